Background: an optimization exercise with open tools, aiming at small area, a short achievable clock period and few clock cycles. Do not read the settings as production practice.
Where RTL was checked, it was by simulation tests only, not by an equivalence proof against the original.
Runs are listed by start time; runs that overlapped did not see each other's results, and the first one shown may already differ from the original design.
Not every run is shown, and edits may drop behaviour that the tests do not exercise.
No functional check of the RTL was part of runs 2, 3, 6 to 8 and 13.
Power and IR drop assume default switching activity.

==> design/flow/design.v <==
module RegisterUnit
#(
    parameter W = 8,
    parameter RstValue = 0
)(
    input                   clk, rst, en, 
    input       [W-1:0]     D,
    output reg  [W-1:0]     Q
);
always @(posedge clk or negedge rst)begin
    if (!rst) Q <= RstValue;
    else if (en) Q <= D;
    else Q <= Q;
end
endmodule
module MultiplexerUnit
#(
    parameter SEL = 2,
    parameter WORD = 8
)
(
    input   [(2**SEL)*WORD-1:0] DATAin,
    input   [SEL-1:0] Select,
    output  [WORD-1:0] DATAout
);
wire [WORD-1:0] Ddatas [2**SEL-1:0];
genvar i;
generate
    for(i = 0; i < 2**SEL; i = i + 1)begin : Dat
        assign Ddatas[i] = DATAin[(WORD-1+WORD*i):(0+WORD*i)];
    end
endgenerate
assign DATAout = Ddatas[Select];
endmodule
module DecoderUnit
#(
    parameter LEN = 2
)
(
    input   [LEN-1:0]   Dir,
    output  [2**LEN-1:0] Sal
);
localparam [2**LEN-1:0]ONE = 'b1;
assign Sal = ONE << Dir;
endmodule
module Register_File
#(
    parameter N = 32,
    parameter ADDR = 5
)
(
    input               clk,
    input               reset,
    input               Reg_Write_i,
    input   [ADDR-1:0]  Write_Register_i,
    input   [ADDR-1:0]  Read_Register_1_i,
    input   [ADDR-1:0]  Read_Register_2_i,
    input   [N-1:0]     Write_Data_i,
    output  [N-1:0]     Read_Data_1_o,
    output  [N-1:0]     Read_Data_2_o
);
wire [2**ADDR-1:0] DecEnables;
wire [(2**ADDR)*N-1:0] Words;
genvar i;
generate
    for(i = 0; i < 2**ADDR; i = i + 1) begin: REG
        if (i == 0)
            RegisterUnit #(.W(N)) R(.clk(clk), .rst(reset), .en(Reg_Write_i & DecEnables[i]), .D({N{1'b0}}), .Q(Words[(N-1+N*i):(0+N*i)]));
        else if (i == 29)
            RegisterUnit #(.W(N), .RstValue(32'h1001_0000 + ('d63 << 2))) R(.clk(clk), .rst(reset), .en(Reg_Write_i & DecEnables[i]), .D(Write_Data_i), .Q(Words[(N-1+N*i):(0+N*i)]));
        else
            RegisterUnit #(.W(N)) R(.clk(clk), .rst(reset), .en(Reg_Write_i & DecEnables[i]), .D(Write_Data_i), .Q(Words[(N-1+N*i):(0+N*i)]));
    end
endgenerate
DecoderUnit #(.LEN(ADDR)) Decoder(.Dir(Write_Register_i), .Sal(DecEnables));
MultiplexerUnit #(.SEL(ADDR), .WORD(N)) Mux0(.DATAin(Words),.Select(Read_Register_1_i),.DATAout(Read_Data_1_o));
MultiplexerUnit #(.SEL(ADDR), .WORD(N)) Mux1(.DATAin(Words),.Select(Read_Register_2_i),.DATAout(Read_Data_2_o));
endmodule
module ALU 
#(
	parameter WIDTH = 8
)(
	input	[WIDTH-1:0]		A_in, B_in,
	input	[3:0]			select,
	output					Z,
	output reg [WIDTH-1:0]		ALUres	
);		  
wire [4:0] shampt;
assign Z = (ALUres == 'h0)? 1'b1: 1'b0;
assign shampt = B_in[10:6];
always @(*) begin
	case (select)
		4'b0000:	ALUres = A_in + B_in;
		4'b0001:	ALUres = A_in & B_in;
		4'b0010:	ALUres = A_in | B_in;
		4'b0011:	ALUres = ~(A_in | B_in);
		4'b0100:	ALUres = (A_in < B_in) ? 'b1: 'b0; 
		4'b0101:	ALUres = A_in << shampt;
		4'b0110:	ALUres = A_in >> shampt;
		4'b0111:	ALUres = A_in - B_in;
		4'b1000:	ALUres = A_in * B_in;
		4'b1001:	ALUres = {B_in[15:0], 16'b0};
		default: 	ALUres = A_in + B_in;
	endcase
end
endmodule
module RAM_mem
#(
    parameter WORD = 32, DEPTH = 64
)(
    input [$clog2(DEPTH)-1:0] ADDR,
    input [WORD-1:0] DATA_in,
    input clk, we,
    output [WORD-1:0] DATA_out
);
reg [WORD-1:0] ram [DEPTH-1:0];
always @(posedge clk) begin
    if (we) ram[ADDR] <= DATA_in;
end
assign DATA_out = ram[ADDR];
endmodule
module Memory_System
#(
    parameter MEMORY_DEPTH = 64,
    DATA_WIDTH = 32,
    ROM_ADDR_W = 10
)(
    input Write_Enable_i, CLK, RST,
    input [DATA_WIDTH-1:0] Write_Data,
    input [31:0] Address_i,
    output [DATA_WIDTH-1:0] Read_Data,
    output [DATA_WIDTH-1:0] OutPort1,
    input [DATA_WIDTH-1:0] InPort1,
    output [ROM_ADDR_W-1:0] ROM_Addr_o,
    input [DATA_WIDTH-1:0] ROM_Data_i
);
wire [DATA_WIDTH-1:0] ram_out, rom_out;
reg [1:0] MUXsel;
wire Outen;
wire [$clog2(MEMORY_DEPTH)-1:0] Addr_mems;
assign ROM_Addr_o = Address_i[ROM_ADDR_W+1:2];
assign rom_out = ROM_Data_i;
RAM_mem
#(
    .WORD(DATA_WIDTH), .DEPTH(MEMORY_DEPTH)
) RAM_U0(
    .ADDR(Addr_mems),
    .DATA_in(Write_Data),
    .clk(CLK),
    .we(Write_Enable_i & (MUXsel == 2'b01)),
    .DATA_out(ram_out)
);
MultiplexerUnit
#(    
    .SEL(2), .WORD(DATA_WIDTH)
) MUX_U0(
    .DATAin({OutPort1, InPort1, ram_out, rom_out}),
    .Select(MUXsel),
    .DATAout(Read_Data)
);
RegisterUnit 
#(
    .W(DATA_WIDTH)
)   OutPort(
    .clk(CLK),
    .rst(RST),
    .en(Outen),
    .D(Write_Data),
    .Q(OutPort1)
);
assign Addr_mems = Address_i[$clog2(MEMORY_DEPTH)+1:2];
assign Outen = (Write_Enable_i && MUXsel == 2'b11)? 1'b1: 1'b0;
always @(*)begin
    if (Address_i == 32'h3F_FFC0) MUXsel <= 2'b11;
    else if (Address_i == 32'h3F_FFBC) MUXsel <= 2'b10;
    else if (Address_i >= 32'h1001_0000) MUXsel <= 2'b01;
    else  MUXsel <= 2'b00;
end
endmodule
module SignExtend(
    input       [15:0]  Imm,
    input               SignZero,
    output      [31:0]  ExtImm
);
assign ExtImm = SignZero? {16'b0,Imm} : {{16{Imm[15]}}, Imm};
endmodule
module UC_FSM
(
    input CLK,
    input CLR,
    input [5:0] Op,
    input [5:0] Funct,
    output  PCWrite, BranchEq, BranchNeq, IorD, MemWrite, IRWrite,
    output  RegDst, MemtoReg, RegWrite, ALUSrcA, PCSrc, Jen, Jal,
    output  SignZero, IntorPeri,
    output [1:0] ALUSrcB,
    output [3:0] ALUControl
);
reg [20:0] Ctrl_signals;
localparam [2:0] 
    IF = 3'b000,
    ID = 3'b001, 
    EX = 3'b010, 
    MA = 3'b011, 
    WB = 3'b100;
localparam [5:0]
    _add    = 'h20,
    _addu   = 'h21,
    _and    = 'h24,
    _jr     = 'h8,
    _nor    = 'h27,
    _or     = 'h25,
    _slt    = 'h2a,
    _sltu   = 'h2b,
    _sll    = 'h0,
    _srl    = 'h2,
    _sub    = 'h22,
    _subu   = 'h23,
    _addi   = 'h8,
    _addiu  = 'h9,
    _andi   = 'hc,
    _beq    = 'h4,
    _bne    = 'h5,
    _lbu    = 'h24,
    _lhu    = 'h25,
    _ll     = 'h30,
    _lui    = 'hf,
    _lw     = 'h23,
    _ori    = 'hd,
    _slti   = 'ha,
    _sltiu  = 'hb,
    _sb     = 'h28,
    _sc     = 'h38,
    _sh     = 'h29,
    _sw     = 'h2b,
    _j      = 'h2,
    _jal    = 'h3,
    _mul    = 'h1C;  
assign {Jal,
        IntorPeri, SignZero, Jen, PCWrite,           
        BranchEq, BranchNeq, IorD, MemWrite,     
        IRWrite, RegDst, MemtoReg, RegWrite,     
        ALUSrcA, ALUSrcB, PCSrc,              
        ALUControl                        
        } = Ctrl_signals;
reg [2:0] STATE, NEXT;
always @(posedge CLK or negedge CLR) begin
    if (!CLR) STATE <= IF;
    else STATE <= NEXT;
end
always @(*) begin
    case (STATE)
        IF:begin     
            NEXT = ID;
            Ctrl_signals = 'h01_08_20;
        end  
        ID:begin     
            case (Op)
                'h0:begin
                    NEXT = EX;
                    case (Funct)
                        _jr:Ctrl_signals = 'h00_00_80;
                        default: Ctrl_signals = 'h0;
                    endcase
                end
                _addi:begin
                    NEXT = EX;
                    Ctrl_signals = 'h00_00_C0;
                end
                _addiu:begin
                    NEXT = EX;
                    Ctrl_signals = 'h00_00_C0;
                end
                _ori:begin
                    NEXT = EX;
                    Ctrl_signals = 'h04_00_C2;
                end
                _slti:begin
                    NEXT = EX;
                    Ctrl_signals = 'h00_00_C4;
                end
                _beq:begin
                    NEXT = EX;
                    Ctrl_signals = 'h00_00_60;
                end
                _j:begin
                    NEXT = IF;
                    Ctrl_signals = 'h03_00_00;
                end
                _jal:begin
                    NEXT = IF;
                    Ctrl_signals = 'h13_01_00;
                end
                _lui:begin
                    NEXT = EX;
                    Ctrl_signals = 'h00_00_C9;
                end
                _lw:begin
                    NEXT = EX;
                    Ctrl_signals = 'h00_22_C0;
                end
                _sw:begin
                    NEXT = EX;
                    Ctrl_signals = 'h00_20_C0;
                end
                _mul:begin
                    NEXT = EX;
                    Ctrl_signals = 'h0;
                end
                default:begin
                    NEXT = EX;
                    Ctrl_signals = 'h0;
                end  
            endcase
        end  
        EX:begin     
            case (Op)
                'h0:begin  
                    case (Funct)
                        _add :begin
                            NEXT = WB;
                            Ctrl_signals = 'h00_04_80;
                        end
                        _jr:begin
                            NEXT = IF;
                            Ctrl_signals = 'h01_00_80;
                        end
                        default: begin
                            NEXT = EX;
                            Ctrl_signals = 'h0;
                        end
                    endcase
                end
                _addi:begin
                    NEXT = WB;
                    Ctrl_signals = 'h00_00_C0;
                end
                _addiu:begin
                    NEXT = WB;
                    Ctrl_signals = 'h00_00_C0;
                end
                _ori:begin
                    NEXT = WB;
                    Ctrl_signals = 'h04_00_C2;
                end
                _slti:begin
                    NEXT = WB;
                    Ctrl_signals = 'h00_00_C4;
                end
                _beq:begin
                    NEXT = IF;
                    Ctrl_signals = 'h00_80_97;
                end
                _lui:begin
                    NEXT = WB;
                    Ctrl_signals = 'h00_00_C9;
                end
                _lw:begin
                    NEXT = MA;
                    Ctrl_signals = 'h00_22_C0;
                end
                _sw:begin
                    NEXT = WB;
                    Ctrl_signals = 'h00_20_C0;
                end
                _mul:begin
                    NEXT = WB;
                    Ctrl_signals = 'h00_04_88;
                end
                default: begin
                    NEXT = WB;
                    Ctrl_signals = 'h0;
                end
            endcase
        end  
        MA:begin  
            case (Op)
                _lw:begin
                    NEXT = WB;
                    Ctrl_signals = 'h00_22_00;
                end
                default:begin
                    NEXT = IF;
                    Ctrl_signals = 'h0;
                end
            endcase
        end       
        WB:begin     
            case (Op)
                'h0:begin  
                    NEXT = IF;
                    case (Funct)
                        _add : Ctrl_signals = 'h00_05_00;
                        default: Ctrl_signals = 'h0;
                    endcase
                end
                _addi:begin
                    NEXT = IF;
                    Ctrl_signals = 'h0_01_00;
                end
                _addiu:begin
                    NEXT = IF;
                    Ctrl_signals = 'h0_01_00;
                end
                _ori :begin
                    NEXT = IF;
                    Ctrl_signals = 'h08_01_00;
                end
                _slti:begin
                    NEXT = IF;
                    Ctrl_signals = 'h00_01_00;
                end
                _lui:begin
                    NEXT = IF;
                    Ctrl_signals = 'h00_01_00;
                end
                _lw:begin
                    NEXT = IF;
                    Ctrl_signals = 'h00_03_00;
                end
                _sw:begin
                    NEXT = IF;
                    Ctrl_signals = 'h00_30_00;
                end
                _mul:begin
                    NEXT = IF;
                    Ctrl_signals = 'h00_05_00;
                end
                default: begin
                    NEXT = IF;
                    Ctrl_signals = 'h0;
                end
            endcase
        end  
        default:begin    
            NEXT = IF;
            Ctrl_signals = 'h0;
        end
    endcase  
end  
endmodule
module MIPS_Multi_Cycle
(
    input clk,
    input reset,
    input   [7:0] GPIO_i,
    output  [31:0] GPIO_o_hex,
    output  [9:0] rom_addr,
    input   [31:0] rom_data
);
localparam BUS = 32;
wire    [BUS-1:0]  MS_Rdat;     
wire    [BUS-1:0]  RF_RD1, RF_RD2;  
wire               ALU_z, PCen;
wire    [BUS-1:0]  ALUresult;  
wire    [BUS-1:0]  SignImm;  
wire IorD, MemWrite, IRWrite, PCWrite;
wire BranchEq, PCSrc, ALUSrcA, RegWrite, Jal;
wire MemtoReg, RegDst, BranchNeq, Jen, SignZero, IntorPeri;
wire [1:0] ALUSrcB;
wire [3:0] ALUControl;
wire [BUS-1:0]  PC_reg, Instr_reg, Data_reg, A_reg, B_reg, ACC_reg;  
wire [BUS-1:0]  AdrSM_mux, WDRF_mux, SrcA_mux, SrcB_mux, PCin_mux, ALUR_mux, Peri_mux;    
wire [4:0] A3RF_mux, IorR_mux;
assign PCen = PCWrite || (BranchEq && ALU_z) || (BranchNeq && ~ALU_z) ;
Memory_System #(.MEMORY_DEPTH(64), .DATA_WIDTH(BUS), .ROM_ADDR_W(10)) 
IDM_U0(
    .Write_Enable_i(MemWrite),
    .CLK(clk),
    .RST(reset),
    .Write_Data(B_reg),
    .Address_i(AdrSM_mux),
    .Read_Data(MS_Rdat),
    .OutPort1(GPIO_o_hex),
    .InPort1({24'b0, GPIO_i}),
    .ROM_Addr_o(rom_addr),
    .ROM_Data_i(rom_data)
);
Register_File #(.N(BUS), .ADDR(5))
RF_U1(
    .clk(clk),
    .reset(reset),
    .Reg_Write_i(RegWrite),
    .Write_Register_i(A3RF_mux),
    .Read_Register_1_i(Instr_reg[25:21]),
    .Read_Register_2_i(Instr_reg[20:16]),
    .Write_Data_i(Peri_mux),
    .Read_Data_1_o(RF_RD1),
    .Read_Data_2_o(RF_RD2)
);
ALU #(.WIDTH(BUS))
ALU_U2(
    .A_in(SrcA_mux),
    .B_in(SrcB_mux),
	.select(ALUControl),
    .Z(ALU_z),
    .ALUres(ALUresult)	
);
SignExtend SigExt_U14(
    .Imm(Instr_reg[15:0]),
    .SignZero(SignZero),
    .ExtImm(SignImm)
);
UC_FSM UC_U15(
    .CLK(clk),
    .CLR(reset),
    .Op(Instr_reg[31:26]),
    .Funct(Instr_reg[5:0]),
    .PCWrite(PCWrite),
    .BranchEq(BranchEq),
    .BranchNeq(BranchNeq),
    .IorD(IorD),
    .MemWrite(MemWrite),
    .IRWrite(IRWrite),
    .RegDst(RegDst),
    .MemtoReg(MemtoReg),
    .RegWrite(RegWrite),
    .ALUSrcA(ALUSrcA),
    .PCSrc(PCSrc),
    .ALUSrcB(ALUSrcB),
    .ALUControl(ALUControl),
    .Jen(Jen),
    .SignZero(SignZero),
    .IntorPeri(IntorPeri),
    .Jal(Jal)
);
RegisterUnit#(.W(BUS), .RstValue(32'h0040_0000))
PC_U3(
    .clk(clk),
    .rst(reset),
    .en(PCen),
    .D(PCin_mux),
    .Q(PC_reg)
);
RegisterUnit#(.W(BUS))
IR_U4(
    .clk(clk),
    .rst(reset),
    .en(IRWrite),
    .D(MS_Rdat),
    .Q(Instr_reg)
);
RegisterUnit#(.W(BUS))
DT_U5(
    .clk(clk),
    .rst(reset),
    .en(1'b1),
    .D(MS_Rdat),
    .Q(Data_reg)
);
RegisterUnit#(.W(2*BUS))
RFreg_U6(
    .clk(clk),
    .rst(reset),
    .en(1'b1),
    .D({RF_RD2, RF_RD1}),
    .Q({B_reg, A_reg})
);
RegisterUnit#(.W(BUS))
ACC_U7(
    .clk(clk),
    .rst(reset),
    .en(1'b1),
    .D(ALUresult),
    .Q(ACC_reg)
);
MultiplexerUnit#(.SEL(1), .WORD(BUS))
DIRmux_U8(
    .DATAin({ACC_reg, PC_reg}),
    .Select(IorD),
    .DATAout(AdrSM_mux)
);
MultiplexerUnit#(.SEL(1), .WORD(5))
WRRFmux_U9(
    .DATAin({Instr_reg[15:11], Instr_reg[20:16]}),
    .Select(RegDst),
    .DATAout(IorR_mux)
);
MultiplexerUnit#(.SEL(1), .WORD(5))
WRRFmux_U18(
    .DATAin({5'd31, IorR_mux}),
    .Select(Jal),
    .DATAout(A3RF_mux)
);
MultiplexerUnit#(.SEL(1), .WORD(BUS))
WDRFmux_U10(
    .DATAin({Data_reg, ACC_reg}),
    .Select(MemtoReg),
    .DATAout(WDRF_mux)
);
MultiplexerUnit#(.SEL(1), .WORD(BUS))
Aselmux_U11(
    .DATAin({A_reg, PC_reg}),
    .Select(ALUSrcA),
    .DATAout(SrcA_mux)
);
MultiplexerUnit#(.SEL(2), .WORD(BUS))
Bselmux_U12(
    .DATAin({SignImm << 2, SignImm, 32'h4, B_reg}),
    .Select(ALUSrcB),
    .DATAout(SrcB_mux)
);
MultiplexerUnit#(.SEL(1), .WORD(BUS))
ALUoutmux_U13(
    .DATAin({ACC_reg, ALUresult}),
    .Select(PCSrc),
    .DATAout(ALUR_mux)
);
MultiplexerUnit#(.SEL(1), .WORD(BUS))
PCselmux_U16(
    .DATAin({{PC_reg[31:28], Instr_reg[25:0], 2'b00}, ALUR_mux}),
    .Select(Jen),
    .DATAout(PCin_mux)
);
MultiplexerUnit#(.SEL(1), .WORD(BUS))
Periphmux_U17(
    .DATAin({{24'h0 , GPIO_i} , WDRF_mux}),
    .Select(IntorPeri),
    .DATAout(Peri_mux)
);
endmodule
==> design/flow/run.sh <==
#!/bin/bash
# synth_recipe.tcl (not shown) runs the flow's synth.tcl, then flattens the netlist and writes it again
# the make line also repeats each setting of config.mk as NAME=value (left out here)
make -C /OpenROAD-flow-scripts/flow DESIGN_CONFIG=/design/flow/config.mk WORK_HOME=/design/flow/orfs CLKGATE_MAP_FILE= SYNTH_SCRIPT=/design/flow/synth_recipe.tcl finish
==> design/flow/config.mk <==
export PLATFORM = sky130hd
export DESIGN_NAME = MIPS_Multi_Cycle
export DESIGN_NICKNAME = MIPS_Multi_Cycle
export VERILOG_FILES = /design/flow/design.v
export SDC_FILE = /design/flow/constraint.sdc
export NUM_CORES = 8
export LEC_CHECK = 0
export CAP_MARGIN = 30
export CORE_MARGIN = 2
export CORE_UTILIZATION = 40
export SLEW_MARGIN = 30
==> design/flow/constraint.sdc <==
create_clock -name core_clock -period 15.0 [get_ports {clk}]
set_input_delay 3.0000 -clock core_clock [delete_from_list [all_inputs] [get_ports {clk}]]
set_output_delay 3.0000 -clock core_clock [all_outputs]
set_load 0.01 [all_outputs]
==> results.txt, run 1 <==
status finished clean; Fmax 0.07204 GHz; hold_buf cts 0; number of placed I/O pins 84; TritonRoute pass-1 iters 13; crit share post-route 92.54%; final slew viol count 0; Final HPWL DP 371700 um; Clock Skew 0.1145 ns; relative slew slack 19.83%; Setup crit end PC_U3.Q[12]$_DFFE_PN0P_; routed wire length 633100 um; slowest CP cell clkinv_1; CP Buf/Inv Count 4; Area Overhead vs Synth 13.49%; Worst setup startpoint IR_U4.Q[29]$_DFFE_PN0P_; min Tclk post-route 13.88 ns; Setup crit start kind register; placed cell areas around 0.16 sq mm; Die X-Extent 617.1 um; RSZ-0062 raised after global routing no; Pwr per Cell Area 253.7 mW/mm^2; EDFF count, synth 2048; grt ovf 0; Sum Neg Setup Slack 0 ns; most used cell, CP fa_1; largest net degree at the start of global routing 163; Root Driver clkbuf_16; latest clock arrival within the worst-skew pair 1.01 ns; Mapped Nets 11760; instance count of the mapped netlist 11090; Worst Path Required 15.88 ns; area of the multi-input gates 0.05510 sq mm; share of layout cells above drive strength 1 20.41%; Final setup viols 0; ys async rst share 37.31%; CTS Buffer Depth 4; final instance area 0.1706 sq mm; ys flop type edfxtp_1; CP Class register to register; Post-DRT Antenna Nets 0; Final GP Congestion approximately 0.98; first-pass GRT wire length 868200 um; cell count along the critical path 34; WP data arrival 14.76 ns; Via density 6.818; clock-pin transition on the worst setup and hold timing paths 0.06 ns; post-synthesis sequential area ratio just over 60%; mean post-synth cell area between 10 and 15 sq um; Max rail drop VDD 0.9478 mV; nets 11760; reg2reg start IR_U4.Q[29]$_DFFE_PN0P_; CTS tree yes; flops & latches, synth 3267; delay-heaviest family, CP compound AO/OA/AOI/OAI gates; die height about 620 um; R2R Setup Slk 1.12 ns; Hold/Removal Path Class register to register; slew of the pin with the lowest slew margin 1.203 ns; floorplan row count 225; register area between 0.09 and 0.1 sq mm; most frequent cells in the layout edfxtp_1 (2048), dfrtp_1 (1178), mux2_2 (1081); initial antenna violation count 44; CP Capture Type register; total track usage roughly a third; number of library cell types mapped by synthesis 103; TritonCTS Buffers about 340; vias in the first global route 108200; cts repair resizes 0; clk sinks roughly 3300; final hold vios 0; number of port buffers 83; final core occ about 46%; reg2reg path depth 34; commonest non-fill, non-tap cell in the layout edfxtp_1; Worst R2R End PC_U3.Q[12]$_DFFE_PN0P_; total core area 0.3750 sq mm; crit-path max FO 36; setup repair bufs after CTS 0; die area 0.3808 sq mm; max incr delay on CP ~0.72 ns; drt initial violations ~18000; WL/cell 38.60 um; Initial Util about 40%; number of remaining DRC errors 0; Max H-tree Level 5; Via Count 111800; Ys Warns 12; Fillers 33190; Leak 60.70 nW; mapped cell area 0.1504 sq mm; Max Cap Viol 0
## metrics by stage
step | cells | hold slack [ns] | setup slack [ns] | total power, W
finish | 16400 | 0.5244 | 1.119 | 0.04329
global route | 16370 | 0.5372 | 0.6638 | 0.04538
CTS | 16360 | 0.5245 | 1.437 | 0.04283
detailed placement | 15740 | 0.5098 | 1.572 | 0.03434
global placement | 15730 | 0.4933 | 1.554 | 0.03426
floorplan | 11090 | 0.4774 | 3.784 | 0.02576
## worst reg2reg max path, delay by kind of cell (launching register included)
| family | cells | cell delay [ns] |
|---|---|---|
| compound gates | 11 | 4.14 |
| xor+xnor | 1 | 0.24 |
| fa+ha+maj | 9 | 3.66 |
| buf+inv | 4 | 0.99 |
| flops | 1 | 0.65 |
| mux | 1 | 0.49 |
| simple gates | 8 | 3.59 |
## state kept, by name, summed over array words and instances, names as in the netlist
signal / cells
IDM_U0.RAM_U0.ram: 2048
RF_U1.REG.genblk1.genblk1.R.Q: 992
RFreg_U6.Q: 64
ACC_U7.Q: 32
DT_U5.Q: 32
IDM_U0.OutPort.Q: 32
IR_U4.Q: 32
PC_U3.Q: 32
UC_U15.STATE: 3
## cells by family after synthesis
kind of cell    after synthesis  synth area share [%]
compound gates             2794                 13.17
xor+xnor                    103                0.6466
fa+ha+maj                   629                 7.281
buf+inv                    1341                 3.392
flops                      3267                 61.20
mux                        1151                 8.568
simple gates               1806                 5.746
## area by class of cell
type / instances / share of cell area (%)
sequential: 3267 / 53.95
multi-input combinational: 6483 / 32.29
clock buffer: 476 / 5.592
tap: 4994 / 3.662
timing repair buffer: 483 / 2.461
inverter: 511 / 1.126
clock inverter: 143 / 0.8586
antenna: 45 / 0.06599
## power breakdown
part / switching (W) / internal [W] / total (W)
clock: 0.00364 / 0.00485 / 0.00848
sequential: 0.000367 / 0.00997 / 0.0103
combinational: 0.0161 / 0.00840 / 0.0245
## how the worst min path moves through the flow
stage | startpoint | end | slack (ns) | cells after the start
floorplan | PC_U3.Q[29]$_DFFE_PN0P_ | PC_U3.Q[29]$_DFFE_PN0P_ | 0.48 | 1
global placement | PC_U3.Q[29]$_DFFE_PN0P_ | PC_U3.Q[29]$_DFFE_PN0P_ | 0.49 | 1
detailed placement | PC_U3.Q[29]$_DFFE_PN0P_ | PC_U3.Q[29]$_DFFE_PN0P_ | 0.51 | 1
CTS | PC_U3.Q[29]$_DFFE_PN0P_ | PC_U3.Q[29]$_DFFE_PN0P_ | 0.52 | 1
global route | RF_U1.REG[26].genblk1.genblk1.R.Q[4]$_DFFE_PN0P_ | RF_U1.REG[26].genblk1.genblk1.R.Q[4]$_DFFE_PN0P_ | 0.54 | 1
finish | PC_U3.Q[29]$_DFFE_PN0P_ | PC_U3.Q[29]$_DFFE_PN0P_ | 0.52 | 1
## per-layer routing
| metal | vias to the layer above | share of wire (%) | track usage [%] |
|---|---|---|---|
| met1 | 57710 | 37 | 42.16 |
| met3 | 2312 | 13 | 10.66 |
| li1 | 42960 | - | - |
| met2 | 8826 | 42 | 47.09 |
| met4 | 22 | 7.2 | 18.76 |
| met5 | - | 0.057 | 0.05051 |
## Yosys cell counts, types with 162 or more instances
cell type	number	area share, %
edfxtp_1	2048	41
dfrtp_1	1210	20
mux2_2	1081	8.1
o22ai_1	1068	4.4
clkbuf_1	679	1.7
nor2_1	631	1.6
a22oi_1	622	3.1
inv_1	495	1.2
fa_1	410	5.5
nand2_1	392	0.98
ha_1	219	1.8
nand3_1	203	0.68
a221oi_1	162	0.94
Testbench counts, summed over its fixed seeds: cycles 1,843,110.
==> run 2, diff against run 1 <==
==> design/flow/design.v (replaced) <==
module Register_File (
    input             clk,
    input             reset,
    input             we,
    input      [4:0]  wa,
    input      [31:0] wd,
    input      [4:0]  ra1,
    input      [4:0]  ra2,
    output     [31:0] rd1,
    output     [31:0] rd2
);
reg [31:0] rf [1:31];
reg [31:1] rv;
always @(posedge clk) begin
    if (we) rf[wa] <= wd;
end
always @(posedge clk or negedge reset) begin
    if (!reset) rv <= 31'b0;
    else if (we) rv[wa] <= 1'b1;
end
function [31:0] rd_port;
    input [4:0] a;
    begin
        if (we && wa == a)
            rd_port = wd;
        else if (a == 5'd0)
            rd_port = 32'h0;
        else if (rv[a])
            rd_port = rf[a];
        else if (a == 5'd29)
            rd_port = 32'h1001_00FC;
        else
            rd_port = 32'h0;
    end
endfunction
assign rd1 = rd_port(ra1);
assign rd2 = rd_port(ra2);
endmodule
module MUL_S1 (
    input  [31:0] a,
    input  [31:0] b,
    output [118:0] cs
);
wire neg0 = b[1];
wire one0 = b[0] ^ 1'b0;
wire two0 = (b[1] & ~b[0] & ~1'b0) | (~b[1] & b[0] & 1'b0);
wire neg1 = b[3];
wire one1 = b[2] ^ b[1];
wire two1 = (b[3] & ~b[2] & ~b[1]) | (~b[3] & b[2] & b[1]);
wire neg2 = b[5];
wire one2 = b[4] ^ b[3];
wire two2 = (b[5] & ~b[4] & ~b[3]) | (~b[5] & b[4] & b[3]);
wire neg3 = b[7];
wire one3 = b[6] ^ b[5];
wire two3 = (b[7] & ~b[6] & ~b[5]) | (~b[7] & b[6] & b[5]);
wire neg4 = b[9];
wire one4 = b[8] ^ b[7];
wire two4 = (b[9] & ~b[8] & ~b[7]) | (~b[9] & b[8] & b[7]);
wire neg5 = b[11];
wire one5 = b[10] ^ b[9];
wire two5 = (b[11] & ~b[10] & ~b[9]) | (~b[11] & b[10] & b[9]);
wire neg6 = b[13];
wire one6 = b[12] ^ b[11];
wire two6 = (b[13] & ~b[12] & ~b[11]) | (~b[13] & b[12] & b[11]);
wire neg7 = b[15];
wire one7 = b[14] ^ b[13];
wire two7 = (b[15] & ~b[14] & ~b[13]) | (~b[15] & b[14] & b[13]);
wire neg8 = b[17];
wire one8 = b[16] ^ b[15];
wire two8 = (b[17] & ~b[16] & ~b[15]) | (~b[17] & b[16] & b[15]);
wire neg9 = b[19];
wire one9 = b[18] ^ b[17];
wire two9 = (b[19] & ~b[18] & ~b[17]) | (~b[19] & b[18] & b[17]);
wire neg10 = b[21];
wire one10 = b[20] ^ b[19];
wire two10 = (b[21] & ~b[20] & ~b[19]) | (~b[21] & b[20] & b[19]);
wire neg11 = b[23];
wire one11 = b[22] ^ b[21];
wire two11 = (b[23] & ~b[22] & ~b[21]) | (~b[23] & b[22] & b[21]);
wire neg12 = b[25];
wire one12 = b[24] ^ b[23];
wire two12 = (b[25] & ~b[24] & ~b[23]) | (~b[25] & b[24] & b[23]);
wire neg13 = b[27];
wire one13 = b[26] ^ b[25];
wire two13 = (b[27] & ~b[26] & ~b[25]) | (~b[27] & b[26] & b[25]);
wire neg14 = b[29];
wire one14 = b[28] ^ b[27];
wire two14 = (b[29] & ~b[28] & ~b[27]) | (~b[29] & b[28] & b[27]);
wire neg15 = b[31];
wire one15 = b[30] ^ b[29];
wire two15 = (b[31] & ~b[30] & ~b[29]) | (~b[31] & b[30] & b[29]);
wire pp0_0 = ((one0 & a[0]) | (two0 & 1'b0)) ^ neg0;
wire pp0_1 = ((one0 & a[1]) | (two0 & a[0])) ^ neg0;
wire pp0_2 = ((one0 & a[2]) | (two0 & a[1])) ^ neg0;
wire pp0_3 = ((one0 & a[3]) | (two0 & a[2])) ^ neg0;
wire pp0_4 = ((one0 & a[4]) | (two0 & a[3])) ^ neg0;
wire pp0_5 = ((one0 & a[5]) | (two0 & a[4])) ^ neg0;
wire pp0_6 = ((one0 & a[6]) | (two0 & a[5])) ^ neg0;
wire pp0_7 = ((one0 & a[7]) | (two0 & a[6])) ^ neg0;
wire pp0_8 = ((one0 & a[8]) | (two0 & a[7])) ^ neg0;
wire pp0_9 = ((one0 & a[9]) | (two0 & a[8])) ^ neg0;
wire pp0_10 = ((one0 & a[10]) | (two0 & a[9])) ^ neg0;
wire pp0_11 = ((one0 & a[11]) | (two0 & a[10])) ^ neg0;
wire pp0_12 = ((one0 & a[12]) | (two0 & a[11])) ^ neg0;
wire pp0_13 = ((one0 & a[13]) | (two0 & a[12])) ^ neg0;
wire pp0_14 = ((one0 & a[14]) | (two0 & a[13])) ^ neg0;
wire pp0_15 = ((one0 & a[15]) | (two0 & a[14])) ^ neg0;
wire pp0_16 = ((one0 & a[16]) | (two0 & a[15])) ^ neg0;
wire pp0_17 = ((one0 & a[17]) | (two0 & a[16])) ^ neg0;
wire pp0_18 = ((one0 & a[18]) | (two0 & a[17])) ^ neg0;
wire pp0_19 = ((one0 & a[19]) | (two0 & a[18])) ^ neg0;
wire pp0_20 = ((one0 & a[20]) | (two0 & a[19])) ^ neg0;
wire pp0_21 = ((one0 & a[21]) | (two0 & a[20])) ^ neg0;
wire pp0_22 = ((one0 & a[22]) | (two0 & a[21])) ^ neg0;
wire pp0_23 = ((one0 & a[23]) | (two0 & a[22])) ^ neg0;
wire pp0_24 = ((one0 & a[24]) | (two0 & a[23])) ^ neg0;
wire pp0_25 = ((one0 & a[25]) | (two0 & a[24])) ^ neg0;
wire pp0_26 = ((one0 & a[26]) | (two0 & a[25])) ^ neg0;
wire pp0_27 = ((one0 & a[27]) | (two0 & a[26])) ^ neg0;
wire pp0_28 = ((one0 & a[28]) | (two0 & a[27])) ^ neg0;
wire pp0_29 = ((one0 & a[29]) | (two0 & a[28])) ^ neg0;
wire pp0_30 = ((one0 & a[30]) | (two0 & a[29])) ^ neg0;
wire pp0_31 = ((one0 & a[31]) | (two0 & a[30])) ^ neg0;
wire pp1_0 = ((one1 & a[0]) | (two1 & 1'b0)) ^ neg1;
wire pp1_1 = ((one1 & a[1]) | (two1 & a[0])) ^ neg1;
wire pp1_2 = ((one1 & a[2]) | (two1 & a[1])) ^ neg1;
wire pp1_3 = ((one1 & a[3]) | (two1 & a[2])) ^ neg1;
wire pp1_4 = ((one1 & a[4]) | (two1 & a[3])) ^ neg1;
wire pp1_5 = ((one1 & a[5]) | (two1 & a[4])) ^ neg1;
wire pp1_6 = ((one1 & a[6]) | (two1 & a[5])) ^ neg1;
wire pp1_7 = ((one1 & a[7]) | (two1 & a[6])) ^ neg1;
wire pp1_8 = ((one1 & a[8]) | (two1 & a[7])) ^ neg1;
wire pp1_9 = ((one1 & a[9]) | (two1 & a[8])) ^ neg1;
wire pp1_10 = ((one1 & a[10]) | (two1 & a[9])) ^ neg1;
wire pp1_11 = ((one1 & a[11]) | (two1 & a[10])) ^ neg1;
wire pp1_12 = ((one1 & a[12]) | (two1 & a[11])) ^ neg1;
wire pp1_13 = ((one1 & a[13]) | (two1 & a[12])) ^ neg1;
wire pp1_14 = ((one1 & a[14]) | (two1 & a[13])) ^ neg1;
wire pp1_15 = ((one1 & a[15]) | (two1 & a[14])) ^ neg1;
wire pp1_16 = ((one1 & a[16]) | (two1 & a[15])) ^ neg1;
wire pp1_17 = ((one1 & a[17]) | (two1 & a[16])) ^ neg1;
wire pp1_18 = ((one1 & a[18]) | (two1 & a[17])) ^ neg1;
wire pp1_19 = ((one1 & a[19]) | (two1 & a[18])) ^ neg1;
wire pp1_20 = ((one1 & a[20]) | (two1 & a[19])) ^ neg1;
wire pp1_21 = ((one1 & a[21]) | (two1 & a[20])) ^ neg1;
wire pp1_22 = ((one1 & a[22]) | (two1 & a[21])) ^ neg1;
wire pp1_23 = ((one1 & a[23]) | (two1 & a[22])) ^ neg1;
wire pp1_24 = ((one1 & a[24]) | (two1 & a[23])) ^ neg1;
wire pp1_25 = ((one1 & a[25]) | (two1 & a[24])) ^ neg1;
wire pp1_26 = ((one1 & a[26]) | (two1 & a[25])) ^ neg1;
wire pp1_27 = ((one1 & a[27]) | (two1 & a[26])) ^ neg1;
wire pp1_28 = ((one1 & a[28]) | (two1 & a[27])) ^ neg1;
wire pp1_29 = ((one1 & a[29]) | (two1 & a[28])) ^ neg1;
wire pp2_0 = ((one2 & a[0]) | (two2 & 1'b0)) ^ neg2;
wire pp2_1 = ((one2 & a[1]) | (two2 & a[0])) ^ neg2;
wire pp2_2 = ((one2 & a[2]) | (two2 & a[1])) ^ neg2;
wire pp2_3 = ((one2 & a[3]) | (two2 & a[2])) ^ neg2;
wire pp2_4 = ((one2 & a[4]) | (two2 & a[3])) ^ neg2;
wire pp2_5 = ((one2 & a[5]) | (two2 & a[4])) ^ neg2;
wire pp2_6 = ((one2 & a[6]) | (two2 & a[5])) ^ neg2;
wire pp2_7 = ((one2 & a[7]) | (two2 & a[6])) ^ neg2;
wire pp2_8 = ((one2 & a[8]) | (two2 & a[7])) ^ neg2;
wire pp2_9 = ((one2 & a[9]) | (two2 & a[8])) ^ neg2;
wire pp2_10 = ((one2 & a[10]) | (two2 & a[9])) ^ neg2;
wire pp2_11 = ((one2 & a[11]) | (two2 & a[10])) ^ neg2;
wire pp2_12 = ((one2 & a[12]) | (two2 & a[11])) ^ neg2;
wire pp2_13 = ((one2 & a[13]) | (two2 & a[12])) ^ neg2;
wire pp2_14 = ((one2 & a[14]) | (two2 & a[13])) ^ neg2;
wire pp2_15 = ((one2 & a[15]) | (two2 & a[14])) ^ neg2;
wire pp2_16 = ((one2 & a[16]) | (two2 & a[15])) ^ neg2;
wire pp2_17 = ((one2 & a[17]) | (two2 & a[16])) ^ neg2;
wire pp2_18 = ((one2 & a[18]) | (two2 & a[17])) ^ neg2;
wire pp2_19 = ((one2 & a[19]) | (two2 & a[18])) ^ neg2;
wire pp2_20 = ((one2 & a[20]) | (two2 & a[19])) ^ neg2;
wire pp2_21 = ((one2 & a[21]) | (two2 & a[20])) ^ neg2;
wire pp2_22 = ((one2 & a[22]) | (two2 & a[21])) ^ neg2;
wire pp2_23 = ((one2 & a[23]) | (two2 & a[22])) ^ neg2;
wire pp2_24 = ((one2 & a[24]) | (two2 & a[23])) ^ neg2;
wire pp2_25 = ((one2 & a[25]) | (two2 & a[24])) ^ neg2;
wire pp2_26 = ((one2 & a[26]) | (two2 & a[25])) ^ neg2;
wire pp2_27 = ((one2 & a[27]) | (two2 & a[26])) ^ neg2;
wire pp3_0 = ((one3 & a[0]) | (two3 & 1'b0)) ^ neg3;
wire pp3_1 = ((one3 & a[1]) | (two3 & a[0])) ^ neg3;
wire pp3_2 = ((one3 & a[2]) | (two3 & a[1])) ^ neg3;
wire pp3_3 = ((one3 & a[3]) | (two3 & a[2])) ^ neg3;
wire pp3_4 = ((one3 & a[4]) | (two3 & a[3])) ^ neg3;
wire pp3_5 = ((one3 & a[5]) | (two3 & a[4])) ^ neg3;
wire pp3_6 = ((one3 & a[6]) | (two3 & a[5])) ^ neg3;
wire pp3_7 = ((one3 & a[7]) | (two3 & a[6])) ^ neg3;
wire pp3_8 = ((one3 & a[8]) | (two3 & a[7])) ^ neg3;
wire pp3_9 = ((one3 & a[9]) | (two3 & a[8])) ^ neg3;
wire pp3_10 = ((one3 & a[10]) | (two3 & a[9])) ^ neg3;
wire pp3_11 = ((one3 & a[11]) | (two3 & a[10])) ^ neg3;
wire pp3_12 = ((one3 & a[12]) | (two3 & a[11])) ^ neg3;
wire pp3_13 = ((one3 & a[13]) | (two3 & a[12])) ^ neg3;
wire pp3_14 = ((one3 & a[14]) | (two3 & a[13])) ^ neg3;
wire pp3_15 = ((one3 & a[15]) | (two3 & a[14])) ^ neg3;
wire pp3_16 = ((one3 & a[16]) | (two3 & a[15])) ^ neg3;
wire pp3_17 = ((one3 & a[17]) | (two3 & a[16])) ^ neg3;
wire pp3_18 = ((one3 & a[18]) | (two3 & a[17])) ^ neg3;
wire pp3_19 = ((one3 & a[19]) | (two3 & a[18])) ^ neg3;
wire pp3_20 = ((one3 & a[20]) | (two3 & a[19])) ^ neg3;
wire pp3_21 = ((one3 & a[21]) | (two3 & a[20])) ^ neg3;
wire pp3_22 = ((one3 & a[22]) | (two3 & a[21])) ^ neg3;
wire pp3_23 = ((one3 & a[23]) | (two3 & a[22])) ^ neg3;
wire pp3_24 = ((one3 & a[24]) | (two3 & a[23])) ^ neg3;
wire pp3_25 = ((one3 & a[25]) | (two3 & a[24])) ^ neg3;
wire pp4_0 = ((one4 & a[0]) | (two4 & 1'b0)) ^ neg4;
wire pp4_1 = ((one4 & a[1]) | (two4 & a[0])) ^ neg4;
wire pp4_2 = ((one4 & a[2]) | (two4 & a[1])) ^ neg4;
wire pp4_3 = ((one4 & a[3]) | (two4 & a[2])) ^ neg4;
wire pp4_4 = ((one4 & a[4]) | (two4 & a[3])) ^ neg4;
wire pp4_5 = ((one4 & a[5]) | (two4 & a[4])) ^ neg4;
wire pp4_6 = ((one4 & a[6]) | (two4 & a[5])) ^ neg4;
wire pp4_7 = ((one4 & a[7]) | (two4 & a[6])) ^ neg4;
wire pp4_8 = ((one4 & a[8]) | (two4 & a[7])) ^ neg4;
wire pp4_9 = ((one4 & a[9]) | (two4 & a[8])) ^ neg4;
wire pp4_10 = ((one4 & a[10]) | (two4 & a[9])) ^ neg4;
wire pp4_11 = ((one4 & a[11]) | (two4 & a[10])) ^ neg4;
wire pp4_12 = ((one4 & a[12]) | (two4 & a[11])) ^ neg4;
wire pp4_13 = ((one4 & a[13]) | (two4 & a[12])) ^ neg4;
wire pp4_14 = ((one4 & a[14]) | (two4 & a[13])) ^ neg4;
wire pp4_15 = ((one4 & a[15]) | (two4 & a[14])) ^ neg4;
wire pp4_16 = ((one4 & a[16]) | (two4 & a[15])) ^ neg4;
wire pp4_17 = ((one4 & a[17]) | (two4 & a[16])) ^ neg4;
wire pp4_18 = ((one4 & a[18]) | (two4 & a[17])) ^ neg4;
wire pp4_19 = ((one4 & a[19]) | (two4 & a[18])) ^ neg4;
wire pp4_20 = ((one4 & a[20]) | (two4 & a[19])) ^ neg4;
wire pp4_21 = ((one4 & a[21]) | (two4 & a[20])) ^ neg4;
wire pp4_22 = ((one4 & a[22]) | (two4 & a[21])) ^ neg4;
wire pp4_23 = ((one4 & a[23]) | (two4 & a[22])) ^ neg4;
wire pp5_0 = ((one5 & a[0]) | (two5 & 1'b0)) ^ neg5;
wire pp5_1 = ((one5 & a[1]) | (two5 & a[0])) ^ neg5;
wire pp5_2 = ((one5 & a[2]) | (two5 & a[1])) ^ neg5;
wire pp5_3 = ((one5 & a[3]) | (two5 & a[2])) ^ neg5;
wire pp5_4 = ((one5 & a[4]) | (two5 & a[3])) ^ neg5;
wire pp5_5 = ((one5 & a[5]) | (two5 & a[4])) ^ neg5;
wire pp5_6 = ((one5 & a[6]) | (two5 & a[5])) ^ neg5;
wire pp5_7 = ((one5 & a[7]) | (two5 & a[6])) ^ neg5;
wire pp5_8 = ((one5 & a[8]) | (two5 & a[7])) ^ neg5;
wire pp5_9 = ((one5 & a[9]) | (two5 & a[8])) ^ neg5;
wire pp5_10 = ((one5 & a[10]) | (two5 & a[9])) ^ neg5;
wire pp5_11 = ((one5 & a[11]) | (two5 & a[10])) ^ neg5;
wire pp5_12 = ((one5 & a[12]) | (two5 & a[11])) ^ neg5;
wire pp5_13 = ((one5 & a[13]) | (two5 & a[12])) ^ neg5;
wire pp5_14 = ((one5 & a[14]) | (two5 & a[13])) ^ neg5;
wire pp5_15 = ((one5 & a[15]) | (two5 & a[14])) ^ neg5;
wire pp5_16 = ((one5 & a[16]) | (two5 & a[15])) ^ neg5;
wire pp5_17 = ((one5 & a[17]) | (two5 & a[16])) ^ neg5;
wire pp5_18 = ((one5 & a[18]) | (two5 & a[17])) ^ neg5;
wire pp5_19 = ((one5 & a[19]) | (two5 & a[18])) ^ neg5;
wire pp5_20 = ((one5 & a[20]) | (two5 & a[19])) ^ neg5;
wire pp5_21 = ((one5 & a[21]) | (two5 & a[20])) ^ neg5;
wire pp6_0 = ((one6 & a[0]) | (two6 & 1'b0)) ^ neg6;
wire pp6_1 = ((one6 & a[1]) | (two6 & a[0])) ^ neg6;
wire pp6_2 = ((one6 & a[2]) | (two6 & a[1])) ^ neg6;
wire pp6_3 = ((one6 & a[3]) | (two6 & a[2])) ^ neg6;
wire pp6_4 = ((one6 & a[4]) | (two6 & a[3])) ^ neg6;
wire pp6_5 = ((one6 & a[5]) | (two6 & a[4])) ^ neg6;
wire pp6_6 = ((one6 & a[6]) | (two6 & a[5])) ^ neg6;
wire pp6_7 = ((one6 & a[7]) | (two6 & a[6])) ^ neg6;
wire pp6_8 = ((one6 & a[8]) | (two6 & a[7])) ^ neg6;
wire pp6_9 = ((one6 & a[9]) | (two6 & a[8])) ^ neg6;
wire pp6_10 = ((one6 & a[10]) | (two6 & a[9])) ^ neg6;
wire pp6_11 = ((one6 & a[11]) | (two6 & a[10])) ^ neg6;
wire pp6_12 = ((one6 & a[12]) | (two6 & a[11])) ^ neg6;
wire pp6_13 = ((one6 & a[13]) | (two6 & a[12])) ^ neg6;
wire pp6_14 = ((one6 & a[14]) | (two6 & a[13])) ^ neg6;
wire pp6_15 = ((one6 & a[15]) | (two6 & a[14])) ^ neg6;
wire pp6_16 = ((one6 & a[16]) | (two6 & a[15])) ^ neg6;
wire pp6_17 = ((one6 & a[17]) | (two6 & a[16])) ^ neg6;
wire pp6_18 = ((one6 & a[18]) | (two6 & a[17])) ^ neg6;
wire pp6_19 = ((one6 & a[19]) | (two6 & a[18])) ^ neg6;
wire pp7_0 = ((one7 & a[0]) | (two7 & 1'b0)) ^ neg7;
wire pp7_1 = ((one7 & a[1]) | (two7 & a[0])) ^ neg7;
wire pp7_2 = ((one7 & a[2]) | (two7 & a[1])) ^ neg7;
wire pp7_3 = ((one7 & a[3]) | (two7 & a[2])) ^ neg7;
wire pp7_4 = ((one7 & a[4]) | (two7 & a[3])) ^ neg7;
wire pp7_5 = ((one7 & a[5]) | (two7 & a[4])) ^ neg7;
wire pp7_6 = ((one7 & a[6]) | (two7 & a[5])) ^ neg7;
wire pp7_7 = ((one7 & a[7]) | (two7 & a[6])) ^ neg7;
wire pp7_8 = ((one7 & a[8]) | (two7 & a[7])) ^ neg7;
wire pp7_9 = ((one7 & a[9]) | (two7 & a[8])) ^ neg7;
wire pp7_10 = ((one7 & a[10]) | (two7 & a[9])) ^ neg7;
wire pp7_11 = ((one7 & a[11]) | (two7 & a[10])) ^ neg7;
wire pp7_12 = ((one7 & a[12]) | (two7 & a[11])) ^ neg7;
wire pp7_13 = ((one7 & a[13]) | (two7 & a[12])) ^ neg7;
wire pp7_14 = ((one7 & a[14]) | (two7 & a[13])) ^ neg7;
wire pp7_15 = ((one7 & a[15]) | (two7 & a[14])) ^ neg7;
wire pp7_16 = ((one7 & a[16]) | (two7 & a[15])) ^ neg7;
wire pp7_17 = ((one7 & a[17]) | (two7 & a[16])) ^ neg7;
wire pp8_0 = ((one8 & a[0]) | (two8 & 1'b0)) ^ neg8;
wire pp8_1 = ((one8 & a[1]) | (two8 & a[0])) ^ neg8;
wire pp8_2 = ((one8 & a[2]) | (two8 & a[1])) ^ neg8;
wire pp8_3 = ((one8 & a[3]) | (two8 & a[2])) ^ neg8;
wire pp8_4 = ((one8 & a[4]) | (two8 & a[3])) ^ neg8;
wire pp8_5 = ((one8 & a[5]) | (two8 & a[4])) ^ neg8;
wire pp8_6 = ((one8 & a[6]) | (two8 & a[5])) ^ neg8;
wire pp8_7 = ((one8 & a[7]) | (two8 & a[6])) ^ neg8;
wire pp8_8 = ((one8 & a[8]) | (two8 & a[7])) ^ neg8;
wire pp8_9 = ((one8 & a[9]) | (two8 & a[8])) ^ neg8;
wire pp8_10 = ((one8 & a[10]) | (two8 & a[9])) ^ neg8;
wire pp8_11 = ((one8 & a[11]) | (two8 & a[10])) ^ neg8;
wire pp8_12 = ((one8 & a[12]) | (two8 & a[11])) ^ neg8;
wire pp8_13 = ((one8 & a[13]) | (two8 & a[12])) ^ neg8;
wire pp8_14 = ((one8 & a[14]) | (two8 & a[13])) ^ neg8;
wire pp8_15 = ((one8 & a[15]) | (two8 & a[14])) ^ neg8;
wire pp9_0 = ((one9 & a[0]) | (two9 & 1'b0)) ^ neg9;
wire pp9_1 = ((one9 & a[1]) | (two9 & a[0])) ^ neg9;
wire pp9_2 = ((one9 & a[2]) | (two9 & a[1])) ^ neg9;
wire pp9_3 = ((one9 & a[3]) | (two9 & a[2])) ^ neg9;
wire pp9_4 = ((one9 & a[4]) | (two9 & a[3])) ^ neg9;
wire pp9_5 = ((one9 & a[5]) | (two9 & a[4])) ^ neg9;
wire pp9_6 = ((one9 & a[6]) | (two9 & a[5])) ^ neg9;
wire pp9_7 = ((one9 & a[7]) | (two9 & a[6])) ^ neg9;
wire pp9_8 = ((one9 & a[8]) | (two9 & a[7])) ^ neg9;
wire pp9_9 = ((one9 & a[9]) | (two9 & a[8])) ^ neg9;
wire pp9_10 = ((one9 & a[10]) | (two9 & a[9])) ^ neg9;
wire pp9_11 = ((one9 & a[11]) | (two9 & a[10])) ^ neg9;
wire pp9_12 = ((one9 & a[12]) | (two9 & a[11])) ^ neg9;
wire pp9_13 = ((one9 & a[13]) | (two9 & a[12])) ^ neg9;
wire pp10_0 = ((one10 & a[0]) | (two10 & 1'b0)) ^ neg10;
wire pp10_1 = ((one10 & a[1]) | (two10 & a[0])) ^ neg10;
wire pp10_2 = ((one10 & a[2]) | (two10 & a[1])) ^ neg10;
wire pp10_3 = ((one10 & a[3]) | (two10 & a[2])) ^ neg10;
wire pp10_4 = ((one10 & a[4]) | (two10 & a[3])) ^ neg10;
wire pp10_5 = ((one10 & a[5]) | (two10 & a[4])) ^ neg10;
wire pp10_6 = ((one10 & a[6]) | (two10 & a[5])) ^ neg10;
wire pp10_7 = ((one10 & a[7]) | (two10 & a[6])) ^ neg10;
wire pp10_8 = ((one10 & a[8]) | (two10 & a[7])) ^ neg10;
wire pp10_9 = ((one10 & a[9]) | (two10 & a[8])) ^ neg10;
wire pp10_10 = ((one10 & a[10]) | (two10 & a[9])) ^ neg10;
wire pp10_11 = ((one10 & a[11]) | (two10 & a[10])) ^ neg10;
wire pp11_0 = ((one11 & a[0]) | (two11 & 1'b0)) ^ neg11;
wire pp11_1 = ((one11 & a[1]) | (two11 & a[0])) ^ neg11;
wire pp11_2 = ((one11 & a[2]) | (two11 & a[1])) ^ neg11;
wire pp11_3 = ((one11 & a[3]) | (two11 & a[2])) ^ neg11;
wire pp11_4 = ((one11 & a[4]) | (two11 & a[3])) ^ neg11;
wire pp11_5 = ((one11 & a[5]) | (two11 & a[4])) ^ neg11;
wire pp11_6 = ((one11 & a[6]) | (two11 & a[5])) ^ neg11;
wire pp11_7 = ((one11 & a[7]) | (two11 & a[6])) ^ neg11;
wire pp11_8 = ((one11 & a[8]) | (two11 & a[7])) ^ neg11;
wire pp11_9 = ((one11 & a[9]) | (two11 & a[8])) ^ neg11;
wire pp12_0 = ((one12 & a[0]) | (two12 & 1'b0)) ^ neg12;
wire pp12_1 = ((one12 & a[1]) | (two12 & a[0])) ^ neg12;
wire pp12_2 = ((one12 & a[2]) | (two12 & a[1])) ^ neg12;
wire pp12_3 = ((one12 & a[3]) | (two12 & a[2])) ^ neg12;
wire pp12_4 = ((one12 & a[4]) | (two12 & a[3])) ^ neg12;
wire pp12_5 = ((one12 & a[5]) | (two12 & a[4])) ^ neg12;
wire pp12_6 = ((one12 & a[6]) | (two12 & a[5])) ^ neg12;
wire pp12_7 = ((one12 & a[7]) | (two12 & a[6])) ^ neg12;
wire pp13_0 = ((one13 & a[0]) | (two13 & 1'b0)) ^ neg13;
wire pp13_1 = ((one13 & a[1]) | (two13 & a[0])) ^ neg13;
wire pp13_2 = ((one13 & a[2]) | (two13 & a[1])) ^ neg13;
wire pp13_3 = ((one13 & a[3]) | (two13 & a[2])) ^ neg13;
wire pp13_4 = ((one13 & a[4]) | (two13 & a[3])) ^ neg13;
wire pp13_5 = ((one13 & a[5]) | (two13 & a[4])) ^ neg13;
wire pp14_0 = ((one14 & a[0]) | (two14 & 1'b0)) ^ neg14;
wire pp14_1 = ((one14 & a[1]) | (two14 & a[0])) ^ neg14;
wire pp14_2 = ((one14 & a[2]) | (two14 & a[1])) ^ neg14;
wire pp14_3 = ((one14 & a[3]) | (two14 & a[2])) ^ neg14;
wire pp15_0 = ((one15 & a[0]) | (two15 & 1'b0)) ^ neg15;
wire pp15_1 = ((one15 & a[1]) | (two15 & a[0])) ^ neg15;
wire s1 = pp0_24 ^ pp1_22;
wire c2 = pp0_24 & pp1_22;
wire s3 = pp0_25 ^ pp1_23;
wire c4 = pp0_25 & pp1_23;
wire s5 = pp0_26 ^ pp1_24 ^ pp2_22;
wire c6 = (pp0_26 & pp1_24) | (pp0_26 & pp2_22) | (pp1_24 & pp2_22);
wire s7 = pp3_20 ^ pp4_18;
wire c8 = pp3_20 & pp4_18;
wire s9 = pp0_27 ^ pp1_25 ^ pp2_23;
wire c10 = (pp0_27 & pp1_25) | (pp0_27 & pp2_23) | (pp1_25 & pp2_23);
wire s11 = pp3_21 ^ pp4_19;
wire c12 = pp3_21 & pp4_19;
wire s13 = pp0_28 ^ pp1_26 ^ pp2_24;
wire c14 = (pp0_28 & pp1_26) | (pp0_28 & pp2_24) | (pp1_26 & pp2_24);
wire s15 = pp3_22 ^ pp4_20 ^ pp5_18;
wire c16 = (pp3_22 & pp4_20) | (pp3_22 & pp5_18) | (pp4_20 & pp5_18);
wire s17 = pp6_16 ^ pp7_14;
wire c18 = pp6_16 & pp7_14;
wire s19 = pp0_29 ^ pp1_27 ^ pp2_25;
wire c20 = (pp0_29 & pp1_27) | (pp0_29 & pp2_25) | (pp1_27 & pp2_25);
wire s21 = pp3_23 ^ pp4_21 ^ pp5_19;
wire c22 = (pp3_23 & pp4_21) | (pp3_23 & pp5_19) | (pp4_21 & pp5_19);
wire s23 = pp6_17 ^ pp7_15;
wire c24 = pp6_17 & pp7_15;
wire s25 = pp0_30 ^ pp1_28 ^ pp2_26;
wire c26 = (pp0_30 & pp1_28) | (pp0_30 & pp2_26) | (pp1_28 & pp2_26);
wire s27 = pp3_24 ^ pp4_22 ^ pp5_20;
wire c28 = (pp3_24 & pp4_22) | (pp3_24 & pp5_20) | (pp4_22 & pp5_20);
wire s29 = pp6_18 ^ pp7_16 ^ pp8_14;
wire c30 = (pp6_18 & pp7_16) | (pp6_18 & pp8_14) | (pp7_16 & pp8_14);
wire s31 = pp9_12 ^ pp10_10;
wire c32 = pp9_12 & pp10_10;
wire s33 = pp0_31 ^ pp1_29 ^ pp2_27;
wire s35 = pp3_25 ^ pp4_23 ^ pp5_21;
wire s37 = pp6_19 ^ pp7_17 ^ pp8_15;
wire s39 = pp9_13 ^ pp10_11;
wire s41 = pp0_16 ^ pp1_14;
wire c42 = pp0_16 & pp1_14;
wire s43 = pp0_17 ^ pp1_15;
wire c44 = pp0_17 & pp1_15;
wire s45 = pp0_18 ^ pp1_16 ^ pp2_14;
wire c46 = (pp0_18 & pp1_16) | (pp0_18 & pp2_14) | (pp1_16 & pp2_14);
wire s47 = pp3_12 ^ pp4_10;
wire c48 = pp3_12 & pp4_10;
wire s49 = pp0_19 ^ pp1_17 ^ pp2_15;
wire c50 = (pp0_19 & pp1_17) | (pp0_19 & pp2_15) | (pp1_17 & pp2_15);
wire s51 = pp3_13 ^ pp4_11;
wire c52 = pp3_13 & pp4_11;
wire s53 = pp0_20 ^ pp1_18 ^ pp2_16;
wire c54 = (pp0_20 & pp1_18) | (pp0_20 & pp2_16) | (pp1_18 & pp2_16);
wire s55 = pp3_14 ^ pp4_12 ^ pp5_10;
wire c56 = (pp3_14 & pp4_12) | (pp3_14 & pp5_10) | (pp4_12 & pp5_10);
wire s57 = pp6_8 ^ pp7_6;
wire c58 = pp6_8 & pp7_6;
wire s59 = pp0_21 ^ pp1_19 ^ pp2_17;
wire c60 = (pp0_21 & pp1_19) | (pp0_21 & pp2_17) | (pp1_19 & pp2_17);
wire s61 = pp3_15 ^ pp4_13 ^ pp5_11;
wire c62 = (pp3_15 & pp4_13) | (pp3_15 & pp5_11) | (pp4_13 & pp5_11);
wire s63 = pp6_9 ^ pp7_7;
wire c64 = pp6_9 & pp7_7;
wire s65 = pp0_22 ^ pp1_20 ^ pp2_18;
wire c66 = (pp0_22 & pp1_20) | (pp0_22 & pp2_18) | (pp1_20 & pp2_18);
wire s67 = pp3_16 ^ pp4_14 ^ pp5_12;
wire c68 = (pp3_16 & pp4_14) | (pp3_16 & pp5_12) | (pp4_14 & pp5_12);
wire s69 = pp6_10 ^ pp7_8 ^ pp8_6;
wire c70 = (pp6_10 & pp7_8) | (pp6_10 & pp8_6) | (pp7_8 & pp8_6);
wire s71 = pp9_4 ^ pp10_2;
wire c72 = pp9_4 & pp10_2;
wire s73 = pp0_23 ^ pp1_21 ^ pp2_19;
wire c74 = (pp0_23 & pp1_21) | (pp0_23 & pp2_19) | (pp1_21 & pp2_19);
wire s75 = pp3_17 ^ pp4_15 ^ pp5_13;
wire c76 = (pp3_17 & pp4_15) | (pp3_17 & pp5_13) | (pp4_15 & pp5_13);
wire s77 = pp6_11 ^ pp7_9 ^ pp8_7;
wire c78 = (pp6_11 & pp7_9) | (pp6_11 & pp8_7) | (pp7_9 & pp8_7);
wire s79 = pp9_5 ^ pp10_3;
wire c80 = pp9_5 & pp10_3;
wire s81 = s1 ^ pp2_20 ^ pp3_18;
wire c82 = (s1 & pp2_20) | (s1 & pp3_18) | (pp2_20 & pp3_18);
wire s83 = pp4_16 ^ pp5_14 ^ pp6_12;
wire c84 = (pp4_16 & pp5_14) | (pp4_16 & pp6_12) | (pp5_14 & pp6_12);
wire s85 = pp7_10 ^ pp8_8 ^ pp9_6;
wire c86 = (pp7_10 & pp8_8) | (pp7_10 & pp9_6) | (pp8_8 & pp9_6);
wire s87 = pp10_4 ^ pp11_2 ^ pp12_0;
wire c88 = (pp10_4 & pp11_2) | (pp10_4 & pp12_0) | (pp11_2 & pp12_0);
wire s89 = s3 ^ pp2_21 ^ pp3_19;
wire c90 = (s3 & pp2_21) | (s3 & pp3_19) | (pp2_21 & pp3_19);
wire s91 = pp4_17 ^ pp5_15 ^ pp6_13;
wire c92 = (pp4_17 & pp5_15) | (pp4_17 & pp6_13) | (pp5_15 & pp6_13);
wire s93 = pp7_11 ^ pp8_9 ^ pp9_7;
wire c94 = (pp7_11 & pp8_9) | (pp7_11 & pp9_7) | (pp8_9 & pp9_7);
wire s95 = pp10_5 ^ pp11_3 ^ pp12_1;
wire c96 = (pp10_5 & pp11_3) | (pp10_5 & pp12_1) | (pp11_3 & pp12_1);
wire s97 = s5 ^ s7 ^ pp5_16;
wire c98 = (s5 & s7) | (s5 & pp5_16) | (s7 & pp5_16);
wire s99 = pp6_14 ^ pp7_12 ^ pp8_10;
wire c100 = (pp6_14 & pp7_12) | (pp6_14 & pp8_10) | (pp7_12 & pp8_10);
wire s101 = pp9_8 ^ pp10_6 ^ pp11_4;
wire c102 = (pp9_8 & pp10_6) | (pp9_8 & pp11_4) | (pp10_6 & pp11_4);
wire s103 = pp12_2 ^ pp13_0 ^ neg13;
wire c104 = (pp12_2 & pp13_0) | (pp12_2 & neg13) | (pp13_0 & neg13);
wire s105 = s9 ^ s11 ^ pp5_17;
wire c106 = (s9 & s11) | (s9 & pp5_17) | (s11 & pp5_17);
wire s107 = pp6_15 ^ pp7_13 ^ pp8_11;
wire c108 = (pp6_15 & pp7_13) | (pp6_15 & pp8_11) | (pp7_13 & pp8_11);
wire s109 = pp9_9 ^ pp10_7 ^ pp11_5;
wire c110 = (pp9_9 & pp10_7) | (pp9_9 & pp11_5) | (pp10_7 & pp11_5);
wire s111 = pp12_3 ^ pp13_1 ^ c6;
wire c112 = (pp12_3 & pp13_1) | (pp12_3 & c6) | (pp13_1 & c6);
wire s113 = s13 ^ s15 ^ s17;
wire c114 = (s13 & s15) | (s13 & s17) | (s15 & s17);
wire s115 = pp8_12 ^ pp9_10 ^ pp10_8;
wire c116 = (pp8_12 & pp9_10) | (pp8_12 & pp10_8) | (pp9_10 & pp10_8);
wire s117 = pp11_6 ^ pp12_4 ^ pp13_2;
wire c118 = (pp11_6 & pp12_4) | (pp11_6 & pp13_2) | (pp12_4 & pp13_2);
wire s119 = pp14_0 ^ neg14 ^ c10;
wire c120 = (pp14_0 & neg14) | (pp14_0 & c10) | (neg14 & c10);
wire s121 = s19 ^ s21 ^ s23;
wire c122 = (s19 & s21) | (s19 & s23) | (s21 & s23);
wire s123 = pp8_13 ^ pp9_11 ^ pp10_9;
wire c124 = (pp8_13 & pp9_11) | (pp8_13 & pp10_9) | (pp9_11 & pp10_9);
wire s125 = pp11_7 ^ pp12_5 ^ pp13_3;
wire c126 = (pp11_7 & pp12_5) | (pp11_7 & pp13_3) | (pp12_5 & pp13_3);
wire s127 = pp14_1 ^ c14 ^ c16;
wire c128 = (pp14_1 & c14) | (pp14_1 & c16) | (c14 & c16);
wire s129 = s25 ^ s27 ^ s29;
wire c130 = (s25 & s27) | (s25 & s29) | (s27 & s29);
wire s131 = s31 ^ pp11_8 ^ pp12_6;
wire c132 = (s31 & pp11_8) | (s31 & pp12_6) | (pp11_8 & pp12_6);
wire s133 = pp13_4 ^ pp14_2 ^ pp15_0;
wire c134 = (pp13_4 & pp14_2) | (pp13_4 & pp15_0) | (pp14_2 & pp15_0);
wire s135 = neg15 ^ c20 ^ c22;
wire c136 = (neg15 & c20) | (neg15 & c22) | (c20 & c22);
wire s137 = s33 ^ s35 ^ s37;
wire s139 = s39 ^ pp11_9 ^ pp12_7;
wire s141 = pp13_5 ^ pp14_3 ^ pp15_1;
wire s143 = c26 ^ c28 ^ c30;
wire s145 = pp0_10 ^ pp1_8;
wire c146 = pp0_10 & pp1_8;
wire s147 = pp0_11 ^ pp1_9;
wire c148 = pp0_11 & pp1_9;
wire s149 = pp0_12 ^ pp1_10 ^ pp2_8;
wire c150 = (pp0_12 & pp1_10) | (pp0_12 & pp2_8) | (pp1_10 & pp2_8);
wire s151 = pp3_6 ^ pp4_4;
wire c152 = pp3_6 & pp4_4;
wire s153 = pp0_13 ^ pp1_11 ^ pp2_9;
wire c154 = (pp0_13 & pp1_11) | (pp0_13 & pp2_9) | (pp1_11 & pp2_9);
wire s155 = pp3_7 ^ pp4_5;
wire c156 = pp3_7 & pp4_5;
wire s157 = pp0_14 ^ pp1_12 ^ pp2_10;
wire c158 = (pp0_14 & pp1_12) | (pp0_14 & pp2_10) | (pp1_12 & pp2_10);
wire s159 = pp3_8 ^ pp4_6 ^ pp5_4;
wire c160 = (pp3_8 & pp4_6) | (pp3_8 & pp5_4) | (pp4_6 & pp5_4);
wire s161 = pp6_2 ^ pp7_0;
wire c162 = pp6_2 & pp7_0;
wire s163 = pp0_15 ^ pp1_13 ^ pp2_11;
wire c164 = (pp0_15 & pp1_13) | (pp0_15 & pp2_11) | (pp1_13 & pp2_11);
wire s165 = pp3_9 ^ pp4_7 ^ pp5_5;
wire c166 = (pp3_9 & pp4_7) | (pp3_9 & pp5_5) | (pp4_7 & pp5_5);
wire s167 = pp6_3 ^ pp7_1;
wire c168 = pp6_3 & pp7_1;
wire s169 = s41 ^ pp2_12 ^ pp3_10;
wire c170 = (s41 & pp2_12) | (s41 & pp3_10) | (pp2_12 & pp3_10);
wire s171 = pp4_8 ^ pp5_6 ^ pp6_4;
wire c172 = (pp4_8 & pp5_6) | (pp4_8 & pp6_4) | (pp5_6 & pp6_4);
wire s173 = pp7_2 ^ pp8_0 ^ neg8;
wire c174 = (pp7_2 & pp8_0) | (pp7_2 & neg8) | (pp8_0 & neg8);
wire s175 = s43 ^ pp2_13 ^ pp3_11;
wire c176 = (s43 & pp2_13) | (s43 & pp3_11) | (pp2_13 & pp3_11);
wire s177 = pp4_9 ^ pp5_7 ^ pp6_5;
wire c178 = (pp4_9 & pp5_7) | (pp4_9 & pp6_5) | (pp5_7 & pp6_5);
wire s179 = pp7_3 ^ pp8_1 ^ c42;
wire c180 = (pp7_3 & pp8_1) | (pp7_3 & c42) | (pp8_1 & c42);
wire s181 = s45 ^ s47 ^ pp5_8;
wire c182 = (s45 & s47) | (s45 & pp5_8) | (s47 & pp5_8);
wire s183 = pp6_6 ^ pp7_4 ^ pp8_2;
wire c184 = (pp6_6 & pp7_4) | (pp6_6 & pp8_2) | (pp7_4 & pp8_2);
wire s185 = pp9_0 ^ neg9 ^ c44;
wire c186 = (pp9_0 & neg9) | (pp9_0 & c44) | (neg9 & c44);
wire s187 = s49 ^ s51 ^ pp5_9;
wire c188 = (s49 & s51) | (s49 & pp5_9) | (s51 & pp5_9);
wire s189 = pp6_7 ^ pp7_5 ^ pp8_3;
wire c190 = (pp6_7 & pp7_5) | (pp6_7 & pp8_3) | (pp7_5 & pp8_3);
wire s191 = pp9_1 ^ c46 ^ c48;
wire c192 = (pp9_1 & c46) | (pp9_1 & c48) | (c46 & c48);
wire s193 = s53 ^ s55 ^ s57;
wire c194 = (s53 & s55) | (s53 & s57) | (s55 & s57);
wire s195 = pp8_4 ^ pp9_2 ^ pp10_0;
wire c196 = (pp8_4 & pp9_2) | (pp8_4 & pp10_0) | (pp9_2 & pp10_0);
wire s197 = neg10 ^ c50 ^ c52;
wire c198 = (neg10 & c50) | (neg10 & c52) | (c50 & c52);
wire s199 = s59 ^ s61 ^ s63;
wire c200 = (s59 & s61) | (s59 & s63) | (s61 & s63);
wire s201 = pp8_5 ^ pp9_3 ^ pp10_1;
wire c202 = (pp8_5 & pp9_3) | (pp8_5 & pp10_1) | (pp9_3 & pp10_1);
wire s203 = c54 ^ c56 ^ c58;
wire c204 = (c54 & c56) | (c54 & c58) | (c56 & c58);
wire s205 = s65 ^ s67 ^ s69;
wire c206 = (s65 & s67) | (s65 & s69) | (s67 & s69);
wire s207 = s71 ^ pp11_0 ^ neg11;
wire c208 = (s71 & pp11_0) | (s71 & neg11) | (pp11_0 & neg11);
wire s209 = c60 ^ c62 ^ c64;
wire c210 = (c60 & c62) | (c60 & c64) | (c62 & c64);
wire s211 = s73 ^ s75 ^ s77;
wire c212 = (s73 & s75) | (s73 & s77) | (s75 & s77);
wire s213 = s79 ^ pp11_1 ^ c66;
wire c214 = (s79 & pp11_1) | (s79 & c66) | (pp11_1 & c66);
wire s215 = c68 ^ c70 ^ c72;
wire c216 = (c68 & c70) | (c68 & c72) | (c70 & c72);
wire s217 = s81 ^ s83 ^ s85;
wire c218 = (s81 & s83) | (s81 & s85) | (s83 & s85);
wire s219 = s87 ^ neg12 ^ c74;
wire c220 = (s87 & neg12) | (s87 & c74) | (neg12 & c74);
wire s221 = c76 ^ c78 ^ c80;
wire c222 = (c76 & c78) | (c76 & c80) | (c78 & c80);
wire s223 = s89 ^ s91 ^ s93;
wire c224 = (s89 & s91) | (s89 & s93) | (s91 & s93);
wire s225 = s95 ^ c2 ^ c82;
wire c226 = (s95 & c2) | (s95 & c82) | (c2 & c82);
wire s227 = c84 ^ c86 ^ c88;
wire c228 = (c84 & c86) | (c84 & c88) | (c86 & c88);
wire s229 = s97 ^ s99 ^ s101;
wire c230 = (s97 & s99) | (s97 & s101) | (s99 & s101);
wire s231 = s103 ^ c4 ^ c90;
wire c232 = (s103 & c4) | (s103 & c90) | (c4 & c90);
wire s233 = c92 ^ c94 ^ c96;
wire c234 = (c92 & c94) | (c92 & c96) | (c94 & c96);
wire s235 = s105 ^ s107 ^ s109;
wire c236 = (s105 & s107) | (s105 & s109) | (s107 & s109);
wire s237 = s111 ^ c8 ^ c98;
wire c238 = (s111 & c8) | (s111 & c98) | (c8 & c98);
wire s239 = c100 ^ c102 ^ c104;
wire c240 = (c100 & c102) | (c100 & c104) | (c102 & c104);
wire s241 = s113 ^ s115 ^ s117;
wire c242 = (s113 & s115) | (s113 & s117) | (s115 & s117);
wire s243 = s119 ^ c12 ^ c106;
wire c244 = (s119 & c12) | (s119 & c106) | (c12 & c106);
wire s245 = c108 ^ c110 ^ c112;
wire c246 = (c108 & c110) | (c108 & c112) | (c110 & c112);
wire s247 = s121 ^ s123 ^ s125;
wire c248 = (s121 & s123) | (s121 & s125) | (s123 & s125);
wire s249 = s127 ^ c18 ^ c114;
wire c250 = (s127 & c18) | (s127 & c114) | (c18 & c114);
wire s251 = c116 ^ c118 ^ c120;
wire c252 = (c116 & c118) | (c116 & c120) | (c118 & c120);
wire s253 = s129 ^ s131 ^ s133;
wire c254 = (s129 & s131) | (s129 & s133) | (s131 & s133);
wire s255 = s135 ^ c24 ^ c122;
wire c256 = (s135 & c24) | (s135 & c122) | (c24 & c122);
wire s257 = c124 ^ c126 ^ c128;
wire c258 = (c124 & c126) | (c124 & c128) | (c126 & c128);
wire s259 = s137 ^ s139 ^ s141;
wire s261 = s143 ^ c32 ^ c130;
wire s263 = c132 ^ c134 ^ c136;
wire s265 = pp0_6 ^ pp1_4;
wire c266 = pp0_6 & pp1_4;
wire s267 = pp0_7 ^ pp1_5;
wire c268 = pp0_7 & pp1_5;
wire s269 = pp0_8 ^ pp1_6 ^ pp2_4;
wire c270 = (pp0_8 & pp1_6) | (pp0_8 & pp2_4) | (pp1_6 & pp2_4);
wire s271 = pp3_2 ^ pp4_0;
wire c272 = pp3_2 & pp4_0;
wire s273 = pp0_9 ^ pp1_7 ^ pp2_5;
wire c274 = (pp0_9 & pp1_7) | (pp0_9 & pp2_5) | (pp1_7 & pp2_5);
wire s275 = pp3_3 ^ pp4_1;
wire c276 = pp3_3 & pp4_1;
wire s277 = s145 ^ pp2_6 ^ pp3_4;
wire c278 = (s145 & pp2_6) | (s145 & pp3_4) | (pp2_6 & pp3_4);
wire s279 = pp4_2 ^ pp5_0 ^ neg5;
wire c280 = (pp4_2 & pp5_0) | (pp4_2 & neg5) | (pp5_0 & neg5);
wire s281 = s147 ^ pp2_7 ^ pp3_5;
wire c282 = (s147 & pp2_7) | (s147 & pp3_5) | (pp2_7 & pp3_5);
wire s283 = pp4_3 ^ pp5_1 ^ c146;
wire c284 = (pp4_3 & pp5_1) | (pp4_3 & c146) | (pp5_1 & c146);
wire s285 = s149 ^ s151 ^ pp5_2;
wire c286 = (s149 & s151) | (s149 & pp5_2) | (s151 & pp5_2);
wire s287 = pp6_0 ^ neg6 ^ c148;
wire c288 = (pp6_0 & neg6) | (pp6_0 & c148) | (neg6 & c148);
wire s289 = s153 ^ s155 ^ pp5_3;
wire c290 = (s153 & s155) | (s153 & pp5_3) | (s155 & pp5_3);
wire s291 = pp6_1 ^ c150 ^ c152;
wire c292 = (pp6_1 & c150) | (pp6_1 & c152) | (c150 & c152);
wire s293 = s157 ^ s159 ^ s161;
wire c294 = (s157 & s159) | (s157 & s161) | (s159 & s161);
wire s295 = neg7 ^ c154 ^ c156;
wire c296 = (neg7 & c154) | (neg7 & c156) | (c154 & c156);
wire s297 = s163 ^ s165 ^ s167;
wire c298 = (s163 & s165) | (s163 & s167) | (s165 & s167);
wire s299 = c158 ^ c160 ^ c162;
wire c300 = (c158 & c160) | (c158 & c162) | (c160 & c162);
wire s301 = s169 ^ s171 ^ s173;
wire c302 = (s169 & s171) | (s169 & s173) | (s171 & s173);
wire s303 = c164 ^ c166 ^ c168;
wire c304 = (c164 & c166) | (c164 & c168) | (c166 & c168);
wire s305 = s175 ^ s177 ^ s179;
wire c306 = (s175 & s177) | (s175 & s179) | (s177 & s179);
wire s307 = c170 ^ c172 ^ c174;
wire c308 = (c170 & c172) | (c170 & c174) | (c172 & c174);
wire s309 = s181 ^ s183 ^ s185;
wire c310 = (s181 & s183) | (s181 & s185) | (s183 & s185);
wire s311 = c176 ^ c178 ^ c180;
wire c312 = (c176 & c178) | (c176 & c180) | (c178 & c180);
wire s313 = s187 ^ s189 ^ s191;
wire c314 = (s187 & s189) | (s187 & s191) | (s189 & s191);
wire s315 = c182 ^ c184 ^ c186;
wire c316 = (c182 & c184) | (c182 & c186) | (c184 & c186);
wire s317 = s193 ^ s195 ^ s197;
wire c318 = (s193 & s195) | (s193 & s197) | (s195 & s197);
wire s319 = c188 ^ c190 ^ c192;
wire c320 = (c188 & c190) | (c188 & c192) | (c190 & c192);
wire s321 = s199 ^ s201 ^ s203;
wire c322 = (s199 & s201) | (s199 & s203) | (s201 & s203);
wire s323 = c194 ^ c196 ^ c198;
wire c324 = (c194 & c196) | (c194 & c198) | (c196 & c198);
wire s325 = s205 ^ s207 ^ s209;
wire c326 = (s205 & s207) | (s205 & s209) | (s207 & s209);
wire s327 = c200 ^ c202 ^ c204;
wire c328 = (c200 & c202) | (c200 & c204) | (c202 & c204);
wire s329 = s211 ^ s213 ^ s215;
wire c330 = (s211 & s213) | (s211 & s215) | (s213 & s215);
wire s331 = c206 ^ c208 ^ c210;
wire c332 = (c206 & c208) | (c206 & c210) | (c208 & c210);
wire s333 = s217 ^ s219 ^ s221;
wire c334 = (s217 & s219) | (s217 & s221) | (s219 & s221);
wire s335 = c212 ^ c214 ^ c216;
wire c336 = (c212 & c214) | (c212 & c216) | (c214 & c216);
wire s337 = s223 ^ s225 ^ s227;
wire c338 = (s223 & s225) | (s223 & s227) | (s225 & s227);
wire s339 = c218 ^ c220 ^ c222;
wire c340 = (c218 & c220) | (c218 & c222) | (c220 & c222);
wire s341 = s229 ^ s231 ^ s233;
wire c342 = (s229 & s231) | (s229 & s233) | (s231 & s233);
wire s343 = c224 ^ c226 ^ c228;
wire c344 = (c224 & c226) | (c224 & c228) | (c226 & c228);
wire s345 = s235 ^ s237 ^ s239;
wire c346 = (s235 & s237) | (s235 & s239) | (s237 & s239);
wire s347 = c230 ^ c232 ^ c234;
wire c348 = (c230 & c232) | (c230 & c234) | (c232 & c234);
wire s349 = s241 ^ s243 ^ s245;
wire c350 = (s241 & s243) | (s241 & s245) | (s243 & s245);
wire s351 = c236 ^ c238 ^ c240;
wire c352 = (c236 & c238) | (c236 & c240) | (c238 & c240);
wire s353 = s247 ^ s249 ^ s251;
wire c354 = (s247 & s249) | (s247 & s251) | (s249 & s251);
wire s355 = c242 ^ c244 ^ c246;
wire c356 = (c242 & c244) | (c242 & c246) | (c244 & c246);
wire s357 = s253 ^ s255 ^ s257;
wire c358 = (s253 & s255) | (s253 & s257) | (s255 & s257);
wire s359 = c248 ^ c250 ^ c252;
wire c360 = (c248 & c250) | (c248 & c252) | (c250 & c252);
wire s361 = s259 ^ s261 ^ s263;
wire s363 = c254 ^ c256 ^ c258;
assign cs[0] = pp0_0;
assign cs[1] = neg0;
assign cs[2] = pp0_1;
assign cs[3] = pp0_2;
assign cs[4] = pp1_0;
assign cs[5] = neg1;
assign cs[6] = pp0_3;
assign cs[7] = pp1_1;
assign cs[8] = pp0_4;
assign cs[9] = pp1_2;
assign cs[10] = pp2_0;
assign cs[11] = neg2;
assign cs[12] = pp0_5;
assign cs[13] = pp1_3;
assign cs[14] = pp2_1;
assign cs[15] = s265;
assign cs[16] = pp2_2;
assign cs[17] = pp3_0;
assign cs[18] = neg3;
assign cs[19] = s267;
assign cs[20] = pp2_3;
assign cs[21] = pp3_1;
assign cs[22] = c266;
assign cs[23] = s269;
assign cs[24] = s271;
assign cs[25] = neg4;
assign cs[26] = c268;
assign cs[27] = s273;
assign cs[28] = s275;
assign cs[29] = c270;
assign cs[30] = c272;
assign cs[31] = s277;
assign cs[32] = s279;
assign cs[33] = c274;
assign cs[34] = c276;
assign cs[35] = s281;
assign cs[36] = s283;
assign cs[37] = c278;
assign cs[38] = c280;
assign cs[39] = s285;
assign cs[40] = s287;
assign cs[41] = c282;
assign cs[42] = c284;
assign cs[43] = s289;
assign cs[44] = s291;
assign cs[45] = c286;
assign cs[46] = c288;
assign cs[47] = s293;
assign cs[48] = s295;
assign cs[49] = c290;
assign cs[50] = c292;
assign cs[51] = s297;
assign cs[52] = s299;
assign cs[53] = c294;
assign cs[54] = c296;
assign cs[55] = s301;
assign cs[56] = s303;
assign cs[57] = c298;
assign cs[58] = c300;
assign cs[59] = s305;
assign cs[60] = s307;
assign cs[61] = c302;
assign cs[62] = c304;
assign cs[63] = s309;
assign cs[64] = s311;
assign cs[65] = c306;
assign cs[66] = c308;
assign cs[67] = s313;
assign cs[68] = s315;
assign cs[69] = c310;
assign cs[70] = c312;
assign cs[71] = s317;
assign cs[72] = s319;
assign cs[73] = c314;
assign cs[74] = c316;
assign cs[75] = s321;
assign cs[76] = s323;
assign cs[77] = c318;
assign cs[78] = c320;
assign cs[79] = s325;
assign cs[80] = s327;
assign cs[81] = c322;
assign cs[82] = c324;
assign cs[83] = s329;
assign cs[84] = s331;
assign cs[85] = c326;
assign cs[86] = c328;
assign cs[87] = s333;
assign cs[88] = s335;
assign cs[89] = c330;
assign cs[90] = c332;
assign cs[91] = s337;
assign cs[92] = s339;
assign cs[93] = c334;
assign cs[94] = c336;
assign cs[95] = s341;
assign cs[96] = s343;
assign cs[97] = c338;
assign cs[98] = c340;
assign cs[99] = s345;
assign cs[100] = s347;
assign cs[101] = c342;
assign cs[102] = c344;
assign cs[103] = s349;
assign cs[104] = s351;
assign cs[105] = c346;
assign cs[106] = c348;
assign cs[107] = s353;
assign cs[108] = s355;
assign cs[109] = c350;
assign cs[110] = c352;
assign cs[111] = s357;
assign cs[112] = s359;
assign cs[113] = c354;
assign cs[114] = c356;
assign cs[115] = s361;
assign cs[116] = s363;
assign cs[117] = c358;
assign cs[118] = c360;
endmodule
module MUL_S2 (
    input  [118:0] cs,
    output [31:0] p
);
wire s1 = cs[8] ^ cs[9];
wire c2 = cs[8] & cs[9];
wire s3 = cs[12] ^ cs[13];
wire c4 = cs[12] & cs[13];
wire s5 = cs[15] ^ cs[16] ^ cs[17];
wire c6 = (cs[15] & cs[16]) | (cs[15] & cs[17]) | (cs[16] & cs[17]);
wire s7 = cs[19] ^ cs[20] ^ cs[21];
wire c8 = (cs[19] & cs[20]) | (cs[19] & cs[21]) | (cs[20] & cs[21]);
wire s9 = cs[23] ^ cs[24] ^ cs[25];
wire c10 = (cs[23] & cs[24]) | (cs[23] & cs[25]) | (cs[24] & cs[25]);
wire s11 = cs[27] ^ cs[28] ^ cs[29];
wire c12 = (cs[27] & cs[28]) | (cs[27] & cs[29]) | (cs[28] & cs[29]);
wire s13 = cs[31] ^ cs[32] ^ cs[33];
wire c14 = (cs[31] & cs[32]) | (cs[31] & cs[33]) | (cs[32] & cs[33]);
wire s15 = cs[35] ^ cs[36] ^ cs[37];
wire c16 = (cs[35] & cs[36]) | (cs[35] & cs[37]) | (cs[36] & cs[37]);
wire s17 = cs[39] ^ cs[40] ^ cs[41];
wire c18 = (cs[39] & cs[40]) | (cs[39] & cs[41]) | (cs[40] & cs[41]);
wire s19 = cs[43] ^ cs[44] ^ cs[45];
wire c20 = (cs[43] & cs[44]) | (cs[43] & cs[45]) | (cs[44] & cs[45]);
wire s21 = cs[47] ^ cs[48] ^ cs[49];
wire c22 = (cs[47] & cs[48]) | (cs[47] & cs[49]) | (cs[48] & cs[49]);
wire s23 = cs[51] ^ cs[52] ^ cs[53];
wire c24 = (cs[51] & cs[52]) | (cs[51] & cs[53]) | (cs[52] & cs[53]);
wire s25 = cs[55] ^ cs[56] ^ cs[57];
wire c26 = (cs[55] & cs[56]) | (cs[55] & cs[57]) | (cs[56] & cs[57]);
wire s27 = cs[59] ^ cs[60] ^ cs[61];
wire c28 = (cs[59] & cs[60]) | (cs[59] & cs[61]) | (cs[60] & cs[61]);
wire s29 = cs[63] ^ cs[64] ^ cs[65];
wire c30 = (cs[63] & cs[64]) | (cs[63] & cs[65]) | (cs[64] & cs[65]);
wire s31 = cs[67] ^ cs[68] ^ cs[69];
wire c32 = (cs[67] & cs[68]) | (cs[67] & cs[69]) | (cs[68] & cs[69]);
wire s33 = cs[71] ^ cs[72] ^ cs[73];
wire c34 = (cs[71] & cs[72]) | (cs[71] & cs[73]) | (cs[72] & cs[73]);
wire s35 = cs[75] ^ cs[76] ^ cs[77];
wire c36 = (cs[75] & cs[76]) | (cs[75] & cs[77]) | (cs[76] & cs[77]);
wire s37 = cs[79] ^ cs[80] ^ cs[81];
wire c38 = (cs[79] & cs[80]) | (cs[79] & cs[81]) | (cs[80] & cs[81]);
wire s39 = cs[83] ^ cs[84] ^ cs[85];
wire c40 = (cs[83] & cs[84]) | (cs[83] & cs[85]) | (cs[84] & cs[85]);
wire s41 = cs[87] ^ cs[88] ^ cs[89];
wire c42 = (cs[87] & cs[88]) | (cs[87] & cs[89]) | (cs[88] & cs[89]);
wire s43 = cs[91] ^ cs[92] ^ cs[93];
wire c44 = (cs[91] & cs[92]) | (cs[91] & cs[93]) | (cs[92] & cs[93]);
wire s45 = cs[95] ^ cs[96] ^ cs[97];
wire c46 = (cs[95] & cs[96]) | (cs[95] & cs[97]) | (cs[96] & cs[97]);
wire s47 = cs[99] ^ cs[100] ^ cs[101];
wire c48 = (cs[99] & cs[100]) | (cs[99] & cs[101]) | (cs[100] & cs[101]);
wire s49 = cs[103] ^ cs[104] ^ cs[105];
wire c50 = (cs[103] & cs[104]) | (cs[103] & cs[105]) | (cs[104] & cs[105]);
wire s51 = cs[107] ^ cs[108] ^ cs[109];
wire c52 = (cs[107] & cs[108]) | (cs[107] & cs[109]) | (cs[108] & cs[109]);
wire s53 = cs[111] ^ cs[112] ^ cs[113];
wire c54 = (cs[111] & cs[112]) | (cs[111] & cs[113]) | (cs[112] & cs[113]);
wire s55 = cs[115] ^ cs[116] ^ cs[117];
wire s57 = cs[3] ^ cs[4];
wire c58 = cs[3] & cs[4];
wire s59 = cs[6] ^ cs[7];
wire c60 = cs[6] & cs[7];
wire s61 = s1 ^ cs[10] ^ cs[11];
wire c62 = (s1 & cs[10]) | (s1 & cs[11]) | (cs[10] & cs[11]);
wire s63 = s3 ^ cs[14] ^ c2;
wire c64 = (s3 & cs[14]) | (s3 & c2) | (cs[14] & c2);
wire s65 = s5 ^ cs[18] ^ c4;
wire c66 = (s5 & cs[18]) | (s5 & c4) | (cs[18] & c4);
wire s67 = s7 ^ cs[22] ^ c6;
wire c68 = (s7 & cs[22]) | (s7 & c6) | (cs[22] & c6);
wire s69 = s9 ^ cs[26] ^ c8;
wire c70 = (s9 & cs[26]) | (s9 & c8) | (cs[26] & c8);
wire s71 = s11 ^ cs[30] ^ c10;
wire c72 = (s11 & cs[30]) | (s11 & c10) | (cs[30] & c10);
wire s73 = s13 ^ cs[34] ^ c12;
wire c74 = (s13 & cs[34]) | (s13 & c12) | (cs[34] & c12);
wire s75 = s15 ^ cs[38] ^ c14;
wire c76 = (s15 & cs[38]) | (s15 & c14) | (cs[38] & c14);
wire s77 = s17 ^ cs[42] ^ c16;
wire c78 = (s17 & cs[42]) | (s17 & c16) | (cs[42] & c16);
wire s79 = s19 ^ cs[46] ^ c18;
wire c80 = (s19 & cs[46]) | (s19 & c18) | (cs[46] & c18);
wire s81 = s21 ^ cs[50] ^ c20;
wire c82 = (s21 & cs[50]) | (s21 & c20) | (cs[50] & c20);
wire s83 = s23 ^ cs[54] ^ c22;
wire c84 = (s23 & cs[54]) | (s23 & c22) | (cs[54] & c22);
wire s85 = s25 ^ cs[58] ^ c24;
wire c86 = (s25 & cs[58]) | (s25 & c24) | (cs[58] & c24);
wire s87 = s27 ^ cs[62] ^ c26;
wire c88 = (s27 & cs[62]) | (s27 & c26) | (cs[62] & c26);
wire s89 = s29 ^ cs[66] ^ c28;
wire c90 = (s29 & cs[66]) | (s29 & c28) | (cs[66] & c28);
wire s91 = s31 ^ cs[70] ^ c30;
wire c92 = (s31 & cs[70]) | (s31 & c30) | (cs[70] & c30);
wire s93 = s33 ^ cs[74] ^ c32;
wire c94 = (s33 & cs[74]) | (s33 & c32) | (cs[74] & c32);
wire s95 = s35 ^ cs[78] ^ c34;
wire c96 = (s35 & cs[78]) | (s35 & c34) | (cs[78] & c34);
wire s97 = s37 ^ cs[82] ^ c36;
wire c98 = (s37 & cs[82]) | (s37 & c36) | (cs[82] & c36);
wire s99 = s39 ^ cs[86] ^ c38;
wire c100 = (s39 & cs[86]) | (s39 & c38) | (cs[86] & c38);
wire s101 = s41 ^ cs[90] ^ c40;
wire c102 = (s41 & cs[90]) | (s41 & c40) | (cs[90] & c40);
wire s103 = s43 ^ cs[94] ^ c42;
wire c104 = (s43 & cs[94]) | (s43 & c42) | (cs[94] & c42);
wire s105 = s45 ^ cs[98] ^ c44;
wire c106 = (s45 & cs[98]) | (s45 & c44) | (cs[98] & c44);
wire s107 = s47 ^ cs[102] ^ c46;
wire c108 = (s47 & cs[102]) | (s47 & c46) | (cs[102] & c46);
wire s109 = s49 ^ cs[106] ^ c48;
wire c110 = (s49 & cs[106]) | (s49 & c48) | (cs[106] & c48);
wire s111 = s51 ^ cs[110] ^ c50;
wire c112 = (s51 & cs[110]) | (s51 & c50) | (cs[110] & c50);
wire s113 = s53 ^ cs[114] ^ c52;
wire c114 = (s53 & cs[114]) | (s53 & c52) | (cs[114] & c52);
wire s115 = s55 ^ cs[118] ^ c54;
wire [31:0] r0 = {s115, s113, s111, s109, s107, s105, s103, s101, s99, s97, s95, s93, s91, s89, s87, s85, s83, s81, s79, s77, s75, s73, s71, s69, s67, s65, s63, s61, s59, s57, cs[2], cs[0]};
wire [31:0] r1 = {c114, c112, c110, c108, c106, c104, c102, c100, c98, c96, c94, c92, c90, c88, c86, c84, c82, c80, c78, c76, c74, c72, c70, c68, c66, c64, c62, c60, c58, cs[5], 1'b0, cs[1]};
assign p = r0 + r1;
endmodule
module MUL (
    input         clk,
    input  [31:0] a,
    input  [31:0] b,
    output [31:0] p
);
wire [118:0] cs;
reg  [118:0] cs_q;
MUL_S1 S1 (.a(a), .b(b), .cs(cs));
always @(posedge clk) cs_q <= cs;
MUL_S2 S2 (.cs(cs_q), .p(p));
endmodule
module RAM_mem (
    input         clk,
    input         we,
    input  [5:0]  addr,
    input  [31:0] din,
    output [31:0] dout
);
reg [31:0] ram [0:63];
always @(posedge clk) begin
    if (we) ram[addr] <= din;
end
assign dout = ram[addr];
endmodule
module Memory_System (
    input  [31:0] addr,
    input  [31:0] ram_q,
    input  [31:0] port_q,
    input  [7:0]  gpio_i,
    input  [31:0] rom_q,
    output        is_port,
    output        is_ram,
    output        is_rom,
    output [31:0] load_q
);
wire is_gpio;
assign is_port = (addr == 32'h003F_FFC0);
assign is_gpio = (addr == 32'h003F_FFBC);
assign is_ram  = (addr[31:16] >= 16'h1001);
assign is_rom  = ~is_port & ~is_gpio & ~is_ram;
assign load_q = is_port ? port_q :
                is_gpio ? {24'b0, gpio_i} :
                is_ram  ? ram_q : rom_q;
endmodule
module UC_FSM (
    input  [31:0] ir,
    output        is_jr,
    output        is_halt,
    output        is_jmp,      
    output        is_jal,
    output        is_beq,
    output        is_slti,
    output        is_mul,
    output        is_lw,
    output        is_sw,
    output        imm_b,       
    output        const_b,     
    output        use_rs,      
    output        use_rt,      
    output        wen,         
    output [4:0]  wdest
);
wire [5:0] op = ir[31:26];
wire [5:0] fn = ir[5:0];
wire [4:0] rt = ir[20:16];
wire [4:0] rd = ir[15:11];
wire is_r    = (op == 6'h00);
wire is_add  = is_r & (fn == 6'h20);
assign is_jr   = is_r & (fn == 6'h08);
assign is_halt = is_r & ~is_add & ~is_jr;
assign is_jal  = (op == 6'h03);
assign is_jmp  = (op == 6'h02) | is_jal;
assign is_beq  = (op == 6'h04);
wire is_addi = (op == 6'h08) | (op == 6'h09);
assign is_slti = (op == 6'h0A);
wire is_ori  = (op == 6'h0D);
wire is_lui  = (op == 6'h0F);
assign is_mul  = (op == 6'h1C);
assign is_lw   = (op == 6'h23);
assign is_sw   = (op == 6'h2B);
assign imm_b   = is_addi | is_slti | is_lw | is_sw;
assign const_b = is_lui | is_ori | is_jal;
assign use_rs  = is_add | is_mul | is_beq | imm_b;
assign use_rt  = is_add | is_mul | is_beq;
wire writes_rd = is_add | is_mul;
wire writes_rt = is_addi | is_slti | is_ori | is_lui | is_lw;
assign wdest = writes_rd ? rd : is_jal ? 5'd31 : rt;
assign wen   = (writes_rd | writes_rt | is_jal) & (wdest != 5'd0);
endmodule
module MIPS_Multi_Cycle
(
    input clk,
    input reset,
    input   [7:0] GPIO_i,
    output  [31:0] GPIO_o_hex,
    output  [9:0] rom_addr,
    input   [31:0] rom_data
);
reg  [9:0]  pc_f;         
reg  [9:0]  ra_q;         
reg         halted;
reg  [31:0] d_ir;
reg  [9:0]  d_pc;
reg         d_v;
reg  [31:0] e_a, e_b, e_sd;
reg  [9:0]  e_bt;
reg  [4:0]  e_rd;
reg         e_we, e_beq, e_lw, e_sw, e_mul, e_slt;
reg         e_sdl;
reg  [31:0] m_res, m_sd;
reg  [4:0]  m_rd;
reg         m_we, m_lw, m_sw, m_mul, m_rom;
reg  [31:0] w_res;
reg  [4:0]  w_rd;
reg         w_we;
reg  [31:0] port_q;
assign rom_addr   = ra_q;
assign GPIO_o_hex = port_q;
wire [4:0] d_rs = d_ir[25:21];
wire [4:0] d_rt = d_ir[20:16];
wire is_jr, is_halt, is_jmp, is_jal, is_beq, is_slti, is_mul, is_lw, is_sw;
wire imm_b, const_b, use_rs, use_rt, wen;
wire [4:0] wdest;
UC_FSM DEC (
    .ir(d_ir), .is_jr(is_jr), .is_halt(is_halt), .is_jmp(is_jmp), .is_jal(is_jal),
    .is_beq(is_beq), .is_slti(is_slti), .is_mul(is_mul), .is_lw(is_lw), .is_sw(is_sw),
    .imm_b(imm_b), .const_b(const_b), .use_rs(use_rs), .use_rt(use_rt),
    .wen(wen), .wdest(wdest)
);
wire [31:0] rs_v, rt_v;
Register_File RF (
    .clk(clk), .reset(reset),
    .we(w_we), .wa(w_rd), .wd(w_res),
    .ra1(d_rs), .ra2(d_rt),
    .rd1(rs_v), .rd2(rt_v)
);
wire ex_wr_rs  = e_we & (e_rd == d_rs);
wire ex_wr_rt  = e_we & (e_rd == d_rt);
wire mem_wr_rs = m_we & (m_rd == d_rs);
wire mem_wr_rt = m_we & (m_rd == d_rt);
wire e_late    = e_lw | e_mul;
wire stall_lu = e_late & (((use_rs | is_jr) & ex_wr_rs) | (use_rt & ex_wr_rt));
wire        ex_taken;
wire        ex_rom;
wire [9:0]  ex_ra;
wire [31:0] x_res;
wire [31:0] mem_res;
wire d_stall = d_v & stall_lu;
wire d_go    = d_v & ~d_stall & ~ex_taken;
wire d_jump  = d_go & (is_jmp | is_jr);
wire d_halt  = d_go & is_halt;
wire [31:0] fwd_rs = ex_wr_rs ? x_res : mem_wr_rs ? mem_res : rs_v;
wire [31:0] fwd_rt = ex_wr_rt ? x_res : mem_wr_rt ? mem_res : rt_v;
wire [9:0]  d_jt = is_jr ? fwd_rs[11:2] : d_ir[9:0];
wire [31:0] sext = {{16{d_ir[15]}}, d_ir[15:0]};
wire [10:0] pc_inc = {1'b0, d_pc} + 11'd1;
wire [31:0] link = {9'b0, 1'b1, 9'b0, pc_inc[10], pc_inc[9:0], 2'b00};
wire [31:0] cval = is_jal ? link :
                   d_ir[27] ? {d_ir[15:0], 16'b0} :    
                   {24'b0, GPIO_i};
wire [31:0] d_b = const_b ? cval :
                  imm_b ? (is_slti ? ~sext : sext) : fwd_rt;
wire [31:0] d_a = const_b ? 32'b0 : fwd_rs;
wire [9:0] pc_next = ex_taken ? e_bt :
                     d_jump   ? d_jt :
                     (d_stall | m_rom | halted | d_halt) ? pc_f :
                     pc_f + 10'd1;
always @(posedge clk or negedge reset) begin
    if (!reset) begin
        pc_f   <= 10'd0;
        ra_q   <= 10'd0;
        halted <= 1'b0;
        d_v    <= 1'b0;
    end else begin
        pc_f   <= pc_next;
        ra_q   <= ex_rom ? ex_ra : pc_next;
        if (d_halt) halted <= 1'b1;
        if (ex_taken | ~d_stall)
            d_v <= ~(ex_taken | d_jump | d_halt | halted | m_rom);
    end
end
always @(posedge clk) begin
    if (~d_stall) begin
        d_ir <= rom_data;
        d_pc <= pc_f;
    end
end
always @(posedge clk or negedge reset) begin
    if (!reset) begin
        e_we <= 1'b0; e_beq <= 1'b0; e_lw <= 1'b0; e_sw <= 1'b0; e_mul <= 1'b0;
        e_slt <= 1'b0; e_sdl <= 1'b0;
    end else begin
        e_we   <= d_go & wen;
        e_beq  <= d_go & is_beq;
        e_lw   <= d_go & is_lw;
        e_sw   <= d_go & is_sw;
        e_mul  <= d_go & is_mul;
        e_slt  <= is_slti;
        e_sdl  <= ex_wr_rt & e_late;
    end
end
always @(posedge clk) begin
    e_a  <= d_a;
    e_b  <= d_b;
    e_sd <= fwd_rt;
    e_bt <= d_pc + 10'd1 + d_ir[9:0];
    e_rd <= wdest;
end
wire [32:0] sum = {1'b0, e_a} + {1'b0, e_b} + {32'b0, e_slt};
assign x_res = e_slt ? {31'b0, ~sum[32]} : sum[31:0];
assign ex_taken = e_beq & (e_a == e_b);
wire x_port = (sum[31:0] == 32'h003F_FFC0);
wire x_gpio = (sum[31:0] == 32'h003F_FFBC);
wire x_ram  = (sum[31:16] >= 16'h1001);
assign ex_rom = e_lw & ~x_port & ~x_gpio & ~x_ram;
assign ex_ra  = sum[11:2];
wire [31:0] mul_p;
MUL MULT (.clk(clk), .a(e_a), .b(e_b), .p(mul_p));
always @(posedge clk or negedge reset) begin
    if (!reset) begin
        m_we <= 1'b0; m_lw <= 1'b0; m_sw <= 1'b0; m_mul <= 1'b0; m_rom <= 1'b0;
    end else begin
        m_we  <= e_we;
        m_lw  <= e_lw;
        m_sw  <= e_sw;
        m_mul <= e_mul;
        m_rom <= ex_rom;
    end
end
always @(posedge clk) begin
    m_res <= x_res;
    m_sd  <= e_sdl ? mem_res : e_sd;    
    m_rd  <= e_rd;
end
wire [31:0] ram_q, load_q;
wire is_port, is_ram, is_rom_unused;
Memory_System MS (
    .addr(m_res), .ram_q(ram_q), .port_q(port_q), .gpio_i(GPIO_i), .rom_q(rom_data),
    .is_port(is_port), .is_ram(is_ram), .is_rom(is_rom_unused), .load_q(load_q)
);
RAM_mem RAM (
    .clk(clk), .we(m_sw & is_ram), .addr(m_res[7:2]), .din(m_sd), .dout(ram_q)
);
assign mem_res = m_lw ? load_q : m_mul ? mul_p : m_res;
always @(posedge clk or negedge reset) begin
    if (!reset) begin
        port_q <= 32'h0;
        w_we   <= 1'b0;
    end else begin
        if (m_sw & is_port) port_q <= m_sd;
        w_we <= m_we;
    end
end
always @(posedge clk) begin
    w_res <= mem_res;
    w_rd  <= m_rd;
end
endmodule
--- a/design/flow/config.mk
+++ b/design/flow/config.mk
@@ -5,6 +5,7 @@
 export SDC_FILE = /design/flow/constraint.sdc
 export NUM_CORES = 8
 export LEC_CHECK = 0
+export ABC_CLOCK_PERIOD_IN_PS = 3000
 export CAP_MARGIN = 30
 export CORE_MARGIN = 2
 export CORE_UTILIZATION = 40
==> run 2 against run 1 <==
Against the previous run:
- setup slack improved by 6.9 ns
- non-clock buffer count fell by 17
- sequential share of layout area rose by 2.9 points
- still clean on timing, DRC and antenna
- sequential power is 17% higher
- die area grew 6.1%
- worst hold slack lost 0.20 ns
- critical path depth shrank 21
- clock skew shrank 0.034 ns
==> results.txt, run 2 <==
Max Cap Viol 0; Via Count 108300; Leak 58.82 nW; total track usage 28.95%; largest family of logic cells by synthesized area multiplexers; TritonRoute pass-1 iters 6; CP Capture Type register; EDFF count, synth 3082; latest clock arrival within the worst-skew pair 1.00 ns; Mapped Nets 11140; ys async rst share 2.779%; Hold/Removal Path Class register to register; area of the multi-input gates 0.05429 sq mm; hold_buf cts 0; grt ovf 0; Hold WS 0.3292 ns; final slew viol count 0; final core occ 45.31%; flops & latches, synth 3526; Post-DRT Antenna Nets 0; Worst Path Required 15.86 ns; Synth Area in Simple Gates ~5%; area leader, netlist edfxtp_1; Sum Neg Setup Slack 0 ns; post-synthesis sequential area ratio between 60 and 70%; die height 635.7 um; vias in the first global route roughly 100k; first-pass GRT wire length ~830000 um; drt initial violations 17760; RSZ-0062 raised after global routing no; max FFs per register 2048; Via density 6.637; WP data arrival ~7.8 ns; routed wire length about 600000 um; final hold vios 0; share of layout cells above drive strength 1 18.91%; Fillers between 30000 and 40000; register area 0.1021 sq mm; die area roughly 0.40 sq mm; mean post-synth cell area 14.80 sq um; Max rail drop VDD 0.2262 mV; Max H-tree Level 5; Final setup viols 0; Die X-Extent 635.7 um; floorplan row count ~230; WL/cell roughly 37 um; clk sinks around 3500; Pwr per Cell Area 168.1 mW/mm^2; post-synthesis compound-gate area fraction 11.35%; number of library cell types mapped by synthesis 100; Setup crit start kind register; nets 11100; number of port buffers 83; post-synthesis xor/xnor area fraction between 1 and 1.5%; Root Driver clkbuf_16; crit share post-route 46.46%; instance count of the mapped netlist 10790; commonest non-fill, non-tap cell in the layout edfxtp_1; slew of the pin with the lowest slew margin 1.177 ns; number of remaining DRC errors 0; Most flops, register RAM.ram; Fmax roughly 0.14 GHz; status finished clean; Area Overhead vs Synth 12.56%; Initial Util between 40 and 50%; Ys Warns 4; relative slew slack 19.27%; multiplexer area fraction after synthesis 12.06%; crit-path max FO 104; Final HPWL DP 373900 um; hold path cells 0; most common cell in the netlist edfxtp_1; top flop regs RAM.ram (2048), RF.rf (992), MULT.cs_q (119); total core area 0.3965 sq mm; post-synth top area share 57.98%; CTS tree yes; CP Class register to register; setup repair bufs after CTS 0; reg2reg path depth 13; Clock Skew 0.08009 ns; most frequent cells in the layout edfxtp_1 (3082), mux4_2 (628), a21oi_1 (588); ys flop type edfxtp_1; Final GP Congestion 0.9807; Synth area leaders edfxtp_1 (58%), mux4_2 (8.9%), dfxtp_1 (4.3%); CTS Buffer Depth 4; largest net degree at the start of global routing 105; initial antenna violation count 44; min Tclk post-route 6.969 ns; clock-pin transition on the worst setup and hold timing paths 0.06 ns; cts repair resizes 0; top cells by count, synth edfxtp_1 (3082), nor2_1 (659), mux4_2 (628), a21oi_1 (590), nand2_1 (547); TritonCTS Buffers 372; mapped cell area 0.1596 sq mm; number of placed I/O pins 84; Synth Area in Adders 3.714%
-- run 2: metrics by stage --
stage,instances,setup slack (ns),power [W],cell area [sq um]
after floorplan,10790,10.64,0.01706,159600
after global placement,15600,8.448,0.02076,167200
after detailed placement,15600,8.469,0.02086,167500
after CTS,16290,8.460,0.02999,179500
after global routing,16300,8.161,0.03101,179600
final,16320,8.031,0.03020,179700
-- run 2: area by class of cell --
class	instances	share of cell area, %
Clock inverter	208	1.178
Multi-Input combinational cell	6185	30.22
Clock buffer	481	5.512
Sequential cell	3526	56.82
Antenna cell	19	0.02646
Tap cell	5242	3.650
Inverter	190	0.3997
Timing Repair Buffer	466	2.192
-- run 2: worst paths after layout --
path / start / to / slack, ns
worst min-delay path: e_sw$_DFF_PN0_ / m_sw$_DFF_PN0_ / 0.33
worst max-delay path: m_res[4]$_DFF_P_ / e_b[24]$_DFF_P_ / 8.03
worst min register to register: e_sw$_DFF_PN0_ / m_sw$_DFF_PN0_ / 0.33
min in group asynchronous: reset / port_q[19]$_DFFE_PN0P_ / 2.05
max in group asynchronous: reset / port_q[28]$_DFFE_PN0P_ / 11.48
worst max register to register: m_res[4]$_DFF_P_ / e_b[24]$_DFF_P_ / 8.03
-- run 2: kinds of logic (layout without fill, tap and decap cells) --
logic type / Yosys count / in the layout
other cells: 0 / 19
xor+xnor: 231 / 231
flops: 3526 / 3526
mux: 1105 / 1105
buf+inv: 1078 / 1345
compound gates: 2724 / 2724
simple gates: 1755 / 1755
fa+ha+maj: 370 / 370
-- run 2: metal layers --
layer	share of wire, %	GRT usage (%)
met1	37	38.87
met2	44	43.41
met5	0.030	0
met3	12	6.779
met4	6.9	16.10
-- run 2: critical path: stages, from the launching register on --
cell       delay, ns
dfxtp_4         0.56
buf_4           0.67
buf_12          0.56
buf_4           0.77
clkinv_1        0.88
a221oi_1        0.54
nor2_1          0.10
a2111oi_2       0.56
buf_4           0.24
a21oi_1         0.25
a2111oi_2       0.87
o221a_2         0.36
a21oi_1         0.06
nor2_1          0.14
-- run 2: where the power goes --
group          internal (W)  leakage [nW]  switching, W
clock               0.00526          5.87       0.00399
sequential           0.0114          32.4      0.000647
combinational       0.00291          20.5       0.00598
==> run 3, diff against run 2 <==
--- a/design/flow/design.v
+++ b/design/flow/design.v
@@ -969,35 +969,36 @@
 module RAM_mem (
     input         clk,
     input         we,
-    input  [5:0]  addr,
+    input  [63:0] wsel,
     input  [31:0] din,
     output [31:0] dout
 );
 reg [31:0] ram [0:63];
+integer i;
 always @(posedge clk) begin
-    if (we) ram[addr] <= din;
+    for (i = 0; i < 64; i = i + 1)
+        if (we & wsel[i]) ram[i] <= din;
 end
-assign dout = ram[addr];
+reg [31:0] q;
+always @(*) begin
+    q = 32'b0;
+    for (i = 0; i < 64; i = i + 1)
+        q = q | (ram[i] & {32{wsel[i]}});
+end
+assign dout = q;
 endmodule
 module Memory_System (
-    input  [31:0] addr,
+    input         is_port,
+    input         is_gpio,
+    input         is_ram,
     input  [31:0] ram_q,
     input  [31:0] port_q,
-    input  [7:0]  gpio_i,
-    input  [31:0] rom_q,
-    output        is_port,
-    output        is_ram,
-    output        is_rom,
+    input  [7:0]  gpio_q,
     output [31:0] load_q
 );
-wire is_gpio;
-assign is_port = (addr == 32'h003F_FFC0);
-assign is_gpio = (addr == 32'h003F_FFBC);
-assign is_ram  = (addr[31:16] >= 16'h1001);
-assign is_rom  = ~is_port & ~is_gpio & ~is_ram;
 assign load_q = is_port ? port_q :
-                is_gpio ? {24'b0, gpio_i} :
-                is_ram  ? ram_q : rom_q;
+                is_gpio ? {24'b0, gpio_q} :
+                is_ram  ? ram_q : 32'b0;
 endmodule
 module UC_FSM (
     input  [31:0] ir,
@@ -1066,11 +1067,14 @@
 reg         e_sdl;
 reg  [31:0] m_res, m_sd;
 reg  [4:0]  m_rd;
-reg         m_we, m_lw, m_sw, m_mul, m_rom;
+reg         m_we, m_lw, m_sw, m_mul, m_rom, m_sdr;
+reg         m_isport, m_isgpio, m_isram;
+reg  [63:0] m_wsel;       
 reg  [31:0] w_res;
 reg  [4:0]  w_rd;
 reg         w_we;
 reg  [31:0] port_q;
+reg  [7:0]  gpio_q;
 assign rom_addr   = ra_q;
 assign GPIO_o_hex = port_q;
 wire [4:0] d_rs = d_ir[25:21];
@@ -1096,7 +1100,9 @@
 wire mem_wr_rs = m_we & (m_rd == d_rs);
 wire mem_wr_rt = m_we & (m_rd == d_rt);
 wire e_late    = e_lw | e_mul;
-wire stall_lu = e_late & (((use_rs | is_jr) & ex_wr_rs) | (use_rt & ex_wr_rt));
+wire m_late    = m_rom | m_mul;    
+wire stall_lu = (e_late & (((use_rs | is_jr) & ex_wr_rs) | (use_rt & ex_wr_rt))) |
+                (m_late & (((use_rs | is_jr) & mem_wr_rs) | ((use_rt | is_sw) & mem_wr_rt)));
 wire        ex_taken;
 wire        ex_rom;
 wire [9:0]  ex_ra;
@@ -1114,7 +1120,7 @@
 wire [31:0] link = {9'b0, 1'b1, 9'b0, pc_inc[10], pc_inc[9:0], 2'b00};
 wire [31:0] cval = is_jal ? link :
                    d_ir[27] ? {d_ir[15:0], 16'b0} :    
-                   {24'b0, GPIO_i};
+                   {24'b0, gpio_q};
 wire [31:0] d_b = const_b ? cval :
                   imm_b ? (is_slti ? ~sext : sext) : fwd_rt;
 wire [31:0] d_a = const_b ? 32'b0 : fwd_rs;
@@ -1171,45 +1177,53 @@
 wire x_ram  = (sum[31:16] >= 16'h1001);
 assign ex_rom = e_lw & ~x_port & ~x_gpio & ~x_ram;
 assign ex_ra  = sum[11:2];
+wire [63:0] x_wsel = 64'b1 << sum[7:2];
 wire [31:0] mul_p;
 MUL MULT (.clk(clk), .a(e_a), .b(e_b), .p(mul_p));
 always @(posedge clk or negedge reset) begin
     if (!reset) begin
         m_we <= 1'b0; m_lw <= 1'b0; m_sw <= 1'b0; m_mul <= 1'b0; m_rom <= 1'b0;
+        m_sdr <= 1'b0;
     end else begin
         m_we  <= e_we;
         m_lw  <= e_lw;
         m_sw  <= e_sw;
         m_mul <= e_mul;
         m_rom <= ex_rom;
+        m_sdr <= e_sdl & m_late;
     end
 end
 always @(posedge clk) begin
     m_res <= x_res;
     m_sd  <= e_sdl ? mem_res : e_sd;    
     m_rd  <= e_rd;
+    m_isport <= x_port;
+    m_isgpio <= x_gpio;
+    m_isram  <= x_ram;
+    m_wsel   <= x_wsel;
+    gpio_q   <= GPIO_i;
 end
+wire [31:0] st_d = m_sdr ? w_res : m_sd;
 wire [31:0] ram_q, load_q;
-wire is_port, is_ram, is_rom_unused;
-Memory_System MS (
-    .addr(m_res), .ram_q(ram_q), .port_q(port_q), .gpio_i(GPIO_i), .rom_q(rom_data),
-    .is_port(is_port), .is_ram(is_ram), .is_rom(is_rom_unused), .load_q(load_q)
-);
 RAM_mem RAM (
-    .clk(clk), .we(m_sw & is_ram), .addr(m_res[7:2]), .din(m_sd), .dout(ram_q)
+    .clk(clk), .we(m_sw & m_isram), .wsel(m_wsel), .din(st_d), .dout(ram_q)
+);
+Memory_System MS (
+    .is_port(m_isport), .is_gpio(m_isgpio), .is_ram(m_isram),
+    .ram_q(ram_q), .port_q(port_q), .gpio_q(gpio_q), .load_q(load_q)
 );
-assign mem_res = m_lw ? load_q : m_mul ? mul_p : m_res;
+assign mem_res = m_lw ? load_q : m_res;
 always @(posedge clk or negedge reset) begin
     if (!reset) begin
         port_q <= 32'h0;
         w_we   <= 1'b0;
     end else begin
-        if (m_sw & is_port) port_q <= m_sd;
+        if (m_sw & m_isport) port_q <= st_d;
         w_we <= m_we;
     end
 end
 always @(posedge clk) begin
-    w_res <= mem_res;
+    w_res <= m_rom ? rom_data : m_mul ? mul_p : mem_res;
     w_rd  <= m_rd;
 end
 endmodule
--- a/design/flow/config.mk
+++ b/design/flow/config.mk
@@ -8,5 +8,5 @@
 export ABC_CLOCK_PERIOD_IN_PS = 3000
 export CAP_MARGIN = 30
 export CORE_MARGIN = 2
-export CORE_UTILIZATION = 40
+export CORE_UTILIZATION = 60
 export SLEW_MARGIN = 30
==> run 3 against run 2 <==
Against the previous run:
- fmax rose by 29%
- global-route usage rose by 17 points
- combinational power fell by about 30%
- critical path depth fell by 1
- routed wire length rose by 2.1%
- sequential power barely moved
- register-to-register slack improved by 1.6 ns
- total power fell by 8.6%
- sequential cell count rose by 76
- via count rose by 0.95%
- cell area fell by 2.0%
- final cell count fell by 13%
==> results.txt, run 3 <==
mean post-synth cell area about 15 sq um; relative slew slack between 20% and 30%; final hold vios 0; Via density roughly 7.7; max FFs per register a little over 2000; flops & latches, synth 3602; final slew viol count 0; first-pass GRT wire length 833000 um; Via Count 109300; Sum Neg Setup Slack 0 ns; Synth area leaders edfxtp_1 (59%), mux4_2 (8.3%), dfxtp_1 (5.3%); nets 10760; Max H-tree Level 5; final core occ 67.20%; Mapped Nets between 10000 and 15000; post-synthesis xor/xnor area fraction 1.397%; total track usage 45.95%; Post-DRT Antenna Nets 0; status finished clean; Worst Path Required 15.81 ns; largest net degree at the start of global routing 118; CP Class register to register; crit-path max FO 18; post-synth top area share 58.57%; most common cell in the netlist edfxtp_1; final instance area 0.1761 sq mm; TritonRoute pass-1 iters 10; WL/cell 43.26 um; hold_buf cts 0; setup repair bufs after CTS 0; mapped cell area 0.1580 sq mm; top flop regs RAM.ram (2048), RF.rf (992), MULT.cs_q (119); CTS Buffer Depth 4; most frequent cells in the layout edfxtp_1 (3082), nor2_1 (598), mux4_2 (582); instance count of the mapped netlist ~10000; vias in the first global route 101100; initial antenna violation count 38; clk sinks between 3000 and 4000; Pwr per Cell Area 156.7 mW/mm^2; delay-heaviest family, CP compound AO/OA/AOI/OAI gates; area leader, netlist edfxtp_1; cts repair resizes 0; largest family of logic cells by synthesized area compound AO/OA/AOI/OAI gates; CP cell instances buf_4 > a22o_1 > a221oi_1 > nand4_1 > or4_1 > a22oi_1 > a21o_1 > o22ai_1 > a211oi_1 > a211o_1 > nand2_1 > mux2_2; Initial Util 60.30%; Max Cap Viol 0; Final setup viols 0; ys flop type edfxtp_1; Synth Area in Simple Gates 4.872%; RSZ-0062 raised after global routing no; TritonCTS Buffers 365; Most flops, register RAM.ram; number of remaining DRC errors 0; post-synthesis sequential area ratio 65.48%; Fmax 0.1846 GHz; crit share post-route 36.12%; drt initial violations 21690; post-synthesis compound-gate area fraction 11.85%; placed cell areas 0.1636 sq mm; number of placed I/O pins between 80 and 90; ys async rst share 2.748%; die height 517.2 um; number of port buffers 83; latest clock arrival within the worst-skew pair 0.99 ns; top cells by count, synth edfxtp_1 (3082), nor2_1 (622), clkbuf_1 (588), mux4_2 (582), a221oi_1 (548); EDFF count, synth between 3000 and 4000; Clock Skew around 0.082 ns; multiplexer area fraction after synthesis 10.18%; Final GP Congestion 1.008; CP Buf/Inv Count 1; Max rail drop VDD 0.1451 mV; slowest CP cell a22oi_1; Area Overhead vs Synth 11.46%; min Tclk post-route roughly 5.4 ns; number of library cell types mapped by synthesis 94; Hold/Removal Path Class register to register; Root Driver clkbuf_16; commonest non-fill, non-tap cell in the layout edfxtp_1; clock-pin transition on the worst setup and hold timing paths 0.06 ns; Ys Warns 5; total core area ~0.26 sq mm; die area 0.2675 sq mm; Synth Area in Adders 3.780%; CP Capture Type register; routed wire length 616300 um; slew of the pin with the lowest slew margin 1.167 ns; Die X-Extent 517.2 um; CTS tree yes; floorplan row count 188; WP data arrival ~6.2 ns; grt ovf 0; max incr delay on CP approximately 0.98 ns; Leak 59.67 nW; Final HPWL DP 357800 um; Setup crit start kind register; share of layout cells above drive strength 1 17.75%
## run 3: area by class of cell
class	instances	area, sq um
well taps	3515	4398
inverters	177	666.9
diodes	18	45.04
fillers	18070	85940
clock buffers	464	9847
multi-input cells	5782	51150
flip-flops and latches	3602	103600
repair buffers	472	3961
clock inverters	215	2414
## run 3: worst reg2reg max path, stage by stage (launching register included)
cell and delay (ns):
dfxtp_2 0.59, buf_4 0.44, a22o_1 0.34, a221oi_1 0.27, nand4_1 0.18, or4_1 0.80, a22oi_1 0.98, a21o_1 0.30
o22ai_1 0.10, a211oi_1 0.65, a211o_1 0.24, nand2_1 0.08, mux2_2 0.27
## run 3: final timing paths
check | start | cells past startpoint | endpoint | slack [ns]
min in group asynchronous | reset | 1 | w_we$_DFF_PN0_ | 2.03
hold / removal | e_sw$_DFF_PN0_ | 0 | m_sw$_DFF_PN0_ | 0.35
setup reg to reg | m_wsel[50]$_SDFF_PP0_ | 12 | ra_q[9]$_DFF_PN0_ | 9.58
hold reg to reg | e_sw$_DFF_PN0_ | 0 | m_sw$_DFF_PN0_ | 0.35
max in group asynchronous | reset | 2 | m_sw$_DFF_PN0_ | 11.66
setup / recovery | m_wsel[50]$_SDFF_PP0_ | 12 | ra_q[9]$_DFF_PN0_ | 9.58
## run 3: kinds of logic (layout without fill, tap and decap cells)
kind of cell	count (synthesis)	in the layout
adder cells (fa/ha/maj)	374	374
XOR/XNOR	249	249
flip-flops	3602	3602
AO/OA/AOI/OAI	2606	2606
other	0	18
AND/OR/NAND/NOR	1693	1693
buffers and inverters	990	1328
multiplexers	860	860
## run 3: stage by stage
stage | instances | setup slack, ns | total power (W) | hold slack [ns]
after floorplan | 10370 | 11.10 | 0.01528 | 0.3312
after global placement | 13530 | 9.656 | 0.01788 | 0.3381
after detailed placement | 13540 | 9.676 | 0.01799 | 0.3449
after CTS | 14220 | 9.668 | 0.02725 | 0.3533
after global routing | 14230 | 9.574 | 0.02819 | 0.3594
final | 14250 | 9.582 | 0.02760 | 0.3548
## run 3: power breakdown
part           switching, W  total (W)  internal, W
clock network       0.00400    0.00946      0.00547
logic               0.00423    0.00621      0.00198
registers          0.000422     0.0119       0.0115
## run 3: routing by layer
layer  track usage (%)  share of wire, %
met1             62.48                34
met2             63.76                41
met3             17.49                17
met4             25.79               7.2
met5            0.2163             0.045
==> run 4, diff against run 3 <==
--- a/design/flow/design.v
+++ b/design/flow/design.v
@@ -1059,7 +1059,9 @@
 reg         halted;
 reg  [31:0] d_ir;
 reg  [9:0]  d_pc;
+reg  [9:0]  d_pt;         
 reg         d_v;
+reg  [9:0]  ras0, ras1;
 reg  [31:0] e_a, e_b, e_sd;
 reg  [9:0]  e_bt;
 reg  [4:0]  e_rd;
@@ -1101,8 +1103,9 @@
 wire mem_wr_rt = m_we & (m_rd == d_rt);
 wire e_late    = e_lw | e_mul;
 wire m_late    = m_rom | m_mul;    
-wire stall_lu = (e_late & (((use_rs | is_jr) & ex_wr_rs) | (use_rt & ex_wr_rt))) |
-                (m_late & (((use_rs | is_jr) & mem_wr_rs) | ((use_rt | is_sw) & mem_wr_rt)));
+wire stall_lu = (e_late & ((use_rs & ex_wr_rs) | (use_rt & ex_wr_rt))) |
+                (m_late & (((use_rs | is_jr) & mem_wr_rs) | ((use_rt | is_sw) & mem_wr_rt))) |
+                (is_jr & ex_wr_rs);
 wire        ex_taken;
 wire        ex_rom;
 wire [9:0]  ex_ra;
@@ -1110,11 +1113,12 @@
 wire [31:0] mem_res;
 wire d_stall = d_v & stall_lu;
 wire d_go    = d_v & ~d_stall & ~ex_taken;
-wire d_jump  = d_go & (is_jmp | is_jr);
+wire [31:0] jr_v = mem_wr_rs ? mem_res : rs_v;
+wire d_jump  = d_go & is_jr & (jr_v[11:2] != d_pt);
 wire d_halt  = d_go & is_halt;
 wire [31:0] fwd_rs = ex_wr_rs ? x_res : mem_wr_rs ? mem_res : rs_v;
 wire [31:0] fwd_rt = ex_wr_rt ? x_res : mem_wr_rt ? mem_res : rt_v;
-wire [9:0]  d_jt = is_jr ? fwd_rs[11:2] : d_ir[9:0];
+wire [9:0]  d_jt = jr_v[11:2];
 wire [31:0] sext = {{16{d_ir[15]}}, d_ir[15:0]};
 wire [10:0] pc_inc = {1'b0, d_pc} + 11'd1;
 wire [31:0] link = {9'b0, 1'b1, 9'b0, pc_inc[10], pc_inc[9:0], 2'b00};
@@ -1124,10 +1128,27 @@
 wire [31:0] d_b = const_b ? cval :
                   imm_b ? (is_slti ? ~sext : sext) : fwd_rt;
 wire [31:0] d_a = const_b ? 32'b0 : fwd_rs;
+wire       if_jmp  = (rom_data[31:27] == 5'b00001);
+wire       if_jal  = if_jmp & rom_data[26];
+wire       if_jr   = (rom_data[31:26] == 6'h00) & (rom_data[5:0] == 6'h08);
+wire [9:0] pc_inc1 = pc_f + 10'd1;
+wire [9:0] pc_seq  = if_jmp ? rom_data[9:0] : if_jr ? ras0 : pc_inc1;
+wire       pc_hold = d_stall | m_rom | halted | d_halt;
+wire       if_go   = ~(ex_taken | d_jump | pc_hold);
 wire [9:0] pc_next = ex_taken ? e_bt :
                      d_jump   ? d_jt :
-                     (d_stall | m_rom | halted | d_halt) ? pc_f :
-                     pc_f + 10'd1;
+                     pc_hold  ? pc_f : pc_seq;
+always @(posedge clk or negedge reset) begin
+    if (!reset) begin
+        ras0 <= 10'd0;
+        ras1 <= 10'd0;
+    end else if (if_go & if_jal) begin
+        ras0 <= pc_inc1;
+        ras1 <= ras0;
+    end else if (if_go & if_jr) begin
+        ras0 <= ras1;
+    end
+end
 always @(posedge clk or negedge reset) begin
     if (!reset) begin
         pc_f   <= 10'd0;
@@ -1146,6 +1167,7 @@
     if (~d_stall) begin
         d_ir <= rom_data;
         d_pc <= pc_f;
+        d_pt <= ras0;
     end
 end
 always @(posedge clk or negedge reset) begin
--- a/design/flow/config.mk
+++ b/design/flow/config.mk
@@ -9,4 +9,7 @@
 export CAP_MARGIN = 30
 export CORE_MARGIN = 2
 export CORE_UTILIZATION = 60
+export CTS_BUF_LIST = sky130_fd_sc_hd__clkbuf_8
+export CTS_CLUSTER_DIAMETER = 50
+export CTS_CLUSTER_SIZE = 12
 export SLEW_MARGIN = 30
==> run 4 against run 3 <==
Against the previous run:
- still clean on timing, DRC and antenna
- register-to-register slack worse by 1.6 ns
- final cell count up 1.4%
- die area up 1.5%
- clock skew up 0.022 ns
- worst hold slack better by 0.0075 ns
- total power down 8.8%
- sequential cell count up 30
- first-iteration DRC count up 1.3%
- fmax down 23%
- largest power group unchanged
==> results.txt, run 4 <==
largest net degree at the start of global routing 137; flops & latches, synth 3632; grt ovf 0; number of remaining DRC errors 0; ys async rst share 3.276%; Pwr per Cell Area roughly 150 mW/mm^2; Hold WS 0.3623 ns; Leak 58.51 nW; Max H-tree Level 5; CTS tree yes; final hold vios 0; Fmax about 0.14 GHz; Clock Skew 0.1040 ns; die area 0.2715 sq mm; TritonRoute pass-1 iters 7; max FFs per register 2048; ys flop type edfxtp_1; Sum Neg Setup Slack 0 ns; first-pass GRT wire length 832800 um; clock-pin transition on the worst setup and hold timing paths 0.09 ns; Post-DRT Antenna Nets 0; hold_buf cts 0; Mapped Nets 11020; Max rail drop VDD between 0.15 and 0.2 mV; CP Capture Type register; mapped cell area 0.1604 sq mm; crit share post-route 46.88%; relative slew slack 25.56%; number of placed I/O pins 84; Hold/Removal Path Class register to register; Die X-Extent about 520 um; WL/cell 42.63 um; instance count of the mapped netlist 10670; vias in the first global route 103200; TritonCTS Buffers 387; Most flops, register RAM.ram; area leader, netlist edfxtp_1; Hold Crit Start e_sw$_DFF_PN0_; floorplan row count approximately 190; WP data arrival 7.98 ns; Worst Path Required 15.94 ns; total core area 0.2656 sq mm; top cells by count, synth edfxtp_1 (3092), nor2_1 (660), a221oi_1 (564), mux4_2 (564), clkbuf_1 (556); top flop regs RAM.ram (2048), RF.rf (992), MULT.cs_q (119); Final HPWL DP 362300 um; post-synthesis sequential area ratio 64.98%; status finished clean; Initial Util 60.41%; final slew viol count 0; share of layout cells above drive strength 1 16.80%; setup repair bufs after CTS 0; cts repair resizes 0; die height 521.1 um; Via density 7.672; Setup crit start kind register; clk sinks 3632; RSZ-0062 raised after global routing no; Root Driver clkbuf_8; min Tclk post-route roughly 7.0 ns; mean post-synth cell area 15.04 sq um; initial antenna violation count 38; EDFF count, synth 3092; routed wire length 615700 um; total track usage 44.77%; Final GP Congestion 0.9695; Max Cap Viol 0; number of library cell types mapped by synthesis 104; number of port buffers 83; slew of the pin with the lowest slew margin 1.117 ns; most common cell in the netlist edfxtp_1; commonest non-fill, non-tap cell in the layout edfxtp_1; most frequent cells in the layout edfxtp_1 (3092), nor2_1 (632), a221oi_1 (564), mux4_2 (564), nand2_1 (542); drt initial violations 21970; crit-path max FO 71; Via Count 110800; CP Class register to register; nets 11010; Final setup viols 0; post-synth top area share 57.87%; Ys Warns 5; Synth area leaders edfxtp_1 (58%), mux4_2 (7.9%), dfxtp_1 (5.3%); CTS Buffer Depth 4; latest clock arrival within the worst-skew pair between 1 and 1.5 ns; Area Overhead vs Synth 7.830%
[run 4: layout make-up]
cell class	count	area (sq um)
flip-flops and latches	3632	104400
clock buffers	401	5519
repair buffers	426	3591
well taps	3533	4420
clock inverters	220	1603
inverters	177	666.9
diodes	30	75.07
multi-input cells	6025	52690
fillers	18700	92570
[run 4: per-layer routing]
layer	global-route usage, %	up-vias	part of all wire (%)
met5	0	-	0.043
met4	24.66	30	7.0
met3	16.50	2340	17
met2	62.95	10490	42
met1	60.78	55430	34
li1	-	42530	-
[run 4: path summary, 6_finish.rpt]
check	end	depth (start not counted)	slack (ns)
worst min register to register	m_sw$_DFF_PN0_	0	0.36
worst max-delay path	ras1[2]$_DFFE_PN0P_	16	7.97
max in group asynchronous	port_q[19]$_DFFE_PN0P_	3	11.78
min in group asynchronous	ras1[9]$_DFFE_PN0P_	1	1.94
worst max register to register	ras1[2]$_DFFE_PN0P_	16	7.97
worst min-delay path	m_sw$_DFF_PN0_	0	0.36
[run 4: stage by stage]
step | total power [W] | utilization [%] | cells | cell area (sq um) | worst slack, ns
after global routing | 0.02580 | 65.12 | 14420 | 172900 | 7.616
after floorplan | 0.01564 | - | 10670 | 160400 | 10.31
final | 0.02518 | 65.14 | 14440 | 173000 | 7.969
after global placement | 0.01851 | 62.30 | 13780 | 165400 | 8.136
after CTS | 0.02483 | 65.03 | 14410 | 172700 | 8.066
after detailed placement | 0.01864 | 62.35 | 13780 | 165600 | 8.126
[run 4: worst max-delay path, cell delays in order, from the launching register on]
cell,delay (ns)
dfxtp_4,0.95
buf_4,0.80
buf_12,0.50
buf_16,0.37
mux4_2,0.55
mux4_2,0.47
nand2_1,0.10
nand3_1,0.29
a222oi_1,0.47
nand2_1,0.11
a32oi_1,0.20
a21oi_1,0.14
a21oi_1,0.29
a31oi_4,0.12
buf_4,0.29
nor2b_4,0.59
mux2_4,0.35
[run 4: kinds of logic (layout without fill, tap and decap cells)]
logic type               count (synthesis)  after routing  share of synthesized area (%)
AND/OR/NAND/NOR                       1835           1835                          5.314
XOR/XNOR                               239            239                          1.309
AO/OA/AOI/OAI                         2710           2710                          12.27
other                                    0             30                              0
buffers and inverters                 1009           1224                          2.470
adder cells (fa/ha/maj)                381            381                          3.767
flip-flops                            3632           3632                          64.98
multiplexers                           860            860                          9.886
[run 4: where the power goes]
| group | total [W] | internal [W] | switching, W |
|---|---|---|---|
| clock | 0.00640 | 0.00277 | 0.00363 |
| combinational | 0.00669 | 0.00212 | 0.00457 |
| sequential | 0.0121 | 0.0116 | 0.000493 |
| total | 0.0252 | 0.0165 | 0.00870 |
Testbench counts for the RTL of run 4, summed over its fixed seeds: cycles 501,966.
==> run 5, diff against run 4 <==
==> design/flow/flow/run.sh (new file) <==
#!/bin/bash
set -euo pipefail
bash standard.sh SETUP_SLACK_MARGIN=10.5 finish > standard.log 2>&1
==> design/flow/standard.sh (new file) <==
#!/bin/bash
# synth_recipe.tcl (not shown) runs the flow's synth.tcl, then flattens the netlist and writes it again
# the make line also repeats each setting of config.mk as NAME=value (left out here)
make -C /OpenROAD-flow-scripts/flow DESIGN_CONFIG=/design/flow/config.mk WORK_HOME=/design/flow/orfs CLKGATE_MAP_FILE= SYNTH_SCRIPT=/design/flow/synth_recipe.tcl "${@:-finish}"
removed: design/flow/run.sh
==> run 5 against run 4 <==
Against the previous run:
- still clean on timing, DRC and antenna
- die area did not move
- total power rose by 2.2%
- clock power rose by 4.1%
- synthesized cell count did not move
- non-clock buffer count rose by 162
- cell area rose by 2.4%
- largest power group unchanged
- highest routed layer unchanged
==> results.txt, run 5 <==
top cells by count, synth edfxtp_1 (3092), nor2_1 (660), a221oi_1 (564), mux4_2 (564), clkbuf_1 (556); Power Internal ~0.017 W; die area 0.2715 sq mm; Setup crit start kind register; routed wire length 631700 um; largest net degree at the start of global routing 113; mapped cell area 0.1604 sq mm; sw power 0.008891 W; Seq pwr share 46.8%; drt initial violations between 20000 and 25000; CP cell instances buf_6; Worst Slack Setup Final 10.22 ns; mean post-synth cell area ~15 sq um; total track usage a little under half; crit share post-route 31.90%; Fmax approximately 0.21 GHz; TritonCTS Buffers 394; final slew viol count 0; latest clock arrival within the worst-skew pair around 1.2 ns; CTS Buffer Depth 4; ys flop type edfxtp_1; switching fraction of total power 34.54%; EDFF count, synth between 3000 and 4000; share of layout cells above drive strength 1 20.26%; Pwr per Cell Area 145.3 mW/mm^2; CP Class register to output pin; number of placed I/O pins 84; CTS tree yes; Via density 7.702; number of library cell types mapped by synthesis ~100; Worst Path Required between 10 and 15 ns; CP Capture Type output pin; Via Count 112600; Max rail drop VDD 0.1765 mV; number of remaining DRC errors 0; grt ovf 0; Hold/Removal Path Class register to register; Final GP Congestion between 0.9 and 1; clock-pin transition on the worst setup and hold timing paths around 0.090 ns; slowest CP cell dfrtp_2; most frequent cells in the layout edfxtp_1 (3092), nor2_1 (627), mux4_2 (564); relative slew slack between 20% and 30%; post-synth top area share between 50 and 60%; most common cell in the netlist edfxtp_1; first-pass GRT wire length between 800000 and 900000 um; total core area 0.2656 sq mm; delay-heaviest family, CP flip-flops; Root Driver clkbuf_8; Ys Warns 5; final hold vios 0; Mapped Nets 11020; Clock Skew 0.1359 ns; Final HPWL DP 361000 um; clk sinks 3632; commonest non-fill, non-tap cell in the layout edfxtp_1; Area Overhead vs Synth 10.42%; floorplan row count 189; Synth area leaders edfxtp_1 (58%), mux4_2 (7.9%), dfxtp_1 (5.3%); Max Cap Viol 0; initial antenna violation count 34; die height 521.1 um; Fillers 18460; nets 11180; Initial Util 60.41%; Post-DRT Antenna Nets 0; max FFs per register roughly 2000; DP Worst Slack 8.489 ns; top flop regs RAM.ram (2048), RF.rf (992), MULT.cs_q (119); crit-path max FO 2; number of port buffers 83; TritonRoute pass-1 iters 9; WP data arrival 1.78 ns; RSZ-0062 raised after global routing yes; slew of the pin with the lowest slew margin 1.173 ns; status finished clean; Die X-Extent 521.1 um; Comb pwr share 27.3%; Sum Neg Setup Slack 0 ns; Max H-tree Level 5; vias in the first global route around 100k; Leak around 60 nW; instance count of the mapped netlist 10670; ys async rst share 3.276%; clock share of power between 20% and 30%; Most flops, register RAM.ram; min Tclk post-route 4.785 ns; max incr delay on CP 0.47 ns; CP Buf/Inv Count 1; post-synthesis sequential area ratio 64.98%; WL/cell 43.22 um; area leader, netlist edfxtp_1; flops & latches, synth 3632; Final setup viols 0
[run 5: cell families (layout without fill, tap and decap cells)]
logic type,after synthesis,count (layout),synth area share (%)
AO/OA/AOI/OAI,2710,2711,12.27
other,0,31,0
flip-flops,3632,3632,64.98
buffers and inverters,1009,1393,2.470
adder cells (fa/ha/maj),381,381,3.767
multiplexers,860,860,9.886
AND/OR/NAND/NOR,1835,1836,5.314
XOR/XNOR,239,239,1.309
[run 5: worst paths after layout]
path	from	end	slack, ns	cells after the start
setup / recovery	port_q[19]$_DFFE_PN0P_	GPIO_o_hex[19]	10.22	1
hold / removal	e_sw$_DFF_PN0_	m_sw$_DFF_PN0_	0.36	0
setup reg to reg	m_wsel[6]$_SDFF_PN0_	w_res[22]$_DFF_P_	10.30	11
hold reg to reg	e_sw$_DFF_PN0_	m_sw$_DFF_PN0_	0.36	0
max in group asynchronous	reset	e_slt$_DFF_PN0_	11.47	2
min in group asynchronous	reset	ras0[0]$_DFFE_PN0P_	1.84	1
[run 5: layout make-up]
class	count	area [sq um]	area share, %
sequential	3632	104600	59.03
multi-input combinational	6027	53670	30.30
timing repair buffer	588	6262	3.535
clock buffer	405	5574	3.147
tap	3533	4420	2.495
clock inverter	223	1886	1.064
inverter	177	686.9	0.3878
antenna	31	77.57	0.04379
[run 5: stage by stage]
step                      hold WS [ns]  instance area (sq um)  utilization [%]  power (W)  cells
after floorplan                 0.3312                 160500                -    0.01564  10670
after global placement          0.3364                 165500            62.32    0.01837  13790
after detailed placement        0.3555                 165600            62.36    0.01848  13790
after CTS                       0.3693                 175600            66.13    0.02512  14520
after global routing            0.3668                 177100            66.68    0.02635  14590
final                           0.3603                 177100            66.71    0.02574  14620
[run 5: what timing repair did]
| item | CTS | global route |
|---|---|---|
| hold buffers | 0 | 0 |
| pin swaps | 31 | 48 |
| gates cloned | 10 | 8 |
| setup endpoints to repair | 215 | 142 |
| setup buffers | 90 | 55 |
| resized for setup | 585 | 152 |
[run 5: routing by layer]
| metal | vias up | wire [um] | track usage (%) |
|---|---|---|---|
| met5 | - | 173 | 0.08775 |
| met4 | 24 | 45740 | 24.89 |
| met3 | 2346 | 106000 | 17.17 |
| met2 | 10570 | 264900 | 64.57 |
| met1 | 56720 | 214800 | 61.53 |
| li1 | 42920 | - | - |
[run 5: power groups by stage]
stage	Clock [W]	Sequential (W)	Combinational, W
floorplan	0	0.0121	0.00355
global placement	0	0.0123	0.00611
detailed placement	0	0.0123	0.00620
CTS	0.00659	0.0120	0.00648
global route	0.00697	0.0121	0.00731
finish	0.00666	0.0120	0.00704
==> run 6, diff against run 5 <==
--- a/design/flow/design.v
+++ b/design/flow/design.v
@@ -1,40 +1,40 @@
 module Register_File (
     input             clk,
     input             reset,
-    input             we,
+    input             we,           
     input      [4:0]  wa,
     input      [31:0] wd,
     input      [4:0]  ra1,
     input      [4:0]  ra2,
+    input      [31:0] ra1_oh,
+    input      [31:0] ra2_oh,
     output     [31:0] rd1,
     output     [31:0] rd2
 );
 reg [31:0] rf [1:31];
 reg [31:1] rv;
+integer i;
 always @(posedge clk) begin
-    if (we) rf[wa] <= wd;
+    for (i = 1; i < 32; i = i + 1)
+        if (we && wa == i) rf[i] <= wd;
 end
 always @(posedge clk or negedge reset) begin
     if (!reset) rv <= 31'b0;
     else if (we) rv[wa] <= 1'b1;
 end
-function [31:0] rd_port;
-    input [4:0] a;
-    begin
-        if (we && wa == a)
-            rd_port = wd;
-        else if (a == 5'd0)
-            rd_port = 32'h0;
-        else if (rv[a])
-            rd_port = rf[a];
-        else if (a == 5'd29)
-            rd_port = 32'h1001_00FC;
-        else
-            rd_port = 32'h0;
+wire [31:1] vs1 = ra1_oh[31:1] & rv;
+wire [31:1] vs2 = ra2_oh[31:1] & rv;
+reg [31:0] q1, q2;
+always @(*) begin
+    q1 = (ra1_oh[29] & ~rv[29]) ? 32'h1001_00FC : 32'h0;
+    q2 = (ra2_oh[29] & ~rv[29]) ? 32'h1001_00FC : 32'h0;
+    for (i = 1; i < 32; i = i + 1) begin
+        q1 = q1 | (rf[i] & {32{vs1[i]}});
+        q2 = q2 | (rf[i] & {32{vs2[i]}});
     end
-endfunction
-assign rd1 = rd_port(ra1);
-assign rd2 = rd_port(ra2);
+end
+assign rd1 = (we && wa == ra1) ? wd : q1;
+assign rd2 = (we && wa == ra2) ? wd : q2;
 endmodule
 module MUL_S1 (
     input  [31:0] a,
@@ -1060,6 +1060,7 @@
 reg  [31:0] d_ir;
 reg  [9:0]  d_pc;
 reg  [9:0]  d_pt;         
+reg  [31:0] d_rs_oh, d_rt_oh;    
 reg         d_v;
 reg  [9:0]  ras0, ras1;
 reg  [31:0] e_a, e_b, e_sd;
@@ -1094,7 +1095,7 @@
 Register_File RF (
     .clk(clk), .reset(reset),
     .we(w_we), .wa(w_rd), .wd(w_res),
-    .ra1(d_rs), .ra2(d_rt),
+    .ra1(d_rs), .ra2(d_rt), .ra1_oh(d_rs_oh), .ra2_oh(d_rt_oh),
     .rd1(rs_v), .rd2(rt_v)
 );
 wire ex_wr_rs  = e_we & (e_rd == d_rs);
@@ -1168,6 +1169,8 @@
         d_ir <= rom_data;
         d_pc <= pc_f;
         d_pt <= ras0;
+        d_rs_oh <= 32'b1 << rom_data[25:21];
+        d_rt_oh <= 32'b1 << rom_data[20:16];
     end
 end
 always @(posedge clk or negedge reset) begin
==> run 6 against run 5 <==
Against the previous run:
- combinational power fell by 31%
- routed wire length rose by 14%
- die area decreased by 2.4%
- total power shrank 8.5%
- setup slack worse by 0.15 ns
- sequential share of layout area grew 2.3 points
- fmax shrank 3.0%
- count of clock-buffer cells in the layout shrank 4
==> results.txt, run 6 <==
floorplan row count 187; routed wire length 720100 um; top flop regs RAM.ram (2048), RF.rf (992), MULT.cs_q (119); min Tclk post-route 4.935 ns; Final GP Congestion 1.004; Synth area leaders edfxtp_1 (61%), dfxtp_1 (5.3%), a221oi_1 (4.5%); top cells by count, synth edfxtp_1 (3154), a221oi_1 (802), a22o_1 (766), clkbuf_1 (717), nor2_1 (641); final core occ about 67%; die height 514.7 um; final slew viol count 0; CTS Buffer Depth 4; Initial Util 60.32%; flops & latches, synth 3684; nets around 12000; TritonCTS Buffers 389; hold_buf cts 0; CP cell instances buf_6; slew of the pin with the lowest slew margin around 1.3 ns; CP Class register to output pin; largest net degree at the start of global routing roughly 80; total core area roughly 0.26 sq mm; crit-path max FO 3; crit share post-route approximately a third; vias in the first global route around 110k; number of placed I/O pins 84; mean post-synth cell area 14.01 sq um; mapped cell area ~0.16 sq mm; Root Driver clkbuf_8; Hold/Removal Path Class register to register; area leader, netlist edfxtp_1; R2R Setup Slk 10.08 ns; Via density 8.188; post-synth top area share approximately three fifths; Worst Path Required about 12 ns; total track usage 53.24%; Max Cap Viol 0; final hold vios 0; drt initial violations 27080; Final setup viols 0; Setup crit start kind register; CTS tree yes; Die X-Extent 514.7 um; Fmax 0.2026 GHz; ys flop type edfxtp_1; Max rail drop VDD 0.1152 mV; commonest non-fill, non-tap cell in the layout edfxtp_1; TritonRoute pass-1 iters 13; CP Buf/Inv Count 1; status finished clean; number of port buffers 83; Sum Neg Setup Slack 0 ns; Final HPWL DP 410300 um; Max H-tree Level 5; number of remaining DRC errors 0; ys async rst share under 10%; first-pass GRT wire length about 950000 um; RSZ-0062 raised after global routing yes; most common cell in the netlist edfxtp_1; slowest CP cell dfrtp_2; Via Count 123000; EDFF count, synth 3154; latest clock arrival within the worst-skew pair 1.24 ns; initial antenna violation count between 50 and 60; CP Capture Type output pin; share of layout cells above drive strength 1 15.10%; grt ovf 0; WL/cell approximately 48 um; relative slew slack 10.18%; clk sinks 3684; WP data arrival roughly 1.9 ns; max FFs per register 2048; number of library cell types mapped by synthesis 95; Leak approximately 60 nW; instance count of the mapped netlist around 11000; Post-DRT Antenna Nets 0; clock-pin transition on the worst setup and hold timing paths 0.09 ns; die area 0.2649 sq mm; Clock Skew 0.1420 ns; post-synthesis sequential area ratio 67.68%; max incr delay on CP 0.52 ns; Ys Warns 6; Most flops, register RAM.ram; Pwr per Cell Area roughly 140 mW/mm^2; most frequent cells in the layout edfxtp_1 (3154), a221oi_1 (779), a22o_1 (766); Area Overhead vs Synth 10.57%; delay-heaviest family, CP flip-flops; Mapped Nets around 12000
==> run 6: area by class of cell <==
class	instances	area [sq um]
clock inverters	220	1755
diodes	41	102.6
flip-flops and latches	3684	106200
clock buffers	401	5519
multi-input cells	6417	48200
repair buffers	664	6306
fillers	18370	86430
inverters	188	718.2
well taps	3402	4257
==> run 6: timing repair <==
| item | in CTS | in global routing |
|---|---|---|
| gates resized for setup | 526 | 141 |
| pin swaps | 35 | 52 |
| gates cloned | 12 | 2 |
| setup buffers | 100 | 52 |
| setup endpoints to repair | 144 | 97 |
==> run 6: per-layer routing <==
layer	part of all wire, %	GRT usage [%]	up-vias
met5	0.053	0.2374	-
met4	11	44.75	52
met3	17	20.79	4227
met2	41	74.71	13960
met1	30	64.67	59620
li1	-	-	45110
==> run 6: metrics by stage <==
| stage | setup slack (ns) | power [W] | cell area [sq um] | hold WS [ns] | instances |
|---|---|---|---|---|---|
| 3_3_place_gp | 7.864 | 0.01657 | 162000 | 0.3411 | 14180 |
| 5_1_grt | 10.11 | 0.02393 | 173000 | 0.3873 | 14980 |
| 4_1_cts | 10.09 | 0.02305 | 171800 | 0.3731 | 14920 |
| 6_report | 10.07 | 0.02355 | 173000 | 0.3804 | 15020 |
| 2_1_floorplan | 9.160 | 0.01454 | 156500 | 0.3312 | 11170 |
| 3_5_place_dp | 8.495 | 0.01665 | 162200 | 0.3457 | 14190 |
==> run 6: path summary, 6_finish.rpt <==
| path | cells past startpoint | from | endpoint |
|---|---|---|---|
| min | 0 | e_mul$_DFF_PN0_ | m_mul$_DFF_PN0_ |
| max in group asynchronous | 2 | reset | m_sdr$_DFF_PN0_ |
| min in group asynchronous | 1 | reset | RF.rv[31]$_DFFE_PN0P_ |
| max | 1 | port_q[31]$_DFFE_PN0P_ | GPIO_o_hex[31] |
| max reg2reg | 10 | RF.rv[24]$_DFFE_PN0P_ | e_b[4]$_DFF_P_ |
| min reg2reg | 0 | e_mul$_DFF_PN0_ | m_mul$_DFF_PN0_ |
==> run 6: kinds of logic after synthesis <==
family,Yosys count,share of synthesized area [%]
flip-flops,3684,67.68
AO/OA/AOI/OAI,3434,16.68
AND/OR/NAND/NOR,2229,6.918
buffers and inverters,1076,2.601
adder cells (fa/ha/maj),371,3.785
XOR/XNOR,237,1.326
multiplexers,141,1.019
==> run 6: report_power, final <==
group          total [W]  internal [W]  switching, W
registers         0.0121        0.0117      0.000417
logic            0.00485       0.00147       0.00337
clock network    0.00660       0.00286       0.00375
==> run 7, diff against run 6 <==
--- a/design/flow/design.v
+++ b/design/flow/design.v
@@ -4,10 +4,11 @@
     input             we,           
     input      [4:0]  wa,
     input      [31:0] wd,
-    input      [4:0]  ra1,
+    input             hold,         
+    input      [4:0]  rs_n,
+    input      [4:0]  rt_n,
+    input      [4:0]  ra1,          
     input      [4:0]  ra2,
-    input      [31:0] ra1_oh,
-    input      [31:0] ra2_oh,
     output     [31:0] rd1,
     output     [31:0] rd2
 );
@@ -18,19 +19,30 @@
     for (i = 1; i < 32; i = i + 1)
         if (we && wa == i) rf[i] <= wd;
 end
+wire [31:1] rv_n = rv | ({31{we}} & (31'b1 << (wa - 5'd1)));
 always @(posedge clk or negedge reset) begin
     if (!reset) rv <= 31'b0;
-    else if (we) rv[wa] <= 1'b1;
+    else rv <= rv_n;
+end
+reg  [31:1] s1, s2;
+reg         sp1, sp2;
+wire [4:0]  a1_n  = hold ? ra1 : rs_n;
+wire [4:0]  a2_n  = hold ? ra2 : rt_n;
+wire [31:1] h1_n  = 31'b1 << (a1_n - 5'd1);
+wire [31:1] h2_n  = 31'b1 << (a2_n - 5'd1);
+always @(posedge clk) begin
+    s1  <= (a1_n == 5'd0) ? 31'b0 : h1_n & rv_n;
+    s2  <= (a2_n == 5'd0) ? 31'b0 : h2_n & rv_n;
+    sp1 <= (a1_n == 5'd29) & ~rv_n[29];
+    sp2 <= (a2_n == 5'd29) & ~rv_n[29];
 end
-wire [31:1] vs1 = ra1_oh[31:1] & rv;
-wire [31:1] vs2 = ra2_oh[31:1] & rv;
 reg [31:0] q1, q2;
 always @(*) begin
-    q1 = (ra1_oh[29] & ~rv[29]) ? 32'h1001_00FC : 32'h0;
-    q2 = (ra2_oh[29] & ~rv[29]) ? 32'h1001_00FC : 32'h0;
+    q1 = sp1 ? 32'h1001_00FC : 32'h0;
+    q2 = sp2 ? 32'h1001_00FC : 32'h0;
     for (i = 1; i < 32; i = i + 1) begin
-        q1 = q1 | (rf[i] & {32{vs1[i]}});
-        q2 = q2 | (rf[i] & {32{vs2[i]}});
+        q1 = q1 | (rf[i] & {32{s1[i]}});
+        q2 = q2 | (rf[i] & {32{s2[i]}});
     end
 end
 assign rd1 = (we && wa == ra1) ? wd : q1;
@@ -1060,7 +1072,6 @@
 reg  [31:0] d_ir;
 reg  [9:0]  d_pc;
 reg  [9:0]  d_pt;         
-reg  [31:0] d_rs_oh, d_rt_oh;    
 reg         d_v;
 reg  [9:0]  ras0, ras1;
 reg  [31:0] e_a, e_b, e_sd;
@@ -1080,6 +1091,7 @@
 reg  [7:0]  gpio_q;
 assign rom_addr   = ra_q;
 assign GPIO_o_hex = port_q;
+wire       d_stall;       
 wire [4:0] d_rs = d_ir[25:21];
 wire [4:0] d_rt = d_ir[20:16];
 wire is_jr, is_halt, is_jmp, is_jal, is_beq, is_slti, is_mul, is_lw, is_sw;
@@ -1095,7 +1107,8 @@
 Register_File RF (
     .clk(clk), .reset(reset),
     .we(w_we), .wa(w_rd), .wd(w_res),
-    .ra1(d_rs), .ra2(d_rt), .ra1_oh(d_rs_oh), .ra2_oh(d_rt_oh),
+    .hold(d_stall), .rs_n(rom_data[25:21]), .rt_n(rom_data[20:16]),
+    .ra1(d_rs), .ra2(d_rt),
     .rd1(rs_v), .rd2(rt_v)
 );
 wire ex_wr_rs  = e_we & (e_rd == d_rs);
@@ -1103,7 +1116,7 @@
 wire mem_wr_rs = m_we & (m_rd == d_rs);
 wire mem_wr_rt = m_we & (m_rd == d_rt);
 wire e_late    = e_lw | e_mul;
-wire m_late    = m_rom | m_mul;    
+wire m_late    = m_lw | m_mul;     
 wire stall_lu = (e_late & ((use_rs & ex_wr_rs) | (use_rt & ex_wr_rt))) |
                 (m_late & (((use_rs | is_jr) & mem_wr_rs) | ((use_rt | is_sw) & mem_wr_rt))) |
                 (is_jr & ex_wr_rs);
@@ -1112,7 +1125,7 @@
 wire [9:0]  ex_ra;
 wire [31:0] x_res;
 wire [31:0] mem_res;
-wire d_stall = d_v & stall_lu;
+assign d_stall = d_v & stall_lu;
 wire d_go    = d_v & ~d_stall & ~ex_taken;
 wire [31:0] jr_v = mem_wr_rs ? mem_res : rs_v;
 wire d_jump  = d_go & is_jr & (jr_v[11:2] != d_pt);
@@ -1169,8 +1182,6 @@
         d_ir <= rom_data;
         d_pc <= pc_f;
         d_pt <= ras0;
-        d_rs_oh <= 32'b1 << rom_data[25:21];
-        d_rt_oh <= 32'b1 << rom_data[20:16];
     end
 end
 always @(posedge clk or negedge reset) begin
@@ -1215,12 +1226,12 @@
         m_sw  <= e_sw;
         m_mul <= e_mul;
         m_rom <= ex_rom;
-        m_sdr <= e_sdl & m_late;
+        m_sdr <= e_sdl;
     end
 end
 always @(posedge clk) begin
     m_res <= x_res;
-    m_sd  <= e_sdl ? mem_res : e_sd;    
+    m_sd  <= e_sd;
     m_rd  <= e_rd;
     m_isport <= x_port;
     m_isgpio <= x_gpio;
@@ -1237,7 +1248,7 @@
     .is_port(m_isport), .is_gpio(m_isgpio), .is_ram(m_isram),
     .ram_q(ram_q), .port_q(port_q), .gpio_q(gpio_q), .load_q(load_q)
 );
-assign mem_res = m_lw ? load_q : m_res;
+assign mem_res = m_res;
 always @(posedge clk or negedge reset) begin
     if (!reset) begin
         port_q <= 32'h0;
@@ -1248,7 +1259,7 @@
     end
 end
 always @(posedge clk) begin
-    w_res <= m_rom ? rom_data : m_mul ? mul_p : mem_res;
+    w_res <= m_rom ? rom_data : m_mul ? mul_p : m_lw ? load_q : m_res;
     w_rd  <= m_rd;
 end
 endmodule
==> run 7 against run 6 <==
Against the previous run:
- still clean on timing, DRC and antenna
- critical path depth is the same
- routed wire length shrank 2.5%
- count of clock-buffer cells in the layout grew 5
- global-route usage shrank 0.69 points
- via count shrank 2.0%
- fmax shrank 0.60%
- combinational power grew 11%
- sequential power is essentially flat
- non-clock buffer count shrank 86
- clock power is essentially flat
- synthesized cell count shrank 1.9%
- area after synthesis shrank 1.4%
- critical endpoint is now GPIO_o_hex[24]
- largest power group unchanged
- highest routed layer unchanged
==> results.txt, run 7 <==
largest net degree at the start of global routing 110; CTS tree yes; CP cell instances buf_6; Hold/Removal Path Class register to register; vias in the first global route 109900; relative slew slack 13.13%; die area roughly 0.26 sq mm; Ys Warns 6; Max Cap Viol 0; Leak 57.34 nW; flops & latches, synth 3686; top flop regs RAM.ram (2048), RF.rf (992), MULT.cs_q (119); total core area 0.2565 sq mm; TritonRoute pass-1 iters 22; post-synth top area share around 60%; max incr delay on CP 0.60 ns; TritonCTS Buffers 386; max FFs per register 2048; routed wire length 702300 um; delay-heaviest family, CP flip-flops; Most flops, register RAM.ram; slowest CP cell dfrtp_2; WL/cell 47.61 um; min Tclk post-route 4.965 ns; number of remaining DRC errors 0; number of port buffers 83; mean post-synth cell area 14.09 sq um; Sum Neg Setup Slack 0 ns; latest clock arrival within the worst-skew pair 1.23 ns; top cells by count, synth edfxtp_1 (3092), a221oi_1 (800), a22o_1 (761), nor2_1 (668), clkbuf_1 (666); Via Count 120500; floorplan row count 186; reg2reg start m_wsel[6]$_SDFF_PN0_; final instance area 0.1690 sq mm; Max H-tree Level 5; Worst setup startpoint port_q[24]$_DFFE_PN0P_; Final HPWL DP 403800 um; total track usage approximately 53%; most frequent cells in the layout edfxtp_1 (3092), a221oi_1 (800), a22o_1 (761); final hold vios 0; Area Overhead vs Synth 9.450%; nets 11410; Worst Path Required between 10 and 15 ns; fin cells 14750; initial antenna violation count 44; CP Class register to output pin; Mapped Nets 11300; CP Capture Type output pin; area leader, netlist edfxtp_1; first-pass GRT wire length 933900 um; crit share post-route 33.10%; commonest non-fill, non-tap cell in the layout edfxtp_1; instance count of the mapped netlist between 10000 and 15000; Clock Skew 0.1610 ns; Die X-Extent 511.3 um; clk sinks roughly 3700; Synth area leaders edfxtp_1 (60%), dfxtp_1 (6.2%), a221oi_1 (4.5%); RSZ-0062 raised after global routing yes; Hold Crit Start e_sd[13]$_DFF_P_; Initial Util 60.20%; crit-path max FO 2; CP Buf/Inv Count 1; DP Cell Count 14000; die height 511.3 um; WP data arrival 1.96 ns; post-synthesis sequential area ratio 68.23%; most common cell in the netlist edfxtp_1; Pwr per Cell Area about 140 mW/mm^2; number of library cell types mapped by synthesis 94; Setup crit start kind register; mapped cell area 0.1544 sq mm; grt ovf 0; Max rail drop VDD 0.1223 mV; Via density 8.166; CTS Buffer Depth 4; Final GP Congestion 0.9870; ys flop type edfxtp_1; Fmax 0.2014 GHz; slew of the pin with the lowest slew margin 1.292 ns; Final setup viols 0; status finished clean; ys async rst share under 10%; EDFF count, synth 3092; Root Driver clkbuf_8; placed cell areas around 0.16 sq mm; Post-DRT Antenna Nets 0; drt initial violations ~26000; number of placed I/O pins 84; final slew viol count 0; share of layout cells above drive strength 1 13.56%; clock-pin transition on the worst setup and hold timing paths 0.09 ns
run 7: changes by cell type after synthesis, moves of 51 or more:
cell      change
clkbuf_1     -51
and2_1       -59
a211oi_1     +53
nand2_1      -53
nor3_1       +62
a21oi_1      +86
dfxtp_1      +64
edfxtp_1     -62
nand3_1     -115
run 7: layout make-up:
cell class              instances  area (sq um)
inverters                     212         802.0
fillers                     18360         87490
multi-input cells            6213         46000
flip-flops and latches       3686        105700
clock buffers                 406          5588
diodes                         46         115.1
clock inverters               228          1669
repair buffers                578          4916
well taps                    3384          4234
run 7: per-stage QoR:
step	setup slack, ns	power (W)	hold slack, ns	util [%]
6_report	10.04	0.02416	0.2788	65.89
5_1_grt	10.12	0.02462	0.2903	65.84
4_1_cts	10.07	0.02372	0.2717	65.56
3_5_place_dp	9.063	0.01739	0.3121	62.51
3_3_place_gp	8.987	0.01732	0.3124	62.42
2_1_floorplan	10.39	0.01495	0.3096	-
run 7: per-layer routing:
layer  track usage, %  part of all wire (%)  vias up
li1                 -                     -    44180
met4            42.87                    11       39
met1            63.39                    30    58200
met5           0.9498                 0.088        -
met3            21.46                    17     4283
met2            74.14                    41    13780
run 7: power by group:
part           internal, W  switching [W]
sequential          0.0117       0.000453
clock              0.00284        0.00374
combinational      0.00163        0.00376
run 7: what timing repair did:
item / 4_1_cts / 5_1_grt
hold buffers: 0 / 0
resized for setup: 261 / 50
pin swaps: 6 / 5
hold endpoints to repair: 0 / 0
buffers inserted: 38 / 25
gates cloned: 3 / 0
setup endpoints to repair: 147 / 138
run 7: worst register-to-register path, cell delays in order, from the launching register on:
cell and delay [ns]:
dfxtp_2 0.47, buf_4 0.34, buf_4 0.32, a22o_1 0.34, a221oi_1 0.29, nand4_1 0.32, nor4_4 0.65, nor2_1 0.16
a21oi_2 0.49, a211oi_1 0.17, a211oi_1 0.56, buf_4 0.29, a21oi_1 0.09
run 7: final timing paths:
path / endpoint / slack (ns) / cells past startpoint
max: GPIO_o_hex[24] / 10.04 / 1
min: m_sd[13]$_DFF_P_ / 0.28 / 0
max reg2reg: w_res[24]$_DFF_P_ / 10.33 / 12
min reg2reg: m_sd[13]$_DFF_P_ / 0.28 / 0
max in group asynchronous: RF.rv[29]$_DFF_PN0_ / 11.77 / 2
min in group asynchronous: port_q[13]$_DFFE_PN0P_ / 1.84 / 1
run 7: logic make-up after synthesis:
| group | count (synthesis) | share of synthesized area (%) |
|---|---|---|
| compound gates | 3485 | 16.96 |
| xor+xnor | 244 | 1.384 |
| fa+ha+maj | 353 | 3.701 |
| buf+inv | 1062 | 2.618 |
| flops | 3686 | 68.23 |
| mux | 136 | 0.9685 |
| simple gates | 1993 | 6.138 |
==> run 8, diff against run 7 <==
==> design/flow/flow/run.sh (replaced) <==
#!/bin/bash
set -euo pipefail
bash standard.sh SETUP_SLACK_MARGIN=11.0 finish > standard.log 2>&1
==> run 8 against run 7 <==
Against the previous run:
- still clean on timing, DRC and antenna
- register-to-register slack lost 0.05 ns
- core utilization increased by 0.82 points
- combinational power is 6.1% higher
==> results.txt, run 8 <==
routed wire length 710400 um; CP Class register to output pin; Worst setup startpoint port_q[21]$_DFFE_PN0P_; post-synthesis sequential area ratio about two thirds; die area 0.2614 sq mm; final core occ 66.71%; clock share of power 26.8%; reg2reg start m_wsel[44]$_SDFF_PP0_; Fillers 18200; Leak 58.23 nW; top cells by count, synth edfxtp_1 (3092), a221oi_1 (800), a22o_1 (761), nor2_1 (668), clkbuf_1 (666); met3 WL 125100 um; slew of the pin with the lowest slew margin 1.337 ns; Area Overhead vs Synth 10.82%; Ys Warns 6; max FFs per register 2048; initial antenna violation count 57; total core area 0.2565 sq mm; WP data arrival 1.96 ns; clock-pin transition on the worst setup and hold timing paths roughly 0.080 ns; final instance area 0.1711 sq mm; max incr delay on CP 0.61 ns; slowest CP cell dfrtp_2; post-synth top area share roughly 60%; RSZ-0062 raised after global routing yes; Via Count ~120k; vias in the first global route between 100k and 150k; Worst Slack Setup Final 10.04 ns; Via density 8.157; Seq pwr share 49.7%; CTS tree yes; met2 wire len ~290000 um; most common cell in the netlist edfxtp_1; Initial Util 60.20%; crit-path max FO 2; Hold Crit Start e_sd[1]$_DFF_P_; DP Worst Slack slightly above 9 ns; Die X-Extent 511.3 um; flops & latches, synth about 3700; latest clock arrival within the worst-skew pair roughly 1.2 ns; Final HPWL DP 410100 um; number of placed I/O pins 84; floorplan row count roughly 190; Mapped Nets approximately 11000; Fmax 0.2015 GHz; Top Metal Used met5; grt ovf 0; TritonCTS Buffers 387; final slew viol count 0; CP Buf/Inv Count 1; Max Cap Viol 0; Synth area leaders edfxtp_1 (60%), dfxtp_1 (6.2%), a221oi_1 (4.5%); Comb pwr share between 20% and 30%; final hold vios 0; largest net degree at the start of global routing 93; Final GP Congestion between 1 and 1.5; placed cell areas 0.1606 sq mm; number of library cell types mapped by synthesis between 90 and 100; TritonRoute pass-1 iters 22; die height between 500 and 600 um; Max H-tree Level 5; sw power 0.008072 W; Final setup viols 0; Setup crit start kind register; Most flops, register RAM.ram; instance count of the mapped netlist 10960; status finished clean; Root Driver clkbuf_8; number of port buffers 83; drt initial violations between 20000 and 30000; relative slew slack 10.89%; met1 wire length 213000 um; ys flop type edfxtp_1; crit share post-route between 30 and 40%; Clock Skew about 0.15 ns; first-pass GRT wire length roughly 940000 um; EDFF count, synth 3092; share of layout cells above drive strength 1 15.26%; total track usage 53.05%; mean post-synth cell area 14.09 sq um; area leader, netlist edfxtp_1; post-layout total power 0.02441 W; CP Capture Type output pin; delay-heaviest family, CP flip-flops; Power Internal 0.01634 W; commonest non-fill, non-tap cell in the layout edfxtp_1; Hold/Removal Path Class register to register; Post-DRT Antenna Nets 0; Sum Neg Setup Slack 0 ns; Pwr per Cell Area 142.7 mW/mm^2; mapped cell area between 0.15 and 0.2 sq mm; WL/cell 47.90 um; CTS Buffer Depth 4; Worst Path Required 12.00 ns; nets 11500; min Tclk post-route 4.962 ns; CP cell instances buf_6; number of remaining DRC errors 0; top flop regs RAM.ram (2048), RF.rf (992), MULT.cs_q (119); clk sinks 3686; ys async rst share 3.228%; most frequent cells in the layout edfxtp_1 (3092), a221oi_1 (794), a22o_1 (761); switching fraction of total power 33.06%; Max rail drop VDD 0.09200 mV
## run 8: cell types whose count changed in the layout (fill, tap and decap cells not counted), moves of 14 or more
cell	before	now
a21oi_1	481	463
a21oi_2	12	26
buf_12	11	41
buf_6	43	87
clkinv_1	29	14
dfxtp_4	35	52
mux2_4	19	36
## run 8: cells by family (layout without fill, tap and decap cells)
family,count (synthesis),count (layout),synth area share (%)
adder cells (fa/ha/maj),353,353,3.701
multiplexers,136,136,0.9685
buffers and inverters,1062,1504,2.618
flip-flops,3686,3686,68.23
AND/OR/NAND/NOR,1993,1993,6.138
XOR/XNOR,244,244,1.384
other,0,43,0
AO/OA/AOI/OAI,3485,3486,16.96
## run 8: stage by stage
stage / cells / hold slack [ns]
detailed placement: 14010 / 0.3121
finish: 14830 / 0.3031
global placement: 14010 / 0.3114
global route: 14790 / 0.3235
CTS: 14750 / 0.3220
floorplan: 10960 / 0.3096
## run 8: final cells by class
| class | instances | area (sq um) | area share, % |
|---|---|---|---|
| well taps | 3384 | 4234 | 2.475 |
| clock inverters | 228 | 1673 | 0.9778 |
| clock buffers | 402 | 5533 | 3.234 |
| inverters | 212 | 812.0 | 0.4746 |
| repair buffers | 662 | 6289 | 3.676 |
| flip-flops and latches | 3686 | 105700 | 61.79 |
| diodes | 43 | 107.6 | 0.06289 |
| multi-input cells | 6212 | 46730 | 27.31 |
## run 8: final timing paths
path                       slack (ns)                      to  depth (start not counted)
hold reg to reg                  0.30         m_sd[1]$_DFF_P_                          0
setup / recovery                10.04          GPIO_o_hex[21]                          1
max in group asynchronous       11.72  port_q[22]$_DFFE_PN0P_                          2
hold / removal                   0.30         m_sd[1]$_DFF_P_                          0
setup reg to reg                10.28       w_res[22]$_DFF_P_                         11
min in group asynchronous        1.81   port_q[9]$_DFFE_PN0P_                          1
## run 8: metal layers
layer	global-route usage, %	vias up
met2	74.40	13920
met1	63.29	58220
met5	0.5114	-
li1	-	44330
met4	45.36	64
met3	22.07	4428
## run 8: power groups by stage
stage          registers (W)  clock network, W  logic [W]
2_1_floorplan         0.0122                 0    0.00271
3_3_place_gp          0.0124                 0    0.00498
3_5_place_dp          0.0124                 0    0.00507
4_1_cts               0.0121           0.00645    0.00533
5_1_grt               0.0122           0.00681    0.00587
6_report              0.0121           0.00655    0.00572
## run 8: what timing repair did
item                                    in CTS  in global routing
cloned                                       6                  3
pin swaps                                   48                 44
setup buffers                              104                 29
hold buffers                                 0                  0
resized for setup                          472                159
endpoints found under the setup margin     268                185
==> run 9, diff against run 8 <==
--- a/design/flow/design.v
+++ b/design/flow/design.v
@@ -9,6 +9,8 @@
     input      [4:0]  rt_n,
     input      [4:0]  ra1,          
     input      [4:0]  ra2,
+    input             byp1,         
+    input             byp2,
     output     [31:0] rd1,
     output     [31:0] rd2
 );
@@ -45,8 +47,8 @@
         q2 = q2 | (rf[i] & {32{s2[i]}});
     end
 end
-assign rd1 = (we && wa == ra1) ? wd : q1;
-assign rd2 = (we && wa == ra2) ? wd : q2;
+assign rd1 = byp1 ? wd : q1;
+assign rd2 = byp2 ? wd : q2;
 endmodule
 module MUL_S1 (
     input  [31:0] a,
@@ -1002,15 +1004,11 @@
 module Memory_System (
     input         is_port,
     input         is_gpio,
-    input         is_ram,
-    input  [31:0] ram_q,
     input  [31:0] port_q,
     input  [7:0]  gpio_q,
-    output [31:0] load_q
+    output [31:0] io_q
 );
-assign load_q = is_port ? port_q :
-                is_gpio ? {24'b0, gpio_q} :
-                is_ram  ? ram_q : 32'b0;
+assign io_q = (port_q & {32{is_port}}) | ({24'b0, gpio_q} & {32{is_gpio}});
 endmodule
 module UC_FSM (
     input  [31:0] ir,
@@ -1075,23 +1073,29 @@
 reg         d_v;
 reg  [9:0]  ras0, ras1;
 reg  [31:0] e_a, e_b, e_sd;
-reg  [9:0]  e_bt;
+reg  [9:0]  e_bt;         
+reg         e_jr, e_jlate;
 reg  [4:0]  e_rd;
 reg         e_we, e_beq, e_lw, e_sw, e_mul, e_slt;
 reg         e_sdl;
 reg  [31:0] m_res, m_sd;
 reg  [4:0]  m_rd;
 reg         m_we, m_lw, m_sw, m_mul, m_rom, m_sdr;
-reg         m_isport, m_isgpio, m_isram;
+reg         m_isport, m_isgpio, m_isram, m_ldram;
 reg  [63:0] m_wsel;       
 reg  [31:0] w_res;
 reg  [4:0]  w_rd;
 reg         w_we;
 reg  [31:0] port_q;
+reg  [31:0] port_rb;
+reg         port_wr;      
 reg  [7:0]  gpio_q;
 assign rom_addr   = ra_q;
 assign GPIO_o_hex = port_q;
 wire       d_stall;       
+reg        f_xs, f_xt;    
+reg        f_ms, f_mt;    
+reg        f_ws, f_wt;    
 wire [4:0] d_rs = d_ir[25:21];
 wire [4:0] d_rt = d_ir[20:16];
 wire is_jr, is_halt, is_jmp, is_jal, is_beq, is_slti, is_mul, is_lw, is_sw;
@@ -1108,31 +1112,42 @@
     .clk(clk), .reset(reset),
     .we(w_we), .wa(w_rd), .wd(w_res),
     .hold(d_stall), .rs_n(rom_data[25:21]), .rt_n(rom_data[20:16]),
-    .ra1(d_rs), .ra2(d_rt),
+    .ra1(d_rs), .ra2(d_rt), .byp1(f_ws), .byp2(f_wt),
     .rd1(rs_v), .rd2(rt_v)
 );
-wire ex_wr_rs  = e_we & (e_rd == d_rs);
-wire ex_wr_rt  = e_we & (e_rd == d_rt);
-wire mem_wr_rs = m_we & (m_rd == d_rs);
-wire mem_wr_rt = m_we & (m_rd == d_rt);
+wire ex_wr_rs  = f_xs;
+wire ex_wr_rt  = f_xt;
+wire mem_wr_rs = f_ms;
+wire mem_wr_rt = f_mt;
 wire e_late    = e_lw | e_mul;
 wire m_late    = m_lw | m_mul;     
-wire stall_lu = (e_late & ((use_rs & ex_wr_rs) | (use_rt & ex_wr_rt))) |
-                (m_late & (((use_rs | is_jr) & mem_wr_rs) | ((use_rt | is_sw) & mem_wr_rt))) |
-                (is_jr & ex_wr_rs);
-wire        ex_taken;
+wire stall_lu = (e_late & (((use_rs | is_jr) & ex_wr_rs) | (use_rt & ex_wr_rt))) |
+                (m_late & ((use_rs & mem_wr_rs) | ((use_rt | is_sw) & mem_wr_rt)));
+wire        ex_redir;      
+wire [9:0]  ex_tgt;
 wire        ex_rom;
 wire [9:0]  ex_ra;
 wire [31:0] x_res;
 wire [31:0] mem_res;
 assign d_stall = d_v & stall_lu;
-wire d_go    = d_v & ~d_stall & ~ex_taken;
-wire [31:0] jr_v = mem_wr_rs ? mem_res : rs_v;
-wire d_jump  = d_go & is_jr & (jr_v[11:2] != d_pt);
+wire d_go    = d_v & ~d_stall & ~ex_redir;
 wire d_halt  = d_go & is_halt;
+wire [4:0] rs_nx = d_stall ? d_rs : rom_data[25:21];
+wire [4:0] rt_nx = d_stall ? d_rt : rom_data[20:16];
+always @(posedge clk or negedge reset) begin
+    if (!reset) begin
+        f_xs <= 1'b0; f_xt <= 1'b0; f_ms <= 1'b0; f_mt <= 1'b0; f_ws <= 1'b0; f_wt <= 1'b0;
+    end else begin
+        f_xs <= d_go & wen & (wdest == rom_data[25:21]);
+        f_xt <= d_go & wen & (wdest == rom_data[20:16]);
+        f_ms <= e_we & (e_rd == rs_nx);
+        f_mt <= e_we & (e_rd == rt_nx);
+        f_ws <= m_we & (m_rd == rs_nx);
+        f_wt <= m_we & (m_rd == rt_nx);
+    end
+end
 wire [31:0] fwd_rs = ex_wr_rs ? x_res : mem_wr_rs ? mem_res : rs_v;
 wire [31:0] fwd_rt = ex_wr_rt ? x_res : mem_wr_rt ? mem_res : rt_v;
-wire [9:0]  d_jt = jr_v[11:2];
 wire [31:0] sext = {{16{d_ir[15]}}, d_ir[15:0]};
 wire [10:0] pc_inc = {1'b0, d_pc} + 11'd1;
 wire [31:0] link = {9'b0, 1'b1, 9'b0, pc_inc[10], pc_inc[9:0], 2'b00};
@@ -1148,9 +1163,8 @@
 wire [9:0] pc_inc1 = pc_f + 10'd1;
 wire [9:0] pc_seq  = if_jmp ? rom_data[9:0] : if_jr ? ras0 : pc_inc1;
 wire       pc_hold = d_stall | m_rom | halted | d_halt;
-wire       if_go   = ~(ex_taken | d_jump | pc_hold);
-wire [9:0] pc_next = ex_taken ? e_bt :
-                     d_jump   ? d_jt :
+wire       if_go   = ~(ex_redir | pc_hold);
+wire [9:0] pc_next = ex_redir ? ex_tgt :
                      pc_hold  ? pc_f : pc_seq;
 always @(posedge clk or negedge reset) begin
     if (!reset) begin
@@ -1173,8 +1187,8 @@
         pc_f   <= pc_next;
         ra_q   <= ex_rom ? ex_ra : pc_next;
         if (d_halt) halted <= 1'b1;
-        if (ex_taken | ~d_stall)
-            d_v <= ~(ex_taken | d_jump | d_halt | halted | m_rom);
+        if (ex_redir | ~d_stall)
+            d_v <= ~(ex_redir | d_halt | halted | m_rom);
     end
 end
 always @(posedge clk) begin
@@ -1187,10 +1201,12 @@
 always @(posedge clk or negedge reset) begin
     if (!reset) begin
         e_we <= 1'b0; e_beq <= 1'b0; e_lw <= 1'b0; e_sw <= 1'b0; e_mul <= 1'b0;
-        e_slt <= 1'b0; e_sdl <= 1'b0;
+        e_slt <= 1'b0; e_sdl <= 1'b0; e_jr <= 1'b0; e_jlate <= 1'b0;
     end else begin
         e_we   <= d_go & wen;
         e_beq  <= d_go & is_beq;
+        e_jr   <= d_go & is_jr;
+        e_jlate <= m_late & mem_wr_rs;
         e_lw   <= d_go & is_lw;
         e_sw   <= d_go & is_sw;
         e_mul  <= d_go & is_mul;
@@ -1202,15 +1218,18 @@
     e_a  <= d_a;
     e_b  <= d_b;
     e_sd <= fwd_rt;
-    e_bt <= d_pc + 10'd1 + d_ir[9:0];
+    e_bt <= is_jr ? d_pt : d_pc + 10'd1 + d_ir[9:0];
     e_rd <= wdest;
 end
 wire [32:0] sum = {1'b0, e_a} + {1'b0, e_b} + {32'b0, e_slt};
 assign x_res = e_slt ? {31'b0, ~sum[32]} : sum[31:0];
-assign ex_taken = e_beq & (e_a == e_b);
+wire [9:0] jr_t = e_jlate ? w_res[11:2] : e_a[11:2];
+assign ex_redir = (e_beq & (e_a == e_b)) | (e_jr & (jr_t != e_bt));
+assign ex_tgt   = e_jr ? jr_t : e_bt;
 wire x_port = (sum[31:0] == 32'h003F_FFC0);
 wire x_gpio = (sum[31:0] == 32'h003F_FFBC);
 wire x_ram  = (sum[31:16] >= 16'h1001);
+wire x_ldram = e_lw & x_ram;
 assign ex_rom = e_lw & ~x_port & ~x_gpio & ~x_ram;
 assign ex_ra  = sum[11:2];
 wire [63:0] x_wsel = 64'b1 << sum[7:2];
@@ -1236,30 +1255,37 @@
     m_isport <= x_port;
     m_isgpio <= x_gpio;
     m_isram  <= x_ram;
+    m_ldram  <= x_ldram;
     m_wsel   <= x_wsel;
     gpio_q   <= GPIO_i;
 end
 wire [31:0] st_d = m_sdr ? w_res : m_sd;
-wire [31:0] ram_q, load_q;
+wire [31:0] ram_q, io_q;
 RAM_mem RAM (
     .clk(clk), .we(m_sw & m_isram), .wsel(m_wsel), .din(st_d), .dout(ram_q)
 );
 Memory_System MS (
-    .is_port(m_isport), .is_gpio(m_isgpio), .is_ram(m_isram),
-    .ram_q(ram_q), .port_q(port_q), .gpio_q(gpio_q), .load_q(load_q)
+    .is_port(m_isport), .is_gpio(m_isgpio),
+    .port_q(port_rb & {32{port_wr}}), .gpio_q(gpio_q), .io_q(io_q)
 );
 assign mem_res = m_res;
 always @(posedge clk or negedge reset) begin
     if (!reset) begin
-        port_q <= 32'h0;
-        w_we   <= 1'b0;
+        port_q  <= 32'h0;
+        port_wr <= 1'b0;
+        w_we    <= 1'b0;
     end else begin
-        if (m_sw & m_isport) port_q <= st_d;
+        if (m_sw & m_isport) begin
+            port_q  <= st_d;
+            port_wr <= 1'b1;
+        end
         w_we <= m_we;
     end
 end
 always @(posedge clk) begin
-    w_res <= m_rom ? rom_data : m_mul ? mul_p : m_lw ? load_q : m_res;
+    if (m_sw & m_isport) port_rb <= st_d;
+    w_res <= (ram_q & {32{m_ldram}}) | (rom_data & {32{m_rom}}) |
+             (m_mul ? mul_p : m_lw ? io_q : m_res);
     w_rd  <= m_rd;
 end
 endmodule
==> design/flow/flow/run.sh (replaced) <==
#!/bin/bash
set -euo pipefail
bash standard.sh SETUP_SLACK_MARGIN=10.5 finish > standard.log 2>&1
--- a/design/flow/config.mk
+++ b/design/flow/config.mk
@@ -9,7 +9,4 @@
 export CAP_MARGIN = 30
 export CORE_MARGIN = 2
 export CORE_UTILIZATION = 60
-export CTS_BUF_LIST = sky130_fd_sc_hd__clkbuf_8
-export CTS_CLUSTER_DIAMETER = 50
-export CTS_CLUSTER_SIZE = 12
 export SLEW_MARGIN = 30
==> run 9 against run 8 <==
Against the previous run:
- setup slack better by 0.30 ns
- final cell count fell by 0.92%
- sequential cell count is 42 higher
- fmax grew 6.5%
- cell area up 1.7%
- combinational power decreased by 3%
- clock skew is 0.034 ns lower
- area after synthesis rose by 0.22%
- global-route usage decreased by 1.1 points
- register-to-register slack better by 0.19 ns
- routed wire length is 2.4% lower
- largest cell class unchanged
==> results.txt, run 9 <==
CP cell instances buf_6; hold path cells 0; top flop regs RAM.ram (2048), RF.rf (992), MULT.cs_q (119); routed wire length 693500 um; slowest CP cell dfrtp_2; Root Driver clkbuf_16; number of remaining DRC errors 0; Hold Crit Start e_sd[29]$_DFF_P_; min Tclk post-route 4.657 ns; Initial Util 60.28%; CTS Buffer Depth 4; Via density 8.108; Final GP Congestion a little over 1; number of port buffers 83; CTS tree yes; post-synth top area share 60.63%; Sum Neg Setup Slack 0 ns; RSZ-0062 raised after global routing yes; Final setup viols 0; number of placed I/O pins 84; largest net degree at the start of global routing 87; Ys Warns 6; Setup crit start kind register; Hold/Removal Path Class register to register; CP Class register to output pin; Mapped Nets 11180; ys flop type edfxtp_1; crit share post-route a little over 30%; Worst R2R End ra_q[3]$_DFF_PN0_; Area Overhead vs Synth 12.44%; max incr delay on CP 0.49 ns; final hold vios 0; reg2reg path depth 15; Worst Path Required 12.00 ns; total core area between 0.2 and 0.3 sq mm; Max Cap Viol 0; hold_buf cts 0; initial antenna violation count 68; Pwr per Cell Area 156.4 mW/mm^2; status finished clean; Fillers 17830; first-pass GRT wire length 923800 um; top cells by count, synth edfxtp_1 (3124), a221oi_1 (860), a22o_1 (797), clkbuf_1 (678), nand2_1 (590); mapped cell area 0.1547 sq mm; clk sinks between 3000 and 4000; EDFF count, synth 3124; floorplan row count 186; slew of the pin with the lowest slew margin 1.192 ns; Max rail drop VDD 0.1291 mV; Clock Skew 0.1112 ns; area leader, netlist edfxtp_1; flops & latches, synth 3728; Die X-Extent 511.8 um; Via Count 119100; final slew viol count 0; TritonRoute pass-1 iters 13; delay-heaviest family, CP flip-flops; max FFs per register 2048; met2 usage roughly 73%; Final HPWL DP 390400 um; Hold Path End m_sd[29]$_DFF_P_; post-synthesis sequential area ratio 68.86%; fin cells 14690; reg2reg start e_slt$_DFF_PN0_; Fmax about 0.21 GHz; grt peak-use layer met2; DP Cell Count roughly 14000; R2R Setup Slk about 10 ns; met1 usage 63.72%; drt initial violations about 26000; instance count of the mapped netlist 10840; Synth area leaders edfxtp_1 (61%), dfxtp_1 (6.2%), a221oi_1 (4.9%); TritonCTS Buffers 374; GR Util met3 between 20 and 25%; die area 0.2620 sq mm; number of library cell types mapped by synthesis 90; most frequent cells in the layout edfxtp_1 (3124), a221oi_1 (860), a22o_1 (797); Post-DRT Antenna Nets 0; clock-pin transition on the worst setup and hold timing paths 0.07 ns; vias in the first global route 109200; Most flops, register RAM.ram; commonest non-fill, non-tap cell in the layout edfxtp_1; mean post-synth cell area 14.27 sq um; CP Buf/Inv Count 1; share of layout cells above drive strength 1 13.56%; most common cell in the netlist edfxtp_1; latest clock arrival within the worst-skew pair a little over 1 ns; WP data arrival approximately 1.7 ns; grt ovf 0; total track usage 51.95%; Max H-tree Level 5; WL/cell 47.20 um; ys async rst share 3.433%; nets around 11000; Leak around 60 nW; die height 511.8 um; relative slew slack 20.50%; CP Capture Type output pin; crit-path max FO 2
==> run 9: layout make-up <==
class | instances | area [sq um] | area share [%]
repair buffers | 549 | 4644 | 2.670
inverters | 182 | 691.9 | 0.3977
flip-flops and latches | 3728 | 106800 | 61.41
diodes | 52 | 130.1 | 0.07480
clock inverters | 215 | 1999 | 1.149
well taps | 3384 | 4234 | 2.434
clock buffers | 471 | 10010 | 5.756
multi-input cells | 6112 | 45420 | 26.11
==> run 9: cell families after synthesis <==
logic type / after synthesis / share of synthesized area (%)
AOI/OAI and AO/OA: 3425 / 16.75
xor gates and xnor gates: 241 / 1.364
adders and majority gates: 339 / 3.602
buffers and inverters: 1004 / 2.451
DFF: 3728 / 68.86
muxes: 144 / 1.021
and+or+nand+nor: 1961 / 5.957
==> run 9: stage by stage <==
| stage | total power, W | instance area (sq um) | worst slack, ns | utilization, % | hold WS [ns] |
|---|---|---|---|---|---|
| final | 0.02721 | 174000 | 10.34 | 67.77 | 0.2835 |
| after CTS | 0.02674 | 173400 | 10.34 | 67.55 | 0.2866 |
| after detailed placement | 0.01762 | 161000 | 8.990 | 62.71 | 0.3121 |
| after global placement | 0.01750 | 160700 | 9.068 | 62.59 | 0.3145 |
| after global routing | 0.02765 | 173900 | 10.37 | 67.74 | 0.2886 |
| after floorplan | 0.01498 | 154800 | 10.48 | - | 0.3096 |
==> run 9: how the worst max path moves through the flow <==
stage	startpoint	end	slack, ns	cells after the start
final	port_q[25]$_DFFE_PN0P_	GPIO_o_hex[25]	10.34	1
after global routing	port_q[25]$_DFFE_PN0P_	GPIO_o_hex[25]	10.37	1
after CTS	port_q[25]$_DFFE_PN0P_	GPIO_o_hex[25]	10.34	1
after detailed placement	e_b[0]$_DFF_P_	ra_q[0]$_DFF_PN0_	8.99	14
after global placement	e_b[0]$_DFF_P_	ra_q[7]$_DFF_PN0_	9.07	14
after floorplan	rom_data[28]	ra_q[7]$_DFF_PN0_	10.48	8
==> run 9: what timing repair did <==
item                       4_1_cts  5_1_grt
gates resized for setup        242       38
pin swaps                       11        4
setup endpoints to repair       84       93
setup buffers                   23       14
gates cloned                     5        0
==> run 9: per-layer routing <==
layer	share of wire, %	vias to the layer above
met3	18	3944
met2	41	13310
met1	31	57890
li1	-	43930
met4	11	48
met5	0.080	-
==> run 9: power by group <==
group / internal [W] / switching, W / total [W]
sequential: 0.0119 / 0.000435 / 0.0123
clock: 0.00520 / 0.00417 / 0.00937
combinational: 0.00167 / 0.00387 / 0.00555
Testbench counts for the RTL of run 9, summed over its fixed seeds: cycles 508,117.
==> run 10, diff against run 9 <==
--- a/design/flow/config.mk
+++ b/design/flow/config.mk
@@ -9,4 +9,7 @@
 export CAP_MARGIN = 30
 export CORE_MARGIN = 2
 export CORE_UTILIZATION = 60
+export CTS_BUF_LIST = sky130_fd_sc_hd__clkbuf_8
+export CTS_CLUSTER_DIAMETER = 50
+export CTS_CLUSTER_SIZE = 12
 export SLEW_MARGIN = 30
==> run 10 against run 9 <==
Against the previous run:
- still clean
- register-to-register slack hardly changed
- worst hold slack better by 0.019 ns
- cell area is 2.7% lower
- clock skew is 0.086 ns higher
- count of clock-buffer cells in the layout is 64 lower
- sequential power hardly changed
- fmax is 3.9% lower
- non-clock buffer count is 4 lower
- critical path depth stayed put
==> results.txt, run 10 <==
status finished clean; Area Overhead vs Synth 9.412%; TritonCTS Buffers around 400; grt ovf 0; Ys Warns 6; max FFs per register 2048; flops & latches, synth around 3700; instance count of the mapped netlist approximately 11000; Max Cap Viol 0; Sum Neg Setup Slack 0 ns; slowest CP cell dfrtp_2; post-synth top area share 60.63%; Setup crit start kind register; max incr delay on CP approximately 0.50 ns; post-synthesis sequential area ratio a little under 70%; commonest non-fill, non-tap cell in the layout edfxtp_1; number of placed I/O pins 84; Worst Path Required 12.00 ns; top flop regs RAM.ram (2048), RF.rf (992), MULT.cs_q (119); number of remaining DRC errors 0; routed wire length about 700000 um; met2 usage between 70% and 80%; CP cell instances buf_6; GR Util met3 20.78%; most common cell in the netlist edfxtp_1; min Tclk post-route slightly below 5 ns; vias in the first global route 109000; TritonRoute pass-1 iters 13; clock share of power a little over a quarter; Mapped Nets 11180; slew of the pin with the lowest slew margin between 1 and 1.5 ns; CP Capture Type output pin; WP data arrival 1.85 ns; die height 511.8 um; Leak 57.20 nW; CTS Buffer Depth 4; Clock Skew 0.1967 ns; Seq pwr share 50.1%; Max H-tree Level 5; clock-pin transition on the worst setup and hold timing paths approximately 0.09 ns; most frequent cells in the layout edfxtp_1 (3124), a221oi_1 (860), a22o_1 (797); DP Worst Slack 8.990 ns; latest clock arrival within the worst-skew pair 1.25 ns; Worst Slack Setup Final 10.15 ns; Initial Util 60.28%; delay-heaviest family, CP flip-flops; sw power 0.008075 W; Via density 8.115; CP Buf/Inv Count 1; ys async rst share 3.433%; number of port buffers 83; Fmax 0.2063 GHz; initial antenna violation count 65; EDFF count, synth about 3100; crit-path max FO 2; total core area 0.2567 sq mm; ys flop type edfxtp_1; met1 usage a little under two thirds; die area 0.2620 sq mm; number of library cell types mapped by synthesis 90; grt peak-use layer met2; first-pass GRT wire length between 900000 and 1000000 um; switching fraction of total power ~33%; Max rail drop VDD 0.1270 mV; Fillers 18350; CP Class register to output pin; RSZ-0062 raised after global routing yes; drt initial violations between 20000 and 30000; Hold/Removal Path Class register to register; Hold WS slightly above 0.3 ns; mean post-synth cell area 14.27 sq um; final hold vios 0; Via Count 118600; crit share post-route 32.32%; Root Driver clkbuf_8; CTS tree yes; final slew viol count 0; Final HPWL DP 390400 um; Most flops, register RAM.ram; Final GP Congestion 1.021; total track usage 51.84%; Die X-Extent 511.8 um; Pwr per Cell Area 144.8 mW/mm^2; WL/cell about 47 um; Post-DRT Antenna Nets 0; clk sinks roughly 3700; Power Internal about 0.016 W; relative slew slack between 20% and 30%; Final setup viols 0; area leader, netlist edfxtp_1; mapped cell area around 0.15 sq mm; floorplan row count roughly 190; top cells by count, synth edfxtp_1 (3124), a221oi_1 (860), a22o_1 (797), clkbuf_1 (678), nand2_1 (590); nets 11300; share of layout cells above drive strength 1 a little over an eighth; Synth area leaders edfxtp_1 (61%), dfxtp_1 (6.2%), a221oi_1 (4.9%); largest net degree at the start of global routing 87; Comb pwr share 22.5%
run 10: cell count changes in the layout (fill, tap and decap cells not counted), sizes merged:
cell,before,now
clkbuf,471,407
buf,506,502
bufinv,26,21
clkinv,155,74
clkinvlp,21,22
clkdlybuf4s50,39,40
diode,52,41
dlygate4sd2,1,0
inv,195,284
run 10: timing repair:
item	in CTS	in global routing
setup endpoints to repair	81	95
cloned	5	0
hold buffers	0	0
pin swaps	10	2
gates resized for setup	240	43
setup buffers	23	11
run 10: kinds of logic after synthesis:
kind of cell	after synthesis	share of synthesized area (%)
xor+xnor	241	1.364
fa+ha+maj	339	3.602
buf+inv	1004	2.451
mux	144	1.021
simple gates	1961	5.957
flops	3728	68.86
compound gates	3425	16.75
run 10: power groups by stage:
| stage | registers, W | clock network [W] | logic [W] |
|---|---|---|---|
| after detailed placement | 0.0125 | 0 | 0.00512 |
| after global placement | 0.0125 | 0 | 0.00501 |
| after floorplan | 0.0123 | 0 | 0.00263 |
| after global routing | 0.0123 | 0.00698 | 0.00567 |
| after CTS | 0.0123 | 0.00661 | 0.00521 |
| final | 0.0123 | 0.00670 | 0.00552 |
run 10: worst paths after layout:
| kind | start | endpoint | slack (ns) | cells after the start |
|---|---|---|---|---|
| max reg2reg | e_slt$_DFF_PN0_ | ra_q[3]$_DFF_PN0_ | 10.46 | 15 |
| min in group asynchronous | reset | e_lw$_DFF_PN0_ | 1.93 | 1 |
| min | e_sd[29]$_DFF_P_ | m_sd[29]$_DFF_P_ | 0.30 | 0 |
| min reg2reg | e_sd[29]$_DFF_P_ | m_sd[29]$_DFF_P_ | 0.30 | 0 |
| max in group asynchronous | reset | f_ms$_DFF_PN0_ | 11.58 | 2 |
| max | port_q[12]$_DFFE_PN0P_ | GPIO_o_hex[12] | 10.15 | 1 |
run 10: area by class of cell:
class                   count  area (sq um)  share of cell area [%]
flip-flops and latches   3728        106800                   63.11
multi-input cells        6112         45410                   26.83
clock buffers             407          5602                   3.309
repair buffers            545          4593                   2.713
well taps                3384          4234                   2.501
clock inverters           219          1809                   1.069
inverters                 182         691.9                  0.4087
diodes                     41         102.6                 0.06061
run 10: metrics by stage:
stage          cell area (sq um)  total power, W  cells  utilization, %
5_1_grt                   169200         0.02494  14590           65.92
6_report                  169300         0.02451  14620           65.95
3_5_place_dp              161000         0.01762  13910           62.71
3_3_place_gp              160700         0.01750  13900           62.59
2_1_floorplan             154800         0.01498  10840               -
4_1_cts                   168800         0.02407  14560           65.75
run 10: per-layer routing:
metal,vias to the layer above,wire length [um],part of all wire (%)
li1,43780,-,-
met3,3717,121800,18
met4,44,72440,10
met1,57800,214800,31
met5,-,349,0.050
met2,13280,283300,41
==> run 11, diff against run 10 <==
--- a/design/flow/config.mk
+++ b/design/flow/config.mk
@@ -9,7 +9,6 @@
 export CAP_MARGIN = 30
 export CORE_MARGIN = 2
 export CORE_UTILIZATION = 60
-export CTS_BUF_LIST = sky130_fd_sc_hd__clkbuf_8
-export CTS_CLUSTER_DIAMETER = 50
-export CTS_CLUSTER_SIZE = 12
+export CTS_CLUSTER_DIAMETER = 90
+export CTS_CLUSTER_SIZE = 27
 export SLEW_MARGIN = 30
==> run 11 against run 10 <==
Against the previous run:
- non-clock buffer count down 1
- critical endpoint unchanged
- area after synthesis unchanged
- sequential share of layout area up 0.89 points
- combinational power about the same
- final cell count down 2.5%
- critical path depth unchanged
- global-route usage down 0.34 points
- routed wire length down 0.58%
- largest cell class unchanged
- clock skew down 0.097 ns
- largest power group unchanged
- setup slack better by 0.28 ns
- critical path type unchanged
==> results.txt, run 11 <==
grt ovf 0; relative slew slack between 20% and 30%; R2R Setup Slk between 10 and 15 ns; Final setup viols 0; initial antenna violation count 61; CP Capture Type output pin; CP cell instances buf_6; Worst Path Required approximately 12 ns; Max Cap Viol 0; floorplan row count 186; hold path cells 0; CTS tree yes; Most flops, register RAM.ram; routed wire length 688600 um; delay-heaviest family, CP flip-flops; max FFs per register 2048; drt initial violations 24980; CP Buf/Inv Count 1; Hold Crit Start e_sd[29]$_DFF_P_; mapped cell area roughly 0.15 sq mm; nets approximately 11000; status finished clean; Max H-tree Level 4; crit-path max FO 2; Final GP Congestion 1.021; ys async rst share between 3 and 4%; Area Overhead vs Synth 7.894%; slew of the pin with the lowest slew margin 1.178 ns; CP Class register to output pin; share of layout cells above drive strength 1 11.05%; vias in the first global route approximately 110k; Synth area leaders edfxtp_1 (61%), dfxtp_1 (6.2%), a221oi_1 (4.9%); most frequent cells in the layout edfxtp_1 (3124), a221oi_1 (860), a22o_1 (797); latest clock arrival within the worst-skew pair 0.93 ns; total track usage 51.50%; top flop regs RAM.ram (2048), RF.rf (992), MULT.cs_q (119); clk sinks about 3700; post-synth top area share 60.63%; number of placed I/O pins 84; EDFF count, synth about 3100; Synth Area in Simple Gates 5.957%; Initial Util 60.28%; TritonRoute pass-1 iters 12; TritonCTS Buffers 169; first-pass GRT wire length 913100 um; Via Count roughly 120k; WP data arrival 1.57 ns; total core area 0.2567 sq mm; final hold vios 0; post-layout total power 0.02344 W; largest family of logic cells by synthesized area compound AO/OA/AOI/OAI gates; die area 0.2620 sq mm; number of remaining DRC errors 0; most common cell in the netlist edfxtp_1; min Tclk post-route 4.572 ns; mean post-synth cell area ~14 sq um; Ys Warns 6; number of library cell types mapped by synthesis 90; post-synthesis sequential area ratio 68.86%; Mapped Nets 11180; WL/cell between 40 and 50 um; slowest CP cell dfrtp_2; Max rail drop VDD 0.1462 mV; reg2reg path depth 14; top cells by count, synth edfxtp_1 (3124), a221oi_1 (860), a22o_1 (797), clkbuf_1 (678), nand2_1 (590); Final HPWL DP approximately 390000 um; Hold Path End m_sd[29]$_DFF_P_; Post-DRT Antenna Nets 0; ys flop type edfxtp_1; Die X-Extent 511.8 um; Fillers 18520; Via density between 8 and 9; RSZ-0062 raised after global routing yes; die height 511.8 um; flops & latches, synth 3728; area leader, netlist edfxtp_1; Leak 55.64 nW; final slew viol count 0; multiplexer area fraction after synthesis 1.021%; instance count of the mapped netlist ~11000; CTS Buffer Depth 3; clock-pin transition on the worst setup and hold timing paths 0.11 ns; Hold/Removal Path Class register to register; DP Worst Slack 8.990 ns; Setup crit start kind register; Clock Skew 0.09970 ns; post-synthesis xor/xnor area fraction under 10%; Pwr per Cell Area 140.4 mW/mm^2; Root Driver clkbuf_16; Synth Area in Adders 3.602%; reg2reg start e_a[3]$_SDFF_PN0_; number of port buffers slightly above 80; Worst R2R End ra_q[3]$_DFF_PN0_; post-synthesis compound-gate area fraction approximately 17%; Fmax between 0.2 and 0.25 GHz; largest net degree at the start of global routing between 80 and 90; crit share post-route a little under a third; Sum Neg Setup Slack 0 ns; max incr delay on CP roughly 0.5 ns; Worst Slack Setup Final 10.43 ns; commonest non-fill, non-tap cell in the layout edfxtp_1
==> run 11: where the power goes <==
| group | internal, W | switching (W) | leakage (nW) |
|---|---|---|---|
| Clock | 0.00222 | 0.00340 | 2.46 |
| Sequential | 0.0118 | 0.000432 | 34.6 |
| Combinational | 0.00167 | 0.00387 | 18.6 |
| Total | 0.0157 | 0.00770 | 55.6 |
==> run 11: kinds of logic after synthesis <==
family                     Yosys count
muxes                              144
xor gates and xnor gates           241
adders and majority gates          339
AOI/OAI and AO/OA                 3425
and+or+nand+nor                   1961
buffers and inverters             1004
DFF                               3728
==> run 11: final cells by class <==
cell class	instances	area [sq um]	area share (%)
Multi-Input combinational cell	6112	45400	27.20
Tap cell	3384	4234	2.536
Inverter	182	691.9	0.4145
Clock buffer	209	4410	2.642
Clock inverter	44	721.9	0.4325
Antenna cell	49	122.6	0.07345
Timing Repair Buffer	544	4514	2.704
Sequential cell	3728	106800	64.00
==> run 11: layer usage <==
layer | global-route usage, % | vias up | share of wire, %
met3 | 20.25 | 3774 | 17
met5 | 0.4201 | - | 0.050
met4 | 40.65 | 42 | 11
met2 | 72.52 | 12810 | 41
met1 | 63.42 | 57600 | 31
li1 | - | 43220 | -
==> run 11: per-stage QoR <==
| stage | instances | util, % | hold WS [ns] | cell area [sq um] |
|---|---|---|---|---|
| finish | 14250 | 65.03 | 0.3330 | 166900 |
| global placement | 13900 | 62.59 | 0.3145 | 160700 |
| global route | 14220 | 65.00 | 0.3365 | 166900 |
| CTS | 14190 | 64.82 | 0.3364 | 166400 |
| detailed placement | 13910 | 62.71 | 0.3121 | 161000 |
| floorplan | 10840 | - | 0.3096 | 154800 |
==> run 11: how the worst max path moves through the flow <==
stage                                      start                 to  slack [ns]  cells after the start
after global routing      port_q[25]$_DFFE_PN0P_     GPIO_o_hex[25]       10.43                      1
after floorplan                     rom_data[28]  ra_q[7]$_DFF_PN0_       10.48                      8
after detailed placement          e_b[0]$_DFF_P_  ra_q[0]$_DFF_PN0_        8.99                     14
after CTS                 port_q[12]$_DFFE_PN0P_     GPIO_o_hex[12]       10.42                      1
after global placement            e_b[0]$_DFF_P_  ra_q[7]$_DFF_PN0_        9.07                     14
final                     port_q[12]$_DFFE_PN0P_     GPIO_o_hex[12]       10.43                      1
==> run 11: timing repair <==
action | in CTS | in global routing
buffers inserted | 19 | 14
gates resized for setup | 222 | 38
endpoints found under the setup margin | 97 | 77
pin swaps | 11 | 4
endpoints found under the hold margin | 0 | 0
hold buffers | 0 | 0
cloned | 5 | 0
==> run 12, diff against run 11 <==
--- a/design/flow/config.mk
+++ b/design/flow/config.mk
@@ -8,7 +8,7 @@
 export ABC_CLOCK_PERIOD_IN_PS = 3000
 export CAP_MARGIN = 30
 export CORE_MARGIN = 2
-export CORE_UTILIZATION = 60
+export CORE_UTILIZATION = 66
 export CTS_CLUSTER_DIAMETER = 90
 export CTS_CLUSTER_SIZE = 27
 export SLEW_MARGIN = 30
==> run 12 against run 11 <==
Against the previous run:
- sequential share of layout area is 0.32 points higher
- critical path depth stayed put
- first-iteration DRC count is 11% higher
- total power is 0.72% lower
- count of clock-buffer cells in the layout is 21 higher
- final cell count is 1.8% lower
- fmax is 0.40% lower
- combinational power is 1% lower
- sequential power hardly changed
- cell area is 0.44% lower
- synthesized cell count stayed put
- global-route usage is 4.2 points higher
- highest routed layer unchanged
==> results.txt, run 12 <==
post-synth top area share 60.63%; Final GP Congestion ~1.1; Most flops, register RAM.ram; post-synthesis compound-gate area fraction approximately 17%; final instance area roughly 0.17 sq mm; Area Overhead vs Synth 7.417%; Fmax roughly 0.22 GHz; post-synthesis sequential area ratio 68.86%; instance count of the mapped netlist 10840; nets 11030; Synth area leaders edfxtp_1 (61%), dfxtp_1 (6.2%), a221oi_1 (4.9%); EDFF count, synth 3124; flops & latches, synth approximately 3700; WL/cell 48.01 um; WP data arrival roughly 1.6 ns; vias in the first global route between 100k and 150k; clock-pin transition on the worst setup and hold timing paths roughly 0.11 ns; delay-heaviest family, CP flip-flops; number of placed I/O pins 84; largest net degree at the start of global routing 100; most frequent cells in the layout edfxtp_1 (3124), a221oi_1 (860), a22o_1 (797); hold path cells 0; number of library cell types mapped by synthesis 90; Fillers about 15000; CP cell instances buf_6; Mapped Nets 11180; final slew viol count 0; cell count along the critical path 1; final hold vios 0; Post-DRT Antenna Nets 0; ys async rst share 3.433%; top flop regs RAM.ram (2048), RF.rf (992), MULT.cs_q (119); Worst Path Required 12.00 ns; largest family of logic cells by synthesized area compound AO/OA/AOI/OAI gates; CP Buf/Inv Count 1; floorplan row count approximately 180; Hold/Removal Path Class register to register; total track usage 55.68%; Final HPWL DP 374800 um; commonest non-fill, non-tap cell in the layout edfxtp_1; drt initial violations 27610; slew of the pin with the lowest slew margin 1.229 ns; CTS Buffer Depth 3; crit share post-route between 30% and 40%; Synth Area in Adders roughly 3.6%; total core area 0.2328 sq mm; Final setup viols 0; Pwr per Cell Area roughly 140 mW/mm^2; CP Class register to output pin; Ys Warns 6; initial antenna violation count 64; mean post-synth cell area roughly 14 sq um; CP Capture Type output pin; reg2reg path depth 15; Initial Util 66.47%; first-pass GRT wire length around 890000 um; Synth Area in Simple Gates under 10%; Via Count 119200; max incr delay on CP 0.52 ns; number of port buffers 83; share of layout cells above drive strength 1 a little over a tenth; Max rail drop VDD 0.1736 mV; die height 488.2 um; CTS tree yes; slowest CP cell dfrtp_2; min Tclk post-route between 4 and 5 ns; grt ovf 0; placed cell areas 0.1602 sq mm; crit-path max FO 2; number of remaining DRC errors 0; max FFs per register about 2000; most common cell in the netlist edfxtp_1; Clock Skew 0.08375 ns; Setup crit start kind register; Sum Neg Setup Slack 0 ns; TritonRoute pass-1 iters 15; Max H-tree Level 4; Max Cap Viol 0; clk sinks 3728; Leak 55.38 nW; Worst R2R End ra_q[3]$_DFF_PN0_; latest clock arrival within the worst-skew pair 0.94 ns; TritonCTS Buffers 163; routed wire length a little under 700000 um; status finished clean; relative slew slack 18.06%; Die X-Extent 488.2 um; R2R Setup Slk 10.48 ns; Via density about 8.5; reg2reg start e_a[1]$_SDFF_PN0_; post-synthesis xor/xnor area fraction 1.364%; area leader, netlist edfxtp_1; die area 0.2383 sq mm; RSZ-0062 raised after global routing yes; ys flop type edfxtp_1; top cells by count, synth edfxtp_1 (3124), a221oi_1 (860), a22o_1 (797), clkbuf_1 (678), nand2_1 (590); Setup crit end GPIO_o_hex[16]; Root Driver clkbuf_16; mapped cell area ~0.15 sq mm; Worst setup startpoint port_q[16]$_DFFE_PN0P_; multiplexer area fraction after synthesis 1.021%
-- run 12: cell types whose count changed in the layout (fill, tap and decap cells not counted), sizes merged --
cell | previous run | this run
clkdlybuf4s50 | 38 | 34
dlymetal6s2s | 1 | 0
diode | 49 | 73
buf | 500 | 458
clkinv | 25 | 18
clkbuf | 210 | 233
dlygate4sd2 | 1 | 6
a311o | 3 | 2
-- run 12: cell type report --
class	instances	area, sq um	share of cell area (%)
antenna	73	182.7	0.1099
clock buffer	230	4424	2.662
sequential	3728	106900	64.32
multi-input combinational	6111	45310	27.26
timing repair buffer	504	4168	2.508
clock inverter	37	605.6	0.3644
inverter	182	696.9	0.4193
tap	3132	3919	2.358
-- run 12: how the worst min path moves through the flow --
stage | start | end | slack, ns
5_1_grt | e_sd[5]$_DFF_P_ | m_sd[5]$_DFF_P_ | 0.34
4_1_cts | e_sd[7]$_DFF_P_ | m_sd[7]$_DFF_P_ | 0.33
3_3_place_gp | e_sd[10]$_DFF_P_ | m_sd[10]$_DFF_P_ | 0.31
2_1_floorplan | e_sd[0]$_DFF_P_ | m_sd[0]$_DFF_P_ | 0.31
3_5_place_dp | e_sd[3]$_DFF_P_ | m_sd[3]$_DFF_P_ | 0.31
6_report | e_sd[7]$_DFF_P_ | m_sd[7]$_DFF_P_ | 0.34
-- run 12: logic make-up (layout without fill, tap and decap cells) --
family | Yosys count | after routing
simple gates | 1961 | 1962
buf+inv | 1004 | 953
flops | 3728 | 3728
xor+xnor | 241 | 241
fa+ha+maj | 339 | 339
compound gates | 3425 | 3425
mux | 144 | 144
other cells | 0 | 73
-- run 12: worst register-to-register path, stage by stage (launching register included) --
cell and delay, ns:
dfxtp_1 0.34, buf_12 0.17, inv_4 0.45, fa_2 0.33, nand2b_4 0.14, a21oi_4 0.08
o41a_1 0.43, a211o_1 0.44, a311oi_2 0.28, o32ai_1 0.18, nor4_4 0.30, a41oi_2 0.16
or2_1 0.28, a311o_2 0.37, buf_12 0.16, mux2_4 0.30
-- run 12: stage by stage --
| stage | std cells | total power (W) | setup WS, ns | hold WS [ns] | utilization (%) |
|---|---|---|---|---|---|
| 3_3_place_gp | 13620 | 0.01739 | 9.233 | 0.3107 | 68.74 |
| 5_1_grt | 13930 | 0.02360 | 10.41 | 0.3434 | 71.34 |
| 2_1_floorplan | 10840 | 0.01498 | 10.48 | 0.3096 | - |
| 3_5_place_dp | 13620 | 0.01750 | 9.190 | 0.3147 | 68.81 |
| 4_1_cts | 13910 | 0.02272 | 10.41 | 0.3328 | 71.15 |
| 6_report | 14000 | 0.02327 | 10.41 | 0.3363 | 71.41 |
-- run 12: timing repair --
action | in CTS | in global routing
setup buffers | 25 | 8
endpoints found under the setup margin | 94 | 75
cloned | 4 | 0
pin swaps | 11 | 4
resized for setup | 242 | 35
hold buffers | 0 | 0
-- run 12: layer usage --
layer  share of wire, %  track usage, %  vias up
met5              0.085           1.511        -
met4                 12           47.41       55
met3                 19           27.65     4738
met2                 40           75.43    14610
met1                 29           65.83    56710
li1                   -               -    43130
-- run 12: where the power goes --
part	total, W	switching, W	internal (W)
clock	0.00551	0.00333	0.00218
combinational	0.00548	0.00380	0.00168
sequential	0.0123	0.000446	0.0118
==> run 13, diff against run 12 <==
--- a/design/flow/design.v
+++ b/design/flow/design.v
@@ -1132,6 +1132,20 @@
 assign d_stall = d_v & stall_lu;
 wire d_go    = d_v & ~d_stall & ~ex_redir;
 wire d_halt  = d_go & is_halt;
+wire [32:0] sum;
+wire        rs0  = (d_rs == 5'd0);
+wire        rt0  = (d_rt == 5'd0);
+wire        bz   = is_beq & (rs0 | rt0);
+wire        z_x  = rt0 ? ex_wr_rs  : ex_wr_rt;      
+wire        z_m  = rt0 ? mem_wr_rs : mem_wr_rt;     
+wire [31:0] z_rf = rt0 ? rs_v : rt_v;
+wire        z_ex = e_slt ? sum[32] :               
+              &(~(e_a ^ e_b ^ {(e_a[30:0] | e_b[30:0]), 1'b0}));    
+wire        z_is = (rs0 & rt0) ? 1'b1 :
+                   z_x ? z_ex :
+                   z_m ? (m_res == 32'b0) : (z_rf == 32'b0);
+wire        d_btaken = d_go & bz & z_is;
+wire [9:0]  d_bt = d_pc + 10'd1 + d_ir[9:0];
 wire [4:0] rs_nx = d_stall ? d_rs : rom_data[25:21];
 wire [4:0] rt_nx = d_stall ? d_rt : rom_data[20:16];
 always @(posedge clk or negedge reset) begin
@@ -1163,8 +1177,9 @@
 wire [9:0] pc_inc1 = pc_f + 10'd1;
 wire [9:0] pc_seq  = if_jmp ? rom_data[9:0] : if_jr ? ras0 : pc_inc1;
 wire       pc_hold = d_stall | m_rom | halted | d_halt;
-wire       if_go   = ~(ex_redir | pc_hold);
+wire       if_go   = ~(ex_redir | d_btaken | pc_hold);
 wire [9:0] pc_next = ex_redir ? ex_tgt :
+                     d_btaken ? d_bt :
                      pc_hold  ? pc_f : pc_seq;
 always @(posedge clk or negedge reset) begin
     if (!reset) begin
@@ -1188,7 +1203,7 @@
         ra_q   <= ex_rom ? ex_ra : pc_next;
         if (d_halt) halted <= 1'b1;
         if (ex_redir | ~d_stall)
-            d_v <= ~(ex_redir | d_halt | halted | m_rom);
+            d_v <= ~(ex_redir | d_btaken | d_halt | halted | m_rom);
     end
 end
 always @(posedge clk) begin
@@ -1204,7 +1219,7 @@
         e_slt <= 1'b0; e_sdl <= 1'b0; e_jr <= 1'b0; e_jlate <= 1'b0;
     end else begin
         e_we   <= d_go & wen;
-        e_beq  <= d_go & is_beq;
+        e_beq  <= d_go & is_beq & ~bz;
         e_jr   <= d_go & is_jr;
         e_jlate <= m_late & mem_wr_rs;
         e_lw   <= d_go & is_lw;
@@ -1218,10 +1233,10 @@
     e_a  <= d_a;
     e_b  <= d_b;
     e_sd <= fwd_rt;
-    e_bt <= is_jr ? d_pt : d_pc + 10'd1 + d_ir[9:0];
+    e_bt <= is_jr ? d_pt : d_bt;
     e_rd <= wdest;
 end
-wire [32:0] sum = {1'b0, e_a} + {1'b0, e_b} + {32'b0, e_slt};
+assign sum = {1'b0, e_a} + {1'b0, e_b} + {32'b0, e_slt};
 assign x_res = e_slt ? {31'b0, ~sum[32]} : sum[31:0];
 wire [9:0] jr_t = e_jlate ? w_res[11:2] : e_a[11:2];
 assign ex_redir = (e_beq & (e_a == e_b)) | (e_jr & (jr_t != e_bt));
--- a/design/flow/config.mk
+++ b/design/flow/config.mk
@@ -8,7 +8,7 @@
 export ABC_CLOCK_PERIOD_IN_PS = 3000
 export CAP_MARGIN = 30
 export CORE_MARGIN = 2
-export CORE_UTILIZATION = 66
+export CORE_UTILIZATION = 60
 export CTS_CLUSTER_DIAMETER = 90
 export CTS_CLUSTER_SIZE = 27
 export SLEW_MARGIN = 30
==> run 13 against run 12 <==
Against the previous run:
- still clean on timing, DRC and antenna
- critical path type is now register to register
- sequential power hardly changed
- cell area is 2.4% higher
- largest cell class unchanged
- worst hold slack worse by 0.0086 ns
- sequential share of layout area is 1.5 points lower
- first-iteration DRC count is 5.9% higher
- die area is 11% higher
- synthesized cell count is 1.1% higher
==> results.txt, run 13 <==
R2R Setup Slk ~10 ns; routed wire length 727200 um; Ys Warns 6; WL/cell 50.24 um; TritonCTS Buffers between 150 and 200; Final GP Congestion ~1.0; min Tclk post-route 4.955 ns; grt ovf 0; Synth area leaders edfxtp_1 (60%), dfxtp_1 (6.1%), a221oi_1 (4.9%); share of layout cells above drive strength 1 12.30%; latest clock arrival within the worst-skew pair 0.98 ns; placed cell areas around 0.16 sq mm; CP Class register to register; Seq pwr share 51.1%; switching fraction of total power 33.61%; top cells by count, synth edfxtp_1 (3124), a221oi_1 (877), a22o_1 (811), clkbuf_1 (697), nor2_1 (565); Via Count 122600; number of port buffers between 80 and 90; flops & latches, synth around 3700; total track usage 53.78%; post-layout total power 0.02401 W; top flop regs RAM.ram (2048), RF.rf (992), MULT.cs_q (119); Power Internal around 0.016 W; Post-DRT Antenna Nets 0; Fmax 0.2018 GHz; TritonRoute pass-1 iters 22; Initial Util 60.30%; Most flops, register RAM.ram; nets 11260; instance count of the mapped netlist approximately 11000; initial antenna violation count 66; Mapped Nets 11330; Leak approximately 57 nW; CTS tree yes; final hold vios 0; Final HPWL DP 417800 um; Hold/Removal Path Class register to register; area leader, netlist edfxtp_1; commonest non-fill, non-tap cell in the layout edfxtp_1; largest net degree at the start of global routing 84; vias in the first global route 111100; Sum Neg Setup Slack 0 ns; final core occ 65.56%; Die X-Extent just over 500 um; max FFs per register between 2000 and 2500; number of remaining DRC errors 0; crit share post-route between 30 and 40%; Max rail drop VDD 0.2164 mV; status finished clean; number of library cell types mapped by synthesis 93; Final setup viols 0; sw power 0.008069 W; Max H-tree Level 4; clk sinks around 3700; post-synthesis sequential area ratio 68.09%; Pwr per Cell Area about 140 mW/mm^2; Clock Skew 0.1065 ns; Worst Path Required 15.68 ns; final slew viol count 0; final instance area between 0.15 and 0.2 sq mm; number of placed I/O pins 84; die area about 0.26 sq mm; first-pass GRT wire length between 900000 and 1000000 um; hold path cells 0; Area Overhead vs Synth 8.714%; most frequent cells in the layout edfxtp_1 (3124), a221oi_1 (876), a22o_1 (811); drt initial violations 29230; Root Driver clkbuf_16; ys flop type edfxtp_1; Setup crit start kind register; Max Cap Viol 0; post-synth top area share 59.95%; clock-pin transition on the worst setup and hold timing paths 0.12 ns; reg2reg path depth 8; slew of the pin with the lowest slew margin between 1 and 1.5 ns; ys async rst share 3.433%; CTS Buffer Depth 4; relative slew slack between 10% and 20%; most common cell in the netlist edfxtp_1; RSZ-0062 raised after global routing yes; crit-path max FO 26; mapped cell area 0.1565 sq mm; Comb pwr share 25.4%; CP Capture Type register; clock share of power a little under a quarter; mean post-synth cell area 14.27 sq um; floorplan row count 187; Via density 8.469; EDFF count, synth 3124; WP data arrival between 5 and 6 ns; die height 514.7 um; total core area between 0.2 and 0.3 sq mm
==> run 13: timing repair <==
| item | 4_1_cts | 5_1_grt |
|---|---|---|
| hold buffers | 0 | 0 |
| pin swaps | 23 | 10 |
| endpoints found under the setup margin | 187 | 74 |
| gates resized for setup | 430 | 70 |
| gates cloned | 13 | 4 |
| buffers inserted | 56 | 42 |
==> run 13: cells by family after synthesis <==
group,share of synthesized area [%]
xor+xnor,1.455
simple gates,5.723
compound gates,17.26
buf+inv,2.664
flops,68.09
mux,1.274
fa+ha+maj,3.534
==> run 13: area by class of cell <==
type | instances | area, sq um
well taps | 3402 | 4257
clock inverters | 36 | 480.5
flip-flops and latches | 3728 | 106900
multi-input cells | 6141 | 47160
repair buffers | 588 | 5405
diodes | 88 | 220.2
clock buffers | 237 | 4612
inverters | 255 | 1069
fillers | 18390 | 89370
==> run 13: worst paths after layout <==
| check | startpoint | endpoint |
|---|---|---|
| setup / recovery | f_wt$_DFF_PN0_ | e_b[12]$_DFF_P_ |
| hold / removal | e_sd[17]$_DFF_P_ | m_sd[17]$_DFF_P_ |
| setup reg to reg | f_wt$_DFF_PN0_ | e_b[12]$_DFF_P_ |
| hold reg to reg | e_sd[17]$_DFF_P_ | m_sd[17]$_DFF_P_ |
| max in group asynchronous | reset | ra_q[8]$_DFF_PN0_ |
| min in group asynchronous | reset | port_q[5]$_DFFE_PN0P_ |
==> run 13: layer usage <==
layer	vias up	track usage, %	share of wire, %
met2	14690	74.57	40
met5	-	0.8219	0.072
met1	59080	65.35	31
met4	44	44.37	12
li1	44110	-	-
met3	4674	22.57	18
==> run 13: power by group through the flow <==
stage | Sequential, W | Clock, W | Combinational, W
floorplan | 0.0123 | 0 | 0.00274
global placement | 0.0125 | 0 | 0.00532
detailed placement | 0.0125 | 0 | 0.00539
CTS | 0.0122 | 0.00552 | 0.00562
global route | 0.0123 | 0.00583 | 0.00621
finish | 0.0123 | 0.00563 | 0.00611
==> run 13: worst max-delay path: stages, from the launching register on <==
cell and delay [ns]:
dfrtp_4 0.66, buf_4 0.33, inv_1 0.36, buf_4 0.61, o32a_1 0.37, mux2i_1 0.28, o21ai_0 0.71, a21oi_1 0.40
o21ai_0 0.88
==> run 13: per-stage QoR <==
step	hold WS [ns]	worst slack, ns	std cells
final	0.3277	10.05	14480
after global routing	0.3401	10.34	14400
after CTS	0.3312	10.34	14340
after detailed placement	0.3121	8.485	14000
after global placement	0.3107	8.512	14000
after floorplan	0.3096	10.38	10970
==> run 14, diff against run 13 <==
--- a/design/flow/design.v
+++ b/design/flow/design.v
@@ -1135,15 +1135,12 @@
 wire [32:0] sum;
 wire        rs0  = (d_rs == 5'd0);
 wire        rt0  = (d_rt == 5'd0);
-wire        bz   = is_beq & (rs0 | rt0);
 wire        z_x  = rt0 ? ex_wr_rs  : ex_wr_rt;      
 wire        z_m  = rt0 ? mem_wr_rs : mem_wr_rt;     
-wire [31:0] z_rf = rt0 ? rs_v : rt_v;
+wire        bz   = is_beq & (rs0 | rt0) & (z_x | z_m);
 wire        z_ex = e_slt ? sum[32] :               
               &(~(e_a ^ e_b ^ {(e_a[30:0] | e_b[30:0]), 1'b0}));    
-wire        z_is = (rs0 & rt0) ? 1'b1 :
-                   z_x ? z_ex :
-                   z_m ? (m_res == 32'b0) : (z_rf == 32'b0);
+wire        z_is = z_x ? z_ex : (m_res == 32'b0);
 wire        d_btaken = d_go & bz & z_is;
 wire [9:0]  d_bt = d_pc + 10'd1 + d_ir[9:0];
 wire [4:0] rs_nx = d_stall ? d_rs : rom_data[25:21];
==> run 14 against run 13 <==
Against the previous run:
- largest cell class unchanged
- total power is 0.40% higher
- still clean
- via count is 1.9% lower
- non-clock buffer count is 7 lower
- worst hold slack worse by 0.048 ns
- register-to-register slack better by 0.44 ns
==> results.txt, run 14 <==
status finished clean; delay-heaviest family, CP flip-flops; Mapped Nets 11260; R2R Setup Slk 10.49 ns; Worst setup startpoint port_q[13]$_DFFE_PN0P_; mean post-synth cell area 14.28 sq um; Final GP Congestion ~1.0; slowest CP cell dfrtp_2; number of library cell types mapped by synthesis 86; CP Buf/Inv Count 1; Most flops, register RAM.ram; EDFF count, synth 3124; Max Cap Viol 0; top cells by count, synth edfxtp_1 (3124), a221oi_1 (885), a22o_1 (815), clkbuf_1 (664), nor2_1 (656); Via Count 120200; most common cell in the netlist edfxtp_1; grt ovf 0; final hold vios 0; most frequent cells in the layout edfxtp_1 (3124), a221oi_1 (884), a22o_1 (815); Max rail drop VDD 0.1670 mV; Root Driver clkbuf_16; ys async rst share about 3.4%; number of port buffers 83; Post-DRT Antenna Nets 0; TritonCTS Buffers 178; Pwr per Cell Area 143.2 mW/mm^2; max incr delay on CP 0.56 ns; Final HPWL DP 419600 um; clk sinks 3728; Clock Skew around 0.11 ns; die height between 500 and 600 um; clock-pin transition on the worst setup and hold timing paths 0.11 ns; Hold Crit Start e_sd[18]$_DFF_P_; Worst Path Required 12.00 ns; die area 0.2632 sq mm; relative slew slack 18.87%; Synth area leaders edfxtp_1 (60%), dfxtp_1 (6.1%), a221oi_1 (5.0%); reg2reg start e_a[11]$_SDFF_PN0_; Sum Neg Setup Slack 0 ns; min Tclk post-route 4.660 ns; DP Worst Slack 9.081 ns; instance count of the mapped netlist 10890; final slew viol count 0; number of remaining DRC errors 0; hold_buf cts 0; total track usage 53.50%; post-synth top area share 60.33%; crit-path max FO 2; RSZ-0062 raised after global routing yes; Leak 56.58 nW; drt initial violations 27940; Die X-Extent 513.1 um; Worst Slack Setup Final 10.34 ns; slew of the pin with the lowest slew margin roughly 1.2 ns; top flop regs RAM.ram (2048), RF.rf (992), MULT.cs_q (119); TritonRoute pass-1 iters 14; initial antenna violation count between 60 and 70; floorplan row count 186; commonest non-fill, non-tap cell in the layout edfxtp_1; CP Class register to output pin; latest clock arrival within the worst-skew pair 0.96 ns; Via density approximately 8.4; CP Capture Type output pin; CP cell instances buf_6; share of layout cells above drive strength 1 11.76%; first-pass GRT wire length about 950000 um; Initial Util 60.41%; area leader, netlist edfxtp_1; routed wire length 718300 um; nets about 11000; largest net degree at the start of global routing 88; Ys Warns 6; Area Overhead vs Synth 8.218%; CTS Buffer Depth 4; WP data arrival 1.66 ns; crit share post-route 31.07%; post-synthesis sequential area ratio 68.52%; Hold/Removal Path Class register to register; Setup crit start kind register; mapped cell area 0.1555 sq mm; Max H-tree Level 4; Final setup viols 0; WL/cell 50.05 um; CTS tree yes; number of placed I/O pins 84; vias in the first global route 110200; Fmax about 0.21 GHz; flops & latches, synth 3728; max FFs per register between 2000 and 2500; ys flop type edfxtp_1; total core area 0.2574 sq mm
==> run 14: cell count changes in the layout (fill, tap and decap cells not counted), moves of 23 or more <==
cell,delta
nor2_1,+96
a21oi_1,+79
o32a_1,-64
a211oi_1,-39
o32ai_1,+38
diode_2,-35
dfxtp_2,+28
dfxtp_4,-26
o32ai_2,+25
nand3_1,-23
==> run 14: final cells by class <==
class | instances | area, sq um
Inverter | 233 | 945.9
Antenna cell | 53 | 132.6
Multi-Input combinational cell | 6107 | 46020
Clock inverter | 38 | 503.0
Sequential cell | 3728 | 106800
Tap cell | 3384 | 4234
Fill cell | 18280 | 89120
Timing Repair Buffer | 581 | 4920
Clock buffer | 228 | 4683
==> run 14: what timing repair did <==
action                     in CTS  in global routing
pin swaps                       8                 11
gates cloned                    1                  2
buffers inserted               26                 30
gates resized for setup       294                 84
setup endpoints to repair     120                 69
==> run 14: worst paths after layout <==
path,endpoint,depth (start not counted)
min reg2reg,m_sd[18]$_DFF_P_,0
min in group asynchronous,pc_f[2]$_DFF_PN0_,1
max,GPIO_o_hex[13],1
min,m_sd[18]$_DFF_P_,0
max in group asynchronous,f_mt$_DFF_PN0_,2
max reg2reg,e_b[22]$_DFF_P_,14
==> run 14: power breakdown <==
part / total (W) / internal (W) / switching [W]
clock network: 0.00570 / 0.00230 / 0.00339
registers: 0.0123 / 0.0119 / 0.000453
logic: 0.00610 / 0.00182 / 0.00428
==> run 14: logic make-up after synthesis <==
group,share of synthesized area [%]
buf+inv,2.568
xor+xnor,1.526
simple gates,5.639
mux,1.154
fa+ha+maj,3.557
compound gates,17.04
flops,68.52
==> run 14: metrics by stage <==
stage / instance area, sq um / hold WS (ns) / std cells / total power [W] / util, %
4_1_cts: 167400 / 0.3005 / 14270 / 0.02357 / 65.04
2_1_floorplan: 155600 / 0.3096 / 10890 / 0.01515 / -
5_1_grt: 168200 / 0.3039 / 14310 / 0.02443 / 65.34
3_5_place_dp: 161700 / 0.3121 / 13970 / 0.01813 / 62.82
6_report: 168300 / 0.2802 / 14350 / 0.02410 / 65.38
3_3_place_gp: 161500 / 0.3109 / 13970 / 0.01806 / 62.76
==> run 14: layer usage <==
layer,wire length (um),vias to the layer above,GRT usage [%],part of all wire (%)
met1,221100,58360,65.92,31
met3,127800,4314,21.81,18
met5,680,-,0.9498,0.095
met4,81370,52,44.22,11
li1,-,43580,-,-
met2,287300,13900,73.69,40
Testbench counts for the RTL of run 14, summed over its fixed seeds: cycles 499,189.
==> run 15, diff against run 14 <==
--- a/design/flow/design.v
+++ b/design/flow/design.v
@@ -1132,17 +1132,6 @@
 assign d_stall = d_v & stall_lu;
 wire d_go    = d_v & ~d_stall & ~ex_redir;
 wire d_halt  = d_go & is_halt;
-wire [32:0] sum;
-wire        rs0  = (d_rs == 5'd0);
-wire        rt0  = (d_rt == 5'd0);
-wire        z_x  = rt0 ? ex_wr_rs  : ex_wr_rt;      
-wire        z_m  = rt0 ? mem_wr_rs : mem_wr_rt;     
-wire        bz   = is_beq & (rs0 | rt0) & (z_x | z_m);
-wire        z_ex = e_slt ? sum[32] :               
-              &(~(e_a ^ e_b ^ {(e_a[30:0] | e_b[30:0]), 1'b0}));    
-wire        z_is = z_x ? z_ex : (m_res == 32'b0);
-wire        d_btaken = d_go & bz & z_is;
-wire [9:0]  d_bt = d_pc + 10'd1 + d_ir[9:0];
 wire [4:0] rs_nx = d_stall ? d_rs : rom_data[25:21];
 wire [4:0] rt_nx = d_stall ? d_rt : rom_data[20:16];
 always @(posedge clk or negedge reset) begin
@@ -1174,9 +1163,8 @@
 wire [9:0] pc_inc1 = pc_f + 10'd1;
 wire [9:0] pc_seq  = if_jmp ? rom_data[9:0] : if_jr ? ras0 : pc_inc1;
 wire       pc_hold = d_stall | m_rom | halted | d_halt;
-wire       if_go   = ~(ex_redir | d_btaken | pc_hold);
+wire       if_go   = ~(ex_redir | pc_hold);
 wire [9:0] pc_next = ex_redir ? ex_tgt :
-                     d_btaken ? d_bt :
                      pc_hold  ? pc_f : pc_seq;
 always @(posedge clk or negedge reset) begin
     if (!reset) begin
@@ -1200,7 +1188,7 @@
         ra_q   <= ex_rom ? ex_ra : pc_next;
         if (d_halt) halted <= 1'b1;
         if (ex_redir | ~d_stall)
-            d_v <= ~(ex_redir | d_btaken | d_halt | halted | m_rom);
+            d_v <= ~(ex_redir | d_halt | halted | m_rom);
     end
 end
 always @(posedge clk) begin
@@ -1216,7 +1204,7 @@
         e_slt <= 1'b0; e_sdl <= 1'b0; e_jr <= 1'b0; e_jlate <= 1'b0;
     end else begin
         e_we   <= d_go & wen;
-        e_beq  <= d_go & is_beq & ~bz;
+        e_beq  <= d_go & is_beq;
         e_jr   <= d_go & is_jr;
         e_jlate <= m_late & mem_wr_rs;
         e_lw   <= d_go & is_lw;
@@ -1230,10 +1218,10 @@
     e_a  <= d_a;
     e_b  <= d_b;
     e_sd <= fwd_rt;
-    e_bt <= is_jr ? d_pt : d_bt;
+    e_bt <= is_jr ? d_pt : d_pc + 10'd1 + d_ir[9:0];
     e_rd <= wdest;
 end
-assign sum = {1'b0, e_a} + {1'b0, e_b} + {32'b0, e_slt};
+wire [32:0] sum = {1'b0, e_a} + {1'b0, e_b} + {32'b0, e_slt};
 assign x_res = e_slt ? {31'b0, ~sum[32]} : sum[31:0];
 wire [9:0] jr_t = e_jlate ? w_res[11:2] : e_a[11:2];
 assign ex_redir = (e_beq & (e_a == e_b)) | (e_jr & (jr_t != e_bt));
==> design/flow/flow/run.sh (replaced) <==
#!/bin/bash
set -euo pipefail
bash standard.sh SETUP_SLACK_MARGIN=10.7 finish > standard.log 2>&1
==> run 15 against run 14 <==
Against the previous run:
- non-clock buffer count is 9 lower
- worst hold slack worse by 0.010 ns
- synthesized cell count is 0.42% lower
- via count is 1.8% lower
- global-route usage is 1.2 points lower
- setup slack worse by 0.070 ns
- critical path type is now register to register
==> results.txt, run 15 <==
status finished clean; Fmax 0.2114 GHz; top cells by count, synth edfxtp_1 (3124), a221oi_1 (860), a22o_1 (797), clkbuf_1 (678), nand2_1 (590); grt ovf 0; hold_buf cts 0; most common cell in the netlist edfxtp_1; commonest non-fill, non-tap cell in the layout edfxtp_1; clock-pin transition on the worst setup and hold timing paths approximately 0.11 ns; CP cell instances inv_1 > buf_4 > o32ai_1 > buf_4 > nor2_1 > a21oi_1 > o21ai_1 > a21oi_1 > o21ai_0; total core area 0.2567 sq mm; share of layout cells above drive strength 1 11.55%; Initial Util between 60% and 70%; Setup crit start kind register; crit-path max FO 24; Area Overhead vs Synth 8.259%; RSZ-0062 raised after global routing yes; CP Class register to register; slew of the pin with the lowest slew margin 1.281 ns; max incr delay on CP 0.81 ns; Die X-Extent 511.8 um; Ys Warns 6; Via density roughly 8.3; post-synthesis sequential area ratio between 60 and 70%; min Tclk post-route 4.730 ns; flops & latches, synth about 3700; routed wire length 698500 um; clk sinks 3728; top flop regs RAM.ram (2048), RF.rf (992), MULT.cs_q (119); nets between 10000 and 15000; CTS tree yes; Clock Skew 0.09929 ns; first-pass GRT wire length 924100 um; largest net degree at the start of global routing 92; total track usage 52.25%; CTS Buffer Depth 3; instance count of the mapped netlist 10840; ys flop type edfxtp_1; fin cells between 10000 and 15000; Mapped Nets 11180; number of library cell types mapped by synthesis 90; latest clock arrival within the worst-skew pair 0.93 ns; Max H-tree Level 4; R2R Setup Slk 10.27 ns; Most flops, register RAM.ram; post-synth top area share 60.63%; Max Cap Viol 0; relative slew slack 14.35%; die height slightly above 500 um; number of placed I/O pins 84; max FFs per register about 2000; delay-heaviest family, CP compound AO/OA/AOI/OAI gates; EDFF count, synth between 3000 and 4000; ys async rst share under 10%; DP Cell Count 13900; WP data arrival 5.40 ns; TritonRoute pass-1 iters 10; Leak approximately 56 nW; number of remaining DRC errors 0; Post-DRT Antenna Nets 0; most frequent cells in the layout edfxtp_1 (3124), a221oi_1 (859), a22o_1 (797); Final setup viols 0; Via Count 118100; CP Capture Type register; drt initial violations 27600; Hold/Removal Path Class register to register; area leader, netlist edfxtp_1; final hold vios 0; mean post-synth cell area 14.27 sq um; WL/cell 48.94 um; Synth area leaders edfxtp_1 (61%), dfxtp_1 (6.2%), a221oi_1 (4.9%); slowest CP cell buf_4; CP Buf/Inv Count 3; Max rail drop VDD 0.1516 mV; vias in the first global route 107500; floorplan row count around 190; Pwr per Cell Area around 140 mW/mm^2; die area ~0.26 sq mm; Worst Path Required around 16 ns; TritonCTS Buffers 167; final slew viol count 0; Final GP Congestion 1.001; crit share post-route 31.53%; Sum Neg Setup Slack 0 ns; number of port buffers between 80 and 90; mapped cell area 0.1547 sq mm; Root Driver clkbuf_16; initial antenna violation count 61; Final HPWL DP about 400000 um
## run 15: layer usage
metal  wire [um]  up-vias  track usage [%]
met4       74230       45            41.33
met3      121200     3797            20.03
li1            -    43250                -
met2      285500    13340            73.34
met1      216900    57640            64.88
met5         654        -           0.5114
## run 15: area by class of cell
class	count	area, sq um
Antenna cell	48	120.1
Clock buffer	205	4322
Clock inverter	42	730.7
Fill cell	18360	89190
Inverter	182	699.4
Multi-Input combinational cell	6111	45660
Sequential cell	3728	106800
Tap cell	3384	4234
Timing Repair Buffer	572	4882
Timing Repair inverter	1	5.005
## run 15: worst register-to-register path: cells and delay by family (launching register included)
kind | cells | cell delay [ns]
flops | 1 | 0.56
simple gates | 1 | 0.11
buf+inv | 3 | 1.71
compound gates | 5 | 2.09
## run 15: where the power goes
| group | internal (W) | switching [W] | total [W] |
|---|---|---|---|
| Sequential | 0.0118 | 0.000402 | 0.0122 |
| Clock | 0.00218 | 0.00339 | 0.00558 |
| Combinational | 0.00172 | 0.00405 | 0.00576 |
| Total | 0.0157 | 0.00784 | 0.0236 |
## run 15: stage by stage
stage                     setup slack [ns]  power (W)  hold slack, ns  util (%)  cell area [sq um]
after CTS                            10.43    0.02309          0.2815     64.90             166600
after global placement               9.215    0.01759          0.3101     62.59             160700
after detailed placement             9.106    0.01773          0.3128     62.70             160900
after global routing                 10.41    0.02396          0.2769     65.22             167400
final                                10.27    0.02359          0.2698     65.25             167500
after floorplan                      10.48    0.01498          0.3096         -             154800
## run 15: cell families after synthesis
group / after synthesis / share of synthesized area [%]
AOI/OAI and AO/OA: 3425 / 16.75
buffers and inverters: 1004 / 2.451
DFF: 3728 / 68.86
adders and majority gates: 339 / 3.602
xor gates and xnor gates: 241 / 1.364
and+or+nand+nor: 1961 / 5.957
muxes: 144 / 1.021
## run 15: worst paths after layout
| kind | from | end | cells after the start |
|---|---|---|---|
| min in group asynchronous | reset | port_q[27]$_DFFE_PN0P_ | 1 |
| setup / recovery | f_wt$_DFF_PN0_ | e_b[1]$_DFF_P_ | 9 |
| hold reg to reg | e_sd[13]$_DFF_P_ | m_sd[13]$_DFF_P_ | 0 |
| max in group asynchronous | reset | f_mt$_DFF_PN0_ | 2 |
| setup reg to reg | f_wt$_DFF_PN0_ | e_b[1]$_DFF_P_ | 9 |
| hold / removal | e_sd[13]$_DFF_P_ | m_sd[13]$_DFF_P_ | 0 |
## run 15: what timing repair did
| action | CTS | global route |
|---|---|---|
| pin swaps | 11 | 11 |
| endpoints found under the setup margin | 162 | 150 |
| buffers inserted | 29 | 37 |
| resized for setup | 265 | 58 |
| cloned | 5 | 0 |
Testbench counts for the RTL of run 15, summed over its fixed seeds: cycles 508,117.
==> run 16, diff against run 15 <==
--- a/design/flow/design.v
+++ b/design/flow/design.v
@@ -1132,6 +1132,17 @@
 assign d_stall = d_v & stall_lu;
 wire d_go    = d_v & ~d_stall & ~ex_redir;
 wire d_halt  = d_go & is_halt;
+wire [32:0] sum;
+wire        rs0  = (d_rs == 5'd0);
+wire        rt0  = (d_rt == 5'd0);
+wire        z_x  = rt0 ? ex_wr_rs  : ex_wr_rt;      
+wire        z_m  = rt0 ? mem_wr_rs : mem_wr_rt;     
+wire        bz   = is_beq & (rs0 | rt0) & (z_x | z_m);
+wire        z_ex = e_slt ? sum[32] :               
+              &(~(e_a ^ e_b ^ {(e_a[30:0] | e_b[30:0]), 1'b0}));    
+wire        z_is = z_x ? z_ex : (m_res == 32'b0);
+wire        d_btaken = d_go & bz & z_is;
+wire [9:0]  d_bt = d_pc + 10'd1 + d_ir[9:0];
 wire [4:0] rs_nx = d_stall ? d_rs : rom_data[25:21];
 wire [4:0] rt_nx = d_stall ? d_rt : rom_data[20:16];
 always @(posedge clk or negedge reset) begin
@@ -1163,8 +1174,9 @@
 wire [9:0] pc_inc1 = pc_f + 10'd1;
 wire [9:0] pc_seq  = if_jmp ? rom_data[9:0] : if_jr ? ras0 : pc_inc1;
 wire       pc_hold = d_stall | m_rom | halted | d_halt;
-wire       if_go   = ~(ex_redir | pc_hold);
+wire       if_go   = ~(ex_redir | d_btaken | pc_hold);
 wire [9:0] pc_next = ex_redir ? ex_tgt :
+                     d_btaken ? d_bt :
                      pc_hold  ? pc_f : pc_seq;
 always @(posedge clk or negedge reset) begin
     if (!reset) begin
@@ -1188,7 +1200,7 @@
         ra_q   <= ex_rom ? ex_ra : pc_next;
         if (d_halt) halted <= 1'b1;
         if (ex_redir | ~d_stall)
-            d_v <= ~(ex_redir | d_halt | halted | m_rom);
+            d_v <= ~(ex_redir | d_btaken | d_halt | halted | m_rom);
     end
 end
 always @(posedge clk) begin
@@ -1204,7 +1216,7 @@
         e_slt <= 1'b0; e_sdl <= 1'b0; e_jr <= 1'b0; e_jlate <= 1'b0;
     end else begin
         e_we   <= d_go & wen;
-        e_beq  <= d_go & is_beq;
+        e_beq  <= d_go & is_beq & ~bz;
         e_jr   <= d_go & is_jr;
         e_jlate <= m_late & mem_wr_rs;
         e_lw   <= d_go & is_lw;
@@ -1218,10 +1230,10 @@
     e_a  <= d_a;
     e_b  <= d_b;
     e_sd <= fwd_rt;
-    e_bt <= is_jr ? d_pt : d_pc + 10'd1 + d_ir[9:0];
+    e_bt <= is_jr ? d_pt : d_bt;
     e_rd <= wdest;
 end
-wire [32:0] sum = {1'b0, e_a} + {1'b0, e_b} + {32'b0, e_slt};
+assign sum = {1'b0, e_a} + {1'b0, e_b} + {32'b0, e_slt};
 assign x_res = e_slt ? {31'b0, ~sum[32]} : sum[31:0];
 wire [9:0] jr_t = e_jlate ? w_res[11:2] : e_a[11:2];
 assign ex_redir = (e_beq & (e_a == e_b)) | (e_jr & (jr_t != e_bt));
==> run 16 against run 15 <==
Against the previous run:
- routed wire length grew 3.0%
- setup slack gained 0.076 ns
- cell area grew 0.94%
- non-clock buffer count grew 40
- fmax grew 1.6%
- total power grew 2.5%
- die area grew 0.49%
- sequential power is essentially flat
- sequential cell count is the same
- area after synthesis grew 0.50%
- combinational power grew 7.8%
- core utilization grew 0.44 points
- critical path type is now register to output pin
- highest routed layer unchanged
==> results.txt, run 16 <==
Worst Path Required 12.00 ns; top flop regs RAM.ram (2048), RF.rf (992), MULT.cs_q (119); routed wire length 719200 um; vias in the first global route roughly 110k; ys flop type edfxtp_1; Root Driver clkbuf_16; crit share post-route 31.03%; Setup crit start kind register; crit-path max FO 2; Sum Neg Setup Slack 0 ns; Hold WS 0.3367 ns; total track usage a little over half; top cells by count, synth edfxtp_1 (3124), a221oi_1 (885), a22o_1 (815), clkbuf_1 (664), nor2_1 (656); met1 usage approximately two thirds; Area Overhead vs Synth 8.738%; post-synthesis sequential area ratio 68.52%; die height 513.1 um; WL/cell between 50 and 60 um; reg2reg path depth 9; TritonRoute pass-1 iters 13; WP data arrival 1.65 ns; number of remaining DRC errors 0; post-synth top area share around three fifths; Final HPWL DP between 400000 and 500000 um; R2R Setup Slk between 10 and 15 ns; final hold vios 0; die area ~0.26 sq mm; ys async rst share 3.433%; most frequent cells in the layout edfxtp_1 (3124), a221oi_1 (884), a22o_1 (815); hold path cells 0; GR Util met3 about a fifth; met2 usage ~74%; clock-pin transition on the worst setup and hold timing paths 0.10 ns; post-layout total power 0.02418 W; number of library cell types mapped by synthesis 86; Most flops, register RAM.ram; Max H-tree Level 4; TritonCTS Buffers 177; Ys Warns 6; final core occ between 60 and 70%; Final GP Congestion ~1.0; Via Count 120100; Post-DRT Antenna Nets 0; max FFs per register 2048; nets 11230; final slew viol count 0; CTS tree yes; Initial Util about three fifths; total core area approximately 0.26 sq mm; flops & latches, synth 3728; Hold Crit Start e_sd[17]$_DFF_P_; area leader, netlist edfxtp_1; most common cell in the netlist edfxtp_1; Fillers around 18000; Max rail drop VDD 0.1761 mV; Hold Path End m_sd[17]$_DFF_P_; number of port buffers 83; Hold/Removal Path Class register to register; largest net degree at the start of global routing between 80 and 90; grt peak-use layer met2; mean post-synth cell area roughly 14 sq um; CP Class register to output pin; slew of the pin with the lowest slew margin 1.328 ns; reg2reg start RF.s2[1]$_SDFF_PN0_; delay-heaviest family, CP flip-flops; CP cell instances buf_6; CTS Buffer Depth 4; number of placed I/O pins 84; hold_buf cts 0; grt ovf 0; Leak about 57 nW; Pwr per Cell Area 143.0 mW/mm^2; instance count of the mapped netlist 10890; initial antenna violation count 49; Worst R2R End e_b[6]$_DFF_P_; EDFF count, synth 3124; min Tclk post-route around 4.7 ns; slowest CP cell dfrtp_2; latest clock arrival within the worst-skew pair 0.96 ns; first-pass GRT wire length roughly 950000 um; clk sinks 3728; Final setup viols 0; CP Capture Type output pin; status finished clean; Via density roughly 8.3; CP Buf/Inv Count 1; Clock Skew 0.09223 ns; area of the multi-input gates 0.04633 sq mm; fin cells around 14000; drt initial violations 27940; share of layout cells above drive strength 1 12.21%; Mapped Nets 11260; RSZ-0062 raised after global routing yes; DP Cell Count 13980; commonest non-fill, non-tap cell in the layout edfxtp_1; max incr delay on CP about 0.53 ns; relative slew slack 11.49%; Max Cap Viol 0; Synth area leaders edfxtp_1 (60%), dfxtp_1 (6.1%), a221oi_1 (5.0%); Fmax 0.2149 GHz; mapped cell area roughly 0.16 sq mm; Die X-Extent 513.1 um; register area ~0.11 sq mm; floorplan row count 186
run 16: cell types whose count changed in the layout (fill, tap and decap cells not counted), sizes merged, moves of 38 or more:
cell    delta
a211oi    +81
a22oi     -44
maj3      -43
nand2    -244
nor2      +92
xnor2     +38
run 16: worst register-to-register path: stages, from the launching register on:
cell and delay [ns]:
dfxtp_2 1.01, buf_4 0.68, a22oi_1 0.23, nand4_1 0.15
o32ai_1 0.26, nor2_1 0.36, a21oi_1 0.10, o21ai_0 0.64
o21ai_0 0.16, a21oi_1 0.55
run 16: repair_timing:
item	4_1_cts	5_1_grt
endpoints found under the hold margin	0	0
cloned	11	2
pin swaps	16	14
resized for setup	354	77
buffers inserted	45	23
endpoints found under the setup margin	178	115
run 16: worst max path at each step:
stage                          end              startpoint  slack, ns  cells after the start
2_1_floorplan    ra_q[3]$_DFF_PN0_            rom_data[31]      10.39                     10
3_3_place_gp   ras0[1]$_DFFE_PN0P_      e_a[20]$_SDFF_PN0_       9.25                     13
3_5_place_dp   ras0[7]$_DFFE_PN0P_      e_a[20]$_SDFF_PN0_       9.19                     13
4_1_cts             GPIO_o_hex[24]  port_q[24]$_DFFE_PN0P_      10.36                      1
5_1_grt             GPIO_o_hex[19]  port_q[19]$_DFFE_PN0P_      10.37                      1
6_report            GPIO_o_hex[22]  port_q[22]$_DFFE_PN0P_      10.35                      1
run 16: kinds of logic after synthesis:
kind of cell / Yosys count / synth area share, %
fa+ha+maj: 327 / 3.557
mux: 164 / 1.154
simple gates: 1837 / 5.639
buf+inv: 1053 / 2.568
compound gates: 3509 / 17.04
xor+xnor: 270 / 1.526
flops: 3728 / 68.52
run 16: area by class of cell:
| type | instances | area share [%] |
|---|---|---|
| Inverter | 233 | 0.5602 |
| Clock inverter | 33 | 0.2982 |
| Antenna cell | 46 | 0.06808 |
| Sequential cell | 3728 | 63.18 |
| Tap cell | 3384 | 2.504 |
| Timing Repair Buffer | 612 | 3.183 |
| Clock buffer | 238 | 2.805 |
| Multi-Input combinational cell | 6109 | 27.40 |
run 16: metrics by stage:
stage | area (sq um) | setup WS, ns
after floorplan | 155600 | 10.39
after global placement | 161600 | 9.250
after detailed placement | 161800 | 9.187
after CTS | 168300 | 10.36
after global routing | 169000 | 10.37
final | 169100 | 10.35
run 16: per-layer routing:
metal	up-vias	share of wire (%)
met1	58100	31
met3	4215	18
met2	14100	40
met4	33	11
li1	43640	-
met5	-	0.055
run 16: report_power, final:
part	internal (W)	switching (W)
logic	0.00188	0.00433
registers	0.0119	0.000406
clock network	0.00233	0.00338
Testbench counts for the RTL of run 16, summed over its fixed seeds: cycles 499,189.
==> run 17, diff against run 16 <==
--- a/design/flow/design.v
+++ b/design/flow/design.v
@@ -9,8 +9,8 @@
     input      [4:0]  rt_n,
     input      [4:0]  ra1,          
     input      [4:0]  ra2,
-    input             byp1,         
-    input             byp2,
+    input             oth1_n,       
+    input             oth2_n,
     output     [31:0] rd1,
     output     [31:0] rd2
 );
@@ -33,10 +33,10 @@
 wire [31:1] h1_n  = 31'b1 << (a1_n - 5'd1);
 wire [31:1] h2_n  = 31'b1 << (a2_n - 5'd1);
 always @(posedge clk) begin
-    s1  <= (a1_n == 5'd0) ? 31'b0 : h1_n & rv_n;
-    s2  <= (a2_n == 5'd0) ? 31'b0 : h2_n & rv_n;
-    sp1 <= (a1_n == 5'd29) & ~rv_n[29];
-    sp2 <= (a2_n == 5'd29) & ~rv_n[29];
+    s1  <= (a1_n == 5'd0 || oth1_n) ? 31'b0 : h1_n & rv_n;
+    s2  <= (a2_n == 5'd0 || oth2_n) ? 31'b0 : h2_n & rv_n;
+    sp1 <= (a1_n == 5'd29) & ~rv_n[29] & ~oth1_n;
+    sp2 <= (a2_n == 5'd29) & ~rv_n[29] & ~oth2_n;
 end
 reg [31:0] q1, q2;
 always @(*) begin
@@ -47,8 +47,8 @@
         q2 = q2 | (rf[i] & {32{s2[i]}});
     end
 end
-assign rd1 = byp1 ? wd : q1;
-assign rd2 = byp2 ? wd : q2;
+assign rd1 = q1;
+assign rd2 = q2;
 endmodule
 module MUL_S1 (
     input  [31:0] a,
@@ -1108,11 +1108,12 @@
     .wen(wen), .wdest(wdest)
 );
 wire [31:0] rs_v, rt_v;
+wire       ms_n, mt_n, ws_n, wt_n;    
 Register_File RF (
     .clk(clk), .reset(reset),
     .we(w_we), .wa(w_rd), .wd(w_res),
     .hold(d_stall), .rs_n(rom_data[25:21]), .rt_n(rom_data[20:16]),
-    .ra1(d_rs), .ra2(d_rt), .byp1(f_ws), .byp2(f_wt),
+    .ra1(d_rs), .ra2(d_rt), .oth1_n(ms_n | ws_n), .oth2_n(mt_n | wt_n),
     .rd1(rs_v), .rd2(rt_v)
 );
 wire ex_wr_rs  = f_xs;
@@ -1145,20 +1146,26 @@
 wire [9:0]  d_bt = d_pc + 10'd1 + d_ir[9:0];
 wire [4:0] rs_nx = d_stall ? d_rs : rom_data[25:21];
 wire [4:0] rt_nx = d_stall ? d_rt : rom_data[20:16];
+assign ms_n = e_we & (e_rd == rs_nx);
+assign mt_n = e_we & (e_rd == rt_nx);
+assign ws_n = m_we & (m_rd == rs_nx);
+assign wt_n = m_we & (m_rd == rt_nx);
 always @(posedge clk or negedge reset) begin
     if (!reset) begin
         f_xs <= 1'b0; f_xt <= 1'b0; f_ms <= 1'b0; f_mt <= 1'b0; f_ws <= 1'b0; f_wt <= 1'b0;
     end else begin
         f_xs <= d_go & wen & (wdest == rom_data[25:21]);
         f_xt <= d_go & wen & (wdest == rom_data[20:16]);
-        f_ms <= e_we & (e_rd == rs_nx);
-        f_mt <= e_we & (e_rd == rt_nx);
-        f_ws <= m_we & (m_rd == rs_nx);
-        f_wt <= m_we & (m_rd == rt_nx);
+        f_ms <= ms_n;
+        f_mt <= mt_n;
+        f_ws <= ws_n & ~ms_n;
+        f_wt <= wt_n & ~mt_n;
     end
 end
-wire [31:0] fwd_rs = ex_wr_rs ? x_res : mem_wr_rs ? mem_res : rs_v;
-wire [31:0] fwd_rt = ex_wr_rt ? x_res : mem_wr_rt ? mem_res : rt_v;
+wire [31:0] rs_q = rs_v | (mem_res & {32{f_ms}}) | (w_res & {32{f_ws}});
+wire [31:0] rt_q = rt_v | (mem_res & {32{f_mt}}) | (w_res & {32{f_wt}});
+wire [31:0] fwd_rs = ex_wr_rs ? x_res : rs_q;
+wire [31:0] fwd_rt = ex_wr_rt ? x_res : rt_q;
 wire [31:0] sext = {{16{d_ir[15]}}, d_ir[15:0]};
 wire [10:0] pc_inc = {1'b0, d_pc} + 11'd1;
 wire [31:0] link = {9'b0, 1'b1, 9'b0, pc_inc[10], pc_inc[9:0], 2'b00};
==> design/flow/flow/run.sh (replaced) <==
#!/bin/bash
set -euo pipefail
bash standard.sh SETUP_SLACK_MARGIN=10.5 finish > standard.log 2>&1
==> run 17 against run 16 <==
Against the previous run:
- still clean
- core utilization shrank 0.22 points
- clock power shrank 2%
- non-clock buffer count grew 56
- worst hold slack is essentially flat
- fmax grew 0.39%
- synthesized cell count shrank 0.13%
- combinational power shrank 1%
- clock skew shrank 0.0087 ns
- register-to-register slack lost 0.13 ns
- final cell count grew 0.40%
- first-iteration DRC count grew 1.8%
- count of clock-buffer cells in the layout shrank 9
- critical path type unchanged
- largest cell class unchanged
==> results.txt, run 17 <==
status finished clean; Leak 56.94 nW; max FFs per register approximately 2000; most frequent cells in the layout edfxtp_1 (3124), a221oi_1 (905), a22o_1 (821); commonest non-fill, non-tap cell in the layout edfxtp_1; clock share of power 23.4%; Max H-tree Level 4; drt initial violations between 20000 and 30000; mapped cell area 0.1558 sq mm; area leader, netlist edfxtp_1; grt ovf 0; WP data arrival roughly 1.6 ns; Comb pwr share about a quarter; crit-path max FO 2; CTS tree yes; R2R Setup Slk 10.49 ns; Hold/Removal Path Class register to register; Fillers 18420; Area Overhead vs Synth 8.844%; number of port buffers 83; min Tclk post-route 4.636 ns; Fmax ~0.22 GHz; relative slew slack 18.57%; Max Cap Viol 0; Max rail drop VDD 0.1536 mV; Ys Warns 6; Die X-Extent 513.6 um; fin cells 14440; total core area 0.2590 sq mm; Sum Neg Setup Slack 0 ns; nets 11250; Mapped Nets 11240; Final setup viols 0; CTS Buffer Depth 4; CP Capture Type output pin; top cells by count, synth edfxtp_1 (3124), a221oi_1 (905), a22o_1 (821), clkbuf_1 (657), a22oi_1 (514); ys async rst share 3.433%; final core occ 65.47%; CP Class register to output pin; Seq pwr share 51.1%; clock-pin transition on the worst setup and hold timing paths 0.11 ns; share of layout cells above drive strength 1 12.80%; crit share post-route 30.91%; Final HPWL DP approximately 430000 um; Setup crit start kind register; TritonCTS Buffers 174; first-pass GRT wire length 957200 um; hold path cells 0; ys flop type edfxtp_1; slowest CP cell dfrtp_2; vias in the first global route roughly 110k; initial antenna violation count 63; number of placed I/O pins 84; Clock Skew 0.08354 ns; flops & latches, synth roughly 3700; DP Cell Count ~14000; delay-heaviest family, CP flip-flops; Most flops, register RAM.ram; total track usage 54.12%; post-synthesis sequential area ratio 68.38%; hold_buf cts 0; floorplan row count about 190; die area about 0.26 sq mm; CP Buf/Inv Count 1; CP cell instances buf_6; Pwr per Cell Area 141.3 mW/mm^2; clk sinks between 3000 and 4000; routed wire length 729200 um; area of the multi-input gates between 0.04 and 0.05 sq mm; reg2reg path depth 15; Hold WS 0.3367 ns; RSZ-0062 raised after global routing yes; Power Internal 0.01589 W; mean post-synth cell area 14.33 sq um; Root Driver clkbuf_16; max incr delay on CP 0.53 ns; register area 0.1069 sq mm; latest clock arrival within the worst-skew pair roughly 0.95 ns; WL/cell 50.49 um; final hold vios 0; Initial Util between 60% and 70%; number of library cell types mapped by synthesis 95; top flop regs RAM.ram (2048), RF.rf (992), MULT.cs_q (119); Via Count 121500; slew of the pin with the lowest slew margin between 1 and 1.5 ns; Post-DRT Antenna Nets 0; switching fraction of total power 33.68%; EDFF count, synth roughly 3100; die height 513.6 um; TritonRoute pass-1 iters 12; instance count of the mapped netlist 10870; cell count along the critical path 1; most common cell in the netlist edfxtp_1; Synth area leaders edfxtp_1 (60%), dfxtp_1 (6.1%), a221oi_1 (5.1%); Worst Path Required 12.00 ns; largest net degree at the start of global routing 80; sw power between 0.008 and 0.009 W; Via density 8.413; post-synth top area share 60.21%; Final GP Congestion approximately 1.0; final slew viol count 0; number of remaining DRC errors 0
[run 17: cell types whose count changed after synthesis, moves of 44 or more]
cell,delta
xnor2_1,-44
a21oi_1,-53
o32ai_1,-65
a22oi_1,+73
nor2_1,-150
nor4_1,+64
[run 17: cells by family after synthesis]
| kind of cell | count (synthesis) | share of synthesized area (%) |
|---|---|---|
| xor+xnor | 254 | 1.428 |
| simple gates | 1815 | 5.801 |
| flops | 3728 | 68.38 |
| mux | 137 | 0.9725 |
| buf+inv | 1091 | 2.674 |
| compound gates | 3522 | 17.19 |
| fa+ha+maj | 327 | 3.549 |
[run 17: final cells by class]
cell class | count | area share (%)
Tap cell | 3402 | 2.510
Multi-Input combinational cell | 6057 | 27.39
Inverter | 256 | 0.6183
Antenna cell | 73 | 0.1077
Clock inverter | 28 | 0.2191
Sequential cell | 3728 | 63.05
Clock buffer | 229 | 2.739
Timing Repair Buffer | 668 | 3.375
[run 17: path summary, 6_finish.rpt]
path | from | endpoint
worst max register to register | e_a[8]$_SDFF_PN0_ | ra_q[8]$_DFF_PN0_
worst max-delay path | port_q[16]$_DFFE_PN0P_ | GPIO_o_hex[16]
worst min-delay path | e_sd[20]$_DFF_P_ | m_sd[20]$_DFF_P_
max in group asynchronous | reset | f_ms$_DFF_PN0_
worst min register to register | e_sd[20]$_DFF_P_ | m_sd[20]$_DFF_P_
min in group asynchronous | reset | port_q[9]$_DFFE_PN0P_
[run 17: timing repair]
action,in CTS,in global routing
endpoints found under the setup margin,170,135
gates cloned,7,3
gates resized for setup,346,92
pin swaps,8,17
buffers inserted,38,38
[run 17: metrics by stage]
step / setup slack [ns] / power (W) / instance area [sq um]
after global routing: 10.36 / 0.02427 / 169400
after global placement: 8.844 / 0.01794 / 162200
after detailed placement: 8.784 / 0.01800 / 162500
final: 10.36 / 0.02397 / 169600
after CTS: 10.37 / 0.02339 / 168500
after floorplan: 10.41 / 0.01508 / 155900
[run 17: power by group through the flow]
| stage | Combinational (W) | Sequential, W | Clock, W |
|---|---|---|---|
| 6_report | 0.00612 | 0.0122 | 0.00560 |
| 3_3_place_gp | 0.00549 | 0.0124 | 0 |
| 5_1_grt | 0.00622 | 0.0123 | 0.00580 |
| 3_5_place_dp | 0.00554 | 0.0125 | 0 |
| 2_1_floorplan | 0.00271 | 0.0124 | 0 |
| 4_1_cts | 0.00569 | 0.0122 | 0.00549 |
[run 17: layer usage]
metal	part of all wire, %	GRT usage [%]	up-vias
li1	-	-	43960
met1	31	65.70	58960
met2	40	74.27	14420
met3	18	24.38	4116
met4	11	43.95	36
met5	0.050	0.7306	-
Testbench counts for the RTL of run 17, summed over its fixed seeds: cycles 499,189.
==> run 18, diff against run 17 <==
--- a/design/flow/design.v
+++ b/design/flow/design.v
@@ -9,8 +9,8 @@
     input      [4:0]  rt_n,
     input      [4:0]  ra1,          
     input      [4:0]  ra2,
-    input             oth1_n,       
-    input             oth2_n,
+    input             byp1,         
+    input             byp2,
     output     [31:0] rd1,
     output     [31:0] rd2
 );
@@ -33,10 +33,10 @@
 wire [31:1] h1_n  = 31'b1 << (a1_n - 5'd1);
 wire [31:1] h2_n  = 31'b1 << (a2_n - 5'd1);
 always @(posedge clk) begin
-    s1  <= (a1_n == 5'd0 || oth1_n) ? 31'b0 : h1_n & rv_n;
-    s2  <= (a2_n == 5'd0 || oth2_n) ? 31'b0 : h2_n & rv_n;
-    sp1 <= (a1_n == 5'd29) & ~rv_n[29] & ~oth1_n;
-    sp2 <= (a2_n == 5'd29) & ~rv_n[29] & ~oth2_n;
+    s1  <= (a1_n == 5'd0) ? 31'b0 : h1_n & rv_n;
+    s2  <= (a2_n == 5'd0) ? 31'b0 : h2_n & rv_n;
+    sp1 <= (a1_n == 5'd29) & ~rv_n[29];
+    sp2 <= (a2_n == 5'd29) & ~rv_n[29];
 end
 reg [31:0] q1, q2;
 always @(*) begin
@@ -47,8 +47,8 @@
         q2 = q2 | (rf[i] & {32{s2[i]}});
     end
 end
-assign rd1 = q1;
-assign rd2 = q2;
+assign rd1 = byp1 ? wd : q1;
+assign rd2 = byp2 ? wd : q2;
 endmodule
 module MUL_S1 (
     input  [31:0] a,
@@ -1108,12 +1108,11 @@
     .wen(wen), .wdest(wdest)
 );
 wire [31:0] rs_v, rt_v;
-wire       ms_n, mt_n, ws_n, wt_n;    
 Register_File RF (
     .clk(clk), .reset(reset),
     .we(w_we), .wa(w_rd), .wd(w_res),
     .hold(d_stall), .rs_n(rom_data[25:21]), .rt_n(rom_data[20:16]),
-    .ra1(d_rs), .ra2(d_rt), .oth1_n(ms_n | ws_n), .oth2_n(mt_n | wt_n),
+    .ra1(d_rs), .ra2(d_rt), .byp1(f_ws), .byp2(f_wt),
     .rd1(rs_v), .rd2(rt_v)
 );
 wire ex_wr_rs  = f_xs;
@@ -1146,26 +1145,20 @@
 wire [9:0]  d_bt = d_pc + 10'd1 + d_ir[9:0];
 wire [4:0] rs_nx = d_stall ? d_rs : rom_data[25:21];
 wire [4:0] rt_nx = d_stall ? d_rt : rom_data[20:16];
-assign ms_n = e_we & (e_rd == rs_nx);
-assign mt_n = e_we & (e_rd == rt_nx);
-assign ws_n = m_we & (m_rd == rs_nx);
-assign wt_n = m_we & (m_rd == rt_nx);
 always @(posedge clk or negedge reset) begin
     if (!reset) begin
         f_xs <= 1'b0; f_xt <= 1'b0; f_ms <= 1'b0; f_mt <= 1'b0; f_ws <= 1'b0; f_wt <= 1'b0;
     end else begin
         f_xs <= d_go & wen & (wdest == rom_data[25:21]);
         f_xt <= d_go & wen & (wdest == rom_data[20:16]);
-        f_ms <= ms_n;
-        f_mt <= mt_n;
-        f_ws <= ws_n & ~ms_n;
-        f_wt <= wt_n & ~mt_n;
+        f_ms <= e_we & (e_rd == rs_nx);
+        f_mt <= e_we & (e_rd == rt_nx);
+        f_ws <= m_we & (m_rd == rs_nx);
+        f_wt <= m_we & (m_rd == rt_nx);
     end
 end
-wire [31:0] rs_q = rs_v | (mem_res & {32{f_ms}}) | (w_res & {32{f_ws}});
-wire [31:0] rt_q = rt_v | (mem_res & {32{f_mt}}) | (w_res & {32{f_wt}});
-wire [31:0] fwd_rs = ex_wr_rs ? x_res : rs_q;
-wire [31:0] fwd_rt = ex_wr_rt ? x_res : rt_q;
+wire [31:0] fwd_rs = ex_wr_rs ? x_res : mem_wr_rs ? mem_res : rs_v;
+wire [31:0] fwd_rt = ex_wr_rt ? x_res : mem_wr_rt ? mem_res : rt_v;
 wire [31:0] sext = {{16{d_ir[15]}}, d_ir[15:0]};
 wire [10:0] pc_inc = {1'b0, d_pc} + 11'd1;
 wire [31:0] link = {9'b0, 1'b1, 9'b0, pc_inc[10], pc_inc[9:0], 2'b00};
@@ -1280,12 +1273,13 @@
 end
 wire [31:0] st_d = m_sdr ? w_res : m_sd;
 wire [31:0] ram_q, io_q;
+wire [31:0] port_rd = port_rb & {32{port_wr}};    
 RAM_mem RAM (
     .clk(clk), .we(m_sw & m_isram), .wsel(m_wsel), .din(st_d), .dout(ram_q)
 );
 Memory_System MS (
     .is_port(m_isport), .is_gpio(m_isgpio),
-    .port_q(port_rb & {32{port_wr}}), .gpio_q(gpio_q), .io_q(io_q)
+    .port_q(port_rd), .gpio_q(gpio_q), .io_q(io_q)
 );
 assign mem_res = m_res;
 always @(posedge clk or negedge reset) begin
@@ -1294,10 +1288,8 @@
         port_wr <= 1'b0;
         w_we    <= 1'b0;
     end else begin
-        if (m_sw & m_isport) begin
-            port_q  <= st_d;
-            port_wr <= 1'b1;
-        end
+        port_q <= (m_sw & m_isport) ? st_d : port_rd;
+        if (m_sw & m_isport) port_wr <= 1'b1;
         w_we <= m_we;
     end
 end
==> run 18 against run 17 <==
Against the previous run:
- final cell count about the same
- die area about the same
- count of clock-buffer cells in the layout fell by 12
- critical endpoint is now e_b[12]$_DFF_P_
- largest power group unchanged
==> results.txt, run 18 <==
WL/cell 49.30 um; Hold WS between 0.3 and 0.4 ns; cell count along the critical path 10; Via Count approximately 120k; min Tclk post-route 4.746 ns; CTS tree yes; Max Cap Viol 0; most common cell in the netlist edfxtp_1; Mapped Nets 11370; WP data arrival 5.45 ns; area leader, netlist edfxtp_1; post-synthesis sequential area ratio about 68%; Worst Slack Setup Final 10.25 ns; ys flop type edfxtp_1; max incr delay on CP between 0.8 and 0.9 ns; clk sinks around 3700; reg2reg start f_wt$_DFF_PN0_; Clock Skew 0.1123 ns; commonest non-fill, non-tap cell in the layout edfxtp_1; Die X-Extent 513.4 um; Leak 56.16 nW; ys async rst share 3.433%; most frequent cells in the layout edfxtp_1 (3124), a221oi_1 (852), a22o_1 (789); Ys Warns 6; Synth area leaders edfxtp_1 (60%), dfxtp_1 (6.1%), a221oi_1 (4.8%); most used cell, CP buf_4; flops & latches, synth 3728; CP Capture Type register; Pwr per Cell Area 141.1 mW/mm^2; drt initial violations around 27000; Area Overhead vs Synth 7.947%; relative slew slack 13.64%; Post-DRT Antenna Nets 0; number of remaining DRC errors 0; EDFF count, synth 3124; top cells by count, synth edfxtp_1 (3124), a221oi_1 (853), a22o_1 (789), clkbuf_1 (704), nor2_1 (667); RSZ-0062 raised after global routing yes; number of port buffers between 80 and 90; Worst Path Required 15.70 ns; register area 0.1068 sq mm; grt ovf 0; die height 513.4 um; crit share post-route 31.64%; floorplan row count roughly 190; slowest CP cell buf_4; vias in the first global route 109400; post-layout total power 0.02372 W; hold path cells 0; instance count of the mapped netlist 11000; die area between 0.2 and 0.3 sq mm; first-pass GRT wire length between 900000 and 1000000 um; Final GP Congestion 1.029; post-synth top area share 60.25%; Max rail drop VDD around 0.15 mV; Hold Path End m_sd[9]$_DFF_P_; CTS Buffer Depth 4; area of the multi-input gates 0.04622 sq mm; routed wire length 711400 um; max FFs per register 2048; Fmax 0.2107 GHz; mean post-synth cell area 14.16 sq um; CP cell instances buf_4 > inv_1 > buf_4 > o32ai_1 > buf_4 > nor2_1 > a21oi_1 > o21ai_0 > a21oi_1 > o21ai_0; number of placed I/O pins 84; CP Class register to register; top flop regs RAM.ram (2048), RF.rf (992), MULT.cs_q (119); initial antenna violation count 83; nets 11270; Hold/Removal Path Class register to register; largest net degree at the start of global routing 79; hold_buf cts 0; final slew viol count 0; mapped cell area about 0.16 sq mm; Final HPWL DP 409600 um; Fillers between 15000 and 20000; Root Driver clkbuf_16; slew of the pin with the lowest slew margin 1.295 ns; latest clock arrival within the worst-skew pair approximately 0.97 ns; total track usage 52.83%; number of library cell types mapped by synthesis between 90 and 100; Worst R2R End e_b[12]$_DFF_P_; DP Worst Slack 9.335 ns; Sum Neg Setup Slack 0 ns; CP Buf/Inv Count 4; Via density 8.303; TritonCTS Buffers about 170; final hold vios 0; TritonRoute pass-1 iters 10; Initial Util 60.17%; R2R Setup Slk a little over 10 ns; Most flops, register RAM.ram; clock-pin transition on the worst setup and hold timing paths about 0.12 ns; Hold Crit Start e_sd[9]$_DFF_P_; Max H-tree Level 4; Setup crit start kind register; crit-path max FO 30; share of layout cells above drive strength 1 11.13%; status finished clean; delay-heaviest family, CP compound AO/OA/AOI/OAI gates; total core area between 0.2 and 0.3 sq mm; Final setup viols 0; reg2reg path depth 10
## run 18: changes by cell type in the layout (fill, tap and decap cells not counted), moves of 28 or more
| cell | change |
|---|---|
| nand2_1 | +42 |
| a22o_1 | -32 |
| o32ai_1 | +38 |
| o21ai_0 | +47 |
| a221oi_1 | -53 |
| buf_4 | -77 |
| nor2_1 | +172 |
| xnor2_1 | +47 |
| mux2_2 | -36 |
| nor4_1 | -61 |
| buf_6 | -28 |
| a21oi_1 | +97 |
## run 18: per-layer routing
metal	wire length, um	global-route usage [%]
met3	124000	20.60
met5	531	0.3836
met2	286100	73.42
met4	81400	43.83
met1	219400	65.14
## run 18: per-stage QoR
step	util, %	area [sq um]	std cells
after global placement	62.42	161500	14070
after CTS	64.69	167400	14360
after floorplan	-	155800	11000
final	64.95	168100	14430
after detailed placement	62.52	161800	14080
after global routing	64.91	168000	14390
## run 18: kinds of logic (layout without fill, tap and decap cells)
family / Yosys count / in the layout / share of synthesized area (%)
other: 0 / 54 / 0
XOR/XNOR: 278 / 278 / 1.564
flip-flops: 3728 / 3728 / 68.42
adder cells (fa/ha/maj): 327 / 327 / 3.552
AO/OA/AOI/OAI: 3590 / 3590 / 17.25
multiplexers: 101 / 101 / 0.7569
AND/OR/NAND/NOR: 1903 / 1905 / 5.836
buffers and inverters: 1073 / 1044 / 2.624
## run 18: cell type report
| type | count | share of cell area (%) |
|---|---|---|
| flip-flops and latches | 3728 | 63.56 |
| multi-input cells | 6201 | 27.50 |
| repair buffers | 564 | 2.785 |
| clock buffers | 217 | 2.730 |
| well taps | 3402 | 2.532 |
| inverters | 231 | 0.5568 |
| clock inverters | 32 | 0.2590 |
| diodes | 54 | 0.08039 |
## run 18: worst max path at each step
stage | startpoint | endpoint
6_report | f_wt$_DFF_PN0_ | e_b[12]$_DFF_P_
5_1_grt | port_q[20]$_DFF_PN0_ | GPIO_o_hex[20]
4_1_cts | port_q[20]$_DFF_PN0_ | GPIO_o_hex[20]
3_5_place_dp | e_b[6]$_DFF_P_ | ras1[6]$_DFFE_PN0P_
3_3_place_gp | rom_data[26] | ra_q[0]$_DFF_PN0_
2_1_floorplan | rom_data[30] | ras1[2]$_DFFE_PN0P_
## run 18: repair_timing
| item | in CTS | in global routing |
|---|---|---|
| gates cloned | 4 | 3 |
| buffers inserted | 30 | 11 |
| endpoints found under the setup margin | 102 | 71 |
| pin swaps | 7 | 6 |
| resized for setup | 276 | 65 |
## run 18: power breakdown
part           leakage [nW]  switching (W)  internal [W]
Sequential             34.5       0.000392        0.0118
Clock                  2.44        0.00335       0.00227
Combinational          19.2        0.00415       0.00172
## run 18: worst register-to-register path, stage by stage, from the launching register on
cell     delay [ns]
dfrtp_1        0.38
buf_4          0.32
inv_1          0.35
buf_4          0.89
o32ai_1        0.31
buf_4          0.27
nor2_1         0.38
a21oi_1        0.08
o21ai_0        0.62
a21oi_1        0.29
o21ai_0        0.64
Testbench counts for the RTL of run 18, summed over its fixed seeds: cycles 499,189.
==> run 19, diff against run 18 <==
--- a/design/flow/design.v
+++ b/design/flow/design.v
@@ -9,8 +9,8 @@
     input      [4:0]  rt_n,
     input      [4:0]  ra1,          
     input      [4:0]  ra2,
-    input             byp1,         
-    input             byp2,
+    input             oth1_n,       
+    input             oth2_n,
     output     [31:0] rd1,
     output     [31:0] rd2
 );
@@ -33,10 +33,10 @@
 wire [31:1] h1_n  = 31'b1 << (a1_n - 5'd1);
 wire [31:1] h2_n  = 31'b1 << (a2_n - 5'd1);
 always @(posedge clk) begin
-    s1  <= (a1_n == 5'd0) ? 31'b0 : h1_n & rv_n;
-    s2  <= (a2_n == 5'd0) ? 31'b0 : h2_n & rv_n;
-    sp1 <= (a1_n == 5'd29) & ~rv_n[29];
-    sp2 <= (a2_n == 5'd29) & ~rv_n[29];
+    s1  <= (a1_n == 5'd0 || oth1_n) ? 31'b0 : h1_n & rv_n;
+    s2  <= (a2_n == 5'd0 || oth2_n) ? 31'b0 : h2_n & rv_n;
+    sp1 <= (a1_n == 5'd29) & ~rv_n[29] & ~oth1_n;
+    sp2 <= (a2_n == 5'd29) & ~rv_n[29] & ~oth2_n;
 end
 reg [31:0] q1, q2;
 always @(*) begin
@@ -47,8 +47,8 @@
         q2 = q2 | (rf[i] & {32{s2[i]}});
     end
 end
-assign rd1 = byp1 ? wd : q1;
-assign rd2 = byp2 ? wd : q2;
+assign rd1 = q1;
+assign rd2 = q2;
 endmodule
 module MUL_S1 (
     input  [31:0] a,
@@ -1108,11 +1108,12 @@
     .wen(wen), .wdest(wdest)
 );
 wire [31:0] rs_v, rt_v;
+wire       ms_n, mt_n, ws_n, wt_n;    
 Register_File RF (
     .clk(clk), .reset(reset),
     .we(w_we), .wa(w_rd), .wd(w_res),
     .hold(d_stall), .rs_n(rom_data[25:21]), .rt_n(rom_data[20:16]),
-    .ra1(d_rs), .ra2(d_rt), .byp1(f_ws), .byp2(f_wt),
+    .ra1(d_rs), .ra2(d_rt), .oth1_n(ms_n | ws_n), .oth2_n(mt_n | wt_n),
     .rd1(rs_v), .rd2(rt_v)
 );
 wire ex_wr_rs  = f_xs;
@@ -1145,20 +1146,26 @@
 wire [9:0]  d_bt = d_pc + 10'd1 + d_ir[9:0];
 wire [4:0] rs_nx = d_stall ? d_rs : rom_data[25:21];
 wire [4:0] rt_nx = d_stall ? d_rt : rom_data[20:16];
+assign ms_n = e_we & (e_rd == rs_nx);
+assign mt_n = e_we & (e_rd == rt_nx);
+assign ws_n = m_we & (m_rd == rs_nx);
+assign wt_n = m_we & (m_rd == rt_nx);
 always @(posedge clk or negedge reset) begin
     if (!reset) begin
         f_xs <= 1'b0; f_xt <= 1'b0; f_ms <= 1'b0; f_mt <= 1'b0; f_ws <= 1'b0; f_wt <= 1'b0;
     end else begin
         f_xs <= d_go & wen & (wdest == rom_data[25:21]);
         f_xt <= d_go & wen & (wdest == rom_data[20:16]);
-        f_ms <= e_we & (e_rd == rs_nx);
-        f_mt <= e_we & (e_rd == rt_nx);
-        f_ws <= m_we & (m_rd == rs_nx);
-        f_wt <= m_we & (m_rd == rt_nx);
+        f_ms <= ms_n;
+        f_mt <= mt_n;
+        f_ws <= ws_n & ~ms_n;
+        f_wt <= wt_n & ~mt_n;
     end
 end
-wire [31:0] fwd_rs = ex_wr_rs ? x_res : mem_wr_rs ? mem_res : rs_v;
-wire [31:0] fwd_rt = ex_wr_rt ? x_res : mem_wr_rt ? mem_res : rt_v;
+wire [31:0] rs_q = rs_v | (mem_res & {32{f_ms}}) | (w_res & {32{f_ws}});
+wire [31:0] rt_q = rt_v | (mem_res & {32{f_mt}}) | (w_res & {32{f_wt}});
+wire [31:0] fwd_rs = ex_wr_rs ? x_res : rs_q;
+wire [31:0] fwd_rt = ex_wr_rt ? x_res : rt_q;
 wire [31:0] sext = {{16{d_ir[15]}}, d_ir[15:0]};
 wire [10:0] pc_inc = {1'b0, d_pc} + 11'd1;
 wire [31:0] link = {9'b0, 1'b1, 9'b0, pc_inc[10], pc_inc[9:0], 2'b00};
==> run 19 against run 18 <==
Against the previous run:
- global-route usage increased by 0.97 points
- first-iteration DRC count grew 3.0%
- clock power grew 1%
- fmax grew 3.0%
- area after synthesis up 0.33%
- sequential cell count did not move
- die area increased by 0.33%
- setup slack improved by 0.14 ns
- critical path depth grew 2
- cell area grew 0.55%
- clock skew down 0.033 ns
- worst hold slack got worse by 0.0071 ns
- critical path type unchanged
- largest cell class unchanged
==> results.txt, run 19 <==
top cells by count, synth edfxtp_1 (3124), a221oi_1 (929), a22o_1 (832), clkbuf_1 (659), nor2_1 (551); Most flops, register RAM.ram; CP Capture Type register; Ys Warns 6; Final GP Congestion 1.063; status finished clean; Mapped Nets 11340; crit share post-route ~31%; relative slew slack 13.86%; initial antenna violation count 60; DP Cell Count 14030; number of remaining DRC errors 0; register area 0.1069 sq mm; TritonRoute pass-1 iters 14; ys flop type edfxtp_1; Initial Util around 60%; Max H-tree Level 4; fin cells 14420; latest clock arrival within the worst-skew pair between 0.9 and 1 ns; instance count of the mapped netlist ~11000; area leader, netlist edfxtp_1; Final HPWL DP 430400 um; die area around 0.26 sq mm; CP Class register to register; Synth area leaders edfxtp_1 (60%), dfxtp_1 (6.1%), a221oi_1 (5.2%); most frequent cells in the layout edfxtp_1 (3124), a221oi_1 (929), a22o_1 (832); EDFF count, synth 3124; ys async rst share 3.433%; final slew viol count 0; RSZ-0062 raised after global routing yes; number of library cell types mapped by synthesis 108; hold_buf cts 0; drt initial violations 28100; post-layout total power 0.02407 W; clk sinks 3728; Fillers about 19000; Root Driver clkbuf_16; max FFs per register about 2000; Die X-Extent roughly 510 um; total core area roughly 0.26 sq mm; number of port buffers 83; Post-DRT Antenna Nets 0; vias in the first global route 110200; Clock Skew 0.07922 ns; mapped cell area 0.1562 sq mm; final hold vios 0; largest net degree at the start of global routing 75; slew of the pin with the lowest slew margin 1.282 ns; Via density 8.458; commonest non-fill, non-tap cell in the layout edfxtp_1; WP data arrival roughly 5.4 ns; clock-pin transition on the worst setup and hold timing paths 0.10 ns; first-pass GRT wire length 955600 um; grt ovf 0; flops & latches, synth 3728; Setup crit start kind register; share of layout cells above drive strength 1 a little under an eighth; die height 514.3 um; TritonCTS Buffers 177; Max rail drop VDD 0.1371 mV; WL/cell 50.42 um; most common cell in the netlist edfxtp_1; Final setup viols 0; area of the multi-input gates 0.04679 sq mm; Hold/Removal Path Class register to register; mean post-synth cell area 14.24 sq um; Via Count 121900; Worst Path Required 15.82 ns; post-synth top area share between 60% and 70%; Area Overhead vs Synth 8.185%; crit-path max FO 52; top flop regs RAM.ram (2048), RF.rf (992), MULT.cs_q (119); routed wire length 726900 um; total track usage a little over half; final core occ 65.19%; Max Cap Viol 0; nets between 10000 and 15000; CTS tree yes; CTS Buffer Depth 4; floorplan row count around 190; Fmax 0.2170 GHz; min Tclk post-route 4.609 ns; Leak 56.42 nW; Hold WS 0.3316 ns; number of placed I/O pins 84; Sum Neg Setup Slack 0 ns; post-synthesis sequential area ratio 68.20%; Pwr per Cell Area 142.4 mW/mm^2
-- run 19: cell types whose count changed after synthesis, sizes merged, moves of 25 or more --
| cell | delta |
|---|---|
| o32ai | -64 |
| inv | +31 |
| nor4 | +78 |
| nor2 | -115 |
| a22o | +43 |
| xnor2 | -31 |
| buf | +39 |
| clkbuf | -45 |
| o21ai | -25 |
| a221oi | +76 |
| a21oi | -53 |
-- run 19: path summary, 6_finish.rpt --
| check | from | endpoint | slack, ns | depth (start not counted) |
|---|---|---|---|---|
| max | e_b[10]$_DFF_P_ | e_b[28]$_DFF_P_ | 10.39 | 12 |
| max in group asynchronous | reset | f_ws$_DFF_PN0_ | 11.66 | 2 |
| min reg2reg | e_sd[7]$_DFF_P_ | m_sd[7]$_DFF_P_ | 0.33 | 0 |
| min in group asynchronous | reset | port_q[29]$_DFF_PN0_ | 2.10 | 1 |
| min | e_sd[7]$_DFF_P_ | m_sd[7]$_DFF_P_ | 0.33 | 0 |
| max reg2reg | e_b[10]$_DFF_P_ | e_b[28]$_DFF_P_ | 10.39 | 12 |
-- run 19: cells by family after synthesis --
| kind of cell | Yosys count | share of synthesized area (%) |
|---|---|---|
| flip-flops | 3728 | 68.20 |
| multiplexers | 105 | 0.7665 |
| XOR/XNOR | 259 | 1.452 |
| buffers and inverters | 1098 | 2.696 |
| AO/OA/AOI/OAI | 3584 | 17.40 |
| AND/OR/NAND/NOR | 1866 | 5.948 |
| adder cells (fa/ha/maj) | 327 | 3.540 |
-- run 19: layer usage --
layer	share of wire [%]	GRT usage, %
met5	0.092	1.023
met4	11	44.55
met3	18	22.48
met2	40	73.88
met1	31	66.02
-- run 19: cell type report --
cell class / count / area share [%]
multi-input cells: 6144 / 27.69
flip-flops and latches: 3728 / 63.26
clock buffers: 223 / 2.791
diodes: 77 / 0.1140
inverters: 262 / 0.6352
repair buffers: 551 / 2.715
clock inverters: 30 / 0.2798
well taps: 3402 / 2.519
-- run 19: where the power goes --
group	total (W)	internal, W	switching, W
clock	0.00570	0.00231	0.00339
combinational	0.00603	0.00180	0.00423
sequential	0.0123	0.0118	0.000506
-- run 19: through the flow --
step / instance area, sq um / setup slack, ns
after floorplan: 156300 / 10.45
after global placement: 162000 / 8.818
after detailed placement: 162300 / 8.782
after CTS: 168100 / 10.40
after global routing: 168900 / 10.37
final: 169000 / 10.39
-- run 19: what timing repair did --
| action | in CTS | in global routing |
|---|---|---|
| pin swaps | 5 | 10 |
| buffers inserted | 23 | 25 |
| resized for setup | 296 | 88 |
| setup endpoints to repair | 185 | 130 |
| cloned | 1 | 3 |
-- run 19: worst max-delay path, stage by stage (launching register included) --
cell      delay (ns)
dfxtp_2         0.34
buf_4           0.46
ha_1            0.51
a21o_2          0.35
nor3_1          0.11
nor4_2          0.32
o311ai_4        0.22
a21oi_2         0.30
o211ai_1        0.16
xnor2_1         0.58
nand2_2         0.36
a32oi_4         0.45
a221o_1         0.31
Testbench counts for the RTL of run 19, summed over its fixed seeds: cycles 499,189.

static timing again, ports no longer ideal:
Ports are ideal in the flow. The routed layouts listed here were re-timed in OpenROAD.
Step 1 assumes that a clkbuf_16 drives the clock port and a buf_2 every other input.
Step 2 adds t to the input delays and takes it off the output delays; t is the mean of the earliest and latest rising clock arrival at the registers after step 1. Input paths then give back, and output paths get back, about the clock's delay inside the block.
a / b / c = ideal ports / drivers / drivers and shift; a / b = the first two.
run	t (ns)	setup slack, ns	latest minus earliest clock arrival (ns)	slew at the worst register clock pin (ns)
run 1	1.049	1.119 / 1.119 / 1.119	0.119 / 0.120	0.07 / 0.07
run 2	1.071	8.031 / 8.031 / 8.031	0.080 / 0.081	0.07 / 0.07
run 3	1.042	9.582 / 9.582 / 9.582	0.092 / 0.092	0.07 / 0.07
run 4	1.185	7.969 / 7.969 / 7.969	0.116 / 0.116	0.09 / 0.09
run 5	1.261	10.215 / 10.107 / 9.386	0.139 / 0.138	0.09 / 0.09
run 6	1.276	10.065 / 9.963 / 9.317	0.142 / 0.143	0.10 / 0.10
run 7	1.234	10.035 / 9.948 / 9.432	0.170 / 0.170	0.09 / 0.09
run 8	1.264	10.038 / 9.930 / 9.668	0.150 / 0.151	0.10 / 0.10
run 9	1.063	10.343 / 10.238 / 9.506	0.113 / 0.113	0.07 / 0.07
run 10	1.249	10.153 / 10.048 / 9.441	0.207 / 0.207	0.09 / 0.09
run 11	0.992	10.428 / 10.319 / 9.663	0.110 / 0.109	0.11 / 0.11
run 12	1.008	10.410 / 10.300 / 9.677	0.088 / 0.088	0.12 / 0.12
run 13	1.039	10.045 / 10.045 / 9.555	0.114 / 0.114	0.12 / 0.12
run 14	1.007	10.340 / 10.237 / 9.465	0.118 / 0.118	0.12 / 0.12
run 15	1.006	10.270 / 10.270 / 9.662	0.125 / 0.125	0.12 / 0.12
run 16	1.028	10.346 / 10.245 / 9.622	0.132 / 0.131	0.12 / 0.12
run 17	1.012	10.364 / 10.254 / 9.356	0.112 / 0.111	0.12 / 0.12
run 18	1.042	10.254 / 10.254 / 9.512	0.121 / 0.121	0.12 / 0.12
run 19	1.052	10.391 / 10.277 / 9.434	0.112 / 0.112	0.12 / 0.12
After both steps every run listed still meets setup and hold. For run 17, which loses most, drivers alone change the setup slack by -0.110 ns; drivers and shift together by -1.008 ns.
